Background: an optimization exercise with open tools, aiming at small area, a short achievable clock period and few clock cycles. Do not read the settings as production practice. Only simulation tests tie the RTL to the original design; equivalence was not proved. Order is by start time. A run may have started before the one above it ended, and the first run may already hold edits. Not every run is shown, and edits may drop behaviour that the tests do not exercise.

$ cat design.v
`timescale 1ns / 1ps
module multi_control(
	clk,
	rst,
	OP,
	PCWriteCond,
	PCWrite,
	IorD,
	MemRead,
	MemWrite,
	MemtoReg,
	IRWrite,
	PCSource,
	ALUOp,
	ALUSrcA,
	ALUSrcB,
	RegWrite,
	RegDst,
	LED
);
	input wire clk, rst;
	input wire [5:0] OP;
	output wire PCWriteCond;
	output wire PCWrite;
	output wire IorD;
	output wire MemRead;
	output wire MemWrite;
	output wire MemtoReg;
	output wire IRWrite;
	output wire [1:0] PCSource;
	output wire [1:0] ALUOp;
	output wire ALUSrcA;
	output wire [1:0] ALUSrcB;
	output wire RegWrite;
	output wire RegDst;
	output wire [4:0] LED;
	reg [3:0] state;
	wire R, LW, SW, BEQ, J;		
	assign PCWriteCond 	= (state == 4'd8);
	assign PCWrite 		= (state == 4'd0) || (state == 4'd9);
	assign IorD				= (state == 4'd3) || (state == 4'd5);
	assign MemRead 		= (state == 4'd0) || (state == 4'd3);
	assign MemWrite		= (state == 4'd5);
	assign MemtoReg		= (state == 4'd4);
	assign IRWrite			= (state == 4'd0);
	assign PCSource		= {state == 4'd9, state == 4'd8};
	assign ALUOp			= {state == 4'd6, state == 4'd8};
	assign ALUSrcA			= (state == 4'd2) || (state == 4'd6) || (state == 4'd8);
	assign ALUSrcB			= {(state == 4'd1) || (state == 4'd2), (state == 4'd0) || (state == 4'd1)};
	assign RegWrite		= (state == 4'd4) || (state == 4'd7);
	assign RegDst			= (state == 4'd7);
	assign R   = ~OP[0] & ~OP[1] & ~OP[2] & ~OP[3] & ~OP[4] & ~OP[5];
	assign LW  =  OP[0] &  OP[1] & ~OP[2] & ~OP[3] & ~OP[4] &  OP[5];
	assign SW  =  OP[0] &  OP[1] & ~OP[2] &  OP[3] & ~OP[4] &  OP[5];
	assign BEQ = ~OP[0] & ~OP[1] &  OP[2] & ~OP[3] & ~OP[4] & ~OP[5];
	assign J   = ~OP[0] &  OP[1] & ~OP[2] & ~OP[3] & ~OP[4] & ~OP[5];
	assign LED[0] = (state == 4'd0);
	assign LED[1] = (state == 4'd1);
	assign LED[2] = (state == 4'd2) || (state == 4'd6) || (state == 4'd8) || (state == 4'd9);
	assign LED[3] = (state == 4'd3) || (state == 4'd5) || (state == 4'd7);
	assign LED[4] = (state == 4'd4);
	always @(posedge clk or posedge rst)
	begin
		if (rst)
			state <= 4'd0;
		else if (state == 4'd0)
			state <= 4'd1;
		else if (state == 4'd1)
		begin
			if (J)
				state <= 4'd9;
			else if (BEQ)
				state <= 4'd8;
			else if (R)
				state <= 4'd6;
			else if (LW || SW)
				state <= 4'd2;
			else
				state <= 4'd0;
		end else if (state == 4'd6)
			state <= 4'd7;
		else if (state == 4'd2)
		begin
			if (SW)
				state <= 4'd5;
			else
				state <= 4'd3;
		end else if (state == 4'd3)
			state <= 4'd4;
		else if (state == 4'd4 || state == 4'd5 || state == 4'd7 || state == 4'd9)
			state <= 4'd0;
		else
			state <= 4'd0;
	end
endmodule
`timescale 1ns / 1ps
module multi_ALU(
	OP,
	A,
	B,
	res,
	zero
);
	parameter num_one  = 32'h00000001;
	parameter num_zero = 32'h00000000;
	input  wire [31:0] A, B;
	input  wire [2 :0] OP;
	output reg  [31:0] res;
	output wire zero;
	wire [31:0] res_add, res_sub, res_and, res_or, res_nor, res_slt, res_xor, res_srl;
	assign res_add = A + B;
	assign res_sub = A - B;
	assign res_and = A & B;
	assign res_or  = A | B;
	assign res_nor = ~(A | B);
	always @*
		case (OP)
			3'b000: res = res_and;
			3'b001: res = res_or;
			3'b010: res = res_add;
			3'b100: res = res_nor;
			3'b110: res = res_sub;
			default: res = res_add;
		endcase
	assign zero = (res == 0) ? 1'b1 : 1'b0;
endmodule
`timescale 1ns / 1ps
module multi_ALU_Ctrl(
	ALUOp,	
	FUNC,		
	OP			
);
	input wire  [1:0] ALUOp;
	input wire  [5:0] FUNC;
	output wire [2:0] OP;
	wire LS, BEQ, R;
	wire OP_ADD, OP_SUB, OP_AND, OP_OR, OP_SLT;
	assign LS  = ~ALUOp[0] & ~ALUOp[1];
	assign BEQ =  ALUOp[0] & ~ALUOp[1];
	assign R   = ~ALUOp[0] &  ALUOp[1];
	assign OP_ADD = LS  | (FUNC[5] & ~FUNC[4] & ~FUNC[3] & ~FUNC[2] & ~FUNC[1] & ~FUNC[0] & R);
	assign OP_SUB = BEQ | (FUNC[5] & ~FUNC[4] & ~FUNC[3] & ~FUNC[2] &  FUNC[1] & ~FUNC[0] & R);
	assign OP_OR  = FUNC[5] & ~FUNC[4] & ~FUNC[3] &  FUNC[2] & ~FUNC[1] &  FUNC[0] & R;
	assign OP_NOR = FUNC[5] & ~FUNC[4] & ~FUNC[3] &  FUNC[2] &  FUNC[1] &  FUNC[0] & R;
	assign OP[2] =  OP_SUB | OP_NOR;
	assign OP[1] =  OP_ADD | OP_SUB;
	assign OP[0] =  OP_OR;
endmodule
`timescale 1ns / 1ps
module multi_register_files(
	clk, rst,
	AddrA, AddrB, AddrC,
	DataA, DataB, DataC,
	WriteAddr, WriteData, WriteEN
);
	input  wire clk, rst, WriteEN;
	input  wire [ 4:0] AddrA, AddrB, AddrC, WriteAddr;
	input  wire [31:0] WriteData;
	output wire [31:0] DataA, DataB, DataC;
	reg  [31:0] mem[31:0];
	assign DataA = mem[AddrA];
	assign DataB = mem[AddrB];
	assign DataC = mem[AddrC];
	always @(posedge clk or posedge rst)
		if (rst)
		begin
			mem[0]  = {32{1'b0}};
			mem[1]  = {32{1'b0}};
			mem[2]  = {32{1'b0}};
			mem[3]  = {32{1'b0}};
			mem[4]  = {32{1'b0}};
			mem[5]  = {32{1'b0}};
			mem[6]  = {32{1'b0}};
			mem[7]  = {32{1'b0}};
			mem[8]  = {32{1'b0}};
			mem[9]  = {32{1'b0}};
			mem[10] = {32{1'b0}};
			mem[11] = {32{1'b0}};
			mem[12] = {32{1'b0}};
			mem[13] = {32{1'b0}};
			mem[14] = {32{1'b0}};
			mem[15] = {32{1'b0}};
			mem[16] = {32{1'b0}};
			mem[17] = {32{1'b0}};
			mem[18] = {32{1'b0}};
			mem[19] = {32{1'b0}};
			mem[20] = {32{1'b0}};
			mem[21] = {32{1'b0}};
			mem[22] = {32{1'b0}};
			mem[23] = {32{1'b0}};
			mem[24] = {32{1'b0}};
			mem[25] = {32{1'b0}};
			mem[26] = {32{1'b0}};
			mem[27] = {32{1'b0}};
			mem[28] = {32{1'b0}};
			mem[29] = {32{1'b0}};
			mem[30] = {32{1'b0}};
			mem[31] = {32{1'b0}};
		end
		else if (WriteEN)
			mem[WriteAddr] = WriteData;
endmodule
`timescale 1ns / 1ps
module multi_register_EN(
	EN,		
	clk,		
	rst,		
	data_in,	
	data_out	
);
	parameter N = 32;
	input  wire EN;
	input  wire clk, rst;
	input  wire [N - 1 : 0] data_in;
	output reg [N - 1 : 0] data_out;
	always @(posedge clk or posedge rst)
		if (rst)
			data_out <= 0;
		else if (EN == 1'b1)
			data_out <= data_in;
		else
			data_out <= data_out;
endmodule
`timescale 1ns / 1ps
module multi_mux2(
	A,		
	B,		
	Ctrl,	
	S		
);
	parameter N = 32;
	input wire [N - 1: 0] A, B;
	output wire [N - 1: 0] S;
	input wire Ctrl;
	assign S = (Ctrl == 1'b0) ? A : B;
endmodule
`timescale 1ns / 1ps
module multi_mux4(
	A,		
	B,		
	C,		
	D,		
	Ctrl,	
	S		
	);
	parameter N = 16;
	input wire [N - 1: 0] A, B, C, D;
	output wire [N - 1: 0] S;
	input wire [1:0] Ctrl;
	assign S = (Ctrl == 2'b00) ? A :
				  ((Ctrl == 2'b01) ? B :
				  ((Ctrl == 2'b10) ? C : D
				  ));
endmodule
`timescale 1ns / 1ps
module multi_signext(
	input_16,	
	output_32	
);
	input wire [15:0]input_16;
	output wire [31:0]output_32;
assign output_32 = {{16{input_16[15]}}, input_16[15:0]};
endmodule
`timescale 1ns / 1ps
module multi_cpu_core(
	clk,         
	rst,         
	mem_addr,    
	mem_we,      
	mem_wdata,   
	mem_rdata,   
	dbg_addr,    
	dbg_data     
);
	input  wire clk;
	input  wire rst;
	output wire [9:0]  mem_addr;
	output wire        mem_we;
	output wire [31:0] mem_wdata;
	input  wire [31:0] mem_rdata;
	input  wire [4:0]  dbg_addr;
	output wire [31:0] dbg_data;
	wire PCWriteCond;
	wire PCWrite;
	wire IorD;
	wire MemRead;
	wire MemWrite;
	wire MemtoReg;
	wire IRWrite;
	wire [1:0] PCSource;
	wire [1:0] ALUOp;
	wire ALUSrcA;
	wire [1:0] ALUSrcB;
	wire RegWrite;
	wire RegDst;
	wire [4:0] LED;
	wire [31:0] InsReg;
	wire [31:0] ImmeSignext;
	wire [31:0] ImmeSignextShift;
	wire [2:0] ALUCtrl;
	wire [31:0] ALU_A;
	wire [31:0] ALU_B;
	wire [31:0] ALUResult;
	wire Zero;
	wire [31:0] ALUOutReg;
	wire [4:0] ReadRegAddrA;
	wire [4:0] ReadRegAddrB;
	wire [4:0] ReadRegAddrC;
	wire [4:0] WriteRegAddr;
	wire [31:0] WriteRegData;
	wire [31:0] ReadRegDataA;
	wire [31:0] ReadRegDataB;
	wire [31:0] ReadRegDataC;
	wire [31:0] AReg;
	wire [31:0] BReg;
	wire PCCtrl;
	wire [31:0] PCIn;
	wire [31:0] PCOutReg;
	wire [31:0] JumpAddr;
	wire [11:0] MemAddr_byte;
	wire [9:0] MemAddr_word;
	wire [31:0] MemData;
	wire [31:0] MemDataReg;
	assign ImmeSignextShift = {ImmeSignext[29:0], 2'b00};
	assign PCCtrl = (Zero & PCWriteCond) | PCWrite;
	assign JumpAddr = {PCOutReg[31:28], InsReg[25:0], 2'b00};
	assign ReadRegAddrA = InsReg[25:21];
	assign ReadRegAddrB = InsReg[20:16];
	assign ReadRegAddrC = dbg_addr;
	assign MemAddr_word = {MemAddr_byte[11:2]};
	assign mem_addr  = MemAddr_word;
	assign mem_we    = MemWrite;
	assign mem_wdata = BReg;
	assign MemData   = mem_rdata;
	assign dbg_data  = ReadRegDataC;
	multi_control control (
		.clk(clk),
		.rst(rst),
		.OP(InsReg[31:26]),
		.PCWriteCond(PCWriteCond),
		.PCWrite(PCWrite),
		.IorD(IorD),
		.MemRead(MemRead),
		.MemWrite(MemWrite),
		.MemtoReg(MemtoReg),
		.IRWrite(IRWrite),
		.PCSource(PCSource),
		.ALUOp(ALUOp),
		.ALUSrcA(ALUSrcA),
		.ALUSrcB(ALUSrcB),
		.RegWrite(RegWrite),
		.RegDst(RegDst),
		.LED(LED)
	);
	multi_register_files register_files(
		.clk(clk), .rst(rst), .WriteEN(RegWrite),
		.WriteData(WriteRegData), .WriteAddr(WriteRegAddr),
		.AddrA(ReadRegAddrA), .AddrB(ReadRegAddrB), .AddrC(ReadRegAddrC),
		.DataA(ReadRegDataA), .DataB(ReadRegDataB), .DataC(ReadRegDataC)
	);
	multi_ALU ALU(
		.OP(ALUCtrl),
		.A(ALU_A), .B(ALU_B),
		.res(ALUResult), .zero(Zero)
	);
	multi_ALU_Ctrl ALU_Ctrl(.ALUOp(ALUOp), .FUNC(InsReg[5:0]), .OP(ALUCtrl));
	multi_register_EN #(.N(32)) instruction_register(.clk(clk), .rst(rst), .EN(IRWrite), .data_in(MemData), .data_out(InsReg));
	multi_register_EN #(.N(32)) memory_register(.clk(clk), .rst(rst), .EN(MemRead), .data_in(MemData), .data_out(MemDataReg));
	multi_register_EN #(.N(32)) ALU_register(.clk(clk), .rst(rst), .EN(1'b1), .data_in(ALUResult), .data_out(ALUOutReg));
	multi_register_EN #(.N(32)) PC_register(.clk(clk), .rst(rst), .EN(PCCtrl), .data_in(PCIn), .data_out(PCOutReg));
	multi_register_EN #(.N(32)) A_register(.clk(clk), .rst(rst), .EN(1'b1), .data_in(ReadRegDataA), .data_out(AReg));
	multi_register_EN #(.N(32)) B_register(.clk(clk), .rst(rst), .EN(1'b1), .data_in(ReadRegDataB), .data_out(BReg));
	multi_mux2 #(.N(12)) mem_addr_mux(.A(PCOutReg[11:0]), .B(ALUOutReg[11:0]), .Ctrl(IorD), .S(MemAddr_byte));
	multi_mux2 #(.N(32)) ALU_A_mux(.A(PCOutReg), .B(AReg), .Ctrl(ALUSrcA), .S(ALU_A));
	multi_mux2 #(.N(5)) write_addr_mux(.A(InsReg[20:16]), .B(InsReg[15:11]), .Ctrl(RegDst), .S(WriteRegAddr));
	multi_mux2 #(.N(32)) write_data_mux(.A(ALUOutReg), .B(MemDataReg), .Ctrl(MemtoReg), .S(WriteRegData));
	multi_mux4 #(.N(32)) ALU_B_mux(
		.A(BReg), .B(32'd4), .C(ImmeSignext), .D(ImmeSignextShift),
		.Ctrl(ALUSrcB), .S(ALU_B)
	);
	multi_mux4 #(.N(32)) PC_mux(
		.A(ALUResult), .B(ALUOutReg),
		.C(JumpAddr), .D(32'd0),
		.Ctrl(PCSource), .S(PCIn)
	);
	multi_signext signextM(.input_16(InsReg[15:0]), .output_32(ImmeSignext));
endmodule
$ cat run.sh
#!/bin/bash
# synth_recipe.tcl (not shown) runs the flow's synth.tcl, then flattens the netlist and writes it again
# the make line also repeats each setting of config.mk as NAME=value (left out here)
make -C /OpenROAD-flow-scripts/flow DESIGN_CONFIG=/design/flow/config.mk WORK_HOME=/design/flow/orfs CLKGATE_MAP_FILE= SYNTH_SCRIPT=/design/flow/synth_recipe.tcl finish
$ cat config.mk
export PLATFORM = sky130hd
export DESIGN_NAME = multi_cpu_core
export DESIGN_NICKNAME = multi_cpu_core
export VERILOG_FILES = /design/flow/design.v
export SDC_FILE = /design/flow/constraint.sdc
export NUM_CORES = 8
export LEC_CHECK = 0
export CAP_MARGIN = 20
export CORE_MARGIN = 2
export CORE_UTILIZATION = 30
export PLACE_DENSITY = 0.5
export SLEW_MARGIN = 20
$ cat constraint.sdc
create_clock -name core_clock -period 8.0 [get_ports {clk}]
set_input_delay 1.6000 -clock core_clock [delete_from_list [all_inputs] [get_ports {clk}]]
set_output_delay 1.6000 -clock core_clock [all_outputs]
set_load 0.01 [all_outputs]
==> results of run 1 <==
[registers in the layout, indices dropped and copies added, names as in the netlist]
signal and flops:
control.state 4, ALU_register.data_out 32, instruction_register.data_out 32, B_register.data_out 32, register_files.mem 1024, PC_register.data_out 32, memory_register.data_out 32, A_register.data_out 32
[path summary, 6_finish.rpt]
path / from / end / cells after the start
worst max-delay path: dbg_addr[1] / dbg_data[13] / 9
worst min-delay path: PC_register.data_out[0] / PC_register.data_out[0] / 1
worst max register to register: control.state[2] / PC_register.data_out[1] / 23
worst min register to register: PC_register.data_out[0] / PC_register.data_out[0] / 1
max in group asynchronous: rst / register_files.mem[9][15] / 4
min in group asynchronous: rst / register_files.mem[31][3] / 2
[kinds of logic (layout without fill, tap and decap cells)]
group / after synthesis / in the layout / synth area share (%)
buffers and inverters: 734 / 693 / 4.39
flip-flops: 1220 / 1220 / 45.9
AO/OA/AOI/OAI: 3094 / 3094 / 32.4
multiplexers: 167 / 167 / 2.76
XOR/XNOR: 55 / 55 / 0.724
adder cells (fa/ha/maj): 35 / 35 / 0.670
AND/OR/NAND/NOR: 1932 / 1932 / 13.1
other: 0 / 73 / 0
[layout by cell type (no fill, tap or decap), types with 25 or more instances in the layout]
master,Yosys,final
buf_12,2,26
nand2_1,726,708
clkbuf_16,0,147
xnor2_1,30,30
mux2i_1,68,36
o21ai_0,659,659
mux2_2,82,82
o221ai_1,28,28
nand3_1,135,135
nor2_1,651,541
nor3_1,34,33
ha_1,34,34
a221oi_1,492,492
a22oi_1,493,493
a21oi_1,646,646
o21a_1,29,29
o32a_1,96,96
clkdlybuf4s50_1,0,113
a22o_1,485,485
dfrtp_1,1220,1218
xor2_1,25,25
nand4_1,217,217
diode_2,0,73
clkbuf_1,624,28
clkinv_2,0,27
inv_1,33,32
buf_4,6,248
nor2_4,0,109
[critical path: stages]
cell,delay [ns]
clkdlybuf4s50_1,0.61
or3b_2,0.60
nor2_4,1.05
buf_4,0.48
a22o_1,0.21
a221oi_1,0.05
nand4_1,0.14
o32a_1,0.36
clkdlybuf4s50_1,0.61
[cell type report]
class                   count  area (sq um)  area share, %
well taps                2958          3700           4.78
diodes                     73           183          0.236
clock inverters            60           699          0.903
clock buffers             199          4110           5.31
repair buffers            399          3810           4.93
multi-input cells        5283         34300           44.3
inverters                  35           135          0.174
flip-flops and latches   1220         30500           39.4
[per-layer routing]
metal  share of wire (%)  vias to the layer above  wire, um
li1                    -                    27500         -
met1                  37                    36400    168000
met2                  38                     8169    172000
met3                  16                     2855     71700
met4                 8.6                       54     38800
met5                0.12                        -       522
[per-stage QoR]
step,util [%],std cells
final,35.2,10200
after global placement,32.8,9881
after CTS,35.0,10100
after detailed placement,32.8,9884
after global routing,35.1,10200
after floorplan,-,7237
==> flow_summary.json, run 1 <==
{
  "outcome": "complete, no violations",
  "crit_type": "in2out",
  "worst_pin_slew_ns": 1.38,
  "cp.arrival_ns": 5.74,
  "core_area_sq_mm": 0.220,
  "fin_ws_ns": 0.657,
  "root_buffer": "clkbuf_16",
  "async_flop_share_pct": 100,
  "fp.dieH_um": 475,
  "grt_start_max_net_pins": 163,
  "synth_fp_nets": 7311,
  "yosys_warnings": 6,
  "vias": 75000,
  "worst_hold_slack_ns": 0.491,
  "cts.repair.resized": 0,
  "cts.reportedPaths.clkPinSlew_ns": 0.06,
  "gp_congestion": 1.03,
  "row_count": 172,
  "drc": 0,
  "finClkSkew_ns": 0.0500,
  "ctsHoldBuffers": 0,
  "finalHoldViolCount": 0,
  "relSlewSlack_pct": 7.76,
  "post-cts-setup-buffers": 0,
  "top_usage_layer": "met2",
  "numCtsBuffers": 143,
  "drv_cap": 0,
  "drtAntennaViolNets": 0,
  "hpwlAfterDp_um": 265000,
  "cts_tree": "built",
  "worst_ep_required_time_ns": 6.40,
  "die_w_um": 475,
  "die_area_sq_mm": 0.225,
  "grt_overflow": 0,
  "ios": 114,
  "netlist_instances": 7237,
  "grt_pass1_wl_um": 604000,
  "finalCritPeriodShare_pct": 91.8,
  "fin_setup_tns_ns": 0,
  "drive_above_1_share_pct": 11.6,
  "start_util_pct": 30.2,
  "stdcell_area_sq_mm": 0.0775,
  "yosysMostFrequentCell": "dfrtp_1",
  "routed_via_density": 7.33,
  "critPathCaptureType": "primary output",
  "rrSetupSlack_ns": 0.66,
  "place_ws_ns": 0.821,
  "finalCriticalPeriod_ns": 7.34,
  "htreeDepth": 4,
  "setup.worst_path.start_class": "input port",
  "cp_max_fo": 19,
  "antenna_found_initial": 57,
  "synth_top_area_share_pct": 45.9,
  "drt_pass1_iterations": 14,
  "grt.met3_usage_pct": 21.7,
  "grt_pass1_vias": 66600,
  "clock-sinks": 1220,
  "n_fill_cell": 22300,
  "rsz0062_at_grt": "false",
  "timing.hold.worst.class": "reg2reg",
  "layout.nets": 7156,
  "port_buffers": 113,
  "grt.total_usage_pct": 39.0,
  "drt_iter0_markers": 16400,
  "setup_viol_count_final": 0,
  "synth.avg_cell_area_sq_um": 9.19,
  "max_freq_mhz": 136,
  "synth_edf_count": 0,
  "clk_latency_ns": 0.87,
  "grt_use_met1_pct": 48.0,
  "synthesis.area_sq_mm": 0.0665,
  "slew_violations": 0,
  "clock_path_buffers": 3,
  "syn_to_final_growth_pct": 16.5,
  "synth_top_area_cell": "dfrtp_1",
  "wire_per_inst_um": 44.1,
  "grt_util_met2_pct": 51.8,
  "synth_area_leaders": "dfrtp_1 (46%), a221oi_1 (6.5%), a22o_1 (6.4%)",
  "drt_wl_total_um": 451000,
  "ys_seq_elements": 1220,
  "placed_area_sq_mm": 0.0722,
  "synthFlopType": "dfrtp_1",
  "ys_types": 99,
  "yosys-top-cells-count": "dfrtp_1 (1220), nand2_1 (726), o21ai_0 (659)",
  "ys_seq_area_share_pct": 45.9
}
Testbench counts, summed over its fixed seeds: cycles 107,698.
Power of run 1 is not shown: the default activity estimate is doubtful for this run.
==> run 2: changes to the inputs <==
==> design.v (replaced) <==
`timescale 1ns / 1ps
module multi_control(
	clk,
	rst,
	OP,
	PCWriteCond,
	PCWrite,
	IorD,
	MemRead,
	MemWrite,
	MemtoReg,
	IRWrite,
	PCSource,
	ALUOp,
	ALUSrcA,
	ALUSrcB,
	RegWrite,
	RegDst,
	LED
);
	input wire clk, rst;
	input wire [5:0] OP;
	output wire PCWriteCond;
	output wire PCWrite;
	output wire IorD;
	output wire MemRead;
	output wire MemWrite;
	output wire MemtoReg;
	output wire IRWrite;
	output wire [1:0] PCSource;
	output wire [1:0] ALUOp;
	output wire ALUSrcA;
	output wire [1:0] ALUSrcB;
	output wire RegWrite;
	output wire RegDst;
	output wire [4:0] LED;
	reg [3:0] state;
	wire R, LW, SW, BEQ, J;		
	assign PCWriteCond 	= (state == 4'd8);
	assign PCWrite 		= (state == 4'd0) || (state == 4'd9);
	assign IorD				= (state == 4'd3) || (state == 4'd5);
	assign MemRead 		= (state == 4'd0) || (state == 4'd3);
	assign MemWrite		= (state == 4'd5);
	assign MemtoReg		= (state == 4'd4);
	assign IRWrite			= (state == 4'd0);
	assign PCSource		= {state == 4'd9, state == 4'd8};
	assign ALUOp			= {state == 4'd6, state == 4'd8};
	assign ALUSrcA			= (state == 4'd2) || (state == 4'd6) || (state == 4'd8);
	assign ALUSrcB			= {(state == 4'd1) || (state == 4'd2), (state == 4'd0) || (state == 4'd1)};
	assign RegWrite		= (state == 4'd4) || (state == 4'd7);
	assign RegDst			= (state == 4'd7);
	assign R   = ~OP[0] & ~OP[1] & ~OP[2] & ~OP[3] & ~OP[4] & ~OP[5];
	assign LW  =  OP[0] &  OP[1] & ~OP[2] & ~OP[3] & ~OP[4] &  OP[5];
	assign SW  =  OP[0] &  OP[1] & ~OP[2] &  OP[3] & ~OP[4] &  OP[5];
	assign BEQ = ~OP[0] & ~OP[1] &  OP[2] & ~OP[3] & ~OP[4] & ~OP[5];
	assign J   = ~OP[0] &  OP[1] & ~OP[2] & ~OP[3] & ~OP[4] & ~OP[5];
	assign LED[0] = (state == 4'd0);
	assign LED[1] = (state == 4'd1);
	assign LED[2] = (state == 4'd2) || (state == 4'd6) || (state == 4'd8) || (state == 4'd9);
	assign LED[3] = (state == 4'd3) || (state == 4'd5) || (state == 4'd7);
	assign LED[4] = (state == 4'd4);
	always @(posedge clk or posedge rst)
	begin
		if (rst)
			state <= 4'd0;
		else if (state == 4'd0)
			state <= 4'd1;
		else if (state == 4'd1)
		begin
			if (J)
				state <= 4'd9;
			else if (BEQ)
				state <= 4'd8;
			else if (R)
				state <= 4'd6;
			else if (LW || SW)
				state <= 4'd2;
			else
				state <= 4'd0;
		end else if (state == 4'd6)
			state <= 4'd7;
		else if (state == 4'd2)
		begin
			if (SW)
				state <= 4'd5;
			else
				state <= 4'd3;
		end else if (state == 4'd3)
			state <= 4'd4;
		else if (state == 4'd4 || state == 4'd5 || state == 4'd7 || state == 4'd9)
			state <= 4'd0;
		else
			state <= 4'd0;
	end
endmodule
`timescale 1ns / 1ps
module multi_ALU(
	A,
	B,
	SUB,
	OP,
	res,
	eq
);
	input  wire [31:0] A, B;
	input  wire SUB;
	input  wire [1:0] OP;
	output reg  [31:0] res;
	output wire eq;
	wire [31:0] b = B ^ {32{SUB}};
	wire [31:0] p = A ^ b;
	wire [31:0] g = A & b;
	reg  [31:0] gk, pk;
	integer l, i, j;
	always @* begin
		gk = g;
		pk = p;
		gk[0] = g[0] | (p[0] & SUB);
		for (l = 0; l < 5; l = l + 1)
			for (i = 0; i < 32; i = i + 1)
				if (i[l]) begin
					j = (i & ~((2 << l) - 1)) + (1 << l) - 1;
					gk[i] = gk[i] | (pk[i] & gk[j]);
					pk[i] = pk[i] & pk[j];
				end
	end
	wire [31:0] sum = p ^ {gk[30:0], SUB};
	always @*
		case (OP)
			2'd0: res = sum;
			2'd1: res = p | g;
			2'd2: res = ~(p | g);
			default: res = g;
		endcase
	assign eq = (A == B);
endmodule
`timescale 1ns / 1ps
module multi_ALU_Ctrl(
	ALUOp,	
	FUNC,		
	OP			
);
	input wire  [1:0] ALUOp;
	input wire  [5:0] FUNC;
	output wire [2:0] OP;
	wire LS, BEQ, R;
	wire OP_ADD, OP_SUB, OP_AND, OP_OR, OP_SLT;
	assign LS  = ~ALUOp[0] & ~ALUOp[1];
	assign BEQ =  ALUOp[0] & ~ALUOp[1];
	assign R   = ~ALUOp[0] &  ALUOp[1];
	assign OP_ADD = LS  | (FUNC[5] & ~FUNC[4] & ~FUNC[3] & ~FUNC[2] & ~FUNC[1] & ~FUNC[0] & R);
	assign OP_SUB = BEQ | (FUNC[5] & ~FUNC[4] & ~FUNC[3] & ~FUNC[2] &  FUNC[1] & ~FUNC[0] & R);
	assign OP_OR  = FUNC[5] & ~FUNC[4] & ~FUNC[3] &  FUNC[2] & ~FUNC[1] &  FUNC[0] & R;
	assign OP_NOR = FUNC[5] & ~FUNC[4] & ~FUNC[3] &  FUNC[2] &  FUNC[1] &  FUNC[0] & R;
	assign OP[2] =  OP_SUB | OP_NOR;
	assign OP[1] =  OP_ADD | OP_SUB;
	assign OP[0] =  OP_OR;
endmodule
`timescale 1ns / 1ps
module multi_register_files(
	clk, rst,
	NextA, NextB, HoldB, AddrC,
	DataA, DataB, DataC,
	WriteAddr, WriteData, WriteEN
);
	input  wire clk, rst, WriteEN, HoldB;
	input  wire [ 4:0] NextA, NextB, AddrC, WriteAddr;
	input  wire [31:0] WriteData;
	output wire [31:0] DataA, DataB, DataC;
	reg  [1023:0] mem;
	reg  [31:0] valid;
	reg  [31:0] selA, selB;
	wire [31:0] wsel  = WriteEN ? (32'd1 << WriteAddr) : 32'd0;
	wire [31:0] vnext = valid | wsel;
	genvar r, b;
	generate
		for (r = 0; r < 32; r = r + 1) begin : regs
			always @(posedge clk)
				if (wsel[r])
					mem[r*32 +: 32] <= WriteData;
			always @(posedge clk or posedge rst)
				if (rst)
					valid[r] <= 1'b0;
				else if (wsel[r])
					valid[r] <= 1'b1;
		end
	endgenerate
	always @(posedge clk) begin
		selA <= (32'd1 << NextA) & vnext;
		if (!HoldB)
			selB <= (32'd1 << NextB) & vnext;
	end
	wire [31:0] selC;
	generate
		for (r = 0; r < 32; r = r + 1) begin : dec
			assign selC[r] = (AddrC == r) & valid[r];
		end
		for (b = 0; b < 32; b = b + 1) begin : rd
			wire [31:0] col;
			for (r = 0; r < 32; r = r + 1) begin : c
				assign col[r] = mem[r*32 + b];
			end
			multi_rf_read ra(.sel(selA), .d(col), .y(DataA[b]));
			multi_rf_read rb(.sel(selB), .d(col), .y(DataB[b]));
			multi_rf_read rc(.sel(selC), .d(col), .y(DataC[b]));
		end
	endgenerate
endmodule
module multi_rf_read(sel, d, y);
	input  wire [31:0] sel, d;
	output wire y;
	wire [3:0] g;
	wire [1:0] n;
	multi_rf_and8 g0(.sel(sel[ 7: 0]), .d(d[ 7: 0]), .y(g[0]));
	multi_rf_and8 g1(.sel(sel[15: 8]), .d(d[15: 8]), .y(g[1]));
	multi_rf_and8 g2(.sel(sel[23:16]), .d(d[23:16]), .y(g[2]));
	multi_rf_and8 g3(.sel(sel[31:24]), .d(d[31:24]), .y(g[3]));
	multi_nor2 n0(.a(g[0]), .b(g[1]), .y(n[0]));
	multi_nor2 n1(.a(g[2]), .b(g[3]), .y(n[1]));
	multi_nand2 o(.a(n[0]), .b(n[1]), .y(y));
endmodule
module multi_rf_and8(sel, d, y);
	input  wire [7:0] sel, d;
	output wire y;
	assign y = |(sel & d);
endmodule
module multi_nor2(a, b, y);
	input  wire a, b;
	output wire y;
	assign y = ~(a | b);
endmodule
module multi_nand2(a, b, y);
	input  wire a, b;
	output wire y;
	assign y = ~(a & b);
endmodule
`timescale 1ns / 1ps
module multi_register_EN(
	EN,		
	clk,		
	rst,		
	data_in,	
	data_out	
);
	parameter N = 32;
	input  wire EN;
	input  wire clk, rst;
	input  wire [N - 1 : 0] data_in;
	output reg [N - 1 : 0] data_out;
	always @(posedge clk or posedge rst)
		if (rst)
			data_out <= 0;
		else if (EN == 1'b1)
			data_out <= data_in;
		else
			data_out <= data_out;
endmodule
`timescale 1ns / 1ps
module multi_mux2(
	A,		
	B,		
	Ctrl,	
	S		
);
	parameter N = 32;
	input wire [N - 1: 0] A, B;
	output wire [N - 1: 0] S;
	input wire Ctrl;
	assign S = (Ctrl == 1'b0) ? A : B;
endmodule
`timescale 1ns / 1ps
module multi_mux4(
	A,		
	B,		
	C,		
	D,		
	Ctrl,	
	S		
	);
	parameter N = 16;
	input wire [N - 1: 0] A, B, C, D;
	output wire [N - 1: 0] S;
	input wire [1:0] Ctrl;
	assign S = (Ctrl == 2'b00) ? A :
				  ((Ctrl == 2'b01) ? B :
				  ((Ctrl == 2'b10) ? C : D
				  ));
endmodule
`timescale 1ns / 1ps
module multi_signext(
	input_16,	
	output_32	
);
	input wire [15:0]input_16;
	output wire [31:0]output_32;
assign output_32 = {{16{input_16[15]}}, input_16[15:0]};
endmodule
`timescale 1ns / 1ps
module multi_cpu_core(
	clk,         
	rst,         
	mem_addr,    
	mem_we,      
	mem_wdata,   
	mem_rdata,   
	dbg_addr,    
	dbg_data     
);
	input  wire clk;
	input  wire rst;
	output wire [9:0]  mem_addr;
	output wire        mem_we;
	output wire [31:0] mem_wdata;
	input  wire [31:0] mem_rdata;
	input  wire [4:0]  dbg_addr;
	output wire [31:0] dbg_data;
	reg  [11:2] pc;           
	reg         e_r, e_lw, e_sw, e_beq;
	reg         e_sub;        
	reg  [1:0]  e_op;         
	reg  [25:0] ir;
	reg  [4:0]  mrt;          
	reg         mc, m_we;
	reg  [9:0]  maddr;
	wire [31:0] ra, rb;
	wire        rf_we;
	wire [4:0]  rf_wa;
	wire [31:0] rf_wd;
	wire [31:0] ins = mem_rdata;    
	wire [31:0] alu_res;
	wire        eq;
	wire [11:0] ea;           
	multi_ALU ALU(
		.A(ra), .B(rb),
		.SUB(e_sub), .OP(e_op),
		.res(alu_res), .eq(eq)
	);
	assign ea = ra[11:0] + ir[11:0];
	wire e_go    = ~mc;                        
	wire br_take = e_beq & eq & e_go;
	wire smc     = e_sw & e_go & (ea[11:2] == pc[11:2]);
	assign rf_we = (e_r & e_go) | (mc & ~m_we);
	assign rf_wa = mc ? mrt : ir[15:11];
	assign rf_wd = mc ? mem_rdata : alu_res;
	multi_register_files register_files(
		.clk(clk), .rst(rst), .WriteEN(rf_we),
		.WriteData(rf_wd), .WriteAddr(rf_wa),
		.NextA(mc ? ir[25:21] : ins[25:21]), .NextB(mc ? ir[20:16] : ins[20:16]),
		.HoldB(e_go & e_sw), .AddrC(dbg_addr),
		.DataA(ra), .DataB(rb), .DataC(dbg_data)
	);
	wire [5:0]  fop = ins[31:26];
	wire [5:0]  ffn = ins[5:0];
	wire f_r   = (fop == 6'd0);
	wire f_lw  = (fop == 6'd35);
	wire f_sw  = (fop == 6'd43);
	wire f_j   = (fop == 6'd2);
	wire f_beq = (fop == 6'd4);
	wire f_bsame = f_beq & (ins[25:21] == ins[20:16]);    
	wire [11:2] pc1    = pc + 10'd1;
	wire [11:2] e_btgt = pc  + ir[9:0];        
	wire [11:2] f_btgt = pc1 + ins[9:0];
	wire [11:2] f_jtgt = ins[9:0];
	wire f_kill  = br_take | smc;              
	wire f_redir = f_j | f_bsame;
	wire [11:2] pc_f = f_j ? f_jtgt : (f_bsame ? f_btgt : pc1);
	wire [11:2] pc_s, pc_n;
	multi_mux2 #(.N(10)) pc_smc(.A(pc_f), .B(pc), .Ctrl(smc), .S(pc_s));
	multi_mux2 #(.N(10)) pc_br(.A(pc_s), .B(e_btgt), .Ctrl(br_take), .S(pc_n));
	always @(posedge clk or posedge rst)
		if (rst)
			pc <= 10'd0;
		else if (e_go)
			pc <= pc_n;
	always @(posedge clk or posedge rst)
		if (rst) begin
			e_r   <= 1'b0;
			e_lw  <= 1'b0;
			e_sw  <= 1'b0;
			e_beq <= 1'b0;
		end else if (e_go) begin
			e_r   <= ~f_kill & f_r;
			e_lw  <= ~f_kill & f_lw;
			e_sw  <= ~f_kill & f_sw;
			e_beq <= ~f_kill & f_beq & ~f_bsame;
		end
	always @(posedge clk)
		if (e_go) begin
			ir    <= ins[25:0];
			e_sub <= (ffn == 6'h22);
			e_op  <= (ffn == 6'h20 || ffn == 6'h22) ? 2'd0 :
			         (ffn == 6'h25) ? 2'd1 :
			         (ffn == 6'h27) ? 2'd2 : 2'd3;
		end
	always @(posedge clk or posedge rst)
		if (rst) begin
			mc   <= 1'b0;
			m_we <= 1'b0;
		end else begin
			mc   <= e_go & (e_lw | e_sw);
			m_we <= e_go & e_sw;
		end
	always @(posedge clk)
		if (e_go) begin
			maddr <= ea[11:2];
			mrt   <= ir[20:16];
		end
	assign mem_addr  = mc ? maddr : pc[11:2];
	assign mem_we    = m_we;
	assign mem_wdata = rb;
endmodule
==> flow/run.sh (new file) <==
#!/bin/bash
# The standard layout (standard.sh: ORFS synthesis through finish), with
# one change: the buffers buffer_ports puts on every input and output port
# are sky130_fd_sc_hd__buf_4 cells instead of the default pick (a clkdlybuf4s
# delay cell, which repair cannot resize into a fast buffer).
# All tool output goes to standard.log here; ORFS keeps its per-step logs
# under orfs/logs/.
set -euo pipefail
export BUFFER_PORTS_ARGS="-buffer_cell sky130_fd_sc_hd__buf_4"
bash standard.sh > standard.log 2>&1
==> standard.sh (new file) <==
#!/bin/bash
# synth_recipe.tcl (not shown) runs the flow's synth.tcl, then flattens the netlist and writes it again
# the make line also repeats each setting of config.mk as NAME=value (left out here)
make -C /OpenROAD-flow-scripts/flow DESIGN_CONFIG=/design/flow/config.mk WORK_HOME=/design/flow/orfs CLKGATE_MAP_FILE= SYNTH_SCRIPT=/design/flow/synth_recipe.tcl "${@:-finish}"
--- a/config.mk
+++ b/config.mk
@@ -7,6 +7,9 @@
 export LEC_CHECK = 0
 export CAP_MARGIN = 20
 export CORE_MARGIN = 2
-export CORE_UTILIZATION = 30
-export PLACE_DENSITY = 0.5
+export CORE_UTILIZATION = 50
+export PLACE_DENSITY = 0.65
+export SETUP_SLACK_MARGIN = 3.0
 export SLEW_MARGIN = 20
+export SYNTH_HIERARCHICAL = 1
+export TNS_END_PERCENT = 10
removed: run.sh
==> flow_summary.json, run 2 <==
{
  "outcome": "complete, no violations",
  "synth_edf_count": 1100,
  "die_w_um": 344,
  "row_count": 124,
  "top_usage_layer": "met2",
  "synth_area_leaders": "edfxtp_1 (57%), a22oi_1 (20%), nand4_1 (4.2%)",
  "start_util_pct": 50.5,
  "drtAntennaViolNets": 0,
  "gp_congestion": 0.982,
  "wire_per_inst_um": 41.7,
  "grt.met3_usage_pct": 21.2,
  "grt_start_max_net_pins": 61,
  "synth_top_area_share_pct": 57.1,
  "synth_top_area_cell": "edfxtp_1",
  "timing.hold.worst.class": "reg2reg",
  "grt_pass1_vias": 48000,
  "drc": 0,
  "critPathBufInv": 3,
  "critPathTopFamily": "simple AND/OR/NAND/NOR gates",
  "numCtsBuffers": 121,
  "critPathCaptureType": "primary output",
  "rr_worst_depth": 18,
  "synthFlopType": "edfxtp_1",
  "syn_to_final_growth_pct": 19.9,
  "fin_setup_tns_ns": 0,
  "drv_cap": 0,
  "clock_path_buffers": 3,
  "r2r-end": "register_files.mem[858]",
  "antenna_found_initial": 24,
  "ys_seq_area_share_pct": 60.3,
  "clk_latency_ns": 0.78,
  "drt_iter0_markers": 11400,
  "grt.total_usage_pct": 44.8,
  "place_ws_ns": 1.91,
  "slew_violations": 0,
  "ys_seq_elements": 1180,
  "core_area_sq_mm": 0.115,
  "synth.avg_cell_area_sq_um": 12.8,
  "crit_type": "in2out",
  "worst_pin_slew_ns": 1.27,
  "finalHoldViolCount": 0,
  "yosys-top-cells-count": "a22oi_1 (1537), edfxtp_1 (1100), nand4_1 (392)",
  "final_common_cell": "a22oi_1",
  "routed_via_density": 8.08,
  "ios": 114,
  "finalCriticalPeriod_ns": 5.27,
  "synthesis.area_sq_mm": 0.0579,
  "htreeDepth": 3,
  "hp-start": "ir[18]",
  "hpwlAfterDp_um": 157000,
  "die_area_sq_mm": 0.118,
  "grt_util_met2_pct": 64.7,
  "netlist_instances": 4508,
  "worstReg2RegStart": "register_files.selA[26]",
  "worst_ep_required_time_ns": 6.40,
  "setup_viol_count_final": 0,
  "crit_chain": "buf_4 > and3_1 > and3_2 > buf_12 > a22oi_2 > nand4_1 > nor2_4 > nand2_4 > buf_6",
  "synth_fp_nets": 4645,
  "finalCritPeriodShare_pct": 65.9,
  "cp_max_fo": 32,
  "ctsHoldBuffers": 0,
  "yosys_warnings": 9,
  "grt_overflow": 0,
  "rrSetupSlack_ns": 2.82,
  "grt_use_met1_pct": 53.1,
  "vias": 53400,
  "max_freq_mhz": 190,
  "fin_ws_ns": 2.73,
  "yosysMostFrequentCell": "a22oi_1",
  "slowest_delay_ns": 0.42,
  "drive_above_1_share_pct": 20.4,
  "cp.arrival_ns": 3.67,
  "largest_reg_flops": 1024,
  "drt_pass1_iterations": 12,
  "cts_tree": "built",
  "layout_common_cells": "a22oi_1 (1504), edfxtp_1 (1100), nand4_1 (392)",
  "worstHoldPathCells": 0,
  "fp.dieH_um": 344,
  "cts.reportedPaths.clkPinSlew_ns": 0.06,
  "relSlewSlack_pct": 15.1,
  "finClkSkew_ns": 0.0392,
  "whs_endpoint": "mrt[2]",
  "ys_types": 86,
  "clock-sinks": 1180,
  "setup.worst_path.start_class": "input port",
  "grt_pass1_wl_um": 372000,
  "port_buffers": 113,
  "drt_wl_total_um": 276000,
  "root_buffer": "clkbuf_16",
  "layout.nets": 5128,
  "async_flop_share_pct": 4.07,
  "rsz0062_at_grt": "true",
  "cp_slowest_cell": "nand4_1"
}
[run 2: cell count changes after synthesis, sizes merged, moves of 174 or more]
cell	change
a22o	-483
dfrtp	-1172
clkbuf	-604
edfxtp	+1100
a22oi	+1042
a21oi	-566
nand4	+174
a221oi	-496
o21ai	-630
nand2	-568
nor2	-371
[run 2: modules after synthesis, one instance, submodules excluded, a selection]
module,copies in the design,cells,area [sq um],flip-flops and latches
multi_register_files,1,1400,34700,1120
multi_nand2,96,1,3.75,0
multi_ALU,1,491,3520,0
multi_rf_and8,384,5,36.3,0
multi_nor2,192,1,3.75,0
multi_cpu_core,1,387,4360,60
[run 2: cell type report]
class	instances	area, sq um
fill	8938	45100
clock inverter	83	851
tap	1512	1890
multi-input combinational	3198	24600
inverter	122	460
sequential	1180	34900
timing repair buffer	368	3540
clock buffer	137	3110
antenna	13	32.5
[run 2: metal layers]
layer / share of wire, % / vias up
met2: 41 / 5752
met1: 31 / 25700
met4: 9.7 / 34
met3: 18 / 1724
li1: - / 20300
met5: 0.21 / -
[run 2: how the worst max path moves through the flow]
stage | slack (ns) | endpoint | cells past startpoint | from
2_1_floorplan | 3.33 | dbg_data[0] | 7 | dbg_addr[3]
3_3_place_gp | 1.95 | register_files.mem[80] | 17 | register_files.selB[0]
3_5_place_dp | 1.91 | register_files.mem[80] | 17 | register_files.selB[0]
4_1_cts | 2.94 | dbg_data[11] | 10 | dbg_addr[0]
5_1_grt | 2.77 | dbg_data[0] | 9 | dbg_addr[4]
6_report | 2.73 | dbg_data[0] | 9 | dbg_addr[4]
[run 2: timing repair]
item | 4_1_cts | 5_1_grt
pin swaps | 96 | 81
resized for setup | 305 | 209
endpoints found under the setup margin | 977 | 746
setup buffers | 92 | 26
cloned | 40 | 12
[run 2: metrics by stage]
| stage | utilization, % | cells | hold WS [ns] | area, sq um |
|---|---|---|---|---|
| 3_5_place_dp | 53.8 | 6210 | 0.437 | 61600 |
| 2_1_floorplan | - | 4508 | 0.420 | 57900 |
| 3_3_place_gp | 53.8 | 6210 | 0.428 | 61600 |
| 4_1_cts | 59.4 | 6562 | 0.452 | 68000 |
| 5_1_grt | 60.6 | 6602 | 0.460 | 69400 |
| 6_report | 60.6 | 6613 | 0.451 | 69400 |
[run 2: cells by family after synthesis]
kind of cell               Yosys count  synth area share (%)
AOI/OAI and AO/OA                 1743                  22.2
DFF                               1180                  60.3
muxes                              123                  2.46
buffers and inverters              173                  1.22
xor gates and xnor gates           124                  1.94
adders and majority gates           98                  2.21
and+or+nand+nor                   1067                  9.67
Testbench counts for the RTL of run 2, summed over its fixed seeds: cycles 36,474.
Power of run 2 is not shown: the default activity estimate is doubtful for this run.
==> run 3: changes to the inputs <==
--- a/design.v
+++ b/design.v
@@ -94,46 +94,288 @@
 	end
 endmodule
 `timescale 1ns / 1ps
-module multi_ALU(
-	A,
-	B,
-	SUB,
-	OP,
-	res,
-	eq
-);
-	input  wire [31:0] A, B;
-	input  wire SUB;
+module multi_ALU(A, B, SUB, OP, LD, D, res, eq);
+	input  wire [31:0] A, B, D;
+	input  wire SUB, LD;
 	input  wire [1:0] OP;
-	output reg  [31:0] res;
+	output wire [31:0] res;
 	output wire eq;
 	wire [31:0] b = B ^ {32{SUB}};
 	wire [31:0] p = A ^ b;
 	wire [31:0] g = A & b;
-	reg  [31:0] gk, pk;
-	integer l, i, j;
-	always @* begin
-		gk = g;
-		pk = p;
-		gk[0] = g[0] | (p[0] & SUB);
-		for (l = 0; l < 5; l = l + 1)
-			for (i = 0; i < 32; i = i + 1)
-				if (i[l]) begin
-					j = (i & ~((2 << l) - 1)) + (1 << l) - 1;
-					gk[i] = gk[i] | (pk[i] & gk[j]);
-					pk[i] = pk[i] & pk[j];
-				end
-	end
-	wire [31:0] sum = p ^ {gk[30:0], SUB};
-	always @*
-		case (OP)
-			2'd0: res = sum;
-			2'd1: res = p | g;
-			2'd2: res = ~(p | g);
-			default: res = g;
-		endcase
+	wire [31:0] gn;     
+	multi_ALU_carry carry(.G(g), .P(p), .CI(SUB), .GN(gn));
+	wire [31:0] sum = p ^ ~{gn[30:0], ~SUB};
+	wire [31:0] lor = p | g;
+	assign res = LD ? D :
+	             (OP == 2'd0) ? sum :
+	             (OP == 2'd1) ? lor :
+	             (OP == 2'd2) ? ~lor : g;
 	assign eq = (A == B);
 endmodule
+module multi_ALU_carry(G, P, CI, GN);
+	input  wire [31:0] G, P;
+	input  wire CI;
+	output wire [31:0] GN;
+	wire [31:0] g0, p0;
+	wire [31:0] g1, p1;
+	wire [31:0] g2, p2;
+	wire [31:0] g3, p3;
+	wire [31:0] g4, p4;
+	wire [31:0] g5, p5;
+	assign g0 = {G[31:1], G[0] | (P[0] & CI)};
+	assign p0 = P;
+	multi_inv ig0_0(.a(g0[0]), .y(g1[0]));
+	assign p1[0] = 1'b0;
+	assign p1[1] = 1'b0;
+	multi_ks_n n0_1(.gi(g0[1]), .pi(p0[1]), .gj(g0[0]), .go(g1[1]));
+	multi_ks_np n0_2(.gi(g0[2]), .pi(p0[2]), .gj(g0[1]), .pj(p0[1]), .po(p1[2]), .go(g1[2]));
+	multi_ks_np n0_3(.gi(g0[3]), .pi(p0[3]), .gj(g0[2]), .pj(p0[2]), .po(p1[3]), .go(g1[3]));
+	multi_ks_np n0_4(.gi(g0[4]), .pi(p0[4]), .gj(g0[3]), .pj(p0[3]), .po(p1[4]), .go(g1[4]));
+	multi_ks_np n0_5(.gi(g0[5]), .pi(p0[5]), .gj(g0[4]), .pj(p0[4]), .po(p1[5]), .go(g1[5]));
+	multi_ks_np n0_6(.gi(g0[6]), .pi(p0[6]), .gj(g0[5]), .pj(p0[5]), .po(p1[6]), .go(g1[6]));
+	multi_ks_np n0_7(.gi(g0[7]), .pi(p0[7]), .gj(g0[6]), .pj(p0[6]), .po(p1[7]), .go(g1[7]));
+	multi_ks_np n0_8(.gi(g0[8]), .pi(p0[8]), .gj(g0[7]), .pj(p0[7]), .po(p1[8]), .go(g1[8]));
+	multi_ks_np n0_9(.gi(g0[9]), .pi(p0[9]), .gj(g0[8]), .pj(p0[8]), .po(p1[9]), .go(g1[9]));
+	multi_ks_np n0_10(.gi(g0[10]), .pi(p0[10]), .gj(g0[9]), .pj(p0[9]), .po(p1[10]), .go(g1[10]));
+	multi_ks_np n0_11(.gi(g0[11]), .pi(p0[11]), .gj(g0[10]), .pj(p0[10]), .po(p1[11]), .go(g1[11]));
+	multi_ks_np n0_12(.gi(g0[12]), .pi(p0[12]), .gj(g0[11]), .pj(p0[11]), .po(p1[12]), .go(g1[12]));
+	multi_ks_np n0_13(.gi(g0[13]), .pi(p0[13]), .gj(g0[12]), .pj(p0[12]), .po(p1[13]), .go(g1[13]));
+	multi_ks_np n0_14(.gi(g0[14]), .pi(p0[14]), .gj(g0[13]), .pj(p0[13]), .po(p1[14]), .go(g1[14]));
+	multi_ks_np n0_15(.gi(g0[15]), .pi(p0[15]), .gj(g0[14]), .pj(p0[14]), .po(p1[15]), .go(g1[15]));
+	multi_ks_np n0_16(.gi(g0[16]), .pi(p0[16]), .gj(g0[15]), .pj(p0[15]), .po(p1[16]), .go(g1[16]));
+	multi_ks_np n0_17(.gi(g0[17]), .pi(p0[17]), .gj(g0[16]), .pj(p0[16]), .po(p1[17]), .go(g1[17]));
+	multi_ks_np n0_18(.gi(g0[18]), .pi(p0[18]), .gj(g0[17]), .pj(p0[17]), .po(p1[18]), .go(g1[18]));
+	multi_ks_np n0_19(.gi(g0[19]), .pi(p0[19]), .gj(g0[18]), .pj(p0[18]), .po(p1[19]), .go(g1[19]));
+	multi_ks_np n0_20(.gi(g0[20]), .pi(p0[20]), .gj(g0[19]), .pj(p0[19]), .po(p1[20]), .go(g1[20]));
+	multi_ks_np n0_21(.gi(g0[21]), .pi(p0[21]), .gj(g0[20]), .pj(p0[20]), .po(p1[21]), .go(g1[21]));
+	multi_ks_np n0_22(.gi(g0[22]), .pi(p0[22]), .gj(g0[21]), .pj(p0[21]), .po(p1[22]), .go(g1[22]));
+	multi_ks_np n0_23(.gi(g0[23]), .pi(p0[23]), .gj(g0[22]), .pj(p0[22]), .po(p1[23]), .go(g1[23]));
+	multi_ks_np n0_24(.gi(g0[24]), .pi(p0[24]), .gj(g0[23]), .pj(p0[23]), .po(p1[24]), .go(g1[24]));
+	multi_ks_np n0_25(.gi(g0[25]), .pi(p0[25]), .gj(g0[24]), .pj(p0[24]), .po(p1[25]), .go(g1[25]));
+	multi_ks_np n0_26(.gi(g0[26]), .pi(p0[26]), .gj(g0[25]), .pj(p0[25]), .po(p1[26]), .go(g1[26]));
+	multi_ks_np n0_27(.gi(g0[27]), .pi(p0[27]), .gj(g0[26]), .pj(p0[26]), .po(p1[27]), .go(g1[27]));
+	multi_ks_np n0_28(.gi(g0[28]), .pi(p0[28]), .gj(g0[27]), .pj(p0[27]), .po(p1[28]), .go(g1[28]));
+	multi_ks_np n0_29(.gi(g0[29]), .pi(p0[29]), .gj(g0[28]), .pj(p0[28]), .po(p1[29]), .go(g1[29]));
+	multi_ks_np n0_30(.gi(g0[30]), .pi(p0[30]), .gj(g0[29]), .pj(p0[29]), .po(p1[30]), .go(g1[30]));
+	multi_ks_np n0_31(.gi(g0[31]), .pi(p0[31]), .gj(g0[30]), .pj(p0[30]), .po(p1[31]), .go(g1[31]));
+	multi_inv ig1_0(.a(g1[0]), .y(g2[0]));
+	assign p2[0] = 1'b0;
+	multi_inv ig1_1(.a(g1[1]), .y(g2[1]));
+	assign p2[1] = 1'b0;
+	assign p2[2] = 1'b0;
+	multi_ks_p n1_2(.gi(g1[2]), .pi(p1[2]), .gj(g1[0]), .go(g2[2]));
+	assign p2[3] = 1'b0;
+	multi_ks_p n1_3(.gi(g1[3]), .pi(p1[3]), .gj(g1[1]), .go(g2[3]));
+	multi_ks_pp n1_4(.gi(g1[4]), .pi(p1[4]), .gj(g1[2]), .pj(p1[2]), .po(p2[4]), .go(g2[4]));
+	multi_ks_pp n1_5(.gi(g1[5]), .pi(p1[5]), .gj(g1[3]), .pj(p1[3]), .po(p2[5]), .go(g2[5]));
+	multi_ks_pp n1_6(.gi(g1[6]), .pi(p1[6]), .gj(g1[4]), .pj(p1[4]), .po(p2[6]), .go(g2[6]));
+	multi_ks_pp n1_7(.gi(g1[7]), .pi(p1[7]), .gj(g1[5]), .pj(p1[5]), .po(p2[7]), .go(g2[7]));
+	multi_ks_pp n1_8(.gi(g1[8]), .pi(p1[8]), .gj(g1[6]), .pj(p1[6]), .po(p2[8]), .go(g2[8]));
+	multi_ks_pp n1_9(.gi(g1[9]), .pi(p1[9]), .gj(g1[7]), .pj(p1[7]), .po(p2[9]), .go(g2[9]));
+	multi_ks_pp n1_10(.gi(g1[10]), .pi(p1[10]), .gj(g1[8]), .pj(p1[8]), .po(p2[10]), .go(g2[10]));
+	multi_ks_pp n1_11(.gi(g1[11]), .pi(p1[11]), .gj(g1[9]), .pj(p1[9]), .po(p2[11]), .go(g2[11]));
+	multi_ks_pp n1_12(.gi(g1[12]), .pi(p1[12]), .gj(g1[10]), .pj(p1[10]), .po(p2[12]), .go(g2[12]));
+	multi_ks_pp n1_13(.gi(g1[13]), .pi(p1[13]), .gj(g1[11]), .pj(p1[11]), .po(p2[13]), .go(g2[13]));
+	multi_ks_pp n1_14(.gi(g1[14]), .pi(p1[14]), .gj(g1[12]), .pj(p1[12]), .po(p2[14]), .go(g2[14]));
+	multi_ks_pp n1_15(.gi(g1[15]), .pi(p1[15]), .gj(g1[13]), .pj(p1[13]), .po(p2[15]), .go(g2[15]));
+	multi_ks_pp n1_16(.gi(g1[16]), .pi(p1[16]), .gj(g1[14]), .pj(p1[14]), .po(p2[16]), .go(g2[16]));
+	multi_ks_pp n1_17(.gi(g1[17]), .pi(p1[17]), .gj(g1[15]), .pj(p1[15]), .po(p2[17]), .go(g2[17]));
+	multi_ks_pp n1_18(.gi(g1[18]), .pi(p1[18]), .gj(g1[16]), .pj(p1[16]), .po(p2[18]), .go(g2[18]));
+	multi_ks_pp n1_19(.gi(g1[19]), .pi(p1[19]), .gj(g1[17]), .pj(p1[17]), .po(p2[19]), .go(g2[19]));
+	multi_ks_pp n1_20(.gi(g1[20]), .pi(p1[20]), .gj(g1[18]), .pj(p1[18]), .po(p2[20]), .go(g2[20]));
+	multi_ks_pp n1_21(.gi(g1[21]), .pi(p1[21]), .gj(g1[19]), .pj(p1[19]), .po(p2[21]), .go(g2[21]));
+	multi_ks_pp n1_22(.gi(g1[22]), .pi(p1[22]), .gj(g1[20]), .pj(p1[20]), .po(p2[22]), .go(g2[22]));
+	multi_ks_pp n1_23(.gi(g1[23]), .pi(p1[23]), .gj(g1[21]), .pj(p1[21]), .po(p2[23]), .go(g2[23]));
+	multi_ks_pp n1_24(.gi(g1[24]), .pi(p1[24]), .gj(g1[22]), .pj(p1[22]), .po(p2[24]), .go(g2[24]));
+	multi_ks_pp n1_25(.gi(g1[25]), .pi(p1[25]), .gj(g1[23]), .pj(p1[23]), .po(p2[25]), .go(g2[25]));
+	multi_ks_pp n1_26(.gi(g1[26]), .pi(p1[26]), .gj(g1[24]), .pj(p1[24]), .po(p2[26]), .go(g2[26]));
+	multi_ks_pp n1_27(.gi(g1[27]), .pi(p1[27]), .gj(g1[25]), .pj(p1[25]), .po(p2[27]), .go(g2[27]));
+	multi_ks_pp n1_28(.gi(g1[28]), .pi(p1[28]), .gj(g1[26]), .pj(p1[26]), .po(p2[28]), .go(g2[28]));
+	multi_ks_pp n1_29(.gi(g1[29]), .pi(p1[29]), .gj(g1[27]), .pj(p1[27]), .po(p2[29]), .go(g2[29]));
+	multi_ks_pp n1_30(.gi(g1[30]), .pi(p1[30]), .gj(g1[28]), .pj(p1[28]), .po(p2[30]), .go(g2[30]));
+	multi_ks_pp n1_31(.gi(g1[31]), .pi(p1[31]), .gj(g1[29]), .pj(p1[29]), .po(p2[31]), .go(g2[31]));
+	multi_inv ig2_0(.a(g2[0]), .y(g3[0]));
+	assign p3[0] = 1'b0;
+	multi_inv ig2_1(.a(g2[1]), .y(g3[1]));
+	assign p3[1] = 1'b0;
+	multi_inv ig2_2(.a(g2[2]), .y(g3[2]));
+	assign p3[2] = 1'b0;
+	multi_inv ig2_3(.a(g2[3]), .y(g3[3]));
+	assign p3[3] = 1'b0;
+	assign p3[4] = 1'b0;
+	multi_ks_n n2_4(.gi(g2[4]), .pi(p2[4]), .gj(g2[0]), .go(g3[4]));
+	assign p3[5] = 1'b0;
+	multi_ks_n n2_5(.gi(g2[5]), .pi(p2[5]), .gj(g2[1]), .go(g3[5]));
+	assign p3[6] = 1'b0;
+	multi_ks_n n2_6(.gi(g2[6]), .pi(p2[6]), .gj(g2[2]), .go(g3[6]));
+	assign p3[7] = 1'b0;
+	multi_ks_n n2_7(.gi(g2[7]), .pi(p2[7]), .gj(g2[3]), .go(g3[7]));
+	multi_ks_np n2_8(.gi(g2[8]), .pi(p2[8]), .gj(g2[4]), .pj(p2[4]), .po(p3[8]), .go(g3[8]));
+	multi_ks_np n2_9(.gi(g2[9]), .pi(p2[9]), .gj(g2[5]), .pj(p2[5]), .po(p3[9]), .go(g3[9]));
+	multi_ks_np n2_10(.gi(g2[10]), .pi(p2[10]), .gj(g2[6]), .pj(p2[6]), .po(p3[10]), .go(g3[10]));
+	multi_ks_np n2_11(.gi(g2[11]), .pi(p2[11]), .gj(g2[7]), .pj(p2[7]), .po(p3[11]), .go(g3[11]));
+	multi_ks_np n2_12(.gi(g2[12]), .pi(p2[12]), .gj(g2[8]), .pj(p2[8]), .po(p3[12]), .go(g3[12]));
+	multi_ks_np n2_13(.gi(g2[13]), .pi(p2[13]), .gj(g2[9]), .pj(p2[9]), .po(p3[13]), .go(g3[13]));
+	multi_ks_np n2_14(.gi(g2[14]), .pi(p2[14]), .gj(g2[10]), .pj(p2[10]), .po(p3[14]), .go(g3[14]));
+	multi_ks_np n2_15(.gi(g2[15]), .pi(p2[15]), .gj(g2[11]), .pj(p2[11]), .po(p3[15]), .go(g3[15]));
+	multi_ks_np n2_16(.gi(g2[16]), .pi(p2[16]), .gj(g2[12]), .pj(p2[12]), .po(p3[16]), .go(g3[16]));
+	multi_ks_np n2_17(.gi(g2[17]), .pi(p2[17]), .gj(g2[13]), .pj(p2[13]), .po(p3[17]), .go(g3[17]));
+	multi_ks_np n2_18(.gi(g2[18]), .pi(p2[18]), .gj(g2[14]), .pj(p2[14]), .po(p3[18]), .go(g3[18]));
+	multi_ks_np n2_19(.gi(g2[19]), .pi(p2[19]), .gj(g2[15]), .pj(p2[15]), .po(p3[19]), .go(g3[19]));
+	multi_ks_np n2_20(.gi(g2[20]), .pi(p2[20]), .gj(g2[16]), .pj(p2[16]), .po(p3[20]), .go(g3[20]));
+	multi_ks_np n2_21(.gi(g2[21]), .pi(p2[21]), .gj(g2[17]), .pj(p2[17]), .po(p3[21]), .go(g3[21]));
+	multi_ks_np n2_22(.gi(g2[22]), .pi(p2[22]), .gj(g2[18]), .pj(p2[18]), .po(p3[22]), .go(g3[22]));
+	multi_ks_np n2_23(.gi(g2[23]), .pi(p2[23]), .gj(g2[19]), .pj(p2[19]), .po(p3[23]), .go(g3[23]));
+	multi_ks_np n2_24(.gi(g2[24]), .pi(p2[24]), .gj(g2[20]), .pj(p2[20]), .po(p3[24]), .go(g3[24]));
+	multi_ks_np n2_25(.gi(g2[25]), .pi(p2[25]), .gj(g2[21]), .pj(p2[21]), .po(p3[25]), .go(g3[25]));
+	multi_ks_np n2_26(.gi(g2[26]), .pi(p2[26]), .gj(g2[22]), .pj(p2[22]), .po(p3[26]), .go(g3[26]));
+	multi_ks_np n2_27(.gi(g2[27]), .pi(p2[27]), .gj(g2[23]), .pj(p2[23]), .po(p3[27]), .go(g3[27]));
+	multi_ks_np n2_28(.gi(g2[28]), .pi(p2[28]), .gj(g2[24]), .pj(p2[24]), .po(p3[28]), .go(g3[28]));
+	multi_ks_np n2_29(.gi(g2[29]), .pi(p2[29]), .gj(g2[25]), .pj(p2[25]), .po(p3[29]), .go(g3[29]));
+	multi_ks_np n2_30(.gi(g2[30]), .pi(p2[30]), .gj(g2[26]), .pj(p2[26]), .po(p3[30]), .go(g3[30]));
+	multi_ks_np n2_31(.gi(g2[31]), .pi(p2[31]), .gj(g2[27]), .pj(p2[27]), .po(p3[31]), .go(g3[31]));
+	multi_inv ig3_0(.a(g3[0]), .y(g4[0]));
+	assign p4[0] = 1'b0;
+	multi_inv ig3_1(.a(g3[1]), .y(g4[1]));
+	assign p4[1] = 1'b0;
+	multi_inv ig3_2(.a(g3[2]), .y(g4[2]));
+	assign p4[2] = 1'b0;
+	multi_inv ig3_3(.a(g3[3]), .y(g4[3]));
+	assign p4[3] = 1'b0;
+	multi_inv ig3_4(.a(g3[4]), .y(g4[4]));
+	assign p4[4] = 1'b0;
+	multi_inv ig3_5(.a(g3[5]), .y(g4[5]));
+	assign p4[5] = 1'b0;
+	multi_inv ig3_6(.a(g3[6]), .y(g4[6]));
+	assign p4[6] = 1'b0;
+	multi_inv ig3_7(.a(g3[7]), .y(g4[7]));
+	assign p4[7] = 1'b0;
+	assign p4[8] = 1'b0;
+	multi_ks_p n3_8(.gi(g3[8]), .pi(p3[8]), .gj(g3[0]), .go(g4[8]));
+	assign p4[9] = 1'b0;
+	multi_ks_p n3_9(.gi(g3[9]), .pi(p3[9]), .gj(g3[1]), .go(g4[9]));
+	assign p4[10] = 1'b0;
+	multi_ks_p n3_10(.gi(g3[10]), .pi(p3[10]), .gj(g3[2]), .go(g4[10]));
+	assign p4[11] = 1'b0;
+	multi_ks_p n3_11(.gi(g3[11]), .pi(p3[11]), .gj(g3[3]), .go(g4[11]));
+	assign p4[12] = 1'b0;
+	multi_ks_p n3_12(.gi(g3[12]), .pi(p3[12]), .gj(g3[4]), .go(g4[12]));
+	assign p4[13] = 1'b0;
+	multi_ks_p n3_13(.gi(g3[13]), .pi(p3[13]), .gj(g3[5]), .go(g4[13]));
+	assign p4[14] = 1'b0;
+	multi_ks_p n3_14(.gi(g3[14]), .pi(p3[14]), .gj(g3[6]), .go(g4[14]));
+	assign p4[15] = 1'b0;
+	multi_ks_p n3_15(.gi(g3[15]), .pi(p3[15]), .gj(g3[7]), .go(g4[15]));
+	multi_ks_pp n3_16(.gi(g3[16]), .pi(p3[16]), .gj(g3[8]), .pj(p3[8]), .po(p4[16]), .go(g4[16]));
+	multi_ks_pp n3_17(.gi(g3[17]), .pi(p3[17]), .gj(g3[9]), .pj(p3[9]), .po(p4[17]), .go(g4[17]));
+	multi_ks_pp n3_18(.gi(g3[18]), .pi(p3[18]), .gj(g3[10]), .pj(p3[10]), .po(p4[18]), .go(g4[18]));
+	multi_ks_pp n3_19(.gi(g3[19]), .pi(p3[19]), .gj(g3[11]), .pj(p3[11]), .po(p4[19]), .go(g4[19]));
+	multi_ks_pp n3_20(.gi(g3[20]), .pi(p3[20]), .gj(g3[12]), .pj(p3[12]), .po(p4[20]), .go(g4[20]));
+	multi_ks_pp n3_21(.gi(g3[21]), .pi(p3[21]), .gj(g3[13]), .pj(p3[13]), .po(p4[21]), .go(g4[21]));
+	multi_ks_pp n3_22(.gi(g3[22]), .pi(p3[22]), .gj(g3[14]), .pj(p3[14]), .po(p4[22]), .go(g4[22]));
+	multi_ks_pp n3_23(.gi(g3[23]), .pi(p3[23]), .gj(g3[15]), .pj(p3[15]), .po(p4[23]), .go(g4[23]));
+	multi_ks_pp n3_24(.gi(g3[24]), .pi(p3[24]), .gj(g3[16]), .pj(p3[16]), .po(p4[24]), .go(g4[24]));
+	multi_ks_pp n3_25(.gi(g3[25]), .pi(p3[25]), .gj(g3[17]), .pj(p3[17]), .po(p4[25]), .go(g4[25]));
+	multi_ks_pp n3_26(.gi(g3[26]), .pi(p3[26]), .gj(g3[18]), .pj(p3[18]), .po(p4[26]), .go(g4[26]));
+	multi_ks_pp n3_27(.gi(g3[27]), .pi(p3[27]), .gj(g3[19]), .pj(p3[19]), .po(p4[27]), .go(g4[27]));
+	multi_ks_pp n3_28(.gi(g3[28]), .pi(p3[28]), .gj(g3[20]), .pj(p3[20]), .po(p4[28]), .go(g4[28]));
+	multi_ks_pp n3_29(.gi(g3[29]), .pi(p3[29]), .gj(g3[21]), .pj(p3[21]), .po(p4[29]), .go(g4[29]));
+	multi_ks_pp n3_30(.gi(g3[30]), .pi(p3[30]), .gj(g3[22]), .pj(p3[22]), .po(p4[30]), .go(g4[30]));
+	multi_ks_pp n3_31(.gi(g3[31]), .pi(p3[31]), .gj(g3[23]), .pj(p3[23]), .po(p4[31]), .go(g4[31]));
+	multi_inv ig4_0(.a(g4[0]), .y(g5[0]));
+	assign p5[0] = 1'b0;
+	multi_inv ig4_1(.a(g4[1]), .y(g5[1]));
+	assign p5[1] = 1'b0;
+	multi_inv ig4_2(.a(g4[2]), .y(g5[2]));
+	assign p5[2] = 1'b0;
+	multi_inv ig4_3(.a(g4[3]), .y(g5[3]));
+	assign p5[3] = 1'b0;
+	multi_inv ig4_4(.a(g4[4]), .y(g5[4]));
+	assign p5[4] = 1'b0;
+	multi_inv ig4_5(.a(g4[5]), .y(g5[5]));
+	assign p5[5] = 1'b0;
+	multi_inv ig4_6(.a(g4[6]), .y(g5[6]));
+	assign p5[6] = 1'b0;
+	multi_inv ig4_7(.a(g4[7]), .y(g5[7]));
+	assign p5[7] = 1'b0;
+	multi_inv ig4_8(.a(g4[8]), .y(g5[8]));
+	assign p5[8] = 1'b0;
+	multi_inv ig4_9(.a(g4[9]), .y(g5[9]));
+	assign p5[9] = 1'b0;
+	multi_inv ig4_10(.a(g4[10]), .y(g5[10]));
+	assign p5[10] = 1'b0;
+	multi_inv ig4_11(.a(g4[11]), .y(g5[11]));
+	assign p5[11] = 1'b0;
+	multi_inv ig4_12(.a(g4[12]), .y(g5[12]));
+	assign p5[12] = 1'b0;
+	multi_inv ig4_13(.a(g4[13]), .y(g5[13]));
+	assign p5[13] = 1'b0;
+	multi_inv ig4_14(.a(g4[14]), .y(g5[14]));
+	assign p5[14] = 1'b0;
+	multi_inv ig4_15(.a(g4[15]), .y(g5[15]));
+	assign p5[15] = 1'b0;
+	assign p5[16] = 1'b0;
+	multi_ks_n n4_16(.gi(g4[16]), .pi(p4[16]), .gj(g4[0]), .go(g5[16]));
+	assign p5[17] = 1'b0;
+	multi_ks_n n4_17(.gi(g4[17]), .pi(p4[17]), .gj(g4[1]), .go(g5[17]));
+	assign p5[18] = 1'b0;
+	multi_ks_n n4_18(.gi(g4[18]), .pi(p4[18]), .gj(g4[2]), .go(g5[18]));
+	assign p5[19] = 1'b0;
+	multi_ks_n n4_19(.gi(g4[19]), .pi(p4[19]), .gj(g4[3]), .go(g5[19]));
+	assign p5[20] = 1'b0;
+	multi_ks_n n4_20(.gi(g4[20]), .pi(p4[20]), .gj(g4[4]), .go(g5[20]));
+	assign p5[21] = 1'b0;
+	multi_ks_n n4_21(.gi(g4[21]), .pi(p4[21]), .gj(g4[5]), .go(g5[21]));
+	assign p5[22] = 1'b0;
+	multi_ks_n n4_22(.gi(g4[22]), .pi(p4[22]), .gj(g4[6]), .go(g5[22]));
+	assign p5[23] = 1'b0;
+	multi_ks_n n4_23(.gi(g4[23]), .pi(p4[23]), .gj(g4[7]), .go(g5[23]));
+	assign p5[24] = 1'b0;
+	multi_ks_n n4_24(.gi(g4[24]), .pi(p4[24]), .gj(g4[8]), .go(g5[24]));
+	assign p5[25] = 1'b0;
+	multi_ks_n n4_25(.gi(g4[25]), .pi(p4[25]), .gj(g4[9]), .go(g5[25]));
+	assign p5[26] = 1'b0;
+	multi_ks_n n4_26(.gi(g4[26]), .pi(p4[26]), .gj(g4[10]), .go(g5[26]));
+	assign p5[27] = 1'b0;
+	multi_ks_n n4_27(.gi(g4[27]), .pi(p4[27]), .gj(g4[11]), .go(g5[27]));
+	assign p5[28] = 1'b0;
+	multi_ks_n n4_28(.gi(g4[28]), .pi(p4[28]), .gj(g4[12]), .go(g5[28]));
+	assign p5[29] = 1'b0;
+	multi_ks_n n4_29(.gi(g4[29]), .pi(p4[29]), .gj(g4[13]), .go(g5[29]));
+	assign p5[30] = 1'b0;
+	multi_ks_n n4_30(.gi(g4[30]), .pi(p4[30]), .gj(g4[14]), .go(g5[30]));
+	assign p5[31] = 1'b0;
+	multi_ks_n n4_31(.gi(g4[31]), .pi(p4[31]), .gj(g4[15]), .go(g5[31]));
+	assign GN = g5;
+endmodule
+module multi_ks_np(gi, pi, gj, pj, go, po);
+	input  wire gi, pi, gj, pj;
+	output wire go, po;
+	assign go = ~(gi | (pi & gj));
+	assign po = ~(pi & pj);
+endmodule
+module multi_ks_n(gi, pi, gj, go);
+	input  wire gi, pi, gj;
+	output wire go;
+	assign go = ~(gi | (pi & gj));
+endmodule
+module multi_ks_pp(gi, pi, gj, pj, go, po);
+	input  wire gi, pi, gj, pj;
+	output wire go, po;
+	assign go = ~(gi & (pi | gj));
+	assign po = ~(pi | pj);
+endmodule
+module multi_ks_p(gi, pi, gj, go);
+	input  wire gi, pi, gj;
+	output wire go;
+	assign go = ~(gi & (pi | gj));
+endmodule
+module multi_inv(a, y);
+	input  wire a;
+	output wire y;
+	assign y = ~a;
+endmodule
 `timescale 1ns / 1ps
 module multi_ALU_Ctrl(
 	ALUOp,	
@@ -159,11 +401,11 @@
 `timescale 1ns / 1ps
 module multi_register_files(
 	clk, rst,
-	NextA, NextB, HoldB, AddrC,
+	NextA, NextB, AddrC,
 	DataA, DataB, DataC,
 	WriteAddr, WriteData, WriteEN
 );
-	input  wire clk, rst, WriteEN, HoldB;
+	input  wire clk, rst, WriteEN;
 	input  wire [ 4:0] NextA, NextB, AddrC, WriteAddr;
 	input  wire [31:0] WriteData;
 	output wire [31:0] DataA, DataB, DataC;
@@ -187,8 +429,7 @@
 	endgenerate
 	always @(posedge clk) begin
 		selA <= (32'd1 << NextA) & vnext;
-		if (!HoldB)
-			selB <= (32'd1 << NextB) & vnext;
+		selB <= (32'd1 << NextB) & vnext;
 	end
 	wire [31:0] selC;
 	generate
@@ -200,8 +441,8 @@
 			for (r = 0; r < 32; r = r + 1) begin : c
 				assign col[r] = mem[r*32 + b];
 			end
-			multi_rf_read ra(.sel(selA), .d(col), .y(DataA[b]));
-			multi_rf_read rb(.sel(selB), .d(col), .y(DataB[b]));
+			multi_rf_read_s ra(.sel(selA), .d(col), .y(DataA[b]));
+			multi_rf_read_s rb(.sel(selB), .d(col), .y(DataB[b]));
 			multi_rf_read rc(.sel(selC), .d(col), .y(DataC[b]));
 		end
 	endgenerate
@@ -234,6 +475,36 @@
 	output wire y;
 	assign y = ~(a & b);
 endmodule
+module multi_rf_read_s(sel, d, y);
+	input  wire [31:0] sel, d;
+	output wire y;
+	wire [2:0] g;
+	wire n, i2;
+	multi_rf_and12 g0(.sel(sel[11: 0]), .d(d[11: 0]), .y(g[0]));
+	multi_rf_and12 g1(.sel(sel[23:12]), .d(d[23:12]), .y(g[1]));
+	multi_rf_and8  g2(.sel(sel[31:24]), .d(d[31:24]), .y(g[2]));
+	multi_nor2 n0(.a(g[0]), .b(g[1]), .y(n));
+	multi_inv  v2(.a(g[2]), .y(i2));
+	multi_nand2 o(.a(n), .b(i2), .y(y));
+endmodule
+module multi_rf_and12(sel, d, y);
+	input  wire [11:0] sel, d;
+	output wire y;
+	wire [3:0] t;
+	genvar k;
+	generate
+		for (k = 0; k < 4; k = k + 1) begin : a
+			multi_aoi222 c(.a0(sel[3*k]), .b0(d[3*k]), .a1(sel[3*k+1]), .b1(d[3*k+1]),
+			               .a2(sel[3*k+2]), .b2(d[3*k+2]), .y(t[k]));
+		end
+	endgenerate
+	assign y = ~&t;
+endmodule
+module multi_aoi222(a0, b0, a1, b1, a2, b2, y);
+	input  wire a0, b0, a1, b1, a2, b2;
+	output wire y;
+	assign y = ~((a0 & b0) | (a1 & b1) | (a2 & b2));
+endmodule
 `timescale 1ns / 1ps
 module multi_register_EN(
 	EN,		
@@ -327,26 +598,29 @@
 	wire [4:0]  rf_wa;
 	wire [31:0] rf_wd;
 	wire [31:0] ins = mem_rdata;    
-	wire [31:0] alu_res;
 	wire        eq;
 	wire [11:0] ea;           
 	multi_ALU ALU(
 		.A(ra), .B(rb),
-		.SUB(e_sub), .OP(e_op),
-		.res(alu_res), .eq(eq)
+		.SUB(e_sub), .OP(e_op), .LD(mc), .D(mem_rdata),
+		.res(rf_wd), .eq(eq)
 	);
 	assign ea = ra[11:0] + ir[11:0];
+	wire [11:0] st_t  = {pc, 2'b00} - ir[11:0];
+	wire [11:2] st_t1 = st_t[11:2] + 10'd1;
+	wire st_hit = (ra[1:0] >= st_t[1:0]) ? (ra[11:2] == st_t[11:2])
+	                                     : (ra[11:2] == st_t1);
 	wire e_go    = ~mc;                        
 	wire br_take = e_beq & eq & e_go;
-	wire smc     = e_sw & e_go & (ea[11:2] == pc[11:2]);
+	wire smc     = e_sw & e_go & st_hit;
 	assign rf_we = (e_r & e_go) | (mc & ~m_we);
 	assign rf_wa = mc ? mrt : ir[15:11];
-	assign rf_wd = mc ? mem_rdata : alu_res;
 	multi_register_files register_files(
 		.clk(clk), .rst(rst), .WriteEN(rf_we),
 		.WriteData(rf_wd), .WriteAddr(rf_wa),
-		.NextA(mc ? ir[25:21] : ins[25:21]), .NextB(mc ? ir[20:16] : ins[20:16]),
-		.HoldB(e_go & e_sw), .AddrC(dbg_addr),
+		.NextA(mc ? ir[25:21] : ins[25:21]),
+		.NextB((mc | e_sw) ? ir[20:16] : ins[20:16]),    
+		.AddrC(dbg_addr),
 		.DataA(ra), .DataB(rb), .DataC(dbg_data)
 	);
 	wire [5:0]  fop = ins[31:26];
@@ -365,12 +639,12 @@
 	wire f_redir = f_j | f_bsame;
 	wire [11:2] pc_f = f_j ? f_jtgt : (f_bsame ? f_btgt : pc1);
 	wire [11:2] pc_s, pc_n;
-	multi_mux2 #(.N(10)) pc_smc(.A(pc_f), .B(pc), .Ctrl(smc), .S(pc_s));
+	multi_mux2 #(.N(10)) pc_smc(.A(pc_f), .B(pc), .Ctrl(mc | smc), .S(pc_s));
 	multi_mux2 #(.N(10)) pc_br(.A(pc_s), .B(e_btgt), .Ctrl(br_take), .S(pc_n));
 	always @(posedge clk or posedge rst)
 		if (rst)
 			pc <= 10'd0;
-		else if (e_go)
+		else
 			pc <= pc_n;
 	always @(posedge clk or posedge rst)
 		if (rst) begin
@@ -378,11 +652,11 @@
 			e_lw  <= 1'b0;
 			e_sw  <= 1'b0;
 			e_beq <= 1'b0;
-		end else if (e_go) begin
-			e_r   <= ~f_kill & f_r;
-			e_lw  <= ~f_kill & f_lw;
-			e_sw  <= ~f_kill & f_sw;
-			e_beq <= ~f_kill & f_beq & ~f_bsame;
+		end else begin
+			e_r   <= ~f_kill & (e_go ? f_r : e_r);
+			e_lw  <= ~f_kill & (e_go ? f_lw : e_lw);
+			e_sw  <= ~f_kill & (e_go ? f_sw : e_sw);
+			e_beq <= ~f_kill & (e_go ? f_beq & ~f_bsame : e_beq);
 		end
 	always @(posedge clk)
 		if (e_go) begin
--- a/config.mk
+++ b/config.mk
@@ -8,6 +8,8 @@
 export CAP_MARGIN = 20
 export CORE_MARGIN = 2
 export CORE_UTILIZATION = 50
+export CTS_CLUSTER_DIAMETER = 80
+export CTS_CLUSTER_SIZE = 20
 export PLACE_DENSITY = 0.65
 export SETUP_SLACK_MARGIN = 3.0
 export SLEW_MARGIN = 20
==> flow_summary.json, run 3 <==
{
  "r2r-end": "pc[5]",
  "yosys_warnings": 8,
  "grt.total_usage_pct": 45.0,
  "outcome": "complete, no violations",
  "drt_iter0_markers": 16200,
  "timing.hold.worst.class": "reg2reg",
  "grt_overflow": 0,
  "netlist_instances": 4361,
  "slew_violations": 0,
  "drt_wl_total_um": 273000,
  "worst_ep_required_time_ns": 6.40,
  "ios": 114,
  "largest_reg_flops": 1024,
  "slowest_delay_ns": 0.48,
  "die_area_sq_mm": 0.118,
  "rsz0062_at_grt": "true",
  "start_util_pct": 50.3,
  "setup.worst_path.end": "dbg_data[23]",
  "cp.arrival_ns": 3.68,
  "setup_viol_count_final": 0,
  "drc": 0,
  "fp.dieH_um": 343,
  "crit_type": "in2out",
  "routed_via_density": 8.48,
  "cp_max_fo": 8,
  "grt_start_max_net_pins": 51,
  "drive_above_1_share_pct": 18.2,
  "critPathCaptureType": "primary output",
  "rrSetupSlack_ns": 2.76,
  "finalHoldViolCount": 0,
  "clk_latency_ns": 0.71,
  "gp_congestion": 0.985,
  "grt_pass1_wl_um": 371000,
  "worstReg2RegStart": "register_files.selA[12]",
  "worstSetupStartpoint": "dbg_addr[0]",
  "fin_setup_tns_ns": 0,
  "cts_tree": "built",
  "root_buffer": "clkbuf_16",
  "cts.reportedPaths.clkPinSlew_ns": 0.09,
  "numCtsBuffers": 71,
  "antenna_found_initial": 9,
  "path_depth": 10,
  "die_w_um": 343,
  "final_common_cell": "edfxtp_1",
  "grt_pass1_vias": 48300,
  "drv_cap": 0,
  "cp_slowest_cell": "nand4_1",
  "relSlewSlack_pct": 20.3,
  "setup.worst_path.start_class": "input port",
  "row_count": 124,
  "vias": 53100,
  "worst_pin_slew_ns": 1.19,
  "layout_common_cells": "edfxtp_1 (1068), a22oi_1 (762), a222oi_1 (512)",
  "synthesis.area_sq_mm": 0.0574,
  "core_area_sq_mm": 0.114,
  "syn_to_final_growth_pct": 14.4,
  "wire_per_inst_um": 43.5,
  "htreeDepth": 3,
  "max_freq_mhz": 190,
  "finalCriticalPeriod_ns": 5.28,
  "hpwlAfterDp_um": 153000,
  "port_buffers": 113,
  "finalCritPeriodShare_pct": 65.9,
  "synth.avg_cell_area_sq_um": 13.2,
  "synth_fp_nets": 4477,
  "layout.nets": 4827,
  "crit_chain": "buf_8 > and2_4 > nor2b_4 > and3_4 > buf_12 > a22oi_2 > nand4_1 > nor2_2 > nand2_2 > buf_6",
  "rr_worst_depth": 17,
  "clock_path_buffers": 3,
  "critPathTopFamily": "simple AND/OR/NAND/NOR gates",
  "critPathBufInv": 3,
  "drt_pass1_iterations": 31,
  "finClkSkew_ns": 0.0503,
  "drtAntennaViolNets": 0,
  "clock-sinks": 1180
}
[run 3: cell count changes in the layout (fill, tap and decap cells not counted), sizes merged, moves of 46 or more]
cell    before  now
mux2       107   43
clkbuf     141   94
a21oi       82  138
a222oi       0  512
a22oi     1537  799
nand4      392  327
clkinv      54    3
inv        127  173
[run 3: what timing repair did]
item	4_1_cts	5_1_grt
pin swaps	122	19
resized for setup	269	54
endpoints found under the setup margin	683	914
gates cloned	17	0
hold buffers	0	0
endpoints found under the hold margin	0	0
setup buffers	26	1
[run 3: area by class of cell]
type | count | area [sq um]
antenna | 8 | 20.0
clock buffer | 93 | 1890
clock inverter | 11 | 128
fill | 9203 | 48500
inverter | 166 | 623
multi-input combinational | 2966 | 23400
sequential | 1180 | 34600
tap | 1512 | 1890
timing repair buffer | 326 | 3180
[run 3: worst min path at each step]
stage                      start      to  cells past startpoint
after floorplan           ir[16]  mrt[0]                      0
after global placement    ir[17]  mrt[1]                      0
after detailed placement  ir[16]  mrt[0]                      0
after CTS                 ir[16]  mrt[0]                      0
after global routing      ir[19]  mrt[3]                      0
final                     ir[17]  mrt[1]                      0
[run 3: layer usage]
layer | global-route usage (%) | share of wire, % | wire length, um | vias up
li1 | - | - | - | 19900
met2 | 59.2 | 38 | 104000 | 6252
met1 | 57.8 | 33 | 90400 | 25400
met4 | 30.3 | 9.3 | 25200 | 6
met5 | 1.04 | 0.049 | 133 | -
met3 | 22.3 | 19 | 52900 | 1532
[run 3: worst register-to-register path: stages, from the launching register on]
cell and delay (ns):
dfxtp_1 0.33, buf_8 0.24, a222oi_1 0.73, nand4_1 0.29
nor2_4 0.26, nand2_4 0.14, inv_1 0.09, ha_1 0.23
nor2b_2 0.16, o211a_1 0.19, nand3_1 0.10, or3b_2 0.49
xnor3_1 0.35, or3_2 0.57, a2bb2oi_4 0.21, buf_6 0.17
mux2_4 0.31, mux2_4 0.27
[run 3: through the flow]
step | worst slack, ns | hold slack (ns) | std cells | instance area (sq um) | util [%]
finish | 2.72 | 0.459 | 6262 | 65700 | 57.5
global placement | 1.96 | 0.431 | 6097 | 61800 | 54.1
detailed placement | 1.87 | 0.435 | 6099 | 61800 | 54.2
global route | 2.78 | 0.461 | 6254 | 65700 | 57.5
floorplan | 3.30 | 0.422 | 4361 | 57400 | -
CTS | 2.96 | 0.457 | 6246 | 65400 | 57.3
Testbench counts for the RTL of run 3, summed over its fixed seeds: cycles 36,474.
Power of run 3 is not shown: the default activity estimate is doubtful for this run.
==> run 4: changes to the inputs <==
--- a/design.v
+++ b/design.v
@@ -432,9 +432,13 @@
 		selB <= (32'd1 << NextB) & vnext;
 	end
 	wire [31:0] selC;
+	wire [3:0]  cl;
+	wire [7:0]  ch;
+	multi_dec2 dcl(.a(AddrC[1:0]), .y(cl));
+	multi_dec3 dch(.a(AddrC[4:2]), .y(ch));
 	generate
 		for (r = 0; r < 32; r = r + 1) begin : dec
-			assign selC[r] = (AddrC == r) & valid[r];
+			multi_and3 sc(.a(cl[r % 4]), .b(ch[r / 4]), .c(valid[r]), .y(selC[r]));
 		end
 		for (b = 0; b < 32; b = b + 1) begin : rd
 			wire [31:0] col;
@@ -505,6 +509,21 @@
 	output wire y;
 	assign y = ~((a0 & b0) | (a1 & b1) | (a2 & b2));
 endmodule
+module multi_dec2(a, y);
+	input  wire [1:0] a;
+	output wire [3:0] y;
+	assign y = 4'd1 << a;
+endmodule
+module multi_dec3(a, y);
+	input  wire [2:0] a;
+	output wire [7:0] y;
+	assign y = 8'd1 << a;
+endmodule
+module multi_and3(a, b, c, y);
+	input  wire a, b, c;
+	output wire y;
+	assign y = a & b & c;
+endmodule
 `timescale 1ns / 1ps
 module multi_register_EN(
 	EN,		
@@ -608,8 +627,8 @@
 	assign ea = ra[11:0] + ir[11:0];
 	wire [11:0] st_t  = {pc, 2'b00} - ir[11:0];
 	wire [11:2] st_t1 = st_t[11:2] + 10'd1;
-	wire st_hit = (ra[1:0] >= st_t[1:0]) ? (ra[11:2] == st_t[11:2])
-	                                     : (ra[11:2] == st_t1);
+	wire st_hit;
+	multi_st_hit sth(.ra(ra[11:0]), .t(st_t), .t1(st_t1), .hit(st_hit));
 	wire e_go    = ~mc;                        
 	wire br_take = e_beq & eq & e_go;
 	wire smc     = e_sw & e_go & st_hit;
@@ -674,12 +693,17 @@
 			mc   <= e_go & (e_lw | e_sw);
 			m_we <= e_go & e_sw;
 		end
-	always @(posedge clk)
-		if (e_go) begin
-			maddr <= ea[11:2];
-			mrt   <= ir[20:16];
-		end
+	always @(posedge clk) begin
+		maddr <= ea[11:2];
+		mrt   <= ir[20:16];
+	end
 	assign mem_addr  = mc ? maddr : pc[11:2];
 	assign mem_we    = m_we;
 	assign mem_wdata = rb;
 endmodule
+module multi_st_hit(ra, t, t1, hit);
+	input  wire [11:0] ra, t;
+	input  wire [11:2] t1;
+	output wire hit;
+	assign hit = (ra[1:0] >= t[1:0]) ? (ra[11:2] == t[11:2]) : (ra[11:2] == t1);
+endmodule
--- a/config.mk
+++ b/config.mk
@@ -7,10 +7,10 @@
 export LEC_CHECK = 0
 export CAP_MARGIN = 20
 export CORE_MARGIN = 2
-export CORE_UTILIZATION = 50
+export CORE_UTILIZATION = 62
 export CTS_CLUSTER_DIAMETER = 80
 export CTS_CLUSTER_SIZE = 20
-export PLACE_DENSITY = 0.65
+export PLACE_DENSITY = 0.72
 export SETUP_SLACK_MARGIN = 3.0
 export SLEW_MARGIN = 20
 export SYNTH_HIERARCHICAL = 1
==> flow_summary.json, run 4 <==
{
  "outcome": "complete, no violations",
  "antenna_found_initial": 6,
  "grt_overflow": 0,
  "wire_per_inst_um": 42.5,
  "cp_slowest_cell": "nor2_1",
  "finalCriticalPeriod_ns": 5.24,
  "n_fill_cell": 6439,
  "final_common_cell": "edfxtp_1",
  "largest_reg_flops": 1024,
  "root_buffer": "clkbuf_16",
  "gp_congestion": 1.00,
  "relSlewSlack_pct": 12.1,
  "cp_max_fo": 32,
  "timing.hold.worst.class": "reg2reg",
  "syn_to_final_growth_pct": 12.3,
  "slew_violations": 0,
  "worstSetupStartpoint": "dbg_addr[2]",
  "finalHoldViolCount": 0,
  "setup.worst_path.end": "dbg_data[16]",
  "cts.reportedPaths.clkPinSlew_ns": 0.09,
  "htreeDepth": 3,
  "vias": 52800,
  "clk_latency_ns": 0.70,
  "rr_worst_depth": 15,
  "grt_pass1_wl_um": 352000,
  "drc": 0,
  "top_usage_layer": "met2",
  "worst_ep_required_time_ns": 6.40,
  "drt_wl_total_um": 254000,
  "rrSetupSlack_ns": 2.77,
  "layout_common_cells": "edfxtp_1 (1053), a22oi_1 (791), a222oi_1 (512)",
  "netlist_instances": 4374,
  "path_depth": 9,
  "grt_util_met2_pct": 70.9,
  "grt_pass1_vias": 48800,
  "grt_start_max_net_pins": 57,
  "slowest_delay_ns": 0.30,
  "ios": 114,
  "multi_input_area_sq_mm": 0.0232,
  "synth_fp_nets": 4489,
  "die_w_um": 308,
  "crit_chain": "buf_6 > and3b_2 > and3_1 > clkbuf_8 > a22oi_1 > nand4_1 > nor2_1 > nand2_2 > buf_4",
  "finClkSkew_ns": 0.0347,
  "numCtsBuffers": 70,
  "drive_above_1_share_pct": 16.8,
  "drv_cap": 0,
  "grt.total_usage_pct": 52.3,
  "cp.arrival_ns": 3.64,
  "core_area_sq_mm": 0.0918,
  "routed_via_density": 8.82,
  "drtAntennaViolNets": 0,
  "layout.nets": 4825,
  "seq_area_sq_mm": 0.0344,
  "setup.worst_path.start_class": "input port",
  "drt_iter0_markers": 17100,
  "max_freq_mhz": 191,
  "drt_pass1_iterations": 21,
  "critPathBufInv": 3,
  "grt_use_met1_pct": 66.3,
  "synth.avg_cell_area_sq_um": 13.1,
  "crit_type": "in2out",
  "rsz0062_at_grt": "true",
  "finalCritPeriodShare_pct": 65.5,
  "start_util_pct": 62.6,
  "setup_viol_count_final": 0,
  "clock_path_buffers": 3,
  "critPathTopFamily": "simple AND/OR/NAND/NOR gates",
  "die_area_sq_mm": 0.0951,
  "hpwlAfterDp_um": 149000,
  "fp.dieH_um": 308,
  "cts_tree": "built",
  "synthesis.area_sq_mm": 0.0575,
  "port_buffers": 113,
  "critPathCaptureType": "primary output",
  "row_count": 111,
  "yosys_warnings": 8,
  "worst_pin_slew_ns": 1.32,
  "grt.met3_usage_pct": 23.7,
  "clock-sinks": 1180,
  "fin_setup_tns_ns": 0,
  "worstReg2RegStart": "register_files.selA[3]",
  "r2r-end": "register_files.mem[316]"
}
## run 4: routing by layer
metal	share of wire (%)	up-vias
li1	-	19900
met1	32	24700
met2	39	6488
met3	19	1723
met4	10	13
met5	0.15	-
## run 4: worst min-delay path by stage
stage / start / to / slack, ns / cells past startpoint
after floorplan: ir[16] / mrt[0] / 0.34 / 0
after global routing: ir[20] / mrt[4] / 0.38 / 0
after detailed placement: ir[20] / mrt[4] / 0.35 / 0
after CTS: ir[20] / mrt[4] / 0.37 / 0
after global placement: ir[20] / mrt[4] / 0.35 / 0
final: ir[19] / mrt[3] / 0.37 / 0
## run 4: final cells by class
| type | instances | area share (%) |
|---|---|---|
| antenna | 4 | 0.0155 |
| inverter | 166 | 0.966 |
| clock buffer | 88 | 2.89 |
| timing repair buffer | 315 | 4.22 |
| multi-input combinational | 2977 | 36.0 |
| sequential | 1180 | 53.3 |
| clock inverter | 10 | 0.169 |
| tap | 1243 | 2.41 |
## run 4: worst reg2reg max path, stage by stage (launching register included)
cell and delay, ns:
dfxtp_1 0.31, buf_4 0.40, a222oi_1 0.62, nand4_1 0.33, nor2_1 0.53, nand2_2 0.36
ha_1 0.48, nand2_1 0.15, nor2_1 0.31, nand2_1 0.16, o21ai_1 0.23, a21oi_2 0.09
xnor2_1 0.13, a22oi_1 0.36, o31ai_4 0.25, buf_6 0.26
## run 4: per-stage QoR
| stage | instance area [sq um] | utilization (%) | setup slack [ns] | instances | hold WS [ns] |
|---|---|---|---|---|---|
| 3_3_place_gp | 61500 | 67.0 | 2.05 | 5843 | 0.347 |
| 6_report | 64500 | 70.3 | 2.76 | 5983 | 0.374 |
| 5_1_grt | 64500 | 70.3 | 2.88 | 5979 | 0.380 |
| 2_1_floorplan | 57500 | - | 3.40 | 4374 | 0.344 |
| 3_5_place_dp | 61600 | 67.1 | 2.15 | 5847 | 0.353 |
| 4_1_cts | 64100 | 69.8 | 2.94 | 5964 | 0.373 |
## run 4: repair_timing
| item | 4_1_cts | 5_1_grt |
|---|---|---|
| pin swaps | 29 | 22 |
| resized for setup | 122 | 68 |
| hold buffers | 0 | 0 |
| hold endpoints to repair | 0 | 0 |
| buffers inserted | 18 | 5 |
| gates cloned | 1 | 2 |
| endpoints found under the setup margin | 687 | 806 |
Testbench counts for the RTL of run 4, summed over its fixed seeds: cycles 36,474.
Power of run 4 is not shown: the default activity estimate is doubtful for this run.
==> run 5: changes to the inputs <==
--- a/design.v
+++ b/design.v
@@ -102,9 +102,9 @@
 	output wire eq;
 	wire [31:0] b = B ^ {32{SUB}};
 	wire [31:0] p = A ^ b;
-	wire [31:0] g = A & b;
+	wire [31:0] g;      
 	wire [31:0] gn;     
-	multi_ALU_carry carry(.G(g), .P(p), .CI(SUB), .GN(gn));
+	multi_ALU_carry carry(.A(A), .B(b), .P(p), .CI(SUB), .G(g), .GN(gn));
 	wire [31:0] sum = p ^ ~{gn[30:0], ~SUB};
 	wire [31:0] lor = p | g;
 	assign res = LD ? D :
@@ -113,10 +113,11 @@
 	             (OP == 2'd2) ? ~lor : g;
 	assign eq = (A == B);
 endmodule
-module multi_ALU_carry(G, P, CI, GN);
-	input  wire [31:0] G, P;
+module multi_ALU_carry(A, B, P, CI, G, GN);
+	input  wire [31:0] A, B, P;
 	input  wire CI;
-	output wire [31:0] GN;
+	output wire [31:0] G, GN;
+	assign G = A & B;
 	wire [31:0] g0, p0;
 	wire [31:0] g1, p1;
 	wire [31:0] g2, p2;
@@ -445,8 +446,8 @@
 			for (r = 0; r < 32; r = r + 1) begin : c
 				assign col[r] = mem[r*32 + b];
 			end
-			multi_rf_read_s ra(.sel(selA), .d(col), .y(DataA[b]));
-			multi_rf_read_s rb(.sel(selB), .d(col), .y(DataB[b]));
+			multi_rf_read ra(.sel(selA), .d(col), .y(DataA[b]));
+			multi_rf_read rb(.sel(selB), .d(col), .y(DataB[b]));
 			multi_rf_read rc(.sel(selC), .d(col), .y(DataC[b]));
 		end
 	endgenerate
==> flow_summary.json, run 5 <==
{
  "outcome": "complete, no violations",
  "worst_ep_required_time_ns": 6.40,
  "fin_setup_tns_ns": 0,
  "multi_input_area_sq_mm": 0.0246,
  "critPathCaptureType": "primary output",
  "antenna_found_initial": 8,
  "finClkSkew_ns": 0.0437,
  "drc": 0,
  "port_buffers": 113,
  "hpwlAfterDp_um": 147000,
  "setup.worst_path.start_class": "input port",
  "whs_endpoint": "mrt[4]",
  "layout_common_cells": "a22oi_1 (1529), edfxtp_1 (1053), nand4_1 (398)",
  "stdcell_area_sq_mm": 0.0655,
  "timing.hold.worst.class": "reg2reg",
  "row_count": 112,
  "synth_fp_nets": 4837,
  "routed_via_density": 8.36,
  "start_util_pct": 62.7,
  "grt_pass1_vias": 48900,
  "largest_reg_flops": 1024,
  "setup_viol_count_final": 0,
  "htreeDepth": 3,
  "relSlewSlack_pct": 13.7,
  "r2r-end": "register_files.mem[636]",
  "drt_pass1_iterations": 14,
  "rsz0062_at_grt": "true",
  "grt.total_usage_pct": 49.4,
  "synthesis.area_sq_mm": 0.0586,
  "fin_util_pct": 70.1,
  "grt_pass1_wl_um": 347000,
  "crit_type": "in2out",
  "vias": 53100,
  "drive_above_1_share_pct": 15.7,
  "cp.arrival_ns": 3.70,
  "n_fill_cell": 6664,
  "cts_tree": "built",
  "final_common_cell": "a22oi_1",
  "seq_area_sq_mm": 0.0344,
  "hp-start": "ir[20]",
  "placed_area_sq_mm": 0.0622,
  "cp_max_fo": 16,
  "yosys_warnings": 8,
  "worstHoldPathCells": 0,
  "netlist_instances": 4754,
  "ios": 114,
  "rr_worst_depth": 17,
  "root_buffer": "clkbuf_16",
  "finalCritPeriodShare_pct": 66.2,
  "slew_violations": 0,
  "syn_to_final_growth_pct": 11.8,
  "drt_wl_total_um": 249000,
  "layout.nets": 5141,
  "die_area_sq_mm": 0.0970,
  "finalCriticalPeriod_ns": 5.30,
  "fp.dieH_um": 311,
  "finalHoldViolCount": 0,
  "clock_path_buffers": 3,
  "core_area_sq_mm": 0.0935,
  "drtAntennaViolNets": 0,
  "synth.avg_cell_area_sq_um": 12.3,
  "rrSetupSlack_ns": 2.96,
  "wire_per_inst_um": 39.1,
  "worstReg2RegStart": "register_files.selA[26]",
  "clk_latency_ns": 0.70,
  "gp_congestion": 0.984,
  "drt_iter0_markers": 12200,
  "grt_start_max_net_pins": 69,
  "clock-sinks": 1180,
  "max_freq_mhz": 189,
  "worst_pin_slew_ns": 1.29,
  "cts.reportedPaths.clkPinSlew_ns": 0.08,
  "numCtsBuffers": 72,
  "grt_overflow": 0,
  "die_w_um": 311,
  "drv_cap": 0
}
==> run 5: final cells by class <==
cell class,count,area share (%)
clock buffers,96,2.92
repair buffers,297,3.77
flip-flops and latches,1180,52.5
multi-input cells,3403,37.6
well taps,1254,2.39
clock inverters,13,0.214
diodes,11,0.0420
inverters,104,0.596
==> run 5: metal layers <==
layer	global-route usage (%)	up-vias	routed length, um
met3	23.3	1484	48000
met4	29.9	6	20600
met5	0	-	56
met1	61.9	25100	78800
li1	-	20600	-
met2	69.6	5970	101000
==> run 5: repair_timing <==
action                     4_1_cts  5_1_grt
resized for setup              121      101
setup endpoints to repair      338      938
gates cloned                    19        2
hold buffers                     0        0
hold endpoints to repair         0        0
pin swaps                       32       21
buffers inserted                20        0
==> run 5: worst max path at each step <==
| stage | depth (start not counted) | to | startpoint | slack [ns] |
|---|---|---|---|---|
| floorplan | 6 | dbg_data[0] | dbg_addr[2] | 3.40 |
| global placement | 9 | dbg_data[6] | dbg_addr[3] | 2.23 |
| detailed placement | 9 | dbg_data[6] | dbg_addr[2] | 2.27 |
| CTS | 17 | register_files.mem[154] | register_files.selB[5] | 2.95 |
| global route | 9 | dbg_data[3] | dbg_addr[1] | 2.89 |
| finish | 8 | dbg_data[26] | dbg_addr[2] | 2.70 |
==> run 5: through the flow <==
| step | cells | worst slack, ns | hold slack (ns) |
|---|---|---|---|
| 2_1_floorplan | 4754 | 3.40 | 0.344 |
| 3_3_place_gp | 6197 | 2.23 | 0.352 |
| 3_5_place_dp | 6197 | 2.27 | 0.362 |
| 4_1_cts | 6345 | 2.95 | 0.381 |
| 5_1_grt | 6347 | 2.89 | 0.393 |
| 6_report | 6358 | 2.70 | 0.382 |
==> run 5: worst max-delay path, stage by stage <==
cell and delay [ns]:
buf_8 0.15, and3b_4 0.31, and3_4 0.36, a22oi_1 0.28, nand4_1 0.28, nor2_1 0.37, nand2_1 0.13, buf_4 0.17
Testbench counts for the RTL of run 5, summed over its fixed seeds: cycles 36,474.
Power of run 5 is not shown: the default activity estimate is doubtful for this run.
==> run 6: changes to the inputs <==
--- a/design.v
+++ b/design.v
@@ -102,9 +102,9 @@
 	output wire eq;
 	wire [31:0] b = B ^ {32{SUB}};
 	wire [31:0] p = A ^ b;
-	wire [31:0] g;      
+	wire [31:0] g = A & b;
 	wire [31:0] gn;     
-	multi_ALU_carry carry(.A(A), .B(b), .P(p), .CI(SUB), .G(g), .GN(gn));
+	multi_ALU_carry carry(.G(g), .P(p), .CI(SUB), .GN(gn));
 	wire [31:0] sum = p ^ ~{gn[30:0], ~SUB};
 	wire [31:0] lor = p | g;
 	assign res = LD ? D :
@@ -113,11 +113,10 @@
 	             (OP == 2'd2) ? ~lor : g;
 	assign eq = (A == B);
 endmodule
-module multi_ALU_carry(A, B, P, CI, G, GN);
-	input  wire [31:0] A, B, P;
+module multi_ALU_carry(G, P, CI, GN);
+	input  wire [31:0] G, P;
 	input  wire CI;
-	output wire [31:0] G, GN;
-	assign G = A & B;
+	output wire [31:0] GN;
 	wire [31:0] g0, p0;
 	wire [31:0] g1, p1;
 	wire [31:0] g2, p2;
@@ -446,8 +445,8 @@
 			for (r = 0; r < 32; r = r + 1) begin : c
 				assign col[r] = mem[r*32 + b];
 			end
-			multi_rf_read ra(.sel(selA), .d(col), .y(DataA[b]));
-			multi_rf_read rb(.sel(selB), .d(col), .y(DataB[b]));
+			multi_rf_read_s ra(.sel(selA), .d(col), .y(DataA[b]));
+			multi_rf_read_s rb(.sel(selB), .d(col), .y(DataB[b]));
 			multi_rf_read rc(.sel(selC), .d(col), .y(DataC[b]));
 		end
 	endgenerate
==> flow/run.sh (replaced) <==
#!/bin/bash
# The standard layout (standard.sh: ORFS synthesis through finish), with
# one change: the buffers buffer_ports puts on every input and output port
# are sky130_fd_sc_hd__buf_1 cells instead of the default pick (a clkdlybuf4s
# delay cell, which repair cannot resize into a fast buffer).
# All tool output goes to standard.log here; ORFS keeps its per-step logs
# under orfs/logs/.
set -euo pipefail
export BUFFER_PORTS_ARGS="-buffer_cell sky130_fd_sc_hd__buf_1"
bash standard.sh > standard.log 2>&1
--- a/config.mk
+++ b/config.mk
@@ -8,8 +8,8 @@
 export CAP_MARGIN = 20
 export CORE_MARGIN = 2
 export CORE_UTILIZATION = 62
-export CTS_CLUSTER_DIAMETER = 80
-export CTS_CLUSTER_SIZE = 20
+export CTS_CLUSTER_DIAMETER = 90
+export CTS_CLUSTER_SIZE = 24
 export PLACE_DENSITY = 0.72
 export SETUP_SLACK_MARGIN = 3.0
 export SLEW_MARGIN = 20
==> flow_summary.json, run 6 <==
{
  "outcome": "complete, no violations",
  "fin_setup_tns_ns": 0,
  "synthesis.area_sq_mm": 0.0575,
  "cp_max_fo": 8,
  "finalHoldViolCount": 0,
  "finalCriticalPeriod_ns": 5.25,
  "cp_slowest_cell": "nand4_1",
  "numCtsBuffers": 57,
  "finClkSkew_ns": 0.0773,
  "grt_start_max_net_pins": 55,
  "root_buffer": "clkbuf_16",
  "final_common_cell": "edfxtp_1",
  "fp.dieH_um": 308,
  "drt_iter0_markers": 16700,
  "drv_cap": 0,
  "r2r-end": "pc[5]",
  "row_count": 111,
  "netlist_instances": 4374,
  "largest_reg_flops": 1024,
  "multi_input_area_sq_mm": 0.0234,
  "finalCritPeriodShare_pct": 65.6,
  "setup.worst_path.start_class": "input port",
  "syn_to_final_growth_pct": 11.4,
  "grt_pass1_wl_um": 355000,
  "drtAntennaViolNets": 0,
  "antenna_found_initial": 3,
  "wire_per_inst_um": 43.0,
  "drive_above_1_share_pct": 15.1,
  "critPathTopFamily": "simple AND/OR/NAND/NOR gates",
  "yosys_warnings": 8,
  "core_area_sq_mm": 0.0918,
  "worstHoldPathCells": 0,
  "start_util_pct": 62.6,
  "clock-sinks": 1180,
  "seq_area_sq_mm": 0.0344,
  "drc": 0,
  "clock_path_buffers": 3,
  "htreeDepth": 2,
  "rr_worst_depth": 14,
  "slowest_delay_ns": 0.46,
  "drt_pass1_iterations": 28,
  "gp_congestion": 0.992,
  "crit_type": "in2out",
  "crit_chain": "buf_6 > and3b_2 > and3_4 > buf_12 > a22oi_2 > nand4_1 > nor2_2 > nand2_1 > buf_2",
  "cp.arrival_ns": 3.65,
  "port_buffers": 113,
  "rsz0062_at_grt": "true",
  "n_fill_cell": 6415,
  "relSlewSlack_pct": 24.0,
  "ios": 114,
  "worstReg2RegStart": "register_files.selA[0]",
  "routed_via_density": 8.89,
  "layout_common_cells": "edfxtp_1 (1053), a22oi_1 (768), a222oi_1 (512)",
  "drt_wl_total_um": 256000,
  "setup_viol_count_final": 0,
  "slew_violations": 0,
  "clk_latency_ns": 0.79,
  "worst_pin_slew_ns": 1.14,
  "grt_pass1_vias": 49500,
  "hpwlAfterDp_um": 149000,
  "rrSetupSlack_ns": 2.85,
  "max_freq_mhz": 190,
  "synth.avg_cell_area_sq_um": 13.1,
  "whs_endpoint": "mrt[1]",
  "layout.nets": 4811,
  "die_w_um": 308,
  "critPathCaptureType": "primary output",
  "cts.reportedPaths.clkPinSlew_ns": 0.09,
  "grt_overflow": 0,
  "grt.total_usage_pct": 52.8,
  "synth_fp_nets": 4489,
  "ctsHoldBuffers": 0,
  "worstSetupStartpoint": "dbg_addr[4]",
  "hp-start": "ir[17]",
  "critPathBufInv": 3,
  "timing.hold.worst.class": "reg2reg",
  "die_area_sq_mm": 0.0951,
  "vias": 53100,
  "cts_tree": "built",
  "worst_ep_required_time_ns": 6.40
}
==> run 6: changes by cell type in the layout (fill, tap and decap cells not counted), sizes merged, moves of 30 or more <==
cell	change
and2	-34
o31ai	+31
xor2	+36
a21oi	-30
ha	+32
a22oi	-739
xnor2	-37
nand2	-31
a222oi	+512
nand4	-73
inv	+63
==> run 6: worst max-delay path by stage <==
| stage | end | slack [ns] | cells past startpoint |
|---|---|---|---|
| floorplan | dbg_data[0] | 3.40 | 6 |
| global placement | dbg_data[29] | 1.94 | 9 |
| detailed placement | dbg_data[23] | 1.99 | 9 |
| CTS | dbg_data[29] | 2.98 | 9 |
| global route | dbg_data[16] | 2.85 | 9 |
| finish | dbg_data[29] | 2.75 | 9 |
==> run 6: through the flow <==
step	cell area, sq um	std cells	hold WS, ns	setup slack (ns)	util, %
after floorplan	57500	4374	0.344	3.40	-
after global placement	61100	5843	0.350	1.94	66.6
after detailed placement	61100	5844	0.351	1.99	66.6
after CTS	63500	5954	0.373	2.98	69.1
after global routing	64000	5967	0.387	2.85	69.7
final	64000	5967	0.374	2.75	69.7
==> run 6: cell type report <==
type / count / area share [%]
diodes: 1 / 0.00391
clock buffers: 78 / 2.35
clock inverters: 8 / 0.229
inverters: 166 / 0.974
multi-input cells: 2981 / 36.6
flip-flops and latches: 1180 / 53.8
well taps: 1243 / 2.43
repair buffers: 310 / 3.63
==> run 6: repair_timing <==
action                                  in CTS  in global routing
gates cloned                                 7                  2
endpoints found under the setup margin     760                887
endpoints found under the hold margin        0                  0
setup buffers                               17                  4
pin swaps                                   49                 38
resized for setup                          142                111
==> run 6: worst reg2reg max path: stages, from the launching register on <==
cell	delay [ns]
dfxtp_1	0.32
buf_4	0.35
a222oi_1	0.57
nand4_1	0.31
nor2_2	0.40
nand2_1	0.40
ha_1	0.47
a21o_4	0.25
a2111oi_4	0.34
nor3_2	0.10
nor4b_4	0.47
nand2_1	0.19
nand2_4	0.23
mux2_4	0.33
mux2_4	0.27
==> run 6: layer usage <==
metal	global-route usage [%]	vias to the layer above	wire [um]
li1	-	19800	-
met3	26.1	1750	50800
met2	70.2	6650	98900
met1	66.5	24800	80400
met5	1.71	-	123
met4	37.3	6	26300
Testbench counts for the RTL of run 6, summed over its fixed seeds: cycles 36,474.
Power of run 6 is not shown: the default activity estimate is doubtful for this run.
==> run 7: changes to the inputs <==
--- a/design.v
+++ b/design.v
@@ -102,9 +102,9 @@
 	output wire eq;
 	wire [31:0] b = B ^ {32{SUB}};
 	wire [31:0] p = A ^ b;
-	wire [31:0] g = A & b;
+	wire [31:0] g;      
 	wire [31:0] gn;     
-	multi_ALU_carry carry(.G(g), .P(p), .CI(SUB), .GN(gn));
+	multi_ALU_carry carry(.A(A), .B(b), .P(p), .CI(SUB), .G(g), .GN(gn));
 	wire [31:0] sum = p ^ ~{gn[30:0], ~SUB};
 	wire [31:0] lor = p | g;
 	assign res = LD ? D :
@@ -113,10 +113,11 @@
 	             (OP == 2'd2) ? ~lor : g;
 	assign eq = (A == B);
 endmodule
-module multi_ALU_carry(G, P, CI, GN);
-	input  wire [31:0] G, P;
+module multi_ALU_carry(A, B, P, CI, G, GN);
+	input  wire [31:0] A, B, P;
 	input  wire CI;
-	output wire [31:0] GN;
+	output wire [31:0] G, GN;
+	assign G = A & B;
 	wire [31:0] g0, p0;
 	wire [31:0] g1, p1;
 	wire [31:0] g2, p2;
@@ -445,8 +446,8 @@
 			for (r = 0; r < 32; r = r + 1) begin : c
 				assign col[r] = mem[r*32 + b];
 			end
-			multi_rf_read_s ra(.sel(selA), .d(col), .y(DataA[b]));
-			multi_rf_read_s rb(.sel(selB), .d(col), .y(DataB[b]));
+			multi_rf_read ra(.sel(selA), .d(col), .y(DataA[b]));
+			multi_rf_read rb(.sel(selB), .d(col), .y(DataB[b]));
 			multi_rf_read rc(.sel(selC), .d(col), .y(DataC[b]));
 		end
 	endgenerate
==> flow_summary.json, run 7 <==
{
  "largest_reg_flops": 1024,
  "setup.worst_path.start_class": "input port",
  "gp_congestion": 1.02,
  "clock_path_buffers": 3,
  "drt_wl_total_um": 257000,
  "cp_max_fo": 7,
  "row_count": 112,
  "slowest_delay_ns": 0.29,
  "htreeDepth": 2,
  "drc": 0,
  "root_buffer": "clkbuf_16",
  "die_area_sq_mm": 0.0970,
  "synthesis.area_sq_mm": 0.0586,
  "stdcell_area_sq_mm": 0.0655,
  "placed_area_sq_mm": 0.0617,
  "crit_type": "in2out",
  "finalCriticalPeriod_ns": 5.30,
  "timing.hold.worst.class": "reg2reg",
  "synth.avg_cell_area_sq_um": 12.3,
  "rsz0062_at_grt": "true",
  "grt_overflow": 0,
  "fin_setup_tns_ns": 0,
  "synth_fp_nets": 4837,
  "critPathTopFamily": "simple AND/OR/NAND/NOR gates",
  "cts_tree": "built",
  "fp.dieH_um": 311,
  "start_util_pct": 62.7,
  "critPathBufInv": 5,
  "cts.reportedPaths.clkPinSlew_ns": 0.10,
  "slew_violations": 0,
  "max_freq_mhz": 189,
  "drt_iter0_markers": 12000,
  "clk_latency_ns": 0.73,
  "cp_slowest_cell": "bufbuf_16",
  "worstHoldPathCells": 0,
  "hp-start": "ir[18]",
  "drt_pass1_iterations": 13,
  "numCtsBuffers": 56,
  "grt_pass1_wl_um": 356000,
  "clock-sinks": 1180,
  "critPathCaptureType": "primary output",
  "rr_worst_depth": 17,
  "vias": 54000,
  "netlist_instances": 4754,
  "port_buffers": 113,
  "drive_above_1_share_pct": 15.1,
  "drt-met1-wl_um": 79700,
  "grt_pass1_vias": 50200,
  "wire_per_inst_um": 40.4,
  "highest_layer": "met5",
  "rrSetupSlack_ns": 2.87,
  "antenna_found_initial": 7,
  "whs_endpoint": "mrt[2]",
  "route.met2.wl_um": 103000,
  "worstSetupStartpoint": "dbg_addr[1]",
  "layout_common_cells": "a22oi_1 (1519), edfxtp_1 (1053), nand4_1 (398)",
  "relSlewSlack_pct": 7.03,
  "worstReg2RegStart": "register_files.selB[4]",
  "finalCritPeriodShare_pct": 66.2,
  "ios": 114,
  "cp.arrival_ns": 3.70,
  "worst_hold_slack_ns": 0.379,
  "core_area_sq_mm": 0.0935,
  "drv_cap": 0,
  "grt.total_usage_pct": 51.2,
  "finalHoldViolCount": 0,
  "hpwlAfterDp_um": 149000,
  "outcome": "complete, no violations",
  "grt_start_max_net_pins": 68,
  "setup_viol_count_final": 0,
  "routed_via_density": 8.49,
  "drtAntennaViolNets": 0,
  "worst_pin_slew_ns": 1.39,
  "finClkSkew_ns": 0.0408,
  "worst_ep_required_time_ns": 6.40,
  "crit_chain": "buf_6 > nor2b_4 > buf_12 > and3_4 > buf_4 > bufbuf_16 > a22oi_2 > nand4_1 > nor2_2 > nand2_1 > buf_1",
  "final_common_cell": "a22oi_1",
  "layout.nets": 5150,
  "yosys_warnings": 8,
  "die_w_um": 311,
  "r2r-end": "register_files.mem[402]",
  "wl_met3_um": 49500,
  "syn_to_final_growth_pct": 11.8,
  "ctsHoldBuffers": 0
}
==> run 7: what timing repair did <==
action	4_1_cts	5_1_grt
endpoints found under the setup margin	842	970
cloned	23	1
setup buffers	24	23
pin swaps	69	15
resized for setup	220	114
==> run 7: worst max-delay path by stage <==
stage	to	cells after the start
floorplan	dbg_data[0]	6
global placement	dbg_data[4]	9
detailed placement	dbg_data[4]	9
CTS	dbg_data[22]	9
global route	dbg_data[9]	9
finish	dbg_data[2]	11
==> run 7: stage by stage <==
step	instances	setup WS, ns	utilization [%]
floorplan	4754	3.40	-
global placement	6192	2.24	66.1
detailed placement	6192	2.14	66.1
CTS	6324	2.98	69.3
global route	6349	2.77	70.0
finish	6355	2.70	70.1
==> run 7: routing by layer <==
metal	vias to the layer above	global-route usage, %
met5	-	0.445
met4	14	36.2
met3	1770	26.4
met2	6047	70.9
met1	25500	61.5
li1	20600	-
==> run 7: area by class of cell <==
type,instances,area (sq um)
antenna,7,17.5
multi-input combinational,3397,24800
clock inverter,7,93.8
inverter,104,390
timing repair buffer,328,2600
fill,6692,28000
tap,1254,1570
clock buffer,78,1540
sequential,1180,34400
==> run 7: worst register-to-register path, stage by stage, from the launching register on <==
cell      delay [ns]
dfxtp_2         0.49
buf_4           0.34
a22oi_1         0.29
nand4_1         0.16
nor2_1          0.43
nand2_1         0.43
xnor2_1         0.47
xnor2_2         0.21
nand2_1         0.20
nor2_1          0.24
nand2_1         0.19
nor2_1          0.18
a21oi_2         0.11
nor2b_1         0.16
a211oi_1        0.23
mux2i_1         0.13
o221ai_2        0.18
buf_4           0.41
Testbench counts for the RTL of run 7, summed over its fixed seeds: cycles 36,474.
Power of run 7 is not shown: the default activity estimate is doubtful for this run.
==> run 8: changes to the inputs <==
--- a/design.v
+++ b/design.v
@@ -102,9 +102,9 @@
 	output wire eq;
 	wire [31:0] b = B ^ {32{SUB}};
 	wire [31:0] p = A ^ b;
-	wire [31:0] g;      
+	wire [31:0] g = A & b;
 	wire [31:0] gn;     
-	multi_ALU_carry carry(.A(A), .B(b), .P(p), .CI(SUB), .G(g), .GN(gn));
+	multi_ALU_carry carry(.G(g), .P(p), .CI(SUB), .GN(gn));
 	wire [31:0] sum = p ^ ~{gn[30:0], ~SUB};
 	wire [31:0] lor = p | g;
 	assign res = LD ? D :
@@ -113,11 +113,10 @@
 	             (OP == 2'd2) ? ~lor : g;
 	assign eq = (A == B);
 endmodule
-module multi_ALU_carry(A, B, P, CI, G, GN);
-	input  wire [31:0] A, B, P;
+module multi_ALU_carry(G, P, CI, GN);
+	input  wire [31:0] G, P;
 	input  wire CI;
-	output wire [31:0] G, GN;
-	assign G = A & B;
+	output wire [31:0] GN;
 	wire [31:0] g0, p0;
 	wire [31:0] g1, p1;
 	wire [31:0] g2, p2;
@@ -446,8 +445,8 @@
 			for (r = 0; r < 32; r = r + 1) begin : c
 				assign col[r] = mem[r*32 + b];
 			end
-			multi_rf_read ra(.sel(selA), .d(col), .y(DataA[b]));
-			multi_rf_read rb(.sel(selB), .d(col), .y(DataB[b]));
+			multi_rf_read_s ra(.sel(selA), .d(col), .y(DataA[b]));
+			multi_rf_read_s rb(.sel(selB), .d(col), .y(DataB[b]));
 			multi_rf_read rc(.sel(selC), .d(col), .y(DataC[b]));
 		end
 	endgenerate
--- a/config.mk
+++ b/config.mk
@@ -10,7 +10,7 @@
 export CORE_UTILIZATION = 62
 export CTS_CLUSTER_DIAMETER = 90
 export CTS_CLUSTER_SIZE = 24
-export PLACE_DENSITY = 0.72
+export PLACE_DENSITY = 0.68
 export SETUP_SLACK_MARGIN = 3.0
 export SLEW_MARGIN = 20
 export SYNTH_HIERARCHICAL = 1
==> flow_summary.json, run 8 <==
{
  "finalCriticalPeriod_ns": 5.22,
  "drc": 0,
  "n_fill_cell": 6421,
  "worst_pin_slew_ns": 1.04,
  "layout_common_cells": "edfxtp_1 (1053), a22oi_1 (767), a222oi_1 (512)",
  "whs_endpoint": "mrt[2]",
  "synthesis.area_sq_mm": 0.0575,
  "die_area_sq_mm": 0.0951,
  "syn_to_final_growth_pct": 12.2,
  "cts.reportedPaths.clkPinSlew_ns": 0.10,
  "hp-start": "ir[18]",
  "setup_viol_count_final": 0,
  "crit_type": "in2out",
  "setup.worst_path.start_class": "input port",
  "clock-sinks": 1180,
  "slew_violations": 0,
  "grt_overflow": 0,
  "relSlewSlack_pct": 30.5,
  "netlist_instances": 4374,
  "synth.avg_cell_area_sq_um": 13.1,
  "yosys_warnings": 8,
  "vias": 53200,
  "rr_worst_depth": 15,
  "timing.hold.worst.class": "reg2reg",
  "grt_pass1_wl_um": 353000,
  "rsz0062_at_grt": "true",
  "drv_cap": 0,
  "cp.arrival_ns": 3.62,
  "ctsHoldBuffers": 0,
  "drt_pass1_iterations": 22,
  "drive_above_1_share_pct": 15.7,
  "gp_congestion": 0.990,
  "port_buffers": 113,
  "synth_fp_nets": 4489,
  "fp.dieH_um": 308,
  "routed_via_density": 8.86,
  "rrSetupSlack_ns": 2.80,
  "r2r-end": "register_files.mem[841]",
  "worstReg2RegStart": "register_files.selA[14]",
  "final_common_cell": "edfxtp_1",
  "max_freq_mhz": 191,
  "cts_tree": "built",
  "grt_pass1_vias": 47800,
  "wire_per_inst_um": 43.2,
  "numCtsBuffers": 56,
  "htreeDepth": 2,
  "worst_ep_required_time_ns": 6.40,
  "finalCritPeriodShare_pct": 65.3,
  "hpwlAfterDp_um": 146000,
  "grt.total_usage_pct": 52.9,
  "clock_path_buffers": 3,
  "largest_reg_flops": 1024,
  "critPathCaptureType": "primary output",
  "outcome": "complete, no violations",
  "ios": 114,
  "fin_setup_tns_ns": 0,
  "finClkSkew_ns": 0.0404,
  "antenna_found_initial": 16,
  "root_buffer": "clkbuf_16",
  "start_util_pct": 62.6,
  "cp_max_fo": 7,
  "grt_start_max_net_pins": 58,
  "core_area_sq_mm": 0.0918,
  "die_w_um": 308,
  "finalHoldViolCount": 0,
  "drt_iter0_markers": 17100,
  "worstHoldPathCells": 0,
  "drtAntennaViolNets": 0,
  "row_count": 111,
  "drt_wl_total_um": 259000,
  "clk_latency_ns": 0.76,
  "layout.nets": 4840
}
run 8: cell count changes in the layout (fill, tap and decap cells not counted), moves of 32 or more:
cell / before / now
nand4_1: 398 / 325
a22oi_1: 1519 / 767
a222oi_1: 0 / 512
xor2_1: 50 / 84
xnor2_2: 43 / 1
and2_1: 37 / 5
inv_1: 104 / 166
run 8: final cells by class:
| type | instances | area, sq um | share of cell area, % |
|---|---|---|---|
| Sequential cell | 1180 | 34400 | 53.4 |
| Multi-Input combinational cell | 2982 | 23500 | 36.4 |
| Timing Repair Buffer | 339 | 2820 | 4.37 |
| Tap cell | 1243 | 1560 | 2.41 |
| Clock buffer | 76 | 1480 | 2.29 |
| Inverter | 166 | 623 | 0.966 |
| Clock inverter | 8 | 101 | 0.157 |
| Antenna cell | 9 | 22.5 | 0.0349 |
run 8: how the worst max path moves through the flow:
stage / cells past startpoint / end / start
2_1_floorplan: 6 / dbg_data[0] / dbg_addr[2]
3_3_place_gp: 9 / dbg_data[28] / dbg_addr[1]
3_5_place_dp: 9 / dbg_data[28] / dbg_addr[1]
4_1_cts: 9 / dbg_data[28] / dbg_addr[1]
5_1_grt: 9 / dbg_data[16] / dbg_addr[2]
6_report: 10 / dbg_data[28] / dbg_addr[1]
run 8: stage by stage:
step	setup slack, ns	utilization [%]	area [sq um]	instances	hold WS [ns]
final	2.78	70.2	64500	6003	0.382
after CTS	2.96	69.6	63800	5971	0.384
after detailed placement	1.88	66.5	61100	5842	0.352
after global routing	2.87	70.2	64500	5996	0.406
after global placement	1.90	66.5	61100	5842	0.346
after floorplan	3.40	-	57500	4374	0.344
run 8: worst max-delay path, stage by stage:
cell     delay (ns)
buf_4          0.14
nor2b_4        0.17
buf_6          0.13
and3_4         0.23
buf_12         0.18
a22oi_2        0.14
nand4_1        0.41
nor2_2         0.34
nand2_2        0.13
buf_6          0.14
run 8: per-layer routing:
layer	global-route usage, %	vias up	part of all wire [%]
li1	-	19900	-
met1	67.5	25000	31
met2	69.7	6543	38
met3	27.3	1713	21
met4	35.6	24	9.7
met5	0.827	-	0.11
run 8: timing repair:
item	4_1_cts	5_1_grt
resized for setup	195	79
pin swaps	69	34
cloned	12	6
buffers inserted	33	12
endpoints found under the setup margin	441	866
Testbench counts for the RTL of run 8, summed over its fixed seeds: cycles 36,474.
Power of run 8 is not shown: the default activity estimate is doubtful for this run.
==> run 9: changes to the inputs <==
--- a/config.mk
+++ b/config.mk
@@ -7,10 +7,10 @@
 export LEC_CHECK = 0
 export CAP_MARGIN = 20
 export CORE_MARGIN = 2
-export CORE_UTILIZATION = 62
+export CORE_UTILIZATION = 66
 export CTS_CLUSTER_DIAMETER = 90
 export CTS_CLUSTER_SIZE = 24
-export PLACE_DENSITY = 0.68
+export PLACE_DENSITY = 0.76
 export SETUP_SLACK_MARGIN = 3.0
 export SLEW_MARGIN = 20
 export SYNTH_HIERARCHICAL = 1
==> flow_summary.json, run 9 <==
{
  "finalCritPeriodShare_pct": 67.3,
  "die_w_um": 299,
  "crit_chain": "buf_4 > and2_4 > and3_4 > buf_12 > a22oi_2 > nand4_1 > nor2_2 > nand2_2 > buf_6",
  "ios": 114,
  "cts.reportedPaths.clkPinSlew_ns": 0.10,
  "worst_ep_required_time_ns": 6.40,
  "outcome": "complete, no violations",
  "layout_common_cells": "edfxtp_1 (1053), a22oi_1 (779), a222oi_1 (512)",
  "synthesis.area_sq_mm": 0.0575,
  "die_area_sq_mm": 0.0894,
  "slowest_delay_ns": 0.56,
  "htreeDepth": 2,
  "wire_per_inst_um": 42.2,
  "crit_type": "in2out",
  "grt_overflow": 0,
  "drt_pass1_iterations": 32,
  "setup.worst_path.start_class": "input port",
  "drtAntennaViolNets": 0,
  "fin_util_pct": 74.2,
  "largest_reg_flops": 1024,
  "netlist_instances": 4374,
  "max_freq_mhz": 186,
  "hpwlAfterDp_um": 147000,
  "grt_pass1_vias": 49800,
  "grt_pass1_wl_um": 348000,
  "layout.nets": 4825,
  "row_count": 108,
  "synth.avg_cell_area_sq_um": 13.1,
  "finalCriticalPeriod_ns": 5.38,
  "gp_congestion": 1.03,
  "cp_max_fo": 16,
  "port_buffers": 113,
  "fp.dieH_um": 299,
  "rsz0062_at_grt": "true",
  "setup_viol_count_final": 0,
  "critPathTopFamily": "simple AND/OR/NAND/NOR gates",
  "drv_cap": 0,
  "antenna_found_initial": 4,
  "grt_start_max_net_pins": 39,
  "drive_above_1_share_pct": 14.8,
  "clock_path_buffers": 3,
  "cp.arrival_ns": 3.78,
  "drt_wl_total_um": 249000,
  "worst_pin_slew_ns": 1.13,
  "cts_tree": "built",
  "numCtsBuffers": 56,
  "finalHoldViolCount": 0,
  "clock-sinks": 1180,
  "n_fill_cell": 5626,
  "syn_to_final_growth_pct": 11.7,
  "drc": 0,
  "critPathBufInv": 3,
  "critPathCaptureType": "primary output",
  "slew_violations": 0,
  "fin_setup_tns_ns": 0,
  "core_area_sq_mm": 0.0865,
  "drt_iter0_markers": 17100,
  "timing.hold.worst.class": "reg2reg",
  "start_util_pct": 66.4,
  "vias": 53100,
  "root_buffer": "clkbuf_16",
  "grt.total_usage_pct": 54.1,
  "clk_latency_ns": 0.73,
  "final_common_cell": "edfxtp_1",
  "yosys_warnings": 8,
  "synth_fp_nets": 4489,
  "finClkSkew_ns": 0.0539,
  "relSlewSlack_pct": 24.7,
  "cp_slowest_cell": "nand4_1",
  "routed_via_density": 9.02
}
-- run 9: cell type report --
cell class                      count  area [sq um]  share of cell area, %
Clock buffer                       76          1520                   2.37
Inverter                          166           623                  0.971
Tap cell                         1155          1450                   2.25
Sequential cell                  1180         34400                   53.6
Clock inverter                      8          97.6                  0.152
Antenna cell                        3          7.51                 0.0117
Multi-Input combinational cell   2976         23300                   36.4
Timing Repair Buffer              330          2750                   4.29
-- run 9: worst register-to-register path: cells and delay by family, from the launching register on --
kind	cells	cell delay (ns)
adders and majority gates	1	0.56
and+or+nand+nor	6	1.75
AOI/OAI and AO/OA	5	1.56
xor gates and xnor gates	1	0.13
buffers and inverters	2	0.58
DFF	1	0.31
-- run 9: layer usage --
layer,part of all wire [%],GRT usage (%)
met4,11,40.3
met5,0.047,1.16
met2,39,72.7
met3,20,26.0
met1,30,67.6
-- run 9: metrics by stage --
stage               setup slack [ns]  cells  cell area (sq um)  hold WS [ns]
detailed placement              2.04   5757              61000         0.354
finish                          2.62   5894              64200         0.367
floorplan                       3.40   4374              57500         0.344
global route                    2.79   5891              64200         0.374
global placement                2.04   5754              61000         0.345
CTS                             2.90   5865              63600         0.367
-- run 9: path summary, 6_finish.rpt --
check                                  startpoint                  endpoint  slack [ns]  cells past startpoint
max                                   dbg_addr[0]               dbg_data[1]        2.62                      9
min                                        ir[18]                    mrt[2]        0.37                      0
max reg2reg                register_files.selA[0]   register_files.mem[508]        2.80                     15
min reg2reg                                ir[18]                    mrt[2]        0.37                      0
max in group asynchronous                     rst                        mc        6.30                      2
min in group asynchronous                     rst  register_files.valid[21]        1.06                      3
-- run 9: what timing repair did --
item,4_1_cts,5_1_grt
hold buffers,0,0
cloned,6,2
gates resized for setup,170,71
setup endpoints to repair,230,946
setup buffers,18,15
pin swaps,46,23
Power of run 9 is not shown: the default activity estimate is doubtful for this run.
==> run 10: changes to the inputs <==
--- a/config.mk
+++ b/config.mk
@@ -7,11 +7,10 @@
 export LEC_CHECK = 0
 export CAP_MARGIN = 20
 export CORE_MARGIN = 2
-export CORE_UTILIZATION = 66
+export CORE_UTILIZATION = 62
 export CTS_CLUSTER_DIAMETER = 90
 export CTS_CLUSTER_SIZE = 24
-export PLACE_DENSITY = 0.76
+export PLACE_DENSITY = 0.72
 export SETUP_SLACK_MARGIN = 3.0
 export SLEW_MARGIN = 20
 export SYNTH_HIERARCHICAL = 1
-export TNS_END_PERCENT = 10
==> flow_summary.json, run 10 <==
{
  "start_util_pct": 62.6,
  "synth_fp_nets": 4489,
  "clock_path_buffers": 3,
  "fin_setup_tns_ns": 0,
  "grt_start_max_net_pins": 55,
  "critPathBufInv": 3,
  "worstHoldPathCells": 0,
  "max_freq_mhz": 191,
  "slew_violations": 0,
  "htreeDepth": 2,
  "wire_per_inst_um": 43.0,
  "grt.total_usage_pct": 52.8,
  "syn_to_final_growth_pct": 11.9,
  "setup.worst_path.start_class": "input port",
  "drtAntennaViolNets": 0,
  "finClkSkew_ns": 0.0765,
  "worst_pin_slew_ns": 1.19,
  "largest_reg_flops": 1024,
  "drive_above_1_share_pct": 15.8,
  "ios": 114,
  "core_area_sq_mm": 0.0918,
  "drv_cap": 0,
  "rrSetupSlack_ns": 2.86,
  "relSlewSlack_pct": 20.8,
  "drt_wl_total_um": 257000,
  "yosys_warnings": 8,
  "critPathTopFamily": "simple AND/OR/NAND/NOR gates",
  "root_buffer": "clkbuf_16",
  "cp_slowest_cell": "nand4_1",
  "synth.avg_cell_area_sq_um": 13.1,
  "crit_chain": "buf_12 > and3b_2 > and3_4 > clkbuf_16 > a22oi_1 > nand4_1 > nor2_2 > nand2_1 > buf_2",
  "routed_via_density": 8.91,
  "clock-sinks": 1180,
  "numCtsBuffers": 57,
  "slowest_delay_ns": 0.37,
  "hpwlAfterDp_um": 149000,
  "grt_pass1_vias": 49500,
  "die_area_sq_mm": 0.0951,
  "drt-met1-wl_um": 79800,
  "vias": 53300,
  "setup_viol_count_final": 0,
  "die_w_um": 308,
  "layout_common_cells": "edfxtp_1 (1053), a22oi_1 (762), a222oi_1 (512)",
  "critPathCaptureType": "primary output",
  "finalCritPeriodShare_pct": 65.5,
  "cp.arrival_ns": 3.64,
  "clk_latency_ns": 0.79,
  "route.met2.wl_um": 99100,
  "netlist_instances": 4374,
  "timing.hold.worst.class": "reg2reg",
  "synthesis.area_sq_mm": 0.0575,
  "cts_tree": "built",
  "drc": 0,
  "wl_met3_um": 51800,
  "finalCriticalPeriod_ns": 5.24,
  "layout.nets": 4822,
  "crit_type": "in2out",
  "grt_overflow": 0,
  "drt_pass1_iterations": 23,
  "drt_iter0_markers": 17100,
  "grt_pass1_wl_um": 355000,
  "outcome": "complete, no violations",
  "port_buffers": 113,
  "row_count": 111,
  "final_common_cell": "edfxtp_1",
  "rr_worst_depth": 17,
  "worst_ep_required_time_ns": 6.40,
  "cp_max_fo": 8,
  "cts.reportedPaths.clkPinSlew_ns": 0.09,
  "path_depth": 9,
  "gp_congestion": 0.992,
  "highest_layer": "met5",
  "finalHoldViolCount": 0,
  "n_fill_cell": 6371,
  "fp.dieH_um": 308,
  "rsz0062_at_grt": "true",
  "antenna_found_initial": 4
}
## run 10: cell types whose count changed in the layout (fill, tap and decap cells not counted), sizes merged
cell,change
buf,-13
clkbuf,+8
and3,+5
bufbuf,-2
clkinv,-2
diode,+2
inv,+2
bufinv,+1
clkinvlp,-1
## run 10: worst paths after layout
kind / startpoint / to
max: dbg_addr[4] / dbg_data[20]
min reg2reg: ir[17] / mrt[1]
max in group asynchronous: rst / mc
min in group asynchronous: rst / register_files.valid[7]
min: ir[17] / mrt[1]
max reg2reg: register_files.selB[14] / register_files.mem[667]
## run 10: final cells by class
type,instances,area [sq um],area share (%)
flip-flops and latches,1180,34400,53.6
multi-input cells,2981,23500,36.5
repair buffers,321,2520,3.92
well taps,1243,1560,2.42
clock buffers,78,1510,2.34
inverters,166,623,0.969
clock inverters,8,146,0.228
diodes,5,12.5,0.0195
## run 10: stage by stage
step           cell area, sq um  util [%]  setup slack (ns)  instances  hold slack [ns]
3_5_place_dp              61100      66.6              1.99       5844            0.351
6_report                  64300      70.0              2.76       5982            0.379
3_3_place_gp              61100      66.6              1.94       5843            0.350
4_1_cts                   63500      69.1              2.98       5954            0.373
5_1_grt                   64300      70.0              2.85       5978            0.387
2_1_floorplan             57500         -              3.40       4374            0.344
## run 10: what timing repair did
item	in CTS	in global routing
pin swaps	49	64
endpoints found under the setup margin	760	887
hold buffers	0	0
resized for setup	142	149
cloned	7	4
buffers inserted	17	13
## run 10: metal layers
metal  global-route usage, %  vias up
met5                    1.71        -
met4                    37.3       10
met3                    26.1     1826
met2                    70.2     6686
met1                    66.5    24900
li1                        -    19900
## run 10: worst reg2reg max path: stages, from the launching register on
cell and delay [ns]:
dfxtp_1 0.31, buf_4 0.33, a222oi_1 1.00, nand4_1 0.23, nor2_2 0.33, nand2_2 0.22
xor2_2 0.21, ha_2 0.42, nand2_1 0.16, nor2_2 0.24, nand2_1 0.10, o21ai_1 0.21
a21oi_2 0.09, xor2_1 0.14, nor3_1 0.06, a311oi_1 0.32, a32oi_2 0.16, buf_4 0.27
Power of run 10 is not shown: the default activity estimate is doubtful for this run.
==> run 11: changes to the inputs <==
--- a/config.mk
+++ b/config.mk
@@ -14,3 +14,4 @@
 export SETUP_SLACK_MARGIN = 3.0
 export SLEW_MARGIN = 20
 export SYNTH_HIERARCHICAL = 1
+export TNS_END_PERCENT = 40
==> flow_summary.json, run 11 <==
{
  "outcome": "complete, no violations",
  "antenna_found_initial": 3,
  "routed_via_density": 8.89,
  "grt_pass1_vias": 49500,
  "syn_to_final_growth_pct": 11.4,
  "largest_reg_flops": 1024,
  "synth_fp_nets": 4489,
  "ios": 114,
  "rsz0062_at_grt": "true",
  "wire_per_inst_um": 42.9,
  "drv_cap": 0,
  "clock-sinks": 1180,
  "setup.worst_path.start_class": "input port",
  "cts.reportedPaths.clkPinSlew_ns": 0.09,
  "top_usage_layer": "met2",
  "synthesis.area_sq_mm": 0.0575,
  "gp_congestion": 0.992,
  "vias": 53100,
  "critPathCaptureType": "primary output",
  "core_area_sq_mm": 0.0918,
  "port_buffers": 113,
  "netlist_instances": 4374,
  "grt.total_usage_pct": 52.8,
  "grt_pass1_wl_um": 355000,
  "clk_latency_ns": 0.79,
  "root_buffer": "clkbuf_16",
  "drtAntennaViolNets": 0,
  "fp.dieH_um": 308,
  "row_count": 111,
  "max_freq_mhz": 190,
  "synth.avg_cell_area_sq_um": 13.1,
  "slew_violations": 0,
  "grt_start_max_net_pins": 55,
  "final_common_cell": "edfxtp_1",
  "layout.nets": 4811,
  "htreeDepth": 2,
  "relSlewSlack_pct": 24.6,
  "yosys_warnings": 8,
  "fin_setup_tns_ns": 0,
  "crit_type": "in2out",
  "die_w_um": 308,
  "drt_iter0_markers": 16800,
  "worst_pin_slew_ns": 1.13,
  "grt.met3_usage_pct": 26.1,
  "clock_path_buffers": 3,
  "drive_above_1_share_pct": 15.2,
  "worst_ep_required_time_ns": 6.40,
  "numCtsBuffers": 57,
  "setup_viol_count_final": 0,
  "drt_wl_total_um": 256000,
  "layout_common_cells": "edfxtp_1 (1053), a22oi_1 (768), a222oi_1 (512)",
  "grt_use_met1_pct": 66.5,
  "die_area_sq_mm": 0.0951,
  "finalCriticalPeriod_ns": 5.25,
  "grt_util_met2_pct": 70.2,
  "cp.arrival_ns": 3.65,
  "hpwlAfterDp_um": 149000,
  "finalCritPeriodShare_pct": 65.6,
  "grt_overflow": 0,
  "finClkSkew_ns": 0.0694,
  "finalHoldViolCount": 0,
  "ctsHoldBuffers": 0,
  "cp_max_fo": 8,
  "timing.hold.worst.class": "reg2reg",
  "start_util_pct": 62.6,
  "drt_pass1_iterations": 22,
  "drc": 0,
  "cts_tree": "built"
}
## run 11: cell count changes in the layout (fill, tap and decap cells not counted), sizes merged
cell    previous run  this run
clkbuf            87        82
buf              312       306
## run 11: stage by stage
step                cells  worst slack [ns]  hold slack (ns)  util (%)  area, sq um
floorplan            4374              3.40            0.344         -        57500
CTS                  5954              2.98            0.373      69.1        63500
detailed placement   5844              1.99            0.351      66.6        61100
global placement     5843              1.94            0.350      66.6        61100
global route         5967              2.85            0.387      69.7        64000
finish               5971              2.75            0.377      69.7        64000
## run 11: repair_timing
item / 4_1_cts / 5_1_grt
pin swaps: 49 / 42
buffers inserted: 17 / 4
resized for setup: 142 / 120
cloned: 7 / 2
endpoints found under the setup margin: 760 / 887
## run 11: worst paths after layout
kind / start / to / slack, ns / cells after the start
setup / recovery: dbg_addr[4] / dbg_data[0] / 2.75 / 9
hold / removal: ir[17] / mrt[1] / 0.38 / 0
setup reg to reg: register_files.selA[14] / register_files.mem[667] / 2.92 / 16
hold reg to reg: ir[17] / mrt[1] / 0.38 / 0
max in group asynchronous: rst / mc / 6.46 / 2
min in group asynchronous: rst / register_files.valid[9] / 0.99 / 3
## run 11: layer usage
layer  share of wire, %  wire length [um]
met5              0.058               149
met4                 10             25800
met3                 20             50500
met2                 39             99500
met1                 31             80200
## run 11: worst max-delay path, cell delays in order
cell	delay (ns)
buf_6	0.11
and3b_2	0.25
and3_4	0.27
buf_12	0.19
a22oi_2	0.17
nand4_1	0.46
nor2_2	0.30
nand2_1	0.11
buf_2	0.16
## run 11: final cells by class
| class | instances | area, sq um |
|---|---|---|
| Tap cell | 1243 | 1560 |
| Fill cell | 6410 | 27800 |
| Inverter | 166 | 623 |
| Multi-Input combinational cell | 2981 | 23400 |
| Sequential cell | 1180 | 34400 |
| Clock buffer | 78 | 1510 |
| Timing Repair Buffer | 310 | 2320 |
| Antenna cell | 5 | 12.5 |
| Clock inverter | 8 | 146 |
Power of run 11 is not shown: the default activity estimate is doubtful for this run.
==> run 12: changes to the inputs <==
--- a/design.v
+++ b/design.v
@@ -102,9 +102,9 @@
 	output wire eq;
 	wire [31:0] b = B ^ {32{SUB}};
 	wire [31:0] p = A ^ b;
-	wire [31:0] g = A & b;
+	wire [31:0] g;      
 	wire [31:0] gn;     
-	multi_ALU_carry carry(.G(g), .P(p), .CI(SUB), .GN(gn));
+	multi_ALU_carry carry(.A(A), .B(b), .P(p), .CI(SUB), .G(g), .GN(gn));
 	wire [31:0] sum = p ^ ~{gn[30:0], ~SUB};
 	wire [31:0] lor = p | g;
 	assign res = LD ? D :
@@ -113,10 +113,11 @@
 	             (OP == 2'd2) ? ~lor : g;
 	assign eq = (A == B);
 endmodule
-module multi_ALU_carry(G, P, CI, GN);
-	input  wire [31:0] G, P;
+module multi_ALU_carry(A, B, P, CI, G, GN);
+	input  wire [31:0] A, B, P;
 	input  wire CI;
-	output wire [31:0] GN;
+	output wire [31:0] G, GN;
+	assign G = A & B;
 	wire [31:0] g0, p0;
 	wire [31:0] g1, p1;
 	wire [31:0] g2, p2;
@@ -436,9 +437,11 @@
 	wire [7:0]  ch;
 	multi_dec2 dcl(.a(AddrC[1:0]), .y(cl));
 	multi_dec3 dch(.a(AddrC[4:2]), .y(ch));
+	wire [31:0] selC2;
 	generate
 		for (r = 0; r < 32; r = r + 1) begin : dec
 			multi_and3 sc(.a(cl[r % 4]), .b(ch[r / 4]), .c(valid[r]), .y(selC[r]));
+			multi_and3 sd(.a(cl[r % 4]), .b(ch[r / 4]), .c(valid[r]), .y(selC2[r]));
 		end
 		for (b = 0; b < 32; b = b + 1) begin : rd
 			wire [31:0] col;
@@ -447,7 +450,7 @@
 			end
 			multi_rf_read_s ra(.sel(selA), .d(col), .y(DataA[b]));
 			multi_rf_read_s rb(.sel(selB), .d(col), .y(DataB[b]));
-			multi_rf_read rc(.sel(selC), .d(col), .y(DataC[b]));
+			multi_rf_read rc(.sel(b < 16 ? selC : selC2), .d(col), .y(DataC[b]));
 		end
 	endgenerate
 endmodule
==> flow/run.sh (replaced) <==
#!/bin/bash
# The standard layout (standard.sh: ORFS synthesis through finish), with
# one change: the buffers buffer_ports puts on every input and output port
# are sky130_fd_sc_hd__buf_1 cells instead of the default pick (a clkdlybuf4s
# instead of the default pick, a slow clkdlybuf4s delay cell.
# All tool output goes to standard.log here; ORFS keeps its per-step logs
# under orfs/logs/.
set -euo pipefail
export BUFFER_PORTS_ARGS="-buffer_cell sky130_fd_sc_hd__buf_1"
bash standard.sh > standard.log 2>&1
==> flow_summary.json, run 12 <==
{
  "start_util_pct": 62.8,
  "antenna_found_initial": 5,
  "rsz0062_at_grt": "true",
  "cts_tree": "built",
  "setup.worst_path.start_class": "flip-flop",
  "drt_iter0_markers": 14500,
  "drv_cap": 0,
  "worst_ep_required_time_ns": 8.53,
  "hpwlAfterDp_um": 153000,
  "clock-sinks": 1180,
  "synth_fp_nets": 4549,
  "row_count": 111,
  "gp_congestion": 1.03,
  "max_freq_mhz": 192,
  "netlist_instances": 4466,
  "layout_common_cells": "edfxtp_1 (1053), a22oi_1 (763), a222oi_1 (512)",
  "n_fill_cell": 6542,
  "routed_via_density": 8.56,
  "ios": 114,
  "layout.nets": 4842,
  "largest_reg_flops": 1024,
  "finClkSkew_ns": 0.0450,
  "die_area_sq_mm": 0.0956,
  "final_common_cell": "edfxtp_1",
  "core_area_sq_mm": 0.0919,
  "yosys_warnings": 8,
  "drt_wl_total_um": 238000,
  "clk_latency_ns": 0.76,
  "fin_util_pct": 70.6,
  "vias": 51800,
  "root_buffer": "clkbuf_16",
  "finalCritPeriodShare_pct": 64.9,
  "drive_above_1_share_pct": 16.7,
  "timing.hold.worst.class": "reg2reg",
  "setup_viol_count_final": 0,
  "grt_overflow": 0,
  "port_buffers": 113,
  "crit_type": "reg2reg",
  "grt_start_max_net_pins": 66,
  "die_w_um": 309,
  "outcome": "complete, no violations",
  "grt_pass1_wl_um": 329000,
  "slew_violations": 0,
  "finalHoldViolCount": 0,
  "cts.reportedPaths.clkPinSlew_ns": 0.10,
  "fp.dieH_um": 309,
  "relSlewSlack_pct": 18.8,
  "grt.total_usage_pct": 47.7,
  "grt_pass1_vias": 46800,
  "cp.arrival_ns": 5.72,
  "worst_pin_slew_ns": 1.22,
  "drt_pass1_iterations": 17,
  "drtAntennaViolNets": 0,
  "wire_per_inst_um": 39.2,
  "synth.avg_cell_area_sq_um": 12.9,
  "cp_max_fo": 32,
  "fin_setup_tns_ns": 0,
  "htreeDepth": 2,
  "synthesis.area_sq_mm": 0.0578,
  "syn_to_final_growth_pct": 12.4,
  "clock_path_buffers": 3,
  "numCtsBuffers": 58,
  "finalCriticalPeriod_ns": 5.20,
  "critPathCaptureType": "flip-flop",
  "drc": 0
}
run 12: layer usage:
metal	track usage [%]	part of all wire, %
met2	69.3	41
met1	62.8	32
met4	17.2	6.0
met3	22.0	20
met5	1.62	0.13
run 12: path summary, 6_finish.rpt:
check | startpoint | to | slack (ns) | cells after the start
setup / recovery | register_files.selB[1] | register_files.mem[1002] | 2.80 | 17
hold / removal | ir[19] | mrt[3] | 0.38 | 0
setup reg to reg | register_files.selB[1] | register_files.mem[1002] | 2.80 | 17
hold reg to reg | ir[19] | mrt[3] | 0.38 | 0
max in group asynchronous | rst | mc | 6.43 | 2
min in group asynchronous | rst | register_files.valid[21] | 1.08 | 3
run 12: layout make-up:
class / instances / area, sq um / area share, %
tap: 1243 / 1560 / 2.40
timing repair buffer: 313 / 2370 / 3.66
clock buffer: 101 / 1660 / 2.55
multi-input combinational: 3038 / 24100 / 37.1
sequential: 1180 / 34400 / 53.0
antenna: 3 / 7.51 / 0.0116
clock inverter: 9 / 160 / 0.247
inverter: 168 / 631 / 0.972
run 12: what timing repair did:
item | CTS | global route
hold endpoints to repair | 0 | 0
buffers inserted | 16 | 42
resized for setup | 239 | 210
hold buffers | 0 | 0
pin swaps | 18 | 94
cloned | 5 | 3
setup endpoints to repair | 939 | 971
run 12: critical path, stage by stage, from the launching register on:
cell      delay (ns)
dfxtp_1         0.48
buf_4           0.35
a222oi_1        0.42
nand4_1         0.50
nor2_4          0.32
nand2_1         0.30
xnor2_4         0.27
xnor2_4         0.28
nand2_1         0.18
nor2_1          0.26
nand2_1         0.14
o21ai_2         0.27
inv_1           0.08
nor2b_1         0.16
a211oi_1        0.26
mux2i_1         0.13
o221ai_2        0.21
buf_6           0.32
run 12: through the flow:
stage	cell area, sq um	hold WS, ns	std cells	worst slack (ns)
6_report	64900	0.376	6055	2.80
5_1_grt	64900	0.393	6052	2.90
4_1_cts	63600	0.375	6006	2.96
3_5_place_dp	60700	0.353	5875	2.12
3_3_place_gp	60700	0.351	5875	1.90
2_1_floorplan	57800	0.344	4466	3.55
Testbench counts for the RTL of run 12, summed over its fixed seeds: cycles 36,474.
Power of run 12 is not shown: the default activity estimate is doubtful for this run.
==> run 13: changes to the inputs <==
--- a/design.v
+++ b/design.v
@@ -437,11 +437,9 @@
 	wire [7:0]  ch;
 	multi_dec2 dcl(.a(AddrC[1:0]), .y(cl));
 	multi_dec3 dch(.a(AddrC[4:2]), .y(ch));
-	wire [31:0] selC2;
 	generate
 		for (r = 0; r < 32; r = r + 1) begin : dec
 			multi_and3 sc(.a(cl[r % 4]), .b(ch[r / 4]), .c(valid[r]), .y(selC[r]));
-			multi_and3 sd(.a(cl[r % 4]), .b(ch[r / 4]), .c(valid[r]), .y(selC2[r]));
 		end
 		for (b = 0; b < 32; b = b + 1) begin : rd
 			wire [31:0] col;
@@ -450,7 +448,7 @@
 			end
 			multi_rf_read_s ra(.sel(selA), .d(col), .y(DataA[b]));
 			multi_rf_read_s rb(.sel(selB), .d(col), .y(DataB[b]));
-			multi_rf_read rc(.sel(b < 16 ? selC : selC2), .d(col), .y(DataC[b]));
+			multi_rf_read rc(.sel(selC), .d(col), .y(DataC[b]));
 		end
 	endgenerate
 endmodule
==> flow_summary.json, run 13 <==
{
  "routed_via_density": 8.75,
  "finalCriticalPeriod_ns": 5.25,
  "layout.nets": 4865,
  "synth.avg_cell_area_sq_um": 13.0,
  "gp_congestion": 1.02,
  "vias": 53100,
  "finalHoldViolCount": 0,
  "critPathTopFamily": "simple AND/OR/NAND/NOR gates",
  "drc": 0,
  "clk_latency_ns": 0.75,
  "grt_pass1_wl_um": 346000,
  "grt.total_usage_pct": 51.1,
  "synth_fp_nets": 4517,
  "cp_slowest_cell": "nand4_1",
  "start_util_pct": 62.7,
  "hp-start": "ir[20]",
  "root_buffer": "clkbuf_16",
  "setup.worst_path.start_class": "input port",
  "r2r-end": "register_files.mem[857]",
  "core_area_sq_mm": 0.0918,
  "die_w_um": 309,
  "layout_common_cells": "edfxtp_1 (1053), a22oi_1 (756), a222oi_1 (512)",
  "crit_chain": "clkbuf_4 > and2_4 > and3_1 > buf_12 > a22oi_2 > nand4_1 > nor2_2 > nand2_2 > buf_6",
  "clock_path_buffers": 3,
  "finClkSkew_ns": 0.0388,
  "hpwlAfterDp_um": 150000,
  "outcome": "complete, no violations",
  "largest_reg_flops": 1024,
  "setup.worst_path.end": "dbg_data[3]",
  "fin_setup_tns_ns": 0,
  "slowest_delay_ns": 0.38,
  "worstSetupStartpoint": "dbg_addr[1]",
  "antenna_found_initial": 6,
  "port_buffers": 113,
  "drive_above_1_share_pct": 16.8,
  "worst_ep_required_time_ns": 6.40,
  "rsz0062_at_grt": "true",
  "crit_type": "in2out",
  "fp.dieH_um": 309,
  "drt_wl_total_um": 252000,
  "finalCritPeriodShare_pct": 65.6,
  "ctsHoldBuffers": 0,
  "die_area_sq_mm": 0.0953,
  "rr_worst_depth": 18,
  "max_freq_mhz": 190,
  "drtAntennaViolNets": 0,
  "setup_viol_count_final": 0,
  "cts.reportedPaths.clkPinSlew_ns": 0.10,
  "netlist_instances": 4434,
  "rrSetupSlack_ns": 2.82,
  "critPathCaptureType": "primary output",
  "htreeDepth": 2,
  "row_count": 111,
  "final_common_cell": "edfxtp_1",
  "drt_pass1_iterations": 22,
  "cts_tree": "built",
  "ios": 114,
  "yosys_warnings": 8,
  "synthesis.area_sq_mm": 0.0576,
  "worst_pin_slew_ns": 1.27,
  "grt_overflow": 0,
  "fin_util_pct": 70.8,
  "critPathBufInv": 3,
  "cp.arrival_ns": 3.65,
  "path_depth": 9,
  "timing.hold.worst.class": "reg2reg",
  "worstReg2RegStart": "register_files.selA[3]",
  "relSlewSlack_pct": 15.2,
  "numCtsBuffers": 56,
  "clock-sinks": 1180,
  "wire_per_inst_um": 41.6,
  "cp_max_fo": 32,
  "grt_start_max_net_pins": 66,
  "syn_to_final_growth_pct": 12.9,
  "drt_iter0_markers": 15700,
  "drv_cap": 0,
  "slew_violations": 0,
  "grt_pass1_vias": 48300
}
-- run 13: worst register-to-register path: cells and delay by family (launching register included) --
| kind | cells | cell delay [ns] |
|---|---|---|
| buf+inv | 3 | 0.70 |
| xor+xnor | 2 | 0.60 |
| mux | 1 | 0.16 |
| simple gates | 7 | 1.76 |
| flops | 1 | 0.32 |
| compound gates | 5 | 1.49 |
-- run 13: layout make-up --
cell class	instances	area (sq um)
flip-flops and latches	1180	34400
fillers	6339	26800
multi-input cells	3012	23900
repair buffers	364	2880
clock buffers	89	1560
well taps	1243	1560
inverters	168	631
clock inverters	7	65.1
diodes	6	15.0
-- run 13: through the flow --
step,hold slack (ns),cells,setup slack [ns],instance area (sq um)
floorplan,0.344,4434,3.40,57600
global placement,0.352,5873,2.13,60800
detailed placement,0.351,5873,2.09,60800
CTS,0.374,6031,2.89,64100
global route,0.382,6063,2.83,65000
finish,0.376,6069,2.75,65000
-- run 13: worst min-delay path by stage --
stage | to | cells after the start
after CTS | mrt[4] | 0
after global placement | mrt[1] | 0
after detailed placement | mrt[4] | 0
final | mrt[4] | 0
after floorplan | mrt[0] | 0
after global routing | mrt[4] | 0
-- run 13: per-layer routing --
metal	track usage [%]	part of all wire, %	vias to the layer above
met5	1.82	0.36	-
met3	29.6	21	1558
li1	-	-	20100
met1	63.2	31	25100
met2	70.3	39	6348
met4	27.4	8.0	24
-- run 13: repair_timing --
item,4_1_cts,5_1_grt
hold endpoints to repair,0,0
setup endpoints to repair,940,971
resized for setup,221,128
cloned,14,3
setup buffers,48,29
pin swaps,67,54
Testbench counts for the RTL of run 13, summed over its fixed seeds: cycles 36,474.
Power of run 13 is not shown: the default activity estimate is doubtful for this run.

-- what the ideal ports hide --
The results above use ideal ports. As a check the final layouts listed here were re-extracted and re-timed, cells and wires unchanged. Step 1 sets driving cells, clkbuf_16 on the clock port and buf_2 on the other inputs (assumed; they add their load-dependent delay and slew). Step 2 moves the port delays by t, midway between the first and last clock arrival at a register: inputs arrive t later, outputs are due t later. That takes back most of the time a late clock gives input paths. Slacks: ideal / step 1 / step 2; pairs: ideal / step 1.
run | shift t [ns] | setup WS [ns] | hold WS [ns] | worst setup path after step 2 | clock arrival spread, ns
run 1 | 0.930 | 0.657 / 0.462 / 0.462 | 0.491 / 0.491 / 0.491 | input to output | 0.050 / 0.050
run 2 | 0.835 | 2.728 / 2.678 / 2.678 | 0.451 / 0.451 / 0.451 | input to output | 0.039 / 0.039
run 3 | 0.760 | 2.725 / 2.681 / 2.681 | 0.459 / 0.459 / 0.459 | input to output | 0.050 / 0.051
run 4 | 0.754 | 2.764 / 2.732 / 2.732 | 0.374 / 0.374 / 0.374 | input to output | 0.035 / 0.035
run 5 | 0.760 | 2.704 / 2.643 / 2.643 | 0.382 / 0.382 / 0.382 | input to output | 0.045 / 0.045
run 6 | 0.828 | 2.750 / 2.712 / 2.712 | 0.374 / 0.374 / 0.374 | input to output | 0.077 / 0.077
run 7 | 0.784 | 2.703 / 2.650 / 2.650 | 0.379 / 0.379 / 0.379 | input to output | 0.041 / 0.040
run 8 | 0.808 | 2.777 / 2.741 / 2.741 | 0.382 / 0.382 / 0.382 | input to output | 0.040 / 0.040
run 9 | 0.780 | 2.619 / 2.558 / 2.558 | 0.367 / 0.367 / 0.367 | input to output | 0.054 / 0.054
run 10 | 0.828 | 2.757 / 2.709 / 2.709 | 0.379 / 0.379 / 0.379 | input to output | 0.077 / 0.076
run 11 | 0.825 | 2.749 / 2.711 / 2.711 | 0.377 / 0.377 / 0.377 | input to output | 0.070 / 0.069
run 12 | 0.810 | 2.805 / 2.722 / 2.722 | 0.376 / 0.376 / 0.376 | input to output | 0.046 / 0.045
run 13 | 0.802 | 2.748 / 2.723 / 2.723 | 0.376 / 0.376 / 0.376 | input to output | 0.038 / 0.039
After both steps every run listed still meets setup and hold. The setup slack of run 1, which loses most, moves by -0.195 ns with the drivers and by -0.195 ns with both steps.
